This is an optimization exercise on Yosys and OpenROAD, whose aim is small area, not a production implementation.
In this exercise RTL edits were held to simulation tests only and were not proved equivalent to the original.
The runs stand in the order in which they began. Some may have run side by side, so a run need not build on the results above it, and the first need not be the original design.
The series may have gaps, and a smaller design here may also do less where the tests do not look.

==> flow/design.v <==
module risc8(cycle, write, ifetch, iack, ie, address, data_out, scan_out, clk, rst_n, nmi, intr, ready, data_in, scan_in, scan_en, scan_mode);
  output cycle;
  reg cycle;
  output write;
  reg write;
  output ifetch;
  reg ifetch;
  output iack;
  reg iack;
  output ie;
  reg ie;
  output [15:0] address;
  reg [15:0] address;
  output [7:0] data_out;
  reg [7:0] data_out;
  output scan_out;
  wire scan_out;
  input clk;
  wire clk;
  input rst_n;
  wire rst_n;
  input nmi;
  wire nmi;
  input intr;
  wire intr;
  input ready;
  wire ready;
  input [7:0] data_in;
  wire [7:0] data_in;
  input scan_in;
  wire scan_in;
  input scan_en;
  wire scan_en;
  input scan_mode;
  wire scan_mode;
  wire _0000_;
  wire _0001_;
  wire _0002_;
  wire _0003_;
  wire _0004_;
  wire _0005_;
  wire _0006_;
  wire _0007_;
  wire _0008_;
  wire _0009_;
  wire _0010_;
  wire _0011_;
  wire _0012_;
  wire _0013_;
  wire _0014_;
  wire _0015_;
  wire _0016_;
  wire _0017_;
  wire _0018_;
  wire _0019_;
  wire _0020_;
  wire _0021_;
  wire _0022_;
  wire _0023_;
  wire _0024_;
  wire _0025_;
  wire _0026_;
  wire _0027_;
  wire _0028_;
  wire _0029_;
  wire _0030_;
  wire _0031_;
  wire _0032_;
  wire _0033_;
  wire _0034_;
  wire _0035_;
  wire _0036_;
  wire _0037_;
  wire _0038_;
  wire _0039_;
  wire _0040_;
  wire _0041_;
  wire _0042_;
  wire _0043_;
  wire _0044_;
  wire _0045_;
  wire _0046_;
  wire _0047_;
  wire _0048_;
  wire _0049_;
  wire _0050_;
  wire _0051_;
  wire _0052_;
  wire _0053_;
  wire _0054_;
  wire _0055_;
  wire _0056_;
  wire _0057_;
  wire _0058_;
  wire _0059_;
  wire _0060_;
  wire _0061_;
  wire _0062_;
  wire _0063_;
  wire _0064_;
  wire _0065_;
  wire _0066_;
  wire _0067_;
  wire _0068_;
  wire _0069_;
  wire _0070_;
  wire _0071_;
  wire _0072_;
  wire _0073_;
  wire _0074_;
  wire _0075_;
  wire _0076_;
  wire _0077_;
  wire _0078_;
  wire _0079_;
  wire _0080_;
  wire _0081_;
  wire _0082_;
  wire _0083_;
  wire _0084_;
  wire _0085_;
  wire _0086_;
  wire _0087_;
  wire _0088_;
  wire _0089_;
  wire _0090_;
  wire _0091_;
  wire _0092_;
  wire _0093_;
  wire _0094_;
  wire _0095_;
  wire _0096_;
  wire _0097_;
  wire _0098_;
  wire _0099_;
  wire _0100_;
  wire _0101_;
  wire _0102_;
  wire _0103_;
  wire _0104_;
  wire _0105_;
  wire _0106_;
  wire _0107_;
  wire _0108_;
  wire _0109_;
  wire _0110_;
  wire _0111_;
  wire _0112_;
  wire _0113_;
  wire _0114_;
  wire _0115_;
  wire _0116_;
  wire _0117_;
  wire _0118_;
  wire _0119_;
  wire _0120_;
  wire _0121_;
  wire _0122_;
  wire _0123_;
  wire _0124_;
  wire _0125_;
  wire _0126_;
  wire _0127_;
  wire _0128_;
  wire _0129_;
  wire _0130_;
  wire _0131_;
  wire _0132_;
  wire _0133_;
  wire _0134_;
  wire _0135_;
  wire _0136_;
  wire _0137_;
  wire _0138_;
  wire _0139_;
  wire _0140_;
  wire _0141_;
  wire _0142_;
  wire _0143_;
  wire _0144_;
  wire _0145_;
  wire _0146_;
  wire _0147_;
  wire _0148_;
  wire _0149_;
  wire _0150_;
  wire _0151_;
  wire _0152_;
  wire _0153_;
  wire _0154_;
  wire _0155_;
  wire _0156_;
  wire _0157_;
  wire _0158_;
  wire _0159_;
  wire _0160_;
  wire _0161_;
  wire _0162_;
  wire _0163_;
  wire _0164_;
  wire _0165_;
  wire _0166_;
  wire _0167_;
  wire _0168_;
  wire _0169_;
  wire _0170_;
  wire _0171_;
  wire _0172_;
  wire _0173_;
  wire _0174_;
  wire _0175_;
  wire _0176_;
  wire _0177_;
  wire _0178_;
  wire _0179_;
  wire _0180_;
  wire _0181_;
  wire _0182_;
  wire _0183_;
  wire _0184_;
  wire _0185_;
  wire _0186_;
  wire _0187_;
  wire _0188_;
  wire _0189_;
  wire _0190_;
  wire _0191_;
  wire _0192_;
  wire _0193_;
  wire _0194_;
  wire _0195_;
  wire _0196_;
  wire _0197_;
  wire _0198_;
  wire _0199_;
  wire _0200_;
  wire _0201_;
  wire _0202_;
  wire _0203_;
  wire _0204_;
  wire _0205_;
  wire _0206_;
  wire _0207_;
  wire _0208_;
  wire _0209_;
  wire _0210_;
  wire _0211_;
  wire _0212_;
  wire _0213_;
  wire _0214_;
  wire _0215_;
  wire _0216_;
  wire _0217_;
  wire _0218_;
  wire _0219_;
  wire _0220_;
  wire _0221_;
  wire _0222_;
  wire _0223_;
  wire _0224_;
  wire _0225_;
  wire _0226_;
  wire _0227_;
  wire _0228_;
  wire _0229_;
  wire _0230_;
  wire _0231_;
  wire _0232_;
  wire _0233_;
  wire _0234_;
  wire _0235_;
  wire _0236_;
  wire _0237_;
  wire _0238_;
  wire _0239_;
  wire _0240_;
  wire _0241_;
  wire _0242_;
  wire _0243_;
  wire _0244_;
  wire _0245_;
  wire _0246_;
  wire _0247_;
  wire _0248_;
  wire _0249_;
  wire _0250_;
  wire _0251_;
  wire _0252_;
  wire _0253_;
  wire _0254_;
  wire _0255_;
  wire _0256_;
  wire _0257_;
  wire _0258_;
  wire _0259_;
  wire _0260_;
  wire _0261_;
  wire _0262_;
  wire _0263_;
  wire _0264_;
  wire _0265_;
  wire _0266_;
  wire _0267_;
  wire _0268_;
  wire _0269_;
  wire _0270_;
  wire _0271_;
  wire _0272_;
  wire _0273_;
  wire _0274_;
  wire _0275_;
  wire _0276_;
  wire _0277_;
  wire _0278_;
  wire _0279_;
  wire _0280_;
  wire _0281_;
  wire _0282_;
  wire _0283_;
  wire _0284_;
  wire _0285_;
  wire _0286_;
  wire _0287_;
  wire _0288_;
  wire _0289_;
  wire _0290_;
  wire _0291_;
  wire _0292_;
  wire _0293_;
  wire _0294_;
  wire _0295_;
  wire _0296_;
  wire _0297_;
  wire _0298_;
  wire _0299_;
  wire _0300_;
  wire _0301_;
  wire _0302_;
  wire _0303_;
  wire _0304_;
  wire _0305_;
  wire _0306_;
  wire _0307_;
  wire _0308_;
  wire _0309_;
  wire _0310_;
  wire _0311_;
  wire _0312_;
  wire _0313_;
  wire _0314_;
  wire _0315_;
  wire _0316_;
  wire _0317_;
  wire _0318_;
  wire _0319_;
  wire _0320_;
  wire _0321_;
  wire _0322_;
  wire _0323_;
  wire _0324_;
  wire _0325_;
  wire _0326_;
  wire _0327_;
  wire _0328_;
  wire _0329_;
  wire _0330_;
  wire _0331_;
  wire _0332_;
  wire _0333_;
  wire _0334_;
  wire _0335_;
  wire _0336_;
  wire _0337_;
  wire _0338_;
  wire _0339_;
  wire _0340_;
  wire _0341_;
  wire _0342_;
  wire _0343_;
  wire _0344_;
  wire _0345_;
  wire _0346_;
  wire _0347_;
  wire _0348_;
  wire _0349_;
  wire _0350_;
  wire _0351_;
  wire _0352_;
  wire _0353_;
  wire _0354_;
  wire _0355_;
  wire _0356_;
  wire _0357_;
  wire _0358_;
  wire _0359_;
  wire _0360_;
  wire _0361_;
  wire _0362_;
  wire _0363_;
  wire _0364_;
  wire _0365_;
  wire _0366_;
  wire _0367_;
  wire _0368_;
  wire _0369_;
  wire _0370_;
  wire _0371_;
  wire _0372_;
  wire _0373_;
  wire _0374_;
  wire _0375_;
  wire _0376_;
  wire _0377_;
  wire _0378_;
  wire _0379_;
  wire _0380_;
  wire _0381_;
  wire _0382_;
  wire _0383_;
  wire _0384_;
  wire _0385_;
  wire _0386_;
  wire _0387_;
  wire _0388_;
  wire _0389_;
  wire _0390_;
  wire _0391_;
  wire _0392_;
  wire _0393_;
  wire _0394_;
  wire _0395_;
  wire _0396_;
  wire _0397_;
  wire _0398_;
  wire _0399_;
  wire _0400_;
  wire _0401_;
  wire _0402_;
  wire _0403_;
  wire _0404_;
  wire _0405_;
  wire _0406_;
  wire _0407_;
  wire _0408_;
  wire _0409_;
  wire _0410_;
  wire _0411_;
  wire _0412_;
  wire _0413_;
  wire _0414_;
  wire _0415_;
  wire _0416_;
  wire _0417_;
  wire _0418_;
  wire _0419_;
  wire _0420_;
  wire _0421_;
  wire _0422_;
  wire _0423_;
  wire _0424_;
  wire _0425_;
  wire _0426_;
  wire _0427_;
  wire _0428_;
  wire _0429_;
  wire _0430_;
  wire _0431_;
  wire _0432_;
  wire _0433_;
  wire _0434_;
  wire _0435_;
  wire _0436_;
  wire _0437_;
  wire _0438_;
  wire _0439_;
  wire _0440_;
  wire _0441_;
  wire _0442_;
  wire _0443_;
  wire _0444_;
  wire _0445_;
  wire _0446_;
  wire _0447_;
  wire _0448_;
  wire _0449_;
  wire _0450_;
  wire _0451_;
  wire _0452_;
  wire _0453_;
  wire _0454_;
  wire _0455_;
  wire _0456_;
  wire _0457_;
  wire _0458_;
  wire _0459_;
  wire _0460_;
  wire _0461_;
  wire _0462_;
  wire _0463_;
  wire _0464_;
  wire _0465_;
  wire _0466_;
  wire _0467_;
  wire _0468_;
  wire _0469_;
  wire _0470_;
  wire _0471_;
  wire _0472_;
  wire _0473_;
  wire _0474_;
  wire _0475_;
  wire _0476_;
  wire _0477_;
  wire _0478_;
  wire _0479_;
  wire _0480_;
  wire _0481_;
  wire _0482_;
  wire _0483_;
  wire _0484_;
  wire _0485_;
  wire _0486_;
  wire _0487_;
  wire _0488_;
  wire _0489_;
  wire _0490_;
  wire _0491_;
  wire _0492_;
  wire _0493_;
  wire _0494_;
  wire _0495_;
  wire _0496_;
  wire _0497_;
  wire _0498_;
  wire _0499_;
  wire _0500_;
  wire _0501_;
  wire _0502_;
  wire _0503_;
  wire _0504_;
  wire _0505_;
  wire _0506_;
  wire _0507_;
  wire _0508_;
  wire _0509_;
  wire _0510_;
  wire _0511_;
  wire _0512_;
  wire _0513_;
  wire _0514_;
  wire _0515_;
  wire _0516_;
  wire _0517_;
  wire _0518_;
  wire _0519_;
  wire _0520_;
  wire _0521_;
  wire _0522_;
  wire _0523_;
  wire _0524_;
  wire _0525_;
  wire _0526_;
  wire _0527_;
  wire _0528_;
  wire _0529_;
  wire _0530_;
  wire _0531_;
  wire _0532_;
  wire _0533_;
  wire _0534_;
  wire _0535_;
  wire _0536_;
  wire _0537_;
  wire _0538_;
  wire _0539_;
  wire _0540_;
  wire _0541_;
  wire _0542_;
  wire _0543_;
  wire _0544_;
  wire _0545_;
  wire _0546_;
  wire _0547_;
  wire _0548_;
  wire _0549_;
  wire _0550_;
  wire _0551_;
  wire _0552_;
  wire _0553_;
  wire _0554_;
  wire _0555_;
  wire _0556_;
  wire _0557_;
  wire _0558_;
  wire _0559_;
  wire _0560_;
  wire _0561_;
  wire _0562_;
  wire _0563_;
  wire _0564_;
  wire _0565_;
  wire _0566_;
  wire _0567_;
  wire _0568_;
  wire _0569_;
  wire _0570_;
  wire _0571_;
  wire _0572_;
  wire _0573_;
  wire _0574_;
  wire _0575_;
  wire _0576_;
  wire _0577_;
  wire _0578_;
  wire _0579_;
  wire _0580_;
  wire _0581_;
  wire _0582_;
  wire _0583_;
  wire _0584_;
  wire _0585_;
  wire _0586_;
  wire _0587_;
  wire _0588_;
  wire _0589_;
  wire _0590_;
  wire _0591_;
  wire _0592_;
  wire _0593_;
  wire _0594_;
  wire _0595_;
  wire _0596_;
  wire _0597_;
  wire _0598_;
  wire _0599_;
  wire _0600_;
  wire _0601_;
  wire _0602_;
  wire _0603_;
  wire _0604_;
  wire _0605_;
  wire _0606_;
  wire _0607_;
  wire _0608_;
  wire _0609_;
  wire _0610_;
  wire _0611_;
  wire _0612_;
  wire _0613_;
  wire _0614_;
  wire _0615_;
  wire _0616_;
  wire _0617_;
  wire _0618_;
  wire _0619_;
  wire _0620_;
  wire _0621_;
  wire _0622_;
  wire _0623_;
  wire _0624_;
  wire _0625_;
  wire _0626_;
  wire _0627_;
  wire _0628_;
  wire _0629_;
  wire _0630_;
  wire _0631_;
  wire _0632_;
  wire _0633_;
  wire _0634_;
  wire _0635_;
  wire _0636_;
  wire _0637_;
  wire _0638_;
  wire _0639_;
  wire _0640_;
  wire _0641_;
  wire _0642_;
  wire _0643_;
  wire _0644_;
  wire _0645_;
  wire _0646_;
  wire _0647_;
  wire _0648_;
  wire _0649_;
  wire _0650_;
  wire _0651_;
  wire _0652_;
  wire _0653_;
  wire _0654_;
  wire _0655_;
  wire _0656_;
  wire _0657_;
  wire _0658_;
  wire _0659_;
  wire _0660_;
  wire _0661_;
  wire _0662_;
  wire _0663_;
  wire _0664_;
  wire _0665_;
  wire _0666_;
  wire _0667_;
  wire _0668_;
  wire _0669_;
  wire _0670_;
  wire _0671_;
  wire _0672_;
  wire _0673_;
  wire _0674_;
  wire _0675_;
  wire _0676_;
  wire _0677_;
  wire _0678_;
  wire _0679_;
  wire _0680_;
  wire _0681_;
  wire _0682_;
  wire _0683_;
  wire _0684_;
  wire _0685_;
  wire _0686_;
  wire _0687_;
  wire _0688_;
  wire _0689_;
  wire _0690_;
  wire _0691_;
  wire _0692_;
  wire _0693_;
  wire _0694_;
  wire _0695_;
  wire _0696_;
  wire _0697_;
  wire _0698_;
  wire _0699_;
  wire _0700_;
  wire _0701_;
  wire _0702_;
  wire _0703_;
  wire _0704_;
  wire _0705_;
  wire _0706_;
  wire _0707_;
  wire _0708_;
  wire _0709_;
  wire _0710_;
  wire _0711_;
  wire _0712_;
  wire _0713_;
  wire _0714_;
  wire _0715_;
  wire _0716_;
  wire _0717_;
  wire _0718_;
  wire _0719_;
  wire _0720_;
  wire _0721_;
  wire _0722_;
  wire _0723_;
  wire _0724_;
  wire _0725_;
  wire _0726_;
  wire _0727_;
  wire _0728_;
  wire _0729_;
  wire _0730_;
  wire _0731_;
  wire _0732_;
  wire _0733_;
  wire _0734_;
  wire _0735_;
  wire _0736_;
  wire _0737_;
  wire _0738_;
  wire _0739_;
  wire _0740_;
  wire _0741_;
  wire _0742_;
  wire _0743_;
  wire _0744_;
  wire _0745_;
  wire _0746_;
  wire _0747_;
  wire _0748_;
  wire _0749_;
  wire _0750_;
  wire _0751_;
  wire _0752_;
  wire _0753_;
  wire _0754_;
  wire _0755_;
  wire _0756_;
  wire _0757_;
  wire _0758_;
  wire _0759_;
  wire _0760_;
  wire _0761_;
  wire _0762_;
  wire _0763_;
  wire _0764_;
  wire _0765_;
  wire _0766_;
  wire _0767_;
  wire _0768_;
  wire _0769_;
  wire _0770_;
  wire _0771_;
  wire _0772_;
  wire _0773_;
  wire _0774_;
  wire _0775_;
  wire _0776_;
  wire _0777_;
  wire _0778_;
  wire _0779_;
  wire _0780_;
  wire _0781_;
  wire _0782_;
  wire _0783_;
  wire _0784_;
  wire _0785_;
  wire _0786_;
  wire _0787_;
  wire _0788_;
  wire _0789_;
  wire _0790_;
  wire _0791_;
  wire _0792_;
  wire _0793_;
  wire _0794_;
  wire _0795_;
  wire _0796_;
  wire _0797_;
  wire _0798_;
  wire _0799_;
  wire _0800_;
  wire _0801_;
  wire _0802_;
  wire _0803_;
  wire _0804_;
  wire _0805_;
  wire _0806_;
  wire _0807_;
  wire _0808_;
  wire _0809_;
  wire _0810_;
  wire _0811_;
  wire _0812_;
  wire _0813_;
  wire _0814_;
  wire _0815_;
  wire _0816_;
  wire _0817_;
  wire _0818_;
  wire _0819_;
  wire _0820_;
  wire _0821_;
  wire _0822_;
  wire _0823_;
  wire _0824_;
  wire _0825_;
  wire _0826_;
  wire _0827_;
  wire _0828_;
  wire _0829_;
  wire _0830_;
  wire _0831_;
  wire _0832_;
  wire _0833_;
  wire _0834_;
  wire _0835_;
  wire _0836_;
  wire _0837_;
  wire _0838_;
  wire _0839_;
  wire _0840_;
  wire _0841_;
  wire _0842_;
  wire _0843_;
  wire _0844_;
  wire _0845_;
  wire _0846_;
  wire _0847_;
  wire _0848_;
  wire _0849_;
  wire _0850_;
  wire _0851_;
  wire _0852_;
  wire _0853_;
  wire _0854_;
  wire _0855_;
  wire _0856_;
  wire _0857_;
  wire _0858_;
  wire _0859_;
  wire _0860_;
  wire _0861_;
  wire _0862_;
  wire _0863_;
  wire _0864_;
  wire _0865_;
  wire _0866_;
  wire _0867_;
  wire _0868_;
  wire _0869_;
  wire _0870_;
  wire _0871_;
  wire _0872_;
  wire _0873_;
  wire _0874_;
  wire _0875_;
  wire _0876_;
  wire _0877_;
  wire _0878_;
  wire _0879_;
  wire _0880_;
  wire _0881_;
  wire _0882_;
  wire _0883_;
  wire _0884_;
  wire _0885_;
  wire _0886_;
  wire _0887_;
  wire _0888_;
  wire _0889_;
  wire _0890_;
  wire _0891_;
  wire _0892_;
  wire _0893_;
  wire _0894_;
  wire _0895_;
  wire _0896_;
  wire _0897_;
  wire _0898_;
  wire _0899_;
  wire _0900_;
  wire _0901_;
  wire _0902_;
  wire _0903_;
  wire _0904_;
  wire _0905_;
  wire _0906_;
  wire _0907_;
  wire _0908_;
  wire _0909_;
  wire _0910_;
  wire _0911_;
  wire _0912_;
  wire _0913_;
  wire _0914_;
  wire _0915_;
  wire _0916_;
  wire _0917_;
  wire _0918_;
  wire _0919_;
  wire _0920_;
  wire _0921_;
  wire _0922_;
  wire _0923_;
  wire _0924_;
  wire _0925_;
  wire _0926_;
  wire _0927_;
  wire _0928_;
  wire _0929_;
  wire _0930_;
  wire _0931_;
  wire _0932_;
  wire _0933_;
  wire _0934_;
  wire _0935_;
  wire _0936_;
  wire _0937_;
  wire _0938_;
  wire _0939_;
  wire _0940_;
  wire _0941_;
  wire _0942_;
  wire _0943_;
  wire _0944_;
  wire _0945_;
  wire _0946_;
  wire _0947_;
  wire _0948_;
  wire _0949_;
  wire _0950_;
  wire _0951_;
  wire _0952_;
  wire _0953_;
  wire _0954_;
  wire _0955_;
  wire _0956_;
  wire _0957_;
  wire _0958_;
  wire _0959_;
  wire _0960_;
  wire _0961_;
  wire _0962_;
  wire _0963_;
  wire _0964_;
  wire _0965_;
  wire _0966_;
  wire _0967_;
  wire _0968_;
  wire _0969_;
  wire _0970_;
  wire _0971_;
  wire _0972_;
  wire _0973_;
  wire _0974_;
  wire _0975_;
  wire _0976_;
  wire _0977_;
  wire _0978_;
  wire _0979_;
  wire _0980_;
  wire _0981_;
  wire _0982_;
  wire _0983_;
  wire _0984_;
  wire _0985_;
  wire _0986_;
  wire _0987_;
  wire _0988_;
  wire _0989_;
  wire _0990_;
  wire _0991_;
  wire _0992_;
  wire _0993_;
  wire _0994_;
  wire _0995_;
  wire _0996_;
  wire _0997_;
  wire _0998_;
  wire _0999_;
  wire _1000_;
  wire _1001_;
  wire _1002_;
  wire _1003_;
  wire _1004_;
  wire _1005_;
  wire _1006_;
  wire _1007_;
  wire _1008_;
  wire _1009_;
  wire _1010_;
  wire _1011_;
  wire _1012_;
  wire _1013_;
  wire _1014_;
  wire _1015_;
  wire _1016_;
  wire _1017_;
  wire _1018_;
  wire _1019_;
  wire _1020_;
  wire _1021_;
  wire _1022_;
  wire _1023_;
  wire _1024_;
  wire _1025_;
  wire _1026_;
  wire _1027_;
  wire _1028_;
  wire _1029_;
  wire _1030_;
  wire _1031_;
  wire _1032_;
  wire _1033_;
  wire _1034_;
  wire _1035_;
  wire _1036_;
  wire _1037_;
  wire _1038_;
  wire _1039_;
  wire _1040_;
  wire _1041_;
  wire _1042_;
  wire _1043_;
  wire _1044_;
  wire _1045_;
  wire _1046_;
  wire _1047_;
  wire _1048_;
  wire _1049_;
  wire _1050_;
  wire _1051_;
  wire _1052_;
  wire _1053_;
  wire _1054_;
  wire _1055_;
  wire _1056_;
  wire _1057_;
  wire _1058_;
  wire _1059_;
  wire _1060_;
  wire _1061_;
  wire _1062_;
  wire _1063_;
  wire _1064_;
  wire _1065_;
  wire _1066_;
  wire _1067_;
  wire _1068_;
  wire _1069_;
  wire _1070_;
  wire _1071_;
  wire _1072_;
  wire _1073_;
  wire _1074_;
  wire _1075_;
  wire _1076_;
  wire _1077_;
  wire _1078_;
  wire _1079_;
  wire _1080_;
  wire _1081_;
  wire _1082_;
  wire _1083_;
  wire _1084_;
  wire _1085_;
  wire _1086_;
  wire _1087_;
  wire _1088_;
  wire _1089_;
  wire _1090_;
  wire _1091_;
  wire _1092_;
  wire _1093_;
  wire _1094_;
  wire _1095_;
  wire _1096_;
  wire _1097_;
  wire _1098_;
  wire _1099_;
  wire _1100_;
  wire _1101_;
  wire _1102_;
  wire _1103_;
  wire _1104_;
  wire _1105_;
  wire _1106_;
  wire _1107_;
  wire _1108_;
  wire _1109_;
  wire _1110_;
  wire _1111_;
  wire _1112_;
  wire _1113_;
  wire _1114_;
  wire _1115_;
  wire _1116_;
  wire _1117_;
  wire _1118_;
  wire _1119_;
  wire _1120_;
  wire _1121_;
  wire _1122_;
  wire _1123_;
  wire _1124_;
  wire _1125_;
  wire _1126_;
  wire _1127_;
  wire _1128_;
  wire _1129_;
  wire _1130_;
  wire _1131_;
  wire _1132_;
  wire _1133_;
  wire _1134_;
  wire _1135_;
  wire _1136_;
  wire _1137_;
  wire _1138_;
  wire _1139_;
  wire _1140_;
  wire _1141_;
  wire _1142_;
  wire _1143_;
  wire _1144_;
  wire _1145_;
  wire _1146_;
  wire _1147_;
  wire _1148_;
  wire _1149_;
  wire _1150_;
  wire _1151_;
  wire _1152_;
  wire _1153_;
  wire _1154_;
  wire _1155_;
  wire _1156_;
  wire _1157_;
  wire _1158_;
  wire _1159_;
  wire _1160_;
  wire _1161_;
  wire _1162_;
  wire _1163_;
  wire _1164_;
  wire _1165_;
  wire _1166_;
  wire _1167_;
  wire _1168_;
  wire _1169_;
  wire _1170_;
  wire _1171_;
  wire _1172_;
  wire _1173_;
  wire _1174_;
  wire _1175_;
  wire _1176_;
  wire _1177_;
  wire _1178_;
  wire _1179_;
  wire _1180_;
  wire _1181_;
  wire _1182_;
  wire _1183_;
  wire _1184_;
  wire _1185_;
  wire _1186_;
  wire _1187_;
  wire _1188_;
  wire _1189_;
  wire _1190_;
  wire _1191_;
  wire _1192_;
  wire _1193_;
  wire _1194_;
  wire _1195_;
  wire _1196_;
  wire _1197_;
  wire _1198_;
  wire _1199_;
  wire _1200_;
  wire _1201_;
  wire _1202_;
  wire _1203_;
  wire _1204_;
  wire _1205_;
  wire _1206_;
  wire _1207_;
  wire _1208_;
  wire _1209_;
  wire _1210_;
  wire _1211_;
  wire _1212_;
  wire _1213_;
  wire _1214_;
  wire _1215_;
  wire _1216_;
  wire _1217_;
  wire _1218_;
  wire _1219_;
  wire _1220_;
  wire _1221_;
  wire _1222_;
  wire _1223_;
  wire _1224_;
  wire _1225_;
  wire _1226_;
  wire _1227_;
  wire _1228_;
  wire _1229_;
  wire _1230_;
  wire _1231_;
  wire _1232_;
  wire _1233_;
  wire _1234_;
  wire _1235_;
  wire _1236_;
  wire _1237_;
  wire _1238_;
  wire _1239_;
  wire _1240_;
  wire _1241_;
  wire _1242_;
  wire _1243_;
  wire _1244_;
  wire _1245_;
  wire _1246_;
  wire _1247_;
  wire _1248_;
  wire _1249_;
  wire _1250_;
  wire _1251_;
  wire _1252_;
  wire _1253_;
  wire _1254_;
  wire _1255_;
  wire _1256_;
  wire _1257_;
  wire _1258_;
  wire _1259_;
  wire _1260_;
  wire _1261_;
  wire _1262_;
  wire _1263_;
  wire _1264_;
  wire _1265_;
  wire _1266_;
  wire _1267_;
  wire _1268_;
  wire _1269_;
  wire _1270_;
  wire _1271_;
  wire _1272_;
  wire _1273_;
  wire _1274_;
  wire _1275_;
  wire _1276_;
  wire _1277_;
  wire _1278_;
  wire _1279_;
  wire _1280_;
  wire _1281_;
  wire _1282_;
  wire _1283_;
  wire _1284_;
  wire _1285_;
  wire _1286_;
  wire _1287_;
  wire _1288_;
  wire _1289_;
  wire _1290_;
  wire _1291_;
  wire _1292_;
  wire _1293_;
  wire _1294_;
  wire _1295_;
  wire _1296_;
  wire _1297_;
  wire _1298_;
  wire _1299_;
  wire _1300_;
  wire _1301_;
  wire _1302_;
  wire _1303_;
  wire _1304_;
  wire _1305_;
  wire _1306_;
  wire _1307_;
  wire _1308_;
  wire _1309_;
  wire _1310_;
  wire _1311_;
  wire _1312_;
  wire _1313_;
  wire _1314_;
  wire _1315_;
  wire _1316_;
  wire _1317_;
  wire _1318_;
  wire _1319_;
  wire _1320_;
  wire _1321_;
  wire _1322_;
  wire _1323_;
  wire _1324_;
  wire _1325_;
  wire _1326_;
  wire _1327_;
  wire _1328_;
  wire _1329_;
  wire _1330_;
  wire _1331_;
  wire _1332_;
  wire _1333_;
  wire _1334_;
  wire _1335_;
  wire _1336_;
  wire _1337_;
  wire _1338_;
  wire _1339_;
  wire _1340_;
  wire _1341_;
  wire _1342_;
  wire _1343_;
  wire _1344_;
  wire _1345_;
  wire _1346_;
  wire _1347_;
  wire _1348_;
  wire _1349_;
  wire _1350_;
  wire _1351_;
  wire _1352_;
  wire _1353_;
  wire _1354_;
  wire _1355_;
  wire _1356_;
  wire _1357_;
  wire _1358_;
  wire _1359_;
  wire _1360_;
  wire _1361_;
  wire _1362_;
  wire _1363_;
  wire _1364_;
  wire _1365_;
  wire _1366_;
  wire _1367_;
  wire _1368_;
  wire _1369_;
  wire _1370_;
  wire _1371_;
  wire _1372_;
  wire _1373_;
  wire _1374_;
  wire _1375_;
  wire _1376_;
  wire _1377_;
  wire _1378_;
  wire _1379_;
  wire _1380_;
  wire _1381_;
  wire _1382_;
  wire _1383_;
  wire _1384_;
  wire _1385_;
  wire _1386_;
  wire _1387_;
  wire _1388_;
  wire _1389_;
  wire _1390_;
  wire _1391_;
  wire _1392_;
  wire _1393_;
  wire _1394_;
  wire _1395_;
  wire _1396_;
  wire _1397_;
  wire _1398_;
  wire _1399_;
  wire _1400_;
  wire _1401_;
  wire _1402_;
  wire _1403_;
  wire _1404_;
  wire _1405_;
  wire _1406_;
  wire _1407_;
  wire _1408_;
  wire _1409_;
  wire _1410_;
  wire _1411_;
  wire _1412_;
  wire _1413_;
  wire _1414_;
  wire _1415_;
  wire _1416_;
  wire _1417_;
  wire _1418_;
  wire _1419_;
  wire _1420_;
  wire _1421_;
  wire _1422_;
  wire _1423_;
  wire _1424_;
  wire _1425_;
  wire _1426_;
  wire _1427_;
  wire _1428_;
  wire _1429_;
  wire _1430_;
  wire _1431_;
  wire _1432_;
  wire _1433_;
  wire _1434_;
  wire _1435_;
  wire _1436_;
  wire _1437_;
  wire _1438_;
  wire _1439_;
  wire _1440_;
  wire _1441_;
  wire _1442_;
  wire _1443_;
  wire _1444_;
  wire _1445_;
  wire _1446_;
  wire _1447_;
  wire _1448_;
  wire _1449_;
  wire _1450_;
  wire _1451_;
  wire _1452_;
  wire _1453_;
  wire _1454_;
  wire _1455_;
  wire _1456_;
  wire _1457_;
  wire _1458_;
  wire _1459_;
  wire _1460_;
  wire _1461_;
  wire _1462_;
  wire _1463_;
  wire _1464_;
  wire _1465_;
  wire _1466_;
  wire _1467_;
  wire _1468_;
  wire _1469_;
  wire _1470_;
  wire _1471_;
  wire _1472_;
  wire _1473_;
  wire _1474_;
  wire _1475_;
  wire _1476_;
  wire _1477_;
  wire _1478_;
  wire _1479_;
  wire _1480_;
  wire _1481_;
  wire _1482_;
  wire _1483_;
  wire _1484_;
  wire _1485_;
  wire _1486_;
  wire _1487_;
  wire _1488_;
  wire _1489_;
  wire _1490_;
  wire _1491_;
  wire _1492_;
  wire _1493_;
  wire _1494_;
  wire _1495_;
  wire _1496_;
  wire _1497_;
  wire _1498_;
  wire _1499_;
  wire _1500_;
  wire _1501_;
  wire _1502_;
  wire _1503_;
  wire _1504_;
  wire _1505_;
  wire _1506_;
  wire _1507_;
  wire _1508_;
  wire _1509_;
  wire _1510_;
  wire _1511_;
  wire _1512_;
  wire _1513_;
  wire _1514_;
  wire _1515_;
  wire _1516_;
  wire _1517_;
  wire _1518_;
  wire _1519_;
  wire _1520_;
  wire _1521_;
  wire _1522_;
  wire _1523_;
  wire _1524_;
  wire _1525_;
  wire _1526_;
  wire _1527_;
  wire _1528_;
  wire _1529_;
  wire _1530_;
  wire _1531_;
  wire _1532_;
  wire _1533_;
  wire _1534_;
  wire _1535_;
  wire _1536_;
  wire _1537_;
  wire _1538_;
  wire _1539_;
  wire _1540_;
  wire _1541_;
  wire _1542_;
  wire _1543_;
  wire _1544_;
  wire _1545_;
  wire _1546_;
  wire _1547_;
  wire _1548_;
  wire _1549_;
  wire _1550_;
  wire _1551_;
  wire _1552_;
  wire _1553_;
  wire _1554_;
  wire _1555_;
  wire _1556_;
  wire _1557_;
  wire _1558_;
  wire _1559_;
  wire _1560_;
  wire _1561_;
  wire _1562_;
  wire _1563_;
  wire _1564_;
  wire _1565_;
  wire _1566_;
  wire _1567_;
  wire _1568_;
  wire _1569_;
  wire _1570_;
  wire _1571_;
  wire _1572_;
  wire _1573_;
  wire _1574_;
  wire _1575_;
  wire _1576_;
  wire _1577_;
  wire _1578_;
  wire _1579_;
  wire _1580_;
  wire _1581_;
  wire _1582_;
  wire _1583_;
  wire _1584_;
  wire _1585_;
  wire _1586_;
  wire _1587_;
  wire _1588_;
  wire _1589_;
  wire _1590_;
  wire _1591_;
  wire _1592_;
  wire _1593_;
  wire _1594_;
  wire _1595_;
  wire _1596_;
  wire _1597_;
  wire _1598_;
  wire _1599_;
  wire _1600_;
  wire _1601_;
  wire _1602_;
  wire _1603_;
  wire _1604_;
  wire _1605_;
  wire _1606_;
  wire _1607_;
  wire _1608_;
  wire _1609_;
  wire _1610_;
  wire _1611_;
  wire _1612_;
  wire _1613_;
  wire _1614_;
  wire _1615_;
  wire _1616_;
  wire _1617_;
  wire _1618_;
  wire _1619_;
  wire _1620_;
  wire _1621_;
  wire _1622_;
  wire _1623_;
  wire _1624_;
  wire _1625_;
  wire _1626_;
  wire _1627_;
  wire _1628_;
  wire _1629_;
  wire _1630_;
  wire _1631_;
  wire _1632_;
  wire _1633_;
  wire _1634_;
  wire _1635_;
  wire _1636_;
  wire _1637_;
  wire _1638_;
  wire _1639_;
  wire _1640_;
  wire _1641_;
  wire _1642_;
  wire _1643_;
  wire _1644_;
  wire _1645_;
  wire _1646_;
  wire _1647_;
  wire _1648_;
  wire _1649_;
  wire _1650_;
  wire _1651_;
  wire _1652_;
  wire _1653_;
  wire _1654_;
  wire _1655_;
  wire _1656_;
  wire _1657_;
  wire _1658_;
  wire _1659_;
  wire _1660_;
  wire _1661_;
  wire _1662_;
  wire _1663_;
  wire _1664_;
  wire _1665_;
  wire _1666_;
  wire _1667_;
  wire _1668_;
  wire _1669_;
  wire _1670_;
  wire _1671_;
  wire _1672_;
  wire _1673_;
  wire _1674_;
  wire _1675_;
  wire _1676_;
  wire _1677_;
  wire _1678_;
  wire _1679_;
  wire _1680_;
  wire _1681_;
  wire _1682_;
  wire _1683_;
  wire _1684_;
  wire _1685_;
  wire _1686_;
  wire _1687_;
  wire _1688_;
  wire _1689_;
  wire _1690_;
  wire _1691_;
  wire _1692_;
  wire _1693_;
  wire _1694_;
  wire _1695_;
  wire _1696_;
  wire _1697_;
  wire _1698_;
  wire _1699_;
  wire _1700_;
  wire _1701_;
  wire _1702_;
  wire _1703_;
  wire _1704_;
  wire _1705_;
  wire _1706_;
  wire _1707_;
  wire _1708_;
  wire _1709_;
  wire _1710_;
  wire _1711_;
  wire _1712_;
  wire _1713_;
  wire _1714_;
  wire _1715_;
  wire _1716_;
  wire _1717_;
  wire _1718_;
  wire _1719_;
  wire _1720_;
  wire _1721_;
  wire _1722_;
  wire _1723_;
  wire _1724_;
  wire _1725_;
  wire _1726_;
  wire _1727_;
  wire _1728_;
  wire _1729_;
  wire _1730_;
  wire _1731_;
  wire _1732_;
  wire _1733_;
  wire _1734_;
  wire _1735_;
  wire _1736_;
  wire _1737_;
  wire _1738_;
  wire _1739_;
  wire _1740_;
  wire _1741_;
  wire _1742_;
  wire _1743_;
  wire _1744_;
  wire _1745_;
  wire _1746_;
  wire _1747_;
  wire _1748_;
  wire _1749_;
  wire _1750_;
  wire _1751_;
  wire _1752_;
  wire _1753_;
  wire _1754_;
  wire _1755_;
  wire _1756_;
  wire _1757_;
  wire _1758_;
  wire _1759_;
  wire _1760_;
  wire _1761_;
  wire _1762_;
  wire _1763_;
  wire _1764_;
  wire _1765_;
  wire _1766_;
  wire _1767_;
  wire _1768_;
  wire _1769_;
  wire _1770_;
  wire _1771_;
  wire _1772_;
  wire _1773_;
  wire _1774_;
  wire _1775_;
  wire _1776_;
  wire _1777_;
  wire _1778_;
  wire _1779_;
  wire _1780_;
  wire _1781_;
  wire _1782_;
  wire _1783_;
  wire _1784_;
  wire _1785_;
  wire _1786_;
  wire _1787_;
  wire _1788_;
  wire _1789_;
  wire _1790_;
  wire _1791_;
  wire _1792_;
  wire _1793_;
  wire _1794_;
  wire _1795_;
  wire _1796_;
  wire _1797_;
  wire _1798_;
  wire _1799_;
  wire _1800_;
  wire _1801_;
  wire _1802_;
  wire _1803_;
  wire _1804_;
  wire _1805_;
  wire _1806_;
  wire _1807_;
  wire _1808_;
  wire _1809_;
  wire _1810_;
  wire _1811_;
  wire _1812_;
  wire _1813_;
  wire _1814_;
  wire _1815_;
  wire _1816_;
  wire _1817_;
  wire _1818_;
  wire _1819_;
  wire _1820_;
  wire _1821_;
  wire _1822_;
  wire _1823_;
  wire _1824_;
  wire _1825_;
  wire _1826_;
  wire _1827_;
  wire _1828_;
  wire _1829_;
  wire _1830_;
  wire _1831_;
  wire _1832_;
  wire _1833_;
  wire _1834_;
  wire _1835_;
  wire _1836_;
  wire _1837_;
  wire _1838_;
  wire _1839_;
  wire _1840_;
  wire _1841_;
  wire _1842_;
  wire _1843_;
  wire _1844_;
  wire _1845_;
  wire _1846_;
  wire _1847_;
  wire _1848_;
  wire _1849_;
  wire _1850_;
  wire _1851_;
  wire _1852_;
  wire _1853_;
  wire _1854_;
  wire _1855_;
  wire _1856_;
  wire _1857_;
  wire _1858_;
  wire _1859_;
  wire _1860_;
  wire _1861_;
  wire _1862_;
  wire _1863_;
  wire _1864_;
  wire _1865_;
  wire _1866_;
  wire _1867_;
  wire _1868_;
  wire _1869_;
  wire _1870_;
  wire _1871_;
  wire _1872_;
  wire _1873_;
  wire _1874_;
  wire _1875_;
  wire _1876_;
  wire _1877_;
  wire _1878_;
  wire _1879_;
  wire _1880_;
  wire _1881_;
  wire _1882_;
  wire _1883_;
  wire _1884_;
  wire _1885_;
  wire _1886_;
  wire _1887_;
  wire _1888_;
  wire _1889_;
  wire _1890_;
  wire _1891_;
  wire _1892_;
  wire _1893_;
  wire _1894_;
  wire _1895_;
  wire _1896_;
  wire _1897_;
  wire _1898_;
  wire _1899_;
  wire _1900_;
  wire _1901_;
  wire _1902_;
  wire _1903_;
  wire _1904_;
  wire _1905_;
  wire _1906_;
  wire _1907_;
  wire _1908_;
  wire _1909_;
  wire _1910_;
  wire _1911_;
  wire _1912_;
  wire _1913_;
  wire _1914_;
  wire _1915_;
  wire _1916_;
  wire _1917_;
  wire _1918_;
  wire _1919_;
  wire _1920_;
  wire _1921_;
  wire _1922_;
  wire _1923_;
  wire _1924_;
  wire _1925_;
  wire _1926_;
  wire _1927_;
  wire _1928_;
  wire _1929_;
  wire _1930_;
  wire _1931_;
  wire _1932_;
  wire _1933_;
  wire _1934_;
  wire _1935_;
  wire _1936_;
  wire _1937_;
  wire _1938_;
  wire _1939_;
  wire _1940_;
  wire _1941_;
  wire _1942_;
  wire _1943_;
  wire _1944_;
  wire _1945_;
  wire _1946_;
  wire _1947_;
  wire _1948_;
  wire _1949_;
  wire _1950_;
  wire _1951_;
  wire _1952_;
  wire _1953_;
  wire _1954_;
  wire _1955_;
  wire _1956_;
  wire _1957_;
  wire _1958_;
  wire _1959_;
  wire _1960_;
  wire _1961_;
  wire _1962_;
  wire _1963_;
  wire _1964_;
  wire _1965_;
  wire _1966_;
  wire _1967_;
  wire _1968_;
  wire _1969_;
  wire _1970_;
  wire _1971_;
  wire _1972_;
  wire _1973_;
  wire _1974_;
  wire _1975_;
  wire _1976_;
  wire _1977_;
  wire _1978_;
  wire _1979_;
  wire _1980_;
  wire _1981_;
  wire _1982_;
  wire _1983_;
  wire _1984_;
  wire _1985_;
  wire _1986_;
  wire _1987_;
  wire _1988_;
  wire _1989_;
  wire _1990_;
  wire _1991_;
  wire _1992_;
  wire _1993_;
  wire _1994_;
  wire _1995_;
  wire _1996_;
  wire _1997_;
  wire _1998_;
  wire _1999_;
  wire _2000_;
  wire _2001_;
  wire _2002_;
  wire _2003_;
  wire _2004_;
  wire _2005_;
  wire _2006_;
  wire _2007_;
  wire _2008_;
  wire _2009_;
  wire _2010_;
  wire _2011_;
  wire _2012_;
  wire _2013_;
  wire _2014_;
  wire _2015_;
  wire _2016_;
  wire _2017_;
  wire _2018_;
  wire _2019_;
  wire _2020_;
  wire _2021_;
  wire _2022_;
  wire _2023_;
  wire _2024_;
  wire _2025_;
  wire _2026_;
  wire _2027_;
  wire _2028_;
  wire _2029_;
  wire _2030_;
  wire _2031_;
  wire _2032_;
  wire _2033_;
  wire _2034_;
  wire _2035_;
  wire _2036_;
  wire _2037_;
  wire _2038_;
  wire _2039_;
  wire _2040_;
  wire _2041_;
  wire _2042_;
  wire _2043_;
  wire _2044_;
  wire _2045_;
  wire _2046_;
  wire _2047_;
  wire _2048_;
  wire _2049_;
  wire _2050_;
  wire _2051_;
  wire _2052_;
  wire _2053_;
  wire _2054_;
  wire _2055_;
  wire _2056_;
  wire _2057_;
  wire _2058_;
  wire _2059_;
  wire _2060_;
  wire _2061_;
  wire _2062_;
  wire _2063_;
  wire _2064_;
  wire _2065_;
  wire _2066_;
  wire _2067_;
  wire _2068_;
  wire _2069_;
  wire _2070_;
  wire _2071_;
  wire _2072_;
  wire _2073_;
  wire _2074_;
  wire _2075_;
  wire _2076_;
  wire _2077_;
  wire _2078_;
  wire _2079_;
  wire _2080_;
  wire _2081_;
  wire _2082_;
  wire _2083_;
  wire _2084_;
  wire _2085_;
  wire _2086_;
  wire _2087_;
  wire _2088_;
  wire _2089_;
  wire _2090_;
  wire _2091_;
  wire _2092_;
  wire _2093_;
  wire _2094_;
  wire _2095_;
  wire _2096_;
  wire _2097_;
  wire _2098_;
  wire _2099_;
  wire _2100_;
  wire _2101_;
  wire _2102_;
  wire _2103_;
  wire _2104_;
  wire _2105_;
  wire _2106_;
  wire _2107_;
  wire _2108_;
  wire _2109_;
  wire _2110_;
  wire _2111_;
  wire _2112_;
  wire _2113_;
  wire _2114_;
  wire _2115_;
  wire _2116_;
  wire _2117_;
  wire _2118_;
  wire _2119_;
  wire _2120_;
  wire _2121_;
  wire _2122_;
  wire _2123_;
  wire _2124_;
  wire _2125_;
  wire _2126_;
  wire _2127_;
  wire _2128_;
  wire _2129_;
  wire _2130_;
  wire _2131_;
  wire _2132_;
  wire _2133_;
  wire _2134_;
  wire _2135_;
  wire _2136_;
  wire _2137_;
  wire _2138_;
  wire _2139_;
  wire _2140_;
  wire _2141_;
  wire _2142_;
  wire _2143_;
  wire _2144_;
  wire _2145_;
  wire _2146_;
  wire _2147_;
  wire _2148_;
  wire _2149_;
  wire _2150_;
  wire _2151_;
  wire _2152_;
  wire _2153_;
  wire _2154_;
  wire _2155_;
  wire _2156_;
  wire _2157_;
  wire _2158_;
  wire _2159_;
  wire _2160_;
  wire _2161_;
  wire _2162_;
  wire _2163_;
  wire _2164_;
  wire _2165_;
  wire _2166_;
  wire _2167_;
  wire _2168_;
  wire _2169_;
  wire _2170_;
  wire _2171_;
  wire _2172_;
  wire _2173_;
  wire _2174_;
  wire _2175_;
  wire _2176_;
  wire _2177_;
  wire _2178_;
  wire _2179_;
  wire _2180_;
  wire _2181_;
  wire _2182_;
  wire _2183_;
  wire _2184_;
  wire _2185_;
  wire _2186_;
  wire _2187_;
  wire _2188_;
  wire _2189_;
  wire _2190_;
  wire _2191_;
  wire _2192_;
  wire _2193_;
  wire _2194_;
  wire _2195_;
  wire _2196_;
  wire _2197_;
  wire _2198_;
  wire _2199_;
  wire _2200_;
  wire _2201_;
  wire _2202_;
  wire _2203_;
  wire _2204_;
  wire _2205_;
  wire _2206_;
  wire _2207_;
  wire _2208_;
  wire _2209_;
  wire _2210_;
  wire _2211_;
  wire _2212_;
  wire _2213_;
  wire _2214_;
  wire _2215_;
  wire _2216_;
  wire _2217_;
  wire _2218_;
  wire _2219_;
  wire _2220_;
  wire _2221_;
  wire _2222_;
  wire _2223_;
  wire _2224_;
  wire _2225_;
  wire _2226_;
  wire _2227_;
  wire _2228_;
  wire _2229_;
  wire _2230_;
  wire _2231_;
  wire _2232_;
  wire _2233_;
  wire _2234_;
  wire _2235_;
  wire _2236_;
  wire _2237_;
  wire _2238_;
  wire _2239_;
  wire _2240_;
  wire _2241_;
  wire _2242_;
  wire _2243_;
  wire _2244_;
  wire _2245_;
  wire _2246_;
  wire _2247_;
  wire _2248_;
  wire _2249_;
  wire _2250_;
  wire _2251_;
  wire _2252_;
  wire _2253_;
  wire _2254_;
  wire _2255_;
  wire _2256_;
  wire _2257_;
  wire _2258_;
  wire _2259_;
  wire _2260_;
  wire _2261_;
  wire _2262_;
  wire _2263_;
  wire _2264_;
  wire _2265_;
  wire _2266_;
  wire _2267_;
  wire _2268_;
  wire _2269_;
  wire _2270_;
  wire _2271_;
  wire _2272_;
  wire _2273_;
  wire _2274_;
  wire _2275_;
  wire _2276_;
  wire _2277_;
  wire _2278_;
  wire _2279_;
  wire _2280_;
  wire _2281_;
  wire _2282_;
  wire _2283_;
  wire _2284_;
  wire _2285_;
  wire _2286_;
  wire _2287_;
  wire _2288_;
  wire _2289_;
  wire _2290_;
  wire _2291_;
  wire _2292_;
  wire _2293_;
  wire _2294_;
  wire _2295_;
  wire _2296_;
  wire _2297_;
  wire _2298_;
  wire _2299_;
  wire _2300_;
  wire _2301_;
  wire _2302_;
  wire _2303_;
  wire _2304_;
  wire _2305_;
  wire _2306_;
  wire _2307_;
  wire _2308_;
  wire _2309_;
  wire _2310_;
  wire _2311_;
  wire _2312_;
  wire _2313_;
  wire _2314_;
  wire _2315_;
  wire _2316_;
  wire _2317_;
  wire _2318_;
  wire _2319_;
  wire _2320_;
  wire _2321_;
  wire _2322_;
  wire _2323_;
  wire _2324_;
  wire _2325_;
  wire _2326_;
  wire _2327_;
  wire _2328_;
  wire _2329_;
  wire _2330_;
  wire _2331_;
  wire _2332_;
  wire [7:0] \U_alu.U0.A ;
  wire \U_alu.U0.CO ;
  reg [7:0] \U_alu.a_reg ;
  reg [3:0] \U_alu.alu_cmd ;
  wire [7:0] \U_alu.b_data ;
  reg [1:0] \U_alu.b_src ;
  reg [2:0] \U_alu.carry_src ;
  reg \U_alu.div ;
  reg \U_alu.div_restore ;
  reg [2:0] \U_alu.flag_op ;
  reg \U_alu.invert_b ;
  reg \U_alu.mul ;
  reg \U_alu.muldiv_init ;
  reg \U_alu.muldiv_save0 ;
  reg \U_alu.muldiv_save1 ;
  wire [7:0] \U_alu.next_psw ;
  reg [8:0] \U_alu.p_reg ;
  wire [7:0] \U_alu.psw ;
  wire [7:0] \U_alu.queue_out ;
  reg \U_alu.save_a7 ;
  reg \U_alu.save_carry ;
  reg \U_alu.sel_imm_a ;
  reg [3:0] \U_control.a_addr ;
  reg [3:0] \U_control.addr_op ;
  reg [3:0] \U_control.b_addr ;
  reg \U_control.clear_opcode ;
  wire [51:0] \U_control.decode ;
  reg \U_control.div_reg ;
  reg [1:0] \U_control.inc_pc ;
  reg \U_control.int_processing ;
  reg \U_control.int_reg ;
  reg [1:0] \U_control.int_type ;
  wire \U_control.load_opcode_tmp ;
  wire \U_control.next_int_processing ;
  wire [1:0] \U_control.next_int_type ;
  reg \U_control.nmi_reg ;
  reg [7:0] \U_control.opcode_tmp ;
  reg [2:0] \U_control.queue_count ;
  reg \U_control.sel_opcode_tmp ;
  reg [3:0] \U_control.state ;
  reg [3:0] \U_control.w_addr ;
  reg \U_control.wr_reg ;
  wire [15:0] \U_regb_biu.addr_incdec ;
  reg [15:0] \U_regb_biu.address_save ;
  reg \U_regb_biu.data_access ;
  reg \U_regb_biu.iack_access ;
  reg [7:0] \U_regb_biu.ins_queue[0] ;
  reg [7:0] \U_regb_biu.ins_queue[1] ;
  reg [7:0] \U_regb_biu.ins_queue[2] ;
  reg [7:0] \U_regb_biu.ins_queue[3] ;
  wire \U_regb_biu.next_cycle ;
  wire \U_regb_biu.next_ifetch ;
  wire \U_regb_biu.next_write ;
  reg [1:0] \U_regb_biu.out_pointer ;
  reg [15:0] \U_regb_biu.pc ;
  reg [7:0] \U_regb_biu.reg_file[0] ;
  reg [7:0] \U_regb_biu.reg_file[1] ;
  reg [7:0] \U_regb_biu.reg_file[2] ;
  reg [7:0] \U_regb_biu.reg_file[3] ;
  reg [7:0] \U_regb_biu.reg_file[4] ;
  reg [7:0] \U_regb_biu.reg_file[5] ;
  reg [7:0] \U_regb_biu.reg_file[6] ;
  reg [7:0] \U_regb_biu.reg_file[7] ;
  wire \U_regb_biu.save_address_reg ;
  reg [15:0] \U_regb_biu.sp ;
  wire [7:0] \U_regb_biu.w_data ;
  reg \U_regb_biu.write_access ;
  assign _1844_ = \U_regb_biu.out_pointer [1] | ~(\U_regb_biu.out_pointer [0]);
  assign _1845_ = \U_regb_biu.ins_queue[1] [1] & ~(_1844_);
  assign _1846_ = \U_regb_biu.out_pointer [0] | \U_regb_biu.out_pointer [1];
  assign _1847_ = \U_regb_biu.ins_queue[0] [1] & ~(_1846_);
  assign _1848_ = _1847_ | _1845_;
  assign _1849_ = \U_regb_biu.out_pointer [0] | ~(\U_regb_biu.out_pointer [1]);
  assign _1850_ = \U_regb_biu.ins_queue[2] [1] & ~(_1849_);
  assign _1851_ = ~(\U_regb_biu.out_pointer [0] & \U_regb_biu.out_pointer [1]);
  assign _1852_ = \U_regb_biu.ins_queue[3] [1] & ~(_1851_);
  assign _1853_ = _1852_ | _1850_;
  assign \U_alu.queue_out [1] = _1853_ | _1848_;
  assign _1854_ = \U_regb_biu.ins_queue[2] [0] & ~(_1849_);
  assign _1855_ = \U_regb_biu.ins_queue[1] [0] & ~(_1844_);
  assign _1856_ = _1855_ | _1854_;
  assign _1857_ = \U_regb_biu.ins_queue[3] [0] & ~(_1851_);
  assign _1858_ = \U_regb_biu.ins_queue[0] [0] & ~(_1846_);
  assign _1859_ = _1858_ | _1857_;
  assign \U_alu.queue_out [0] = _1859_ | _1856_;
  assign _1860_ = \U_regb_biu.ins_queue[1] [3] & ~(_1844_);
  assign _1861_ = \U_regb_biu.ins_queue[0] [3] & ~(_1846_);
  assign _1862_ = _1861_ | _1860_;
  assign _1863_ = \U_regb_biu.ins_queue[2] [3] & ~(_1849_);
  assign _1864_ = \U_regb_biu.ins_queue[3] [3] & ~(_1851_);
  assign _1865_ = _1864_ | _1863_;
  assign \U_alu.queue_out [3] = _1865_ | _1862_;
  assign _1866_ = \U_regb_biu.ins_queue[1] [7] & ~(_1844_);
  assign _1867_ = \U_regb_biu.ins_queue[3] [7] & ~(_1851_);
  assign _1868_ = ~(_1867_ | _1866_);
  assign _1869_ = \U_regb_biu.ins_queue[2] [7] & ~(_1849_);
  assign _1870_ = \U_regb_biu.ins_queue[0] [7] & ~(_1846_);
  assign _1871_ = _1870_ | _1869_;
  assign _1872_ = _1868_ & ~(_1871_);
  assign \U_alu.queue_out [7] = ~_1872_;
  assign _1873_ = \U_alu.sel_imm_a  | \U_alu.muldiv_save1 ;
  assign _1874_ = \U_alu.mul  | \U_alu.div_restore ;
  assign _0001_ = _1874_ | \U_alu.div ;
  assign _1875_ = _0001_ | _1873_;
  assign _1876_ = _1875_ | \U_alu.muldiv_save0 ;
  assign _1877_ = ~(\U_control.a_addr [3] & \U_control.a_addr [2]);
  assign _1878_ = _1877_ | \U_regb_biu.sp [15];
  assign _1879_ = ~\U_regb_biu.reg_file[6] [7];
  assign _1880_ = ~\U_control.a_addr [1];
  assign _1881_ = \U_control.a_addr [3] | ~(\U_control.a_addr [2]);
  assign _1882_ = _1881_ | _1880_;
  assign _1883_ = _1879_ & ~(_1882_);
  assign _1884_ = ~\U_regb_biu.reg_file[0] [7];
  assign _1885_ = \U_control.a_addr [3] | \U_control.a_addr [2];
  assign _1886_ = _1885_ | \U_control.a_addr [1];
  assign _1887_ = _1884_ & ~(_1886_);
  assign _1888_ = ~\U_regb_biu.reg_file[2] [7];
  assign _1889_ = _1885_ | _1880_;
  assign _1890_ = _1888_ & ~(_1889_);
  assign _1891_ = _1890_ | _1887_;
  assign _1892_ = _1891_ | _1883_;
  assign _1893_ = ~\U_regb_biu.reg_file[4] [7];
  assign _1894_ = _1881_ | \U_control.a_addr [1];
  assign _1895_ = _1893_ & ~(_1894_);
  assign _1896_ = _1895_ | \U_control.a_addr [0];
  assign _1897_ = \U_control.a_addr [2] | ~(\U_control.a_addr [3]);
  assign _1898_ = _1897_ | \U_control.a_addr [1];
  assign _1899_ = ~(_1898_ | \U_alu.next_psw [7]);
  assign _1900_ = ~\U_regb_biu.pc [15];
  assign _1901_ = _1897_ | _1880_;
  assign _1902_ = _1900_ & ~(_1901_);
  assign _1903_ = _1902_ | _1899_;
  assign _1904_ = _1903_ | _1896_;
  assign _1905_ = _1904_ | _1892_;
  assign _1906_ = _1901_ | \U_regb_biu.sp [7];
  assign _1907_ = ~\U_regb_biu.reg_file[7] [7];
  assign _1908_ = _1907_ & ~(_1882_);
  assign _1909_ = ~\U_regb_biu.reg_file[5] [7];
  assign _1910_ = _1909_ & ~(_1894_);
  assign _1911_ = _1910_ | _1908_;
  assign _1912_ = _1906_ & ~(_1911_);
  assign _1913_ = ~\U_control.a_addr [0];
  assign _1914_ = ~\U_regb_biu.pc [7];
  assign _1915_ = _1914_ & ~(_1898_);
  assign _1916_ = _1915_ | _1913_;
  assign _1917_ = ~\U_regb_biu.reg_file[3] [7];
  assign _1918_ = _1917_ & ~(_1889_);
  assign _1919_ = ~\U_regb_biu.reg_file[1] [7];
  assign _1920_ = _1919_ & ~(_1886_);
  assign _1921_ = _1920_ | _1918_;
  assign _1922_ = _1921_ | _1916_;
  assign _1923_ = _1912_ & ~(_1922_);
  assign _1924_ = _1905_ & ~(_1923_);
  assign _1925_ = _1878_ & ~(_1924_);
  assign _1926_ = _1925_ | _1876_;
  assign _1927_ = _1872_ & \U_alu.sel_imm_a ;
  assign _1928_ = ~\U_alu.a_reg [7];
  assign _1929_ = _1875_ | ~(\U_alu.muldiv_save0 );
  assign _1930_ = _1928_ & ~(_1929_);
  assign _1931_ = ~\U_alu.p_reg [6];
  assign _1932_ = _1874_ | ~(\U_alu.div );
  assign _1933_ = _1932_ | _1873_;
  assign _1934_ = _1931_ & ~(_1933_);
  assign _1935_ = ~\U_alu.p_reg [7];
  assign _1936_ = ~(_1874_ | \U_alu.muldiv_save1 );
  assign _1937_ = _1936_ | \U_alu.sel_imm_a ;
  assign _1938_ = _1935_ & ~(_1937_);
  assign _1939_ = _1938_ | _1934_;
  assign _1940_ = _1939_ | _1930_;
  assign _1941_ = _1940_ | _1927_;
  assign \U_alu.U0.A [7] = _1926_ & ~(_1941_);
  assign \U_regb_biu.addr_incdec [0] = ~address[0];
  assign _1942_ = \U_control.addr_op [2] & ~(\U_control.addr_op [3]);
  assign _1943_ = \U_control.addr_op [1] | \U_control.addr_op [0];
  assign _1944_ = _1942_ & ~(_1943_);
  assign _1945_ = address[0] | address[1];
  assign _1946_ = _1944_ & ~(_1945_);
  assign _1947_ = ~(address[0] & address[1]);
  assign _1948_ = _1944_ ? _1945_ : _1947_;
  assign _1949_ = address[2] & ~(_1948_);
  assign _1950_ = _1949_ | address[3];
  assign _1951_ = _1946_ & ~(_1950_);
  assign _1952_ = ~(_1947_ | _1944_);
  assign _1953_ = ~(address[3] & address[2]);
  assign _1954_ = _1952_ & ~(_1953_);
  assign _1955_ = _1954_ | _1946_;
  assign _1956_ = _1950_ & ~(_1955_);
  assign _1957_ = _1944_ & ~(_1953_);
  assign _1958_ = _1957_ | _1956_;
  assign \U_regb_biu.addr_incdec [3] = _1958_ | _1951_;
  assign _1959_ = ~(\U_control.state [1] | \U_control.state [2]);
  assign _1960_ = _1959_ & ~(\U_control.state [0]);
  assign _1961_ = _1960_ & ~(\U_control.state [3]);
  assign _1962_ = ~(\U_control.nmi_reg  | \U_control.div_reg );
  assign _1963_ = ie & \U_control.int_reg ;
  assign _1964_ = _1962_ & ~(_1963_);
  assign _1965_ = _1961_ & ~(_1964_);
  assign _1966_ = _1965_ | \U_control.int_processing ;
  assign _1967_ = \U_control.state [2] & ~(\U_control.state [1]);
  assign _1968_ = ~_1967_;
  assign _1969_ = _1966_ & ~(_1968_);
  assign _1970_ = _1969_ & ~(\U_control.state [0]);
  assign _1971_ = \U_control.div_reg  & ~(\U_control.nmi_reg );
  assign \U_control.next_int_type [0] = _1970_ & ~(_1971_);
  assign _1972_ = \U_regb_biu.ins_queue[2] [4] & ~(_1849_);
  assign _1973_ = \U_regb_biu.ins_queue[3] [4] & ~(_1851_);
  assign _1974_ = ~(_1973_ | _1972_);
  assign _1975_ = \U_regb_biu.ins_queue[0] [4] & ~(_1846_);
  assign _1976_ = \U_regb_biu.ins_queue[1] [4] & ~(_1844_);
  assign _1977_ = _1976_ | _1975_;
  assign _1978_ = _1974_ & ~(_1977_);
  assign \U_alu.queue_out [4] = ~_1978_;
  assign _1979_ = \U_regb_biu.ins_queue[1] [5] & ~(_1844_);
  assign _1980_ = \U_regb_biu.ins_queue[0] [5] & ~(_1846_);
  assign _1981_ = ~(_1980_ | _1979_);
  assign _1982_ = \U_regb_biu.ins_queue[3] [5] & ~(_1851_);
  assign _1983_ = \U_regb_biu.ins_queue[2] [5] & ~(_1849_);
  assign _1984_ = _1983_ | _1982_;
  assign _1985_ = _1981_ & ~(_1984_);
  assign \U_alu.queue_out [5] = ~_1985_;
  assign _1986_ = \U_regb_biu.ins_queue[1] [6] & ~(_1844_);
  assign _1987_ = \U_regb_biu.ins_queue[0] [6] & ~(_1846_);
  assign _1988_ = ~(_1987_ | _1986_);
  assign _1989_ = \U_regb_biu.ins_queue[2] [6] & ~(_1849_);
  assign _1990_ = \U_regb_biu.ins_queue[3] [6] & ~(_1851_);
  assign _1991_ = _1990_ | _1989_;
  assign _1992_ = _1988_ & ~(_1991_);
  assign \U_alu.queue_out [6] = ~_1992_;
  assign _1993_ = ~\U_control.state [2];
  assign _1994_ = ~\U_control.clear_opcode ;
  assign _1995_ = ~(\U_control.queue_count [1] | \U_control.queue_count [2]);
  assign _1996_ = \U_control.sel_opcode_tmp  ? \U_control.opcode_tmp [4] : \U_alu.queue_out [4];
  assign _1997_ = \U_control.sel_opcode_tmp  ? \U_control.opcode_tmp [5] : \U_alu.queue_out [5];
  assign _1998_ = \U_control.sel_opcode_tmp  ? \U_control.opcode_tmp [6] : \U_alu.queue_out [6];
  assign _1999_ = \U_control.sel_opcode_tmp  ? \U_control.opcode_tmp [7] : \U_alu.queue_out [7];
  assign _2000_ = _1999_ & _1998_;
  assign _2001_ = ~(_2000_ & _1997_);
  assign _2002_ = _1996_ & ~(_2001_);
  assign _2003_ = \U_control.queue_count [0] & ~(_2002_);
  assign _2004_ = _1995_ & ~(_2003_);
  assign _2005_ = _1994_ & ~(_2004_);
  assign _2006_ = _2005_ | \U_control.sel_opcode_tmp ;
  assign _2007_ = _2006_ & ~(_1966_);
  assign _2008_ = _2007_ & ~(_1993_);
  assign _2009_ = ~\U_control.state [0];
  assign _2010_ = \U_control.sel_opcode_tmp  ? \U_control.opcode_tmp [3] : \U_alu.queue_out [3];
  assign _2011_ = _2009_ & ~(_2010_);
  assign _2012_ = \U_control.state [1] & ~(_2011_);
  assign _2013_ = _2008_ & ~(_2012_);
  assign _2014_ = \U_control.state [1] & ~(\U_control.state [3]);
  assign _2015_ = \U_control.state [2] | ~(\U_control.state [0]);
  assign _2016_ = _2015_ | ~(_2014_);
  assign _2017_ = _2006_ & ~(_2016_);
  assign _2018_ = \U_control.state [1] & \U_control.state [2];
  assign _2019_ = _1966_ & ~(_2018_);
  assign _2020_ = \U_control.state [1] & \U_control.state [0];
  assign _2021_ = ~(\U_control.state [1] | \U_control.state [0]);
  assign _2022_ = ~(_2021_ | _2020_);
  assign _2023_ = _2022_ | _1959_;
  assign _2024_ = _2019_ & ~(_2023_);
  assign _2025_ = _2024_ | _2017_;
  assign \U_control.decode [50] = _2025_ | _2013_;
  assign _2026_ = \U_control.b_addr [0] | ~(\U_control.b_addr [1]);
  assign _2027_ = \U_regb_biu.reg_file[6] [0] & ~(_2026_);
  assign _2028_ = \U_control.b_addr [2] & ~(_2027_);
  assign _2029_ = ~(\U_control.b_addr [1] & \U_control.b_addr [0]);
  assign _2030_ = \U_regb_biu.reg_file[7] [0] & ~(_2029_);
  assign _2031_ = \U_control.b_addr [1] | ~(\U_control.b_addr [0]);
  assign _2032_ = \U_regb_biu.reg_file[5] [0] & ~(_2031_);
  assign _2033_ = \U_control.b_addr [1] | \U_control.b_addr [0];
  assign _2034_ = \U_regb_biu.reg_file[4] [0] & ~(_2033_);
  assign _2035_ = _2034_ | _2032_;
  assign _2036_ = _2035_ | _2030_;
  assign _2037_ = _2028_ & ~(_2036_);
  assign _2038_ = ~\U_control.b_addr [2];
  assign _2039_ = \U_regb_biu.reg_file[3] [0] & ~(_2029_);
  assign _2040_ = _2038_ & ~(_2039_);
  assign _2041_ = \U_regb_biu.reg_file[2] [0] & ~(_2026_);
  assign _2042_ = \U_regb_biu.reg_file[1] [0] & ~(_2031_);
  assign _2043_ = \U_regb_biu.reg_file[0] [0] & ~(_2033_);
  assign _2044_ = _2043_ | _2042_;
  assign _2045_ = _2044_ | _2041_;
  assign _2046_ = _2040_ & ~(_2045_);
  assign _2047_ = _2046_ | \U_control.b_addr [3];
  assign _2048_ = _2047_ | _2037_;
  assign _2049_ = _2031_ | \U_regb_biu.pc [0];
  assign _2050_ = ~\U_alu.psw [0];
  assign _2051_ = _2050_ & ~(_2033_);
  assign _2052_ = ~\U_control.b_addr [3];
  assign _2053_ = \U_control.b_addr [1] & ~(\U_regb_biu.pc [8]);
  assign _2054_ = _2053_ | _2052_;
  assign _2055_ = _2054_ | _2051_;
  assign _2056_ = _2049_ & ~(_2055_);
  assign _2057_ = _2048_ & ~(_2056_);
  assign \U_alu.b_data [0] = ~_2057_;
  assign _2058_ = ~\U_regb_biu.reg_file[1] [1];
  assign _2059_ = _2058_ & ~(_2031_);
  assign _2060_ = _2038_ & ~(_2059_);
  assign _2061_ = ~\U_regb_biu.reg_file[3] [1];
  assign _2062_ = _2061_ & ~(_2029_);
  assign _2063_ = ~(_2026_ | \U_regb_biu.reg_file[2] [1]);
  assign _2064_ = ~\U_regb_biu.reg_file[0] [1];
  assign _2065_ = _2064_ & ~(_2033_);
  assign _2066_ = _2065_ | _2063_;
  assign _2067_ = _2066_ | _2062_;
  assign _2068_ = _2067_ | ~(_2060_);
  assign _2069_ = ~\U_regb_biu.reg_file[4] [1];
  assign _2070_ = _2069_ & ~(_2033_);
  assign _2071_ = \U_control.b_addr [2] & ~(_2070_);
  assign _2072_ = ~\U_regb_biu.reg_file[6] [1];
  assign _2073_ = _2072_ & ~(_2026_);
  assign _2074_ = ~\U_regb_biu.reg_file[5] [1];
  assign _2075_ = _2074_ & ~(_2031_);
  assign _2076_ = ~\U_regb_biu.reg_file[7] [1];
  assign _2077_ = _2076_ & ~(_2029_);
  assign _2078_ = _2077_ | _2075_;
  assign _2079_ = _2078_ | _2073_;
  assign _2080_ = _2071_ & ~(_2079_);
  assign _2081_ = _2080_ | \U_control.b_addr [3];
  assign _2082_ = _2081_ | ~(_2068_);
  assign _2083_ = ~\U_alu.psw [1];
  assign _2084_ = _2033_ | _2083_;
  assign _2085_ = \U_regb_biu.pc [1] & ~(_2031_);
  assign _2086_ = \U_regb_biu.pc [9] & \U_control.b_addr [1];
  assign _2087_ = _2086_ | _2052_;
  assign _2088_ = _2087_ | _2085_;
  assign _2089_ = _2084_ & ~(_2088_);
  assign \U_alu.b_data [1] = _2082_ & ~(_2089_);
  assign _2090_ = ~\U_regb_biu.reg_file[5] [2];
  assign _2091_ = _2090_ & ~(_2031_);
  assign _2092_ = \U_control.b_addr [2] & ~(_2091_);
  assign _2093_ = ~\U_regb_biu.reg_file[6] [2];
  assign _2094_ = _2093_ & ~(_2026_);
  assign _2095_ = ~\U_regb_biu.reg_file[4] [2];
  assign _2096_ = _2095_ & ~(_2033_);
  assign _2097_ = ~(_2029_ | \U_regb_biu.reg_file[7] [2]);
  assign _2098_ = _2097_ | _2096_;
  assign _2099_ = _2098_ | _2094_;
  assign _2100_ = _2092_ & ~(_2099_);
  assign _2101_ = ~\U_regb_biu.reg_file[3] [2];
  assign _2102_ = _2101_ & ~(_2029_);
  assign _2103_ = _2038_ & ~(_2102_);
  assign _2104_ = ~\U_regb_biu.reg_file[0] [2];
  assign _2105_ = _2104_ & ~(_2033_);
  assign _2106_ = ~\U_regb_biu.reg_file[1] [2];
  assign _2107_ = _2106_ & ~(_2031_);
  assign _2108_ = ~\U_regb_biu.reg_file[2] [2];
  assign _2109_ = _2108_ & ~(_2026_);
  assign _2110_ = _2109_ | _2107_;
  assign _2111_ = _2110_ | _2105_;
  assign _2112_ = _2103_ & ~(_2111_);
  assign _2113_ = _2112_ | \U_control.b_addr [3];
  assign _2114_ = _2113_ | _2100_;
  assign _2115_ = ~\U_regb_biu.pc [2];
  assign _2116_ = _2031_ | _2115_;
  assign _2117_ = \U_alu.psw [2] & ~(_2033_);
  assign _2118_ = \U_regb_biu.pc [10] & \U_control.b_addr [1];
  assign _2119_ = _2118_ | _2052_;
  assign _2120_ = _2119_ | _2117_;
  assign _2121_ = _2116_ & ~(_2120_);
  assign \U_alu.b_data [2] = _2114_ & ~(_2121_);
  assign _2122_ = ~\U_regb_biu.reg_file[7] [3];
  assign _2123_ = _2122_ & ~(_2029_);
  assign _2124_ = _2123_ | _2038_;
  assign _2125_ = ~\U_regb_biu.reg_file[5] [3];
  assign _2126_ = _2125_ & ~(_2031_);
  assign _2127_ = ~\U_regb_biu.reg_file[4] [3];
  assign _2128_ = _2127_ & ~(_2033_);
  assign _2129_ = ~\U_regb_biu.reg_file[6] [3];
  assign _2130_ = _2129_ & ~(_2026_);
  assign _2131_ = _2130_ | _2128_;
  assign _2132_ = _2131_ | _2126_;
  assign _2133_ = _2132_ | _2124_;
  assign _2134_ = ~\U_regb_biu.reg_file[1] [3];
  assign _2135_ = _2134_ & ~(_2031_);
  assign _2136_ = _2038_ & ~(_2135_);
  assign _2137_ = ~\U_regb_biu.reg_file[0] [3];
  assign _2138_ = _2137_ & ~(_2033_);
  assign _2139_ = ~(_2026_ | \U_regb_biu.reg_file[2] [3]);
  assign _2140_ = ~\U_regb_biu.reg_file[3] [3];
  assign _2141_ = _2140_ & ~(_2029_);
  assign _2142_ = _2141_ | _2139_;
  assign _2143_ = _2142_ | _2138_;
  assign _2144_ = _2136_ & ~(_2143_);
  assign _2145_ = _2133_ & ~(_2144_);
  assign _2146_ = _2052_ & ~(_2145_);
  assign _2147_ = _2031_ | \U_regb_biu.pc [3];
  assign _2148_ = ~\U_alu.psw [3];
  assign _2149_ = _2148_ & ~(_2033_);
  assign _2150_ = \U_control.b_addr [1] & ~(\U_regb_biu.pc [11]);
  assign _2151_ = _2150_ | _2052_;
  assign _2152_ = _2151_ | _2149_;
  assign _2153_ = _2147_ & ~(_2152_);
  assign \U_alu.b_data [3] = _2153_ | _2146_;
  assign _2154_ = \U_regb_biu.reg_file[5] [4] & ~(_2031_);
  assign _2155_ = _2154_ | _2038_;
  assign _2156_ = \U_regb_biu.reg_file[6] [4] & ~(_2026_);
  assign _2157_ = \U_regb_biu.reg_file[4] [4] & ~(_2033_);
  assign _2158_ = \U_regb_biu.reg_file[7] [4] & ~(_2029_);
  assign _2159_ = _2158_ | _2157_;
  assign _2160_ = _2159_ | _2156_;
  assign _2161_ = _2160_ | _2155_;
  assign _2162_ = \U_regb_biu.reg_file[3] [4] & ~(_2029_);
  assign _2163_ = _2038_ & ~(_2162_);
  assign _2164_ = \U_regb_biu.reg_file[1] [4] & ~(_2031_);
  assign _2165_ = \U_regb_biu.reg_file[0] [4] & ~(_2033_);
  assign _2166_ = \U_regb_biu.reg_file[2] [4] & ~(_2026_);
  assign _2167_ = _2166_ | _2165_;
  assign _2168_ = _2167_ | _2164_;
  assign _2169_ = _2163_ & ~(_2168_);
  assign _2170_ = _2161_ & ~(_2169_);
  assign _2171_ = _2170_ | \U_control.b_addr [3];
  assign _2172_ = _2033_ | ~(ie);
  assign _2173_ = \U_regb_biu.pc [4] & ~(_2031_);
  assign _2174_ = \U_regb_biu.pc [12] & \U_control.b_addr [1];
  assign _2175_ = _2174_ | _2052_;
  assign _2176_ = _2175_ | _2173_;
  assign _2177_ = _2172_ & ~(_2176_);
  assign \U_alu.b_data [4] = _2171_ & ~(_2177_);
  assign _2178_ = ~(_2026_ | \U_regb_biu.reg_file[6] [5]);
  assign _2179_ = \U_control.b_addr [2] & ~(_2178_);
  assign _2180_ = ~\U_regb_biu.reg_file[7] [5];
  assign _2181_ = _2180_ & ~(_2029_);
  assign _2182_ = ~(_2031_ | \U_regb_biu.reg_file[5] [5]);
  assign _2183_ = ~(_2033_ | \U_regb_biu.reg_file[4] [5]);
  assign _2184_ = _2183_ | _2182_;
  assign _2185_ = _2184_ | _2181_;
  assign _2186_ = _2179_ & ~(_2185_);
  assign _2187_ = ~(_2029_ | \U_regb_biu.reg_file[3] [5]);
  assign _2188_ = _2038_ & ~(_2187_);
  assign _2189_ = ~(_2033_ | \U_regb_biu.reg_file[0] [5]);
  assign _2190_ = ~(_2031_ | \U_regb_biu.reg_file[1] [5]);
  assign _2191_ = ~(_2026_ | \U_regb_biu.reg_file[2] [5]);
  assign _2192_ = _2191_ | _2190_;
  assign _2193_ = _2192_ | _2189_;
  assign _2194_ = _2188_ & ~(_2193_);
  assign _2195_ = _2194_ | \U_control.b_addr [3];
  assign _2196_ = ~(_2195_ | _2186_);
  assign _2197_ = ~\U_regb_biu.pc [5];
  assign _2198_ = _2031_ | _2197_;
  assign _2199_ = \U_alu.next_psw [5] & ~(_2033_);
  assign _2200_ = \U_regb_biu.pc [13] & \U_control.b_addr [1];
  assign _2201_ = _2200_ | _2052_;
  assign _2202_ = _2201_ | _2199_;
  assign _2203_ = _2198_ & ~(_2202_);
  assign \U_alu.b_data [5] = ~(_2203_ | _2196_);
  assign _2204_ = \U_regb_biu.reg_file[6] [6] & ~(_2026_);
  assign _2205_ = _2204_ | _2038_;
  assign _2206_ = \U_regb_biu.reg_file[7] [6] & ~(_2029_);
  assign _2207_ = \U_regb_biu.reg_file[5] [6] & ~(_2031_);
  assign _2208_ = \U_regb_biu.reg_file[4] [6] & ~(_2033_);
  assign _2209_ = _2208_ | _2207_;
  assign _2210_ = _2209_ | _2206_;
  assign _2211_ = _2210_ | _2205_;
  assign _2212_ = \U_regb_biu.reg_file[1] [6] & ~(_2031_);
  assign _2213_ = _2038_ & ~(_2212_);
  assign _2214_ = \U_regb_biu.reg_file[3] [6] & ~(_2029_);
  assign _2215_ = \U_regb_biu.reg_file[2] [6] & ~(_2026_);
  assign _2216_ = \U_regb_biu.reg_file[0] [6] & ~(_2033_);
  assign _2217_ = _2216_ | _2215_;
  assign _2218_ = _2217_ | _2214_;
  assign _2219_ = _2213_ & ~(_2218_);
  assign _2220_ = _2211_ & ~(_2219_);
  assign _2221_ = _2052_ & ~(_2220_);
  assign _2222_ = ~\U_regb_biu.pc [6];
  assign _2223_ = _2031_ | _2222_;
  assign _2224_ = \U_alu.next_psw [6] & ~(_2033_);
  assign _2225_ = \U_regb_biu.pc [14] & \U_control.b_addr [1];
  assign _2226_ = _2225_ | _2052_;
  assign _2227_ = _2226_ | _2224_;
  assign _2228_ = _2223_ & ~(_2227_);
  assign \U_alu.b_data [6] = ~(_2228_ | _2221_);
  assign _2229_ = _1879_ & ~(_2026_);
  assign _2230_ = _2229_ | _2038_;
  assign _2231_ = _1907_ & ~(_2029_);
  assign _2232_ = _1909_ & ~(_2031_);
  assign _2233_ = _1893_ & ~(_2033_);
  assign _2234_ = _2233_ | _2232_;
  assign _2235_ = _2234_ | _2231_;
  assign _2236_ = _2235_ | _2230_;
  assign _2237_ = _1919_ & ~(_2031_);
  assign _2238_ = _2038_ & ~(_2237_);
  assign _2239_ = _1917_ & ~(_2029_);
  assign _2240_ = _1888_ & ~(_2026_);
  assign _2241_ = _1884_ & ~(_2033_);
  assign _2242_ = _2241_ | _2240_;
  assign _2243_ = _2242_ | _2239_;
  assign _2244_ = _2238_ & ~(_2243_);
  assign _2245_ = _2236_ & ~(_2244_);
  assign _2246_ = _2052_ & ~(_2245_);
  assign _2247_ = _2033_ | \U_alu.next_psw [7];
  assign _2248_ = _1914_ & ~(_2031_);
  assign _2249_ = \U_control.b_addr [1] & ~(\U_regb_biu.pc [15]);
  assign _2250_ = _2249_ | _2052_;
  assign _2251_ = _2250_ | _2248_;
  assign _2252_ = _2247_ & ~(_2251_);
  assign \U_alu.b_data [7] = _2252_ | _2246_;
  assign _2253_ = ~_1997_;
  assign _2254_ = \U_control.sel_opcode_tmp  ? \U_control.opcode_tmp [0] : \U_alu.queue_out [0];
  assign _2255_ = \U_regb_biu.ins_queue[2] [2] & ~(_1849_);
  assign _2256_ = \U_regb_biu.ins_queue[1] [2] & ~(_1844_);
  assign _2257_ = _2256_ | _2255_;
  assign _2258_ = \U_regb_biu.ins_queue[3] [2] & ~(_1851_);
  assign _2259_ = \U_regb_biu.ins_queue[0] [2] & ~(_1846_);
  assign _2260_ = _2259_ | _2258_;
  assign \U_alu.queue_out [2] = _2260_ | _2257_;
  assign _2261_ = \U_control.sel_opcode_tmp  ? \U_control.opcode_tmp [2] : \U_alu.queue_out [2];
  assign _2262_ = \U_control.sel_opcode_tmp  ? \U_control.opcode_tmp [1] : \U_alu.queue_out [1];
  assign _2263_ = _2262_ | _2261_;
  assign _2264_ = _2263_ | _2050_;
  assign _2265_ = ~(\U_alu.psw [3] ^ \U_alu.psw [2]);
  assign _2266_ = _2265_ | ~(_2262_);
  assign _2267_ = _2050_ & ~(_2263_);
  assign _2268_ = _2266_ & ~(_2267_);
  assign _2269_ = _2261_ | \U_alu.psw [0];
  assign _2270_ = _2268_ & ~(_2269_);
  assign _2271_ = _2264_ & ~(_2270_);
  assign _2272_ = _2271_ | _2254_;
  assign _2273_ = ~\U_alu.psw [2];
  assign _2274_ = _2261_ & ~(_2273_);
  assign _2275_ = _2268_ & ~(_2274_);
  assign _2276_ = _2254_ & ~(_2275_);
  assign _2277_ = _2254_ | ~(_2261_);
  assign _2278_ = _2277_ | _2262_;
  assign _2279_ = \U_alu.psw [1] & ~(_2278_);
  assign _2280_ = _2262_ & _2261_;
  assign _2281_ = _2148_ & ~(_2254_);
  assign _2282_ = _2280_ & ~(_2281_);
  assign _2283_ = _2282_ | _2279_;
  assign _2284_ = _2283_ | _2276_;
  assign _2285_ = _2272_ & ~(_2284_);
  assign _2286_ = ~\U_control.state [1];
  assign _2287_ = _2010_ & ~(_2286_);
  assign _2288_ = _2287_ & ~(_1996_);
  assign _2289_ = ~(_2288_ & _1993_);
  assign _2290_ = _2289_ | _2285_;
  assign _2291_ = _1993_ & ~(_1998_);
  assign _2292_ = _2291_ & _2287_;
  assign _2293_ = _2290_ & ~(_2292_);
  assign _2294_ = ~(_2293_ | _2253_);
  assign _2295_ = ~(_2010_ | _1997_);
  assign _2296_ = _1999_ & ~(_2295_);
  assign _2297_ = _2014_ & ~(_2296_);
  assign _2298_ = \U_control.state [1] & ~(_1999_);
  assign _2299_ = _2298_ | _2297_;
  assign _2300_ = ~(_2299_ | _2294_);
  assign _2301_ = \U_control.queue_count [1] | \U_control.queue_count [0];
  assign _2302_ = ~(_2301_ | \U_control.queue_count [2]);
  assign _2303_ = _1996_ | ~(_1998_);
  assign _2304_ = ~_2014_;
  assign _2305_ = _2304_ | _2010_;
  assign _2306_ = ~(_2305_ | _2303_);
  assign _2307_ = ~(_2306_ & _2285_);
  assign _2308_ = _2010_ & _1997_;
  assign _2309_ = \U_control.state [1] & ~(_1996_);
  assign _2310_ = _2309_ & _2308_;
  assign _2311_ = _2310_ & ~(\U_control.state [2]);
  assign _2312_ = _2307_ & ~(_2311_);
  assign _2313_ = _2302_ & ~(_2312_);
  assign _2314_ = _2313_ | \U_control.state [0];
  assign _2315_ = _2300_ & ~(_2314_);
  assign _2316_ = _2303_ | ~(_2285_);
  assign _2317_ = _2316_ | _2302_;
  assign _2318_ = \U_alu.b_data [6] | \U_alu.b_data [5];
  assign _2319_ = ~(_2318_ | \U_alu.b_data [7]);
  assign _2320_ = \U_alu.alu_cmd [1] | ~(\U_alu.alu_cmd [0]);
  assign _2321_ = \U_alu.alu_cmd [2] | ~(\U_alu.alu_cmd [3]);
  assign _2322_ = _2321_ | _2320_;
  assign _2323_ = \U_alu.muldiv_init  & ~(_2322_);
  assign _2324_ = ~(_2323_ & _2057_);
  assign _2325_ = \U_alu.b_data [2] | \U_alu.b_data [1];
  assign _2326_ = \U_alu.b_data [4] | \U_alu.b_data [3];
  assign _2327_ = _2326_ | _2325_;
  assign _2328_ = _2327_ | _2324_;
  assign _2329_ = _2319_ & ~(_2328_);
  assign _2330_ = ~(_2329_ | _1999_);
  assign _2331_ = ~_1995_;
  assign _2332_ = _2331_ & ~(_2001_);
  assign _0120_ = _2295_ & ~(_1996_);
  assign _0121_ = ~(_0120_ | _2332_);
  assign _0122_ = ~\U_control.state [3];
  assign _0123_ = _0122_ & ~(_2015_);
  assign _0124_ = ~(_0123_ & _0121_);
  assign _0125_ = _0124_ | _2330_;
  assign _0126_ = _2317_ & ~(_0125_);
  assign _0127_ = _0126_ | _2020_;
  assign _0128_ = _0127_ | _2315_;
  assign _0129_ = \U_control.state [0] & ~(_2302_);
  assign _0130_ = _0129_ & ~(_2285_);
  assign _0131_ = _2010_ & ~(_1997_);
  assign _0132_ = _0131_ & _0130_;
  assign _0133_ = _1996_ & ~(\U_control.state [1]);
  assign _0134_ = ~_0133_;
  assign _0135_ = \U_control.state [0] & ~(_1998_);
  assign _0136_ = ~(_0135_ & _2010_);
  assign _0137_ = ~(_0136_ | _0134_);
  assign _0138_ = _0137_ & _2261_;
  assign _0139_ = _1996_ & ~(_2010_);
  assign _0140_ = _0135_ & ~(_0139_);
  assign _0141_ = _0140_ & ~(_2308_);
  assign _0142_ = _0141_ | _0138_;
  assign _0143_ = _0142_ | _0132_;
  assign _0144_ = _0128_ & ~(_0143_);
  assign _0145_ = _2007_ & ~(_0144_);
  assign _0146_ = _1966_ & ~(\U_control.state [2]);
  assign _0147_ = _0146_ & _2022_;
  assign \U_control.decode [49] = _0147_ | _0145_;
  assign _0148_ = ~(_2285_ & \U_control.queue_count [0]);
  assign _0149_ = _1997_ & ~(_1996_);
  assign _0150_ = ~_1959_;
  assign _0151_ = _1998_ & ~(_0150_);
  assign _0152_ = ~(_0151_ & _0149_);
  assign _0153_ = _0148_ & ~(_0152_);
  assign _0154_ = _2302_ | _1997_;
  assign _0155_ = _1996_ ? _2000_ : _0131_;
  assign _0156_ = _0155_ & _0154_;
  assign _0157_ = _0156_ | _0153_;
  assign _0158_ = ~(_1995_ & \U_control.state [0]);
  assign _0159_ = _0158_ | ~(_2007_);
  assign _0160_ = _0157_ & ~(_0159_);
  assign _0161_ = _1999_ & ~(\U_control.state [1]);
  assign _0162_ = _1997_ & ~(_2010_);
  assign _0163_ = _1996_ & ~(_1998_);
  assign _0164_ = ~(_0163_ | _0162_);
  assign _0165_ = _1997_ & _1996_;
  assign _0166_ = ~(_2261_ & _2010_);
  assign _0167_ = _0166_ | ~(_0165_);
  assign _0168_ = _2278_ & ~(_0167_);
  assign _0169_ = ~(_0168_ | _0164_);
  assign _0170_ = _2010_ & _1998_;
  assign _0171_ = _2303_ & ~(_0170_);
  assign _0172_ = _0171_ & ~(_0169_);
  assign _0173_ = ~(_1997_ | _1996_);
  assign _0174_ = ~(_0173_ | _0165_);
  assign _0175_ = _0172_ & ~(_0174_);
  assign _0176_ = _0161_ & ~(_0175_);
  assign _0177_ = ~(_0162_ & _0133_);
  assign _0178_ = _1998_ & ~(_0177_);
  assign _0179_ = _0178_ | _2019_;
  assign _0180_ = ~(_0179_ | _0176_);
  assign _0181_ = ~(_0180_ & _2300_);
  assign _0182_ = _2019_ | _2007_;
  assign _0183_ = ~(_0182_ & _2009_);
  assign _0184_ = _0181_ & ~(_0183_);
  assign \U_control.decode [48] = _0184_ | _0160_;
  assign _0185_ = _1966_ ? _1967_ : _2006_;
  assign _0186_ = ~(_1998_ & _1997_);
  assign _0187_ = \U_control.state [0] & ~(_0186_);
  assign _0188_ = _1993_ & ~(_0187_);
  assign _0189_ = _2010_ & ~(_0188_);
  assign _0190_ = _2308_ & ~(_2286_);
  assign _0191_ = ~(_0190_ | _0189_);
  assign _0192_ = \U_control.state [3] & \U_control.state [1];
  assign _0193_ = _0192_ | ~(_1996_);
  assign _0194_ = _0122_ & ~(_1997_);
  assign _0195_ = _0194_ | _2021_;
  assign _0196_ = _1999_ & ~(_1998_);
  assign _0197_ = ~_0196_;
  assign _0198_ = _0197_ & _0195_;
  assign _0199_ = _0193_ & ~(_0198_);
  assign _0200_ = ~(_2308_ & _1999_);
  assign _0201_ = _2278_ & ~(_0200_);
  assign _0202_ = _2280_ & _2254_;
  assign _0203_ = _0201_ & ~(_0202_);
  assign _0204_ = _1999_ & ~(_2010_);
  assign _0205_ = _0204_ | _0165_;
  assign _0206_ = ~(_1998_ & _1961_);
  assign _0207_ = _0205_ & ~(_0206_);
  assign _0208_ = _1998_ & _1996_;
  assign _0209_ = _0208_ & _0204_;
  assign _0210_ = _0209_ | _1966_;
  assign _0211_ = _0210_ | _0207_;
  assign _0212_ = _0211_ | _0203_;
  assign _0213_ = _0212_ | _0199_;
  assign _0214_ = _0191_ & ~(_0213_);
  assign \U_control.decode [47] = _0185_ & ~(_0214_);
  assign _0215_ = ~_0163_;
  assign _0216_ = _0200_ | _0215_;
  assign _0217_ = _0216_ | ~(_0202_);
  assign _0218_ = ~_2021_;
  assign _0219_ = _0171_ | _0218_;
  assign _0220_ = _0174_ & ~(_0219_);
  assign _0221_ = _0217_ & ~(_0220_);
  assign \U_control.decode [46] = _2007_ & ~(_0221_);
  assign _0222_ = _2007_ & ~(_1999_);
  assign _0223_ = _0208_ & _2295_;
  assign _0224_ = ~_1996_;
  assign _0225_ = ~(_0170_ & _0224_);
  assign _0226_ = _0225_ & ~(_0223_);
  assign _0227_ = _0222_ & ~(_0226_);
  assign _0228_ = _0197_ | ~(_0168_);
  assign _0229_ = _2007_ & ~(_0228_);
  assign \U_control.decode [45] = _0229_ | _0227_;
  assign _0230_ = ~(_2010_ | _1999_);
  assign _0231_ = _0206_ | ~(_0230_);
  assign _0232_ = _2280_ & ~(_0216_);
  assign _0233_ = _0231_ & ~(_0232_);
  assign \U_control.decode [44] = _2007_ & ~(_0233_);
  assign _0234_ = _2007_ & ~(_0201_);
  assign _0235_ = ~_2000_;
  assign _0236_ = _0131_ & ~(_1996_);
  assign _0237_ = _0171_ & ~(_0236_);
  assign _0238_ = _0235_ & ~(_0237_);
  assign _0239_ = _0162_ & _0135_;
  assign _0240_ = _0196_ & ~(_1996_);
  assign _0241_ = _0240_ | _0223_;
  assign _0242_ = _0241_ | _0239_;
  assign _0243_ = _0242_ | _0238_;
  assign _0244_ = _0234_ & ~(_0243_);
  assign \U_control.decode [43] = ~(_0244_ | _2019_);
  assign _0245_ = _1998_ | _1997_;
  assign _0246_ = _0245_ & _0167_;
  assign _0247_ = _0246_ | _2009_;
  assign _0248_ = ~_0129_;
  assign _0249_ = _0236_ & ~(_0248_);
  assign _0250_ = _0249_ | _2287_;
  assign _0251_ = _0247_ & ~(_0250_);
  assign _0252_ = _2007_ & ~(_0251_);
  assign _0253_ = ~(_0163_ & _2253_);
  assign _0254_ = _0253_ | ~(_2010_);
  assign _0255_ = _0222_ & ~(_0254_);
  assign \U_control.decode [42] = _0255_ | _0252_;
  assign _0256_ = _1997_ & ~(_1999_);
  assign _0257_ = _2010_ & ~(_1996_);
  assign _0258_ = _0257_ | _1998_;
  assign _0259_ = _0256_ & ~(_0258_);
  assign _0260_ = ~(_2010_ | _1998_);
  assign _0261_ = _1996_ & ~(\U_control.state [0]);
  assign _0262_ = _2261_ & _1997_;
  assign _0263_ = _0262_ | ~(_0261_);
  assign _0264_ = _0260_ & ~(_0263_);
  assign _0265_ = _0264_ | _0259_;
  assign _0266_ = _0251_ & ~(_0265_);
  assign \U_control.decode [41] = _2007_ & ~(_0266_);
  assign _0267_ = _1999_ & _1996_;
  assign _0268_ = _2308_ | _1996_;
  assign _0269_ = _0267_ | ~(_0268_);
  assign _0270_ = _0150_ | ~(_2261_);
  assign _0271_ = _0165_ & ~(_0270_);
  assign _0272_ = _0271_ | ~(_0269_);
  assign _0273_ = ~(_0133_ & _0131_);
  assign _0274_ = _0273_ & ~(_0272_);
  assign _0275_ = _0274_ | _1998_;
  assign \U_control.decode [40] = _2007_ & ~(_0275_);
  assign _0276_ = _0168_ | ~(_1999_);
  assign _0277_ = _0166_ & _1997_;
  assign _0278_ = _0277_ | _0173_;
  assign _0279_ = _0278_ | _0276_;
  assign _0280_ = ~(_0208_ & _2308_);
  assign _0281_ = _2254_ & ~(_0280_);
  assign _0282_ = \U_control.state [1] & ~(_2261_);
  assign _0283_ = _0282_ | _2019_;
  assign _0284_ = _0283_ | ~(_0188_);
  assign _0285_ = _0284_ | _0281_;
  assign _0286_ = _0279_ & ~(_0285_);
  assign \U_control.decode [39] = _0182_ & ~(_0286_);
  assign _0287_ = _2291_ & ~(_0166_);
  assign _0288_ = ~(_0287_ | _2262_);
  assign _0289_ = _0277_ & _1999_;
  assign _0290_ = ~(_0289_ & _0191_);
  assign _0291_ = _0173_ & ~(_2021_);
  assign _0292_ = _0291_ | _0135_;
  assign _0293_ = _0290_ & ~(_0292_);
  assign _0294_ = _0293_ | _0288_;
  assign _0295_ = _0256_ & ~(_0139_);
  assign _0296_ = ~(_0240_ & _2295_);
  assign _0297_ = _0296_ & ~(_0295_);
  assign _0298_ = _2261_ & ~(_0297_);
  assign _0299_ = \U_control.state [0] | ~(\U_control.state [2]);
  assign _0300_ = _0170_ & _2261_;
  assign _0301_ = _0299_ & ~(_0300_);
  assign _0302_ = _0133_ & ~(_0301_);
  assign _0303_ = _1996_ & ~(_2009_);
  assign _0304_ = _0303_ & ~(_1997_);
  assign _0305_ = _0304_ | _2292_;
  assign _0306_ = _0305_ | _0302_;
  assign _0307_ = _0306_ | _0298_;
  assign _0308_ = _0294_ & ~(_0307_);
  assign \U_control.decode [38] = _2007_ & ~(_0308_);
  assign _0309_ = _0272_ | _2253_;
  assign _0310_ = _0161_ & ~(\U_control.state [0]);
  assign _0311_ = _0279_ | ~(_0310_);
  assign _0312_ = _0309_ & ~(_0311_);
  assign _0313_ = ~(_0312_ | _2019_);
  assign _0314_ = _2310_ | _2254_;
  assign _0315_ = ~_2309_;
  assign _0316_ = _0315_ & ~(_0291_);
  assign _0317_ = _0316_ & ~(_0289_);
  assign _0318_ = _0314_ & ~(_0317_);
  assign _0319_ = ~(_2295_ & _2009_);
  assign _0320_ = ~(_0319_ | _0197_);
  assign _0321_ = _0208_ & _2010_;
  assign _0322_ = _0321_ | _0295_;
  assign _0323_ = ~(_0322_ | _0320_);
  assign _0324_ = _2262_ & ~(_0323_);
  assign _0325_ = _1993_ & ~(_0208_);
  assign _0326_ = _0134_ & ~(_0325_);
  assign _0327_ = _0326_ | _0187_;
  assign _0328_ = _0327_ | _0324_;
  assign _0329_ = _0328_ | _0318_;
  assign _0330_ = _0313_ & ~(_0329_);
  assign \U_control.decode [37] = _0182_ & ~(_0330_);
  assign _0331_ = _2286_ & ~(_0165_);
  assign _0332_ = _1998_ & ~(_0331_);
  assign _0333_ = _2254_ & ~(_0332_);
  assign _0334_ = _0333_ & ~(_0323_);
  assign _0335_ = _0277_ | ~(_2291_);
  assign _0336_ = \U_control.state [2] & ~(_2261_);
  assign _0337_ = _2009_ & ~(_0336_);
  assign _0338_ = _0335_ & ~(_0337_);
  assign _0339_ = _0338_ | ~(_0315_);
  assign _0340_ = _0339_ | _0334_;
  assign _0341_ = _0313_ & ~(_0340_);
  assign \U_control.decode [36] = _0182_ & ~(_0341_);
  assign _0342_ = _2010_ & ~(_1993_);
  assign _0343_ = _0342_ | _0190_;
  assign _0344_ = ~(_0343_ | _0304_);
  assign _0345_ = _2007_ & ~(_0344_);
  assign _0346_ = _2019_ & ~(_1960_);
  assign \U_control.decode [35] = _0346_ | _0345_;
  assign _0347_ = ~(_0261_ & _2308_);
  assign _0348_ = _2296_ & ~(_1996_);
  assign _0349_ = _0347_ & ~(_0348_);
  assign _0350_ = _0303_ & _0131_;
  assign _0351_ = _0350_ | ~(_0349_);
  assign _0352_ = _0351_ | ~(_2261_);
  assign _0353_ = _0129_ | _0150_;
  assign _0354_ = _0353_ | ~(_1999_);
  assign _0355_ = _0354_ | ~(_2010_);
  assign _0356_ = _2262_ & ~(_0355_);
  assign _0357_ = _0352_ & ~(_0356_);
  assign \U_control.decode [34] = _2007_ & ~(_0357_);
  assign _0358_ = _0351_ | ~(_2262_);
  assign _0359_ = _2254_ & ~(_0355_);
  assign _0360_ = _0359_ | _0342_;
  assign _0361_ = _0358_ & ~(_0360_);
  assign _0362_ = _2007_ & ~(_0361_);
  assign _0363_ = _2024_ | _1969_;
  assign \U_control.decode [33] = _0363_ | _0362_;
  assign _0364_ = \U_control.state [0] | ~(\U_control.state [1]);
  assign _0365_ = _0146_ & ~(_0364_);
  assign _0366_ = ~(_0304_ | _2254_);
  assign _0367_ = ~(_0349_ | _2011_);
  assign _0368_ = _0367_ | _0366_;
  assign _0369_ = ~(_2010_ & \U_control.state [0]);
  assign _0370_ = \U_control.state [1] & ~(_0369_);
  assign _0371_ = _0368_ & ~(_0370_);
  assign _0372_ = _2007_ & ~(_0371_);
  assign \U_control.decode [32] = _0372_ | _0365_;
  assign _0373_ = ~(_2010_ | _1996_);
  assign _0374_ = \U_control.state [0] & ~(\U_control.state [3]);
  assign _0375_ = ~(_0374_ & _0373_);
  assign _0376_ = _0321_ & ~(_2286_);
  assign _0377_ = _0376_ | _2306_;
  assign _0378_ = _0375_ & ~(_0377_);
  assign _0379_ = ~(_0200_ | _2261_);
  assign _0380_ = _0161_ & ~(_0253_);
  assign _0381_ = ~(_0380_ | _0379_);
  assign _0382_ = _2254_ | ~(_0133_);
  assign _0383_ = ~(_0382_ | _0186_);
  assign _0384_ = _2009_ ? \U_control.state [2] : _0170_;
  assign _0385_ = _0190_ | _2019_;
  assign _0386_ = _0385_ | _0384_;
  assign _0387_ = ~(_0386_ | _0383_);
  assign _0388_ = ~(_0387_ & _0381_);
  assign _0389_ = _0378_ & ~(_0388_);
  assign \U_control.decode [31] = _0182_ & ~(_0389_);
  assign _0390_ = _0192_ & ~(_0261_);
  assign _0391_ = ~_0390_;
  assign _0392_ = \U_control.state [1] & ~(_0245_);
  assign _0393_ = ~_0374_;
  assign _0394_ = _2295_ & ~(_0393_);
  assign _0395_ = _0394_ | _0392_;
  assign _0396_ = _0391_ & ~(_0395_);
  assign _0397_ = _0261_ & _0170_;
  assign _0398_ = _0397_ & ~(\U_control.state [1]);
  assign _0399_ = _1997_ | ~(_1999_);
  assign _0400_ = _0257_ & ~(_0399_);
  assign _0401_ = ~_1960_;
  assign _0402_ = _2000_ & ~(_0401_);
  assign _0403_ = _0402_ | _0400_;
  assign _0404_ = _0403_ | _0398_;
  assign _0405_ = _0396_ & ~(_0404_);
  assign _0406_ = ~_0135_;
  assign _0407_ = _0149_ & ~(_0401_);
  assign _0408_ = _0406_ & ~(_0407_);
  assign _0409_ = _2262_ & ~(_0408_);
  assign _0410_ = _1996_ | _0122_;
  assign _0411_ = _2009_ & ~(_0410_);
  assign _0412_ = _0149_ & ~(_1999_);
  assign _0413_ = ~(_0412_ | _0411_);
  assign _0414_ = ~(_0139_ & _2014_);
  assign _0415_ = ~(_0414_ & _0413_);
  assign _0416_ = _0415_ | _0409_;
  assign _0417_ = _0405_ & ~(_0416_);
  assign _0418_ = _0417_ | ~(_2261_);
  assign _0419_ = _2262_ & ~(_0177_);
  assign _0420_ = _0135_ & ~(_0165_);
  assign _0421_ = _0420_ & ~(_0262_);
  assign _0422_ = _0421_ | _0419_;
  assign _0423_ = _0418_ & ~(_0422_);
  assign \U_control.decode [30] = _2007_ & ~(_0423_);
  assign _0424_ = ~(_1966_ & \U_control.state [0]);
  assign _0425_ = _2286_ & ~(_0424_);
  assign _0426_ = _1966_ ? _1993_ : _2006_;
  assign _0427_ = _1996_ & ~(_2304_);
  assign _0428_ = _0261_ & ~(_0399_);
  assign _0429_ = _0428_ | _0427_;
  assign _0430_ = _0413_ & ~(_0429_);
  assign _0431_ = _0373_ | _1997_;
  assign _0432_ = _0310_ & ~(_0431_);
  assign _0433_ = _2011_ | ~(_0208_);
  assign _0434_ = _0369_ & ~(_0433_);
  assign _0435_ = _0434_ | _0432_;
  assign _0436_ = _0430_ & ~(_0435_);
  assign _0437_ = _0436_ | ~(_2262_);
  assign _0438_ = _0342_ & ~(_2009_);
  assign _0439_ = _0438_ | _1996_;
  assign _0440_ = _0384_ & ~(_0439_);
  assign _0441_ = _0149_ & _2277_;
  assign _0442_ = _0253_ & ~(_0441_);
  assign _0443_ = _0310_ & ~(_0442_);
  assign _0444_ = _0443_ | _0377_;
  assign _0445_ = _0444_ | _0440_;
  assign _0446_ = _2015_ | ~(_0257_);
  assign _0447_ = _2261_ & ~(_0446_);
  assign _0448_ = _0177_ & ~(_0447_);
  assign _0449_ = _2254_ & ~(_0448_);
  assign _0450_ = _0190_ & ~(\U_control.state [0]);
  assign _0451_ = _0165_ & ~(\U_control.state [1]);
  assign _0452_ = _0369_ | \U_control.state [2];
  assign _0453_ = _0451_ & ~(_0452_);
  assign _0454_ = _0453_ | _0146_;
  assign _0455_ = _0454_ | _0450_;
  assign _0456_ = _0455_ | _0449_;
  assign _0457_ = _0456_ | _0445_;
  assign _0458_ = _0437_ & ~(_0457_);
  assign _0459_ = _0426_ & ~(_0458_);
  assign \U_control.decode [29] = _0459_ | _0425_;
  assign _0460_ = \U_control.state [2] & ~(_2021_);
  assign _0461_ = _1966_ & ~(_0460_);
  assign _0462_ = _0273_ & ~(_0374_);
  assign _0463_ = _0462_ | ~(_1998_);
  assign _0464_ = _2287_ & ~(_1998_);
  assign _0465_ = _0464_ | _0432_;
  assign _0466_ = _0465_ | _0415_;
  assign _0467_ = _0463_ & ~(_0466_);
  assign _0468_ = _0467_ | ~(_2254_);
  assign _0469_ = _2254_ | ~(_0192_);
  assign _0470_ = _2286_ & ~(_0162_);
  assign _0471_ = _0470_ | ~(_0469_);
  assign _0472_ = _0471_ & ~(_0170_);
  assign _0473_ = \U_control.state [0] & ~(_0472_);
  assign _0474_ = \U_control.state [2] | ~(\U_control.state [1]);
  assign _0475_ = _2010_ & ~(_0474_);
  assign _0476_ = _0475_ & _0277_;
  assign _0477_ = _0476_ | _0473_;
  assign _0478_ = _2021_ & ~(_0381_);
  assign _0479_ = _0393_ & ~(_0475_);
  assign _0480_ = _2261_ & ~(_0479_);
  assign _0481_ = _1968_ & ~(_0480_);
  assign _0482_ = ~(_0481_ | _1996_);
  assign _0483_ = _0482_ | _0478_;
  assign _0484_ = _0483_ | _0477_;
  assign _0485_ = _0468_ & ~(_0484_);
  assign _0486_ = _2007_ & ~(_0485_);
  assign \U_control.decode [28] = _0486_ | _0461_;
  assign _0487_ = ~(_0373_ & _1997_);
  assign _0488_ = _0487_ | _2285_;
  assign _0489_ = _0488_ | ~(_1998_);
  assign _0490_ = ~(_0489_ | _2021_);
  assign _0491_ = _0132_ & ~(_0224_);
  assign _0492_ = _2010_ & ~(_2263_);
  assign _0493_ = _0165_ & ~(_0492_);
  assign _0494_ = ~(_0493_ | _1999_);
  assign _0495_ = ~_0282_;
  assign _0496_ = _0267_ | ~(_0162_);
  assign _0497_ = _0495_ & ~(_0496_);
  assign _0498_ = ~(_0497_ | _1998_);
  assign _0499_ = _0498_ | _0494_;
  assign _0500_ = _0276_ | _0167_;
  assign _0501_ = _0474_ & ~(_0500_);
  assign _0502_ = _0499_ & ~(_0501_);
  assign _0503_ = _0133_ | \U_control.state [0];
  assign _0504_ = _0315_ & ~(_0503_);
  assign _0505_ = _0342_ & ~(_0504_);
  assign _0506_ = _0131_ & ~(_0495_);
  assign _0507_ = \U_control.state [0] & ~(_0410_);
  assign _0508_ = _0507_ | _0192_;
  assign _0509_ = _0508_ | _0506_;
  assign _0510_ = ~(_0248_ & _1996_);
  assign _0511_ = _2295_ & ~(_0510_);
  assign _0512_ = _0267_ & ~(_2286_);
  assign _0513_ = _0512_ & ~(_2308_);
  assign _0514_ = _0513_ | _0511_;
  assign _0515_ = _0514_ | _0509_;
  assign _0516_ = _0515_ | _0505_;
  assign _0517_ = _0516_ | _0502_;
  assign _0518_ = ~(_0517_ | _0491_);
  assign _0519_ = _0518_ & ~(_0490_);
  assign \U_control.decode [27] = _2007_ & ~(_0519_);
  assign _0520_ = ~(_0321_ & _0130_);
  assign _0521_ = _0520_ & ~(_2002_);
  assign _0522_ = ~(_2296_ & _1998_);
  assign _0523_ = _0522_ | _0174_;
  assign _0524_ = _0248_ & ~(_0523_);
  assign _0525_ = _0524_ & ~(\U_control.state [1]);
  assign _0526_ = _0460_ & _0257_;
  assign _0527_ = _0526_ | _0210_;
  assign _0528_ = _0527_ | _0525_;
  assign _0529_ = _0528_ | _0490_;
  assign _0530_ = _0521_ & ~(_0529_);
  assign \U_control.decode [25] = _0185_ & ~(_0530_);
  assign _0531_ = ~(_2287_ & _1998_);
  assign \U_control.decode [24] = _2007_ & ~(_0531_);
  assign _0532_ = ~(_0196_ | _0149_);
  assign _0533_ = _0532_ & ~(_0249_);
  assign \U_control.decode [23] = _2007_ & ~(_0533_);
  assign _0534_ = _1970_ & ~(_1962_);
  assign _0535_ = ~(_0239_ & _1996_);
  assign _0536_ = _2007_ & ~(_0535_);
  assign \U_control.decode [22] = _0536_ | _0534_;
  assign _0537_ = _0162_ & ~(_0224_);
  assign _0538_ = ~(_0537_ | _0276_);
  assign _0539_ = ~(_0538_ | _1998_);
  assign _0540_ = ~(_0539_ | _0412_);
  assign \U_control.decode [21] = _2007_ & ~(_0540_);
  assign \U_control.decode [20] = _0222_ & _0186_;
  assign _0541_ = _0261_ & _0192_;
  assign _0542_ = \U_control.state [1] | ~(\U_control.state [3]);
  assign _0543_ = _0542_ & ~(_0541_);
  assign _0544_ = _2007_ & ~(_0543_);
  assign \U_control.decode [19] = _0544_ & _0303_;
  assign \U_control.decode [18] = _2007_ & ~(_0391_);
  assign _0545_ = ~(_0541_ | _0507_);
  assign \U_control.decode [17] = _2007_ & ~(_0545_);
  assign _0546_ = _0163_ | ~(_1999_);
  assign _0547_ = ~(_0546_ & _0171_);
  assign _0548_ = _0171_ | _1997_;
  assign _0549_ = _0269_ & ~(_0548_);
  assign _0550_ = _0547_ & ~(_0549_);
  assign _0551_ = _0550_ & _1961_;
  assign _0552_ = _0551_ | ~(_2007_);
  assign \U_control.decode [16] = _0207_ & ~(_0552_);
  assign _0553_ = ~(_0139_ & \U_control.state [2]);
  assign _0554_ = ~(_0374_ | _2014_);
  assign _0555_ = ~(_0554_ | _1999_);
  assign _0556_ = ~(_2021_ & \U_control.state [3]);
  assign _0557_ = _1996_ & ~(_0556_);
  assign _0558_ = _0557_ | _0555_;
  assign _0559_ = _0553_ & ~(_0558_);
  assign \U_control.decode [15] = _2007_ & ~(_0559_);
  assign _0560_ = \U_control.state [2] & ~(_2010_);
  assign _0561_ = _0556_ & ~(_0560_);
  assign _0562_ = _0561_ | _1996_;
  assign _0563_ = _0554_ | _0133_;
  assign _0564_ = _2295_ & ~(_0563_);
  assign _0565_ = _0562_ & ~(_0564_);
  assign \U_control.decode [14] = _2007_ & ~(_0565_);
  assign _0566_ = _2001_ | _0401_;
  assign \U_control.decode [13] = _2007_ & ~(_0566_);
  assign _0567_ = ~(_0374_ & _1959_);
  assign _0568_ = _2329_ & ~(_0567_);
  assign _0569_ = _0208_ & ~(_0568_);
  assign _0570_ = ~(_0569_ | _1999_);
  assign _0571_ = _0223_ & ~(_2302_);
  assign _0572_ = _0257_ & _0135_;
  assign _0573_ = _0572_ | _0390_;
  assign _0574_ = _0573_ | _0571_;
  assign _0575_ = _0260_ & ~(_2021_);
  assign _0576_ = _0575_ & ~(_0331_);
  assign _0577_ = _1960_ & ~(_2295_);
  assign _0578_ = _0577_ & ~(_0171_);
  assign _0579_ = _0578_ | _0576_;
  assign _0580_ = _0579_ | _0574_;
  assign _0581_ = _0580_ | _0570_;
  assign _0582_ = _0208_ & ~(_0256_);
  assign _0583_ = ~(_0582_ | _0168_);
  assign _0584_ = _0583_ & _0245_;
  assign _0585_ = _2021_ & ~(_0584_);
  assign _0586_ = _0208_ & ~(_1997_);
  assign _0587_ = ~(_0586_ & _0129_);
  assign _0588_ = _2285_ & ~(_0587_);
  assign _0589_ = ~(_0588_ | _0585_);
  assign _0590_ = _0589_ & ~(_0581_);
  assign \U_control.decode [12] = _2007_ & ~(_0590_);
  assign _0591_ = _0135_ & ~(_2261_);
  assign _0592_ = _0163_ & _2308_;
  assign _0593_ = ~(_0592_ & _0591_);
  assign _0594_ = _0586_ | _0342_;
  assign _0595_ = _0489_ & ~(_0594_);
  assign _0596_ = \U_control.state [1] & ~(_0595_);
  assign _0597_ = _0593_ & ~(_0596_);
  assign _0598_ = _2007_ & ~(_0597_);
  assign _0599_ = ~(_0424_ | _1968_);
  assign _0600_ = _0146_ & ~(_0218_);
  assign _0601_ = _0600_ | _0599_;
  assign \U_control.decode [10] = _0601_ | _0598_;
  assign _0602_ = \U_control.state [0] & ~(_0154_);
  assign _0603_ = ~(_0602_ | _0235_);
  assign _0604_ = _0603_ | ~(_0500_);
  assign _0605_ = _0120_ | \U_control.state [1];
  assign _0606_ = _0605_ | ~(_0604_);
  assign _0607_ = _0606_ & ~(_2294_);
  assign _0608_ = _2285_ | ~(_1998_);
  assign _0609_ = _0173_ | \U_control.state [1];
  assign _0610_ = _0608_ & ~(_0609_);
  assign _0611_ = ~(_0610_ | _0369_);
  assign _0612_ = ~(_1997_ & _1993_);
  assign _0613_ = ~(_0612_ | _2316_);
  assign _0614_ = ~(_2302_ & \U_control.state [1]);
  assign _0615_ = _0613_ & ~(_0614_);
  assign _0616_ = _0615_ | _0611_;
  assign _0617_ = _0607_ & ~(_0616_);
  assign _0618_ = _2007_ & ~(_0617_);
  assign \U_control.decode [9] = _0618_ | _1970_;
  assign _0619_ = ~(_0500_ | _0150_);
  assign _0620_ = _0619_ | _0208_;
  assign _0621_ = ~(_0620_ & _0310_);
  assign _0622_ = _0402_ & ~(_2295_);
  assign _0623_ = _0621_ & ~(_0622_);
  assign \U_control.load_opcode_tmp  = _2007_ & ~(_0623_);
  assign \U_control.decode [6] = _1970_ & _1962_;
  assign _0624_ = _2331_ & ~(_0608_);
  assign _0625_ = _0446_ | ~(_0624_);
  assign _0626_ = _0121_ & ~(_0287_);
  assign _0627_ = _0303_ & ~(_0626_);
  assign _0628_ = _0428_ & _0260_;
  assign _0629_ = _0628_ | _0146_;
  assign _0630_ = _2010_ & ~(_2023_);
  assign _0631_ = _0630_ | _0141_;
  assign _0632_ = _0631_ | _0249_;
  assign _0633_ = _0632_ | _0629_;
  assign _0634_ = _0633_ | _0627_;
  assign _0635_ = _0634_ | _2294_;
  assign _0636_ = _0625_ & ~(_0635_);
  assign \U_control.decode [5] = _0426_ & ~(_0636_);
  assign _0637_ = ~_2288_;
  assign _0638_ = ~(_0170_ & \U_control.state [0]);
  assign _0639_ = _2331_ & ~(_0638_);
  assign _0640_ = _0637_ & ~(_0639_);
  assign _0641_ = _0640_ | _0612_;
  assign _0642_ = _0641_ | _2285_;
  assign _0643_ = _0260_ & _2261_;
  assign _0644_ = _0280_ & ~(_0643_);
  assign _0645_ = _0639_ | _0141_;
  assign _0646_ = _0645_ & ~(_0644_);
  assign _0647_ = _0249_ & _2261_;
  assign _0648_ = _0630_ & ~(_1996_);
  assign _0649_ = _0648_ | _0629_;
  assign _0650_ = _0649_ | _0647_;
  assign _0651_ = _0650_ | _0646_;
  assign _0652_ = _0642_ & ~(_0651_);
  assign \U_control.decode [4] = _0426_ & ~(_0652_);
  assign _0653_ = _2308_ | ~(_0196_);
  assign _0654_ = _0174_ & ~(_0653_);
  assign _0655_ = _0654_ & ~(_2295_);
  assign _0656_ = _0523_ & ~(_0655_);
  assign _0657_ = _0656_ | ~(_2021_);
  assign _0658_ = _0657_ & ~(_0438_);
  assign _0659_ = _2007_ & ~(_0658_);
  assign \U_control.decode [3] = _0659_ | _1970_;
  assign _0660_ = _0146_ & ~(_2021_);
  assign _0661_ = _0135_ & _2295_;
  assign _0662_ = _2290_ & ~(_0661_);
  assign _0663_ = _0342_ | _0131_;
  assign _0664_ = _0230_ | _0224_;
  assign _0665_ = _0664_ | _0663_;
  assign _0666_ = _0236_ | _2291_;
  assign _0667_ = _0665_ & ~(_0666_);
  assign _0668_ = \U_control.state [1] & ~(_0667_);
  assign _0669_ = _0668_ | _0630_;
  assign _0670_ = _0662_ & ~(_0669_);
  assign _0671_ = _2007_ & ~(_0670_);
  assign \U_control.decode [2] = _0671_ | _0660_;
  assign _0672_ = _0625_ | \U_control.state [1];
  assign _0673_ = _0488_ & ~(_0663_);
  assign _0674_ = \U_control.state [1] & ~(_0673_);
  assign _0675_ = _0158_ & ~(_0523_);
  assign _0676_ = _0249_ | _0137_;
  assign _0677_ = _0676_ | _0654_;
  assign _0678_ = _0677_ | _0675_;
  assign _0679_ = _0678_ | _0674_;
  assign _0680_ = _0672_ & ~(_0679_);
  assign _0681_ = _2007_ & ~(_0680_);
  assign \U_control.decode [1] = _0681_ | _0600_;
  assign _0682_ = _0139_ | ~(_0174_);
  assign _0683_ = _0624_ & ~(_0682_);
  assign _0684_ = _0637_ & ~(_0683_);
  assign _0685_ = _0684_ | _2009_;
  assign _0686_ = _1995_ & ~(_0521_);
  assign _0687_ = ~(_0654_ | _0619_);
  assign _0688_ = _2009_ & ~(_0687_);
  assign _0689_ = _0289_ & ~(_0347_);
  assign _0690_ = _0257_ & ~(_1968_);
  assign _0691_ = _0690_ | _0146_;
  assign _0692_ = _0691_ | _0689_;
  assign _0693_ = _0692_ | _0524_;
  assign _0694_ = ~(_0693_ | _0688_);
  assign _0695_ = ~(_0694_ & _0662_);
  assign _0696_ = _0695_ | _0686_;
  assign _0697_ = _0685_ & ~(_0696_);
  assign \U_control.decode [0] = _0426_ & ~(_0697_);
  assign _0698_ = \U_regb_biu.sp [14] & ~(_1877_);
  assign _0699_ = \U_regb_biu.reg_file[2] [6] & ~(_1889_);
  assign _0700_ = \U_regb_biu.reg_file[6] [6] & ~(_1882_);
  assign _0701_ = \U_regb_biu.pc [14] & ~(_1901_);
  assign _0702_ = _0701_ | _0700_;
  assign _0703_ = _0702_ | _0699_;
  assign _0704_ = \U_regb_biu.reg_file[4] [6] & ~(_1894_);
  assign _0705_ = _0704_ | \U_control.a_addr [0];
  assign _0706_ = \U_alu.next_psw [6] & ~(_1898_);
  assign _0707_ = \U_regb_biu.reg_file[0] [6] & ~(_1886_);
  assign _0708_ = _0707_ | _0706_;
  assign _0709_ = _0708_ | _0705_;
  assign _0710_ = _0709_ | _0703_;
  assign _0711_ = _1889_ | ~(\U_regb_biu.reg_file[3] [6]);
  assign _0712_ = \U_regb_biu.reg_file[7] [6] & ~(_1882_);
  assign _0713_ = \U_regb_biu.pc [6] & ~(_1898_);
  assign _0714_ = _0713_ | _0712_;
  assign _0715_ = _0711_ & ~(_0714_);
  assign _0716_ = \U_regb_biu.reg_file[1] [6] & ~(_1886_);
  assign _0717_ = _0716_ | _1913_;
  assign _0718_ = \U_regb_biu.sp [6] & ~(_1901_);
  assign _0719_ = \U_regb_biu.reg_file[5] [6] & ~(_1894_);
  assign _0720_ = _0719_ | _0718_;
  assign _0721_ = _0720_ | _0717_;
  assign _0722_ = _0715_ & ~(_0721_);
  assign _0723_ = _0710_ & ~(_0722_);
  assign _0724_ = _0723_ | _0698_;
  assign _0725_ = _0724_ | _1876_;
  assign _0726_ = ~\U_alu.a_reg [6];
  assign _0727_ = _0726_ & ~(_1929_);
  assign _0728_ = _1992_ & \U_alu.sel_imm_a ;
  assign _0729_ = _1931_ & ~(_1937_);
  assign _0730_ = ~(_1933_ | \U_alu.p_reg [5]);
  assign _0731_ = _0730_ | _0729_;
  assign _0732_ = _0731_ | _0728_;
  assign _0733_ = _0732_ | _0727_;
  assign _0734_ = _0725_ & ~(_0733_);
  assign _0735_ = \U_alu.div  & ~(\U_alu.p_reg [8]);
  assign _0736_ = ~(_0735_ | \U_alu.invert_b );
  assign _0737_ = \U_alu.b_src [1] & ~(\U_alu.b_src [0]);
  assign _0738_ = _0737_ & \U_alu.save_a7 ;
  assign _0739_ = ~(_0738_ ^ _0736_);
  assign _0740_ = ~_0739_;
  assign _0741_ = \U_alu.p_reg [8] | ~(\U_alu.div_restore );
  assign _0742_ = \U_alu.b_src [0] & ~(\U_alu.b_src [1]);
  assign _0743_ = _0741_ & ~(_0742_);
  assign _0744_ = _0743_ | \U_alu.mul ;
  assign _0745_ = \U_alu.mul  & ~(\U_alu.a_reg [0]);
  assign _0746_ = _0745_ | _0737_;
  assign _0747_ = _0744_ & ~(_0746_);
  assign _0748_ = _0747_ ^ _0740_;
  assign _0749_ = \U_alu.b_data [6] ? _0748_ : _0740_;
  assign _0750_ = ~_0749_;
  assign _0751_ = _0750_ ^ _0734_;
  assign _0752_ = _1877_ | ~(\U_regb_biu.sp [13]);
  assign _0753_ = \U_alu.next_psw [5] & ~(_1898_);
  assign _0754_ = \U_regb_biu.reg_file[0] [5] & ~(_1886_);
  assign _0755_ = \U_regb_biu.reg_file[2] [5] & ~(_1889_);
  assign _0756_ = _0755_ | _0754_;
  assign _0757_ = _0756_ | _0753_;
  assign _0758_ = \U_regb_biu.reg_file[6] [5] & ~(_1882_);
  assign _0759_ = _0758_ | \U_control.a_addr [0];
  assign _0760_ = \U_regb_biu.pc [13] & ~(_1901_);
  assign _0761_ = \U_regb_biu.reg_file[4] [5] & ~(_1894_);
  assign _0762_ = _0761_ | _0760_;
  assign _0763_ = _0762_ | _0759_;
  assign _0764_ = _0763_ | _0757_;
  assign _0765_ = _1882_ | _2180_;
  assign _0766_ = \U_regb_biu.sp [5] & ~(_1901_);
  assign _0767_ = \U_regb_biu.reg_file[3] [5] & ~(_1889_);
  assign _0768_ = _0767_ | _0766_;
  assign _0769_ = _0765_ & ~(_0768_);
  assign _0770_ = \U_regb_biu.pc [5] & ~(_1898_);
  assign _0771_ = _0770_ | _1913_;
  assign _0772_ = \U_regb_biu.reg_file[1] [5] & ~(_1886_);
  assign _0773_ = \U_regb_biu.reg_file[5] [5] & ~(_1894_);
  assign _0774_ = _0773_ | _0772_;
  assign _0775_ = _0774_ | _0771_;
  assign _0776_ = _0769_ & ~(_0775_);
  assign _0777_ = _0764_ & ~(_0776_);
  assign _0778_ = _0752_ & ~(_0777_);
  assign _0779_ = ~(_0778_ | _1876_);
  assign _0780_ = \U_alu.sel_imm_a  & ~(_1985_);
  assign _0781_ = \U_alu.a_reg [5] & ~(_1929_);
  assign _0782_ = \U_alu.p_reg [4] & ~(_1933_);
  assign _0783_ = \U_alu.p_reg [5] & ~(_1937_);
  assign _0784_ = _0783_ | _0782_;
  assign _0785_ = _0784_ | _0781_;
  assign _0786_ = _0785_ | _0780_;
  assign _0787_ = _0786_ | _0779_;
  assign _0788_ = ~_0748_;
  assign _0789_ = \U_alu.b_data [5] ? _0788_ : _0739_;
  assign _0790_ = _0789_ | _0787_;
  assign _0791_ = _0789_ ^ _0787_;
  assign _0792_ = \U_regb_biu.sp [12] & ~(_1877_);
  assign _0793_ = \U_regb_biu.reg_file[7] [4] & ~(_1882_);
  assign _0794_ = \U_regb_biu.pc [4] & ~(_1898_);
  assign _0795_ = \U_regb_biu.reg_file[1] [4] & ~(_1886_);
  assign _0796_ = _0795_ | _0794_;
  assign _0797_ = _0796_ | _0793_;
  assign _0798_ = \U_regb_biu.reg_file[3] [4] & ~(_1889_);
  assign _0799_ = _0798_ | _1913_;
  assign _0800_ = \U_regb_biu.reg_file[5] [4] & ~(_1894_);
  assign _0801_ = \U_regb_biu.sp [4] & ~(_1901_);
  assign _0802_ = _0801_ | _0800_;
  assign _0803_ = _0802_ | _0799_;
  assign _0804_ = _0803_ | _0797_;
  assign _0805_ = _1889_ | ~(\U_regb_biu.reg_file[2] [4]);
  assign _0806_ = \U_regb_biu.reg_file[6] [4] & ~(_1882_);
  assign _0807_ = \U_regb_biu.pc [12] & ~(_1901_);
  assign _0808_ = _0807_ | _0806_;
  assign _0809_ = _0805_ & ~(_0808_);
  assign _0810_ = \U_regb_biu.reg_file[4] [4] & ~(_1894_);
  assign _0811_ = _0810_ | \U_control.a_addr [0];
  assign _0812_ = \U_regb_biu.reg_file[0] [4] & ~(_1886_);
  assign _0813_ = ie & ~(_1898_);
  assign _0814_ = _0813_ | _0812_;
  assign _0815_ = _0814_ | _0811_;
  assign _0816_ = _0809_ & ~(_0815_);
  assign _0817_ = _0804_ & ~(_0816_);
  assign _0818_ = _0817_ | _0792_;
  assign _0819_ = _0818_ | _1876_;
  assign _0820_ = _1978_ & \U_alu.sel_imm_a ;
  assign _0821_ = ~\U_alu.a_reg [4];
  assign _0822_ = _0821_ & ~(_1929_);
  assign _0823_ = ~(_1937_ | \U_alu.p_reg [4]);
  assign _0824_ = ~\U_alu.p_reg [3];
  assign _0825_ = _0824_ & ~(_1933_);
  assign _0826_ = _0825_ | _0823_;
  assign _0827_ = _0826_ | _0822_;
  assign _0828_ = _0827_ | _0820_;
  assign _0829_ = _0819_ & ~(_0828_);
  assign _0830_ = \U_alu.b_data [4] ? _0748_ : _0740_;
  assign _0831_ = _0830_ | ~(_0829_);
  assign _0832_ = _1877_ | \U_regb_biu.sp [11];
  assign _0833_ = _2125_ & ~(_1894_);
  assign _0834_ = ~\U_regb_biu.pc [3];
  assign _0835_ = _0834_ & ~(_1898_);
  assign _0836_ = _2140_ & ~(_1889_);
  assign _0837_ = _0836_ | _0835_;
  assign _0838_ = _0837_ | _0833_;
  assign _0839_ = ~(_1901_ | \U_regb_biu.sp [3]);
  assign _0840_ = _0839_ | _1913_;
  assign _0841_ = _2134_ & ~(_1886_);
  assign _0842_ = _2122_ & ~(_1882_);
  assign _0843_ = _0842_ | _0841_;
  assign _0844_ = _0843_ | _0840_;
  assign _0845_ = _0844_ | _0838_;
  assign _0846_ = _1889_ | \U_regb_biu.reg_file[2] [3];
  assign _0847_ = _2127_ & ~(_1894_);
  assign _0848_ = _2129_ & ~(_1882_);
  assign _0849_ = _0848_ | _0847_;
  assign _0850_ = _0846_ & ~(_0849_);
  assign _0851_ = _2148_ & ~(_1898_);
  assign _0852_ = _0851_ | \U_control.a_addr [0];
  assign _0853_ = _2137_ & ~(_1886_);
  assign _0854_ = ~\U_regb_biu.pc [11];
  assign _0855_ = _0854_ & ~(_1901_);
  assign _0856_ = _0855_ | _0853_;
  assign _0857_ = _0856_ | _0852_;
  assign _0858_ = _0850_ & ~(_0857_);
  assign _0859_ = _0845_ & ~(_0858_);
  assign _0860_ = _0832_ & ~(_0859_);
  assign _0861_ = _0860_ | _1876_;
  assign _0862_ = \U_alu.sel_imm_a  & ~(\U_alu.queue_out [3]);
  assign _0863_ = ~\U_alu.a_reg [3];
  assign _0864_ = _0863_ & ~(_1929_);
  assign _0865_ = ~\U_alu.p_reg [2];
  assign _0866_ = _0865_ & ~(_1933_);
  assign _0867_ = _0824_ & ~(_1937_);
  assign _0868_ = _0867_ | _0866_;
  assign _0869_ = _0868_ | _0864_;
  assign _0870_ = _0869_ | _0862_;
  assign _0871_ = _0861_ & ~(_0870_);
  assign _0872_ = \U_alu.b_data [3] ? _0748_ : _0740_;
  assign _0873_ = _0871_ & ~(_0872_);
  assign _0874_ = ~(_0872_ ^ _0871_);
  assign _0875_ = _1877_ | \U_regb_biu.sp [10];
  assign _0876_ = _2104_ & ~(_1886_);
  assign _0877_ = _2093_ & ~(_1882_);
  assign _0878_ = _2273_ & ~(_1898_);
  assign _0879_ = _0878_ | _0877_;
  assign _0880_ = _0879_ | _0876_;
  assign _0881_ = ~\U_regb_biu.pc [10];
  assign _0882_ = _0881_ & ~(_1901_);
  assign _0883_ = _0882_ | \U_control.a_addr [0];
  assign _0884_ = _2095_ & ~(_1894_);
  assign _0885_ = _2108_ & ~(_1889_);
  assign _0886_ = _0885_ | _0884_;
  assign _0887_ = _0886_ | _0883_;
  assign _0888_ = _0887_ | _0880_;
  assign _0889_ = _1882_ | \U_regb_biu.reg_file[7] [2];
  assign _0890_ = _2101_ & ~(_1889_);
  assign _0891_ = _2115_ & ~(_1898_);
  assign _0892_ = _0891_ | _0890_;
  assign _0893_ = _0889_ & ~(_0892_);
  assign _0894_ = _2090_ & ~(_1894_);
  assign _0895_ = _0894_ | _1913_;
  assign _0896_ = ~(_1901_ | \U_regb_biu.sp [2]);
  assign _0897_ = _2106_ & ~(_1886_);
  assign _0898_ = _0897_ | _0896_;
  assign _0899_ = _0898_ | _0895_;
  assign _0900_ = _0893_ & ~(_0899_);
  assign _0901_ = _0888_ & ~(_0900_);
  assign _0902_ = _0875_ & ~(_0901_);
  assign _0903_ = _0902_ | _1876_;
  assign _0904_ = ~\U_alu.a_reg [2];
  assign _0905_ = _0904_ & ~(_1929_);
  assign _0906_ = \U_alu.sel_imm_a  & ~(\U_alu.queue_out [2]);
  assign _0907_ = _0865_ & ~(_1937_);
  assign _0908_ = ~\U_alu.p_reg [1];
  assign _0909_ = _0908_ & ~(_1933_);
  assign _0910_ = _0909_ | _0907_;
  assign _0911_ = _0910_ | _0906_;
  assign _0912_ = _0911_ | _0905_;
  assign _0913_ = _0903_ & ~(_0912_);
  assign _0914_ = \U_alu.b_data [2] ? _0788_ : _0739_;
  assign _0915_ = ~(_0914_ | _0913_);
  assign _0916_ = _1877_ | \U_regb_biu.sp [9];
  assign _0917_ = _2058_ & ~(_1886_);
  assign _0918_ = _2076_ & ~(_1882_);
  assign _0919_ = _2074_ & ~(_1894_);
  assign _0920_ = _0919_ | _0918_;
  assign _0921_ = _0920_ | _0917_;
  assign _0922_ = ~(_1898_ | \U_regb_biu.pc [1]);
  assign _0923_ = _0922_ | _1913_;
  assign _0924_ = ~(_1901_ | \U_regb_biu.sp [1]);
  assign _0925_ = _2061_ & ~(_1889_);
  assign _0926_ = _0925_ | _0924_;
  assign _0927_ = _0926_ | _0923_;
  assign _0928_ = _0927_ | _0921_;
  assign _0929_ = _1889_ | \U_regb_biu.reg_file[2] [1];
  assign _0930_ = _2069_ & ~(_1894_);
  assign _0931_ = _2072_ & ~(_1882_);
  assign _0932_ = _0931_ | _0930_;
  assign _0933_ = _0929_ & ~(_0932_);
  assign _0934_ = _2064_ & ~(_1886_);
  assign _0935_ = _0934_ | \U_control.a_addr [0];
  assign _0936_ = ~\U_regb_biu.pc [9];
  assign _0937_ = _0936_ & ~(_1901_);
  assign _0938_ = _2083_ & ~(_1898_);
  assign _0939_ = _0938_ | _0937_;
  assign _0940_ = _0939_ | _0935_;
  assign _0941_ = _0933_ & ~(_0940_);
  assign _0942_ = _0928_ & ~(_0941_);
  assign _0943_ = _0916_ & ~(_0942_);
  assign _0944_ = _0943_ | _1876_;
  assign _0945_ = \U_alu.sel_imm_a  & ~(\U_alu.queue_out [1]);
  assign _0946_ = ~\U_alu.a_reg [1];
  assign _0947_ = _0946_ & ~(_1929_);
  assign _0948_ = ~\U_alu.p_reg [0];
  assign _0949_ = _0948_ & ~(_1933_);
  assign _0950_ = _0908_ & ~(_1937_);
  assign _0951_ = _0950_ | _0949_;
  assign _0952_ = _0951_ | _0947_;
  assign _0953_ = _0952_ | _0945_;
  assign _0954_ = _0944_ & ~(_0953_);
  assign _0955_ = \U_alu.b_data [1] ? _0748_ : _0740_;
  assign _0956_ = _0955_ | ~(_0954_);
  assign _0957_ = _1877_ | \U_regb_biu.sp [8];
  assign _0958_ = ~(_1901_ | \U_regb_biu.sp [0]);
  assign _0959_ = ~(_1886_ | \U_regb_biu.reg_file[1] [0]);
  assign _0960_ = ~(_1894_ | \U_regb_biu.reg_file[5] [0]);
  assign _0961_ = _0960_ | _0959_;
  assign _0962_ = _0961_ | _0958_;
  assign _0963_ = ~(_1889_ | \U_regb_biu.reg_file[3] [0]);
  assign _0964_ = _0963_ | _1913_;
  assign _0965_ = ~(_1882_ | \U_regb_biu.reg_file[7] [0]);
  assign _0966_ = ~(_1898_ | \U_regb_biu.pc [0]);
  assign _0967_ = _0966_ | _0965_;
  assign _0968_ = _0967_ | _0964_;
  assign _0969_ = _0968_ | _0962_;
  assign _0970_ = _1901_ | \U_regb_biu.pc [8];
  assign _0971_ = _2050_ & ~(_1898_);
  assign _0972_ = ~(_1889_ | \U_regb_biu.reg_file[2] [0]);
  assign _0973_ = _0972_ | _0971_;
  assign _0974_ = _0970_ & ~(_0973_);
  assign _0975_ = ~(_1882_ | \U_regb_biu.reg_file[6] [0]);
  assign _0976_ = _0975_ | \U_control.a_addr [0];
  assign _0977_ = ~(_1894_ | \U_regb_biu.reg_file[4] [0]);
  assign _0978_ = ~(_1886_ | \U_regb_biu.reg_file[0] [0]);
  assign _0979_ = _0978_ | _0977_;
  assign _0980_ = _0979_ | _0976_;
  assign _0981_ = _0974_ & ~(_0980_);
  assign _0982_ = _0969_ & ~(_0981_);
  assign _0983_ = _0957_ & ~(_0982_);
  assign _0984_ = _0983_ | _1876_;
  assign _0985_ = \U_alu.sel_imm_a  & ~(\U_alu.queue_out [0]);
  assign _0986_ = ~\U_alu.a_reg [0];
  assign _0987_ = _0986_ & ~(_1929_);
  assign _0988_ = _1928_ & ~(_1933_);
  assign _0989_ = _0948_ & ~(_1937_);
  assign _0990_ = _0989_ | _0988_;
  assign _0991_ = _0990_ | _0987_;
  assign _0992_ = _0991_ | _0985_;
  assign _0993_ = _0984_ & ~(_0992_);
  assign _0994_ = _2057_ ? _0740_ : _0748_;
  assign _0995_ = _0993_ & ~(_0994_);
  assign _0996_ = ~(_0994_ ^ _0993_);
  assign _0997_ = \U_alu.save_carry  | ~(\U_alu.carry_src [1]);
  assign _0998_ = ~(_0997_ & \U_alu.carry_src [0]);
  assign _0999_ = \U_alu.carry_src [0] | \U_alu.psw [1];
  assign _1000_ = \U_alu.carry_src [1] & ~(_0999_);
  assign _1001_ = _0998_ & ~(_1000_);
  assign _1002_ = _1001_ | \U_alu.carry_src [2];
  assign _1003_ = \U_alu.carry_src [2] & \U_alu.psw [1];
  assign _1004_ = _1003_ | _0735_;
  assign _1005_ = _1002_ & ~(_1004_);
  assign _1006_ = _0996_ & ~(_1005_);
  assign _1007_ = _1006_ | _0995_;
  assign _1008_ = _0955_ ^ _0954_;
  assign _1009_ = _1007_ & ~(_1008_);
  assign _1010_ = _0956_ & ~(_1009_);
  assign _1011_ = ~(_0914_ ^ _0913_);
  assign _1012_ = _1010_ & ~(_1011_);
  assign _1013_ = _1012_ | _0915_;
  assign _1014_ = _0874_ & ~(_1013_);
  assign _1015_ = _1014_ | _0873_;
  assign _1016_ = ~(_0830_ ^ _0829_);
  assign _1017_ = _1016_ & _1015_;
  assign _1018_ = _0831_ & ~(_1017_);
  assign _1019_ = _1018_ & _0791_;
  assign _1020_ = _0790_ & ~(_1019_);
  assign _1021_ = _1020_ ^ _0751_;
  assign _1022_ = ~\U_alu.alu_cmd [3];
  assign _1023_ = \U_alu.alu_cmd [1] | \U_alu.alu_cmd [0];
  assign _1024_ = _1023_ | \U_alu.alu_cmd [2];
  assign _1025_ = _1022_ & ~(_1024_);
  assign _1026_ = ~_1025_;
  assign _1027_ = _1026_ | _1021_;
  assign _1028_ = \U_alu.alu_cmd [3] | \U_alu.alu_cmd [2];
  assign _1029_ = \U_alu.alu_cmd [1] & ~(_1028_);
  assign _1030_ = ~(_1029_ & _0751_);
  assign _1031_ = ~\U_alu.alu_cmd [2];
  assign _1032_ = _2320_ | \U_alu.alu_cmd [3];
  assign _1033_ = _1032_ | _1031_;
  assign _1034_ = _0787_ & ~(_1033_);
  assign _1035_ = ~\U_alu.alu_cmd [1];
  assign _1036_ = \U_alu.alu_cmd [2] & ~(\U_alu.alu_cmd [3]);
  assign _1037_ = _2321_ & ~(_1036_);
  assign _1038_ = _1037_ | _1035_;
  assign _1039_ = \U_alu.U0.A [7] & ~(_1038_);
  assign _1040_ = _1039_ | _1034_;
  assign _1041_ = _1030_ & ~(_1040_);
  assign _1042_ = _0734_ | _1022_;
  assign _1043_ = _0734_ & ~(_1031_);
  assign _1044_ = _1043_ | _1023_;
  assign _1045_ = _1042_ & ~(_1044_);
  assign _1046_ = _2322_ & ~(_1029_);
  assign _1047_ = ~\U_alu.alu_cmd [0];
  assign _1048_ = \U_alu.alu_cmd [1] & ~(\U_alu.alu_cmd [2]);
  assign _1049_ = _1048_ & ~(_1047_);
  assign _1050_ = _1049_ | _1046_;
  assign _1051_ = _1048_ | _1036_;
  assign _1052_ = _0734_ & ~(_1051_);
  assign _1053_ = _1050_ & ~(_1052_);
  assign _1054_ = _0750_ & ~(_1053_);
  assign _1055_ = _1054_ | _1045_;
  assign _1056_ = _1041_ & ~(_1055_);
  assign _1057_ = _1027_ & ~(_1056_);
  assign _1058_ = iack & cycle;
  assign _1059_ = ifetch & cycle;
  assign _1060_ = ~(_1059_ | _1058_);
  assign _1061_ = write | ~(cycle);
  assign _1062_ = _1060_ & ~(_1061_);
  assign \U_regb_biu.w_data [6] = _1062_ ? data_in[6] : _1057_;
  assign _1063_ = _1018_ ^ _0791_;
  assign _1064_ = _1025_ & ~(_1063_);
  assign _1065_ = ~_1029_;
  assign _1066_ = _0791_ & ~(_1065_);
  assign _1067_ = _0829_ & ~(_1033_);
  assign _1068_ = _0734_ & ~(_1038_);
  assign _1069_ = _1068_ | _1067_;
  assign _1070_ = _1069_ | _1066_;
  assign _1071_ = _1036_ | _0787_;
  assign _1072_ = _0787_ & _2321_;
  assign _1073_ = _1072_ | _1023_;
  assign _1074_ = _1071_ & ~(_1073_);
  assign _1075_ = _1047_ & ~(_1028_);
  assign _1076_ = _2322_ & ~(_1075_);
  assign _1077_ = _1048_ | ~(_1037_);
  assign _1078_ = _1076_ & ~(_1077_);
  assign _1079_ = _2322_ & ~(_1078_);
  assign _1080_ = _0787_ & ~(_1079_);
  assign _1081_ = _1050_ & ~(_1080_);
  assign _1082_ = _0789_ & ~(_1081_);
  assign _1083_ = _1082_ | _1074_;
  assign _1084_ = _1083_ | _1070_;
  assign _1085_ = _1084_ | _1064_;
  assign \U_regb_biu.w_data [5] = _1062_ ? data_in[5] : _1085_;
  assign _1086_ = _1016_ ^ _1015_;
  assign _1087_ = _1086_ | _1026_;
  assign _1088_ = _1078_ & _0831_;
  assign _1089_ = _0829_ & ~(\U_alu.alu_cmd [3]);
  assign _1090_ = \U_alu.alu_cmd [3] & ~(_0829_);
  assign _1091_ = _1090_ | _1023_;
  assign _1092_ = _1091_ | _1089_;
  assign _1093_ = _1016_ & ~(_1028_);
  assign _1094_ = _1079_ & ~(_1075_);
  assign _1095_ = ~(_1094_ | _0830_);
  assign _1096_ = _0871_ & ~(_1032_);
  assign _1097_ = _0787_ & ~(_1038_);
  assign _1098_ = _1097_ | _1096_;
  assign _1099_ = _1098_ | _1095_;
  assign _1100_ = _1099_ | _1093_;
  assign _1101_ = _1092_ & ~(_1100_);
  assign _1102_ = _1101_ | _1088_;
  assign _1103_ = _1087_ & ~(_1102_);
  assign \U_regb_biu.w_data [4] = _1062_ ? data_in[4] : _1103_;
  assign _1104_ = ~(_1013_ ^ _0874_);
  assign _1105_ = _1104_ | _1026_;
  assign _1106_ = _1065_ | ~(_0874_);
  assign _1107_ = _1023_ | \U_alu.alu_cmd [3];
  assign _1108_ = ~(_1107_ | _0871_);
  assign _1109_ = _0829_ & ~(_1038_);
  assign _1110_ = _0913_ & ~(_1033_);
  assign _1111_ = _1110_ | _1109_;
  assign _1112_ = _1111_ | _1108_;
  assign _1113_ = _0873_ & ~(_1051_);
  assign _1114_ = _0871_ & ~(_1024_);
  assign _1115_ = ~(_1050_ | _0872_);
  assign _1116_ = _1115_ | _1114_;
  assign _1117_ = _1116_ | _1113_;
  assign _1118_ = _1117_ | _1112_;
  assign _1119_ = _1106_ & ~(_1118_);
  assign _1120_ = _1105_ & ~(_1119_);
  assign \U_regb_biu.w_data [3] = _1062_ ? data_in[3] : _1120_;
  assign _1121_ = _1011_ ^ _1010_;
  assign _1122_ = ~(_1121_ | _1028_);
  assign _1123_ = \U_alu.alu_cmd [3] & ~(_0913_);
  assign _1124_ = _0913_ & ~(_1031_);
  assign _1125_ = _1124_ | _1023_;
  assign _1126_ = _1125_ | _1123_;
  assign _1127_ = ~(_1126_ | _1122_);
  assign _1128_ = _0913_ & ~(_1079_);
  assign _1129_ = _1050_ & ~(_1128_);
  assign _1130_ = _0914_ & ~(_1129_);
  assign _1131_ = _1029_ & ~(_1011_);
  assign _1132_ = _0954_ & ~(_1033_);
  assign _1133_ = _0871_ & ~(_1038_);
  assign _1134_ = _1133_ | _1132_;
  assign _1135_ = _1134_ | _1131_;
  assign _1136_ = _1135_ | _1130_;
  assign _1137_ = ~(_1136_ | _1127_);
  assign _1138_ = ~_1137_;
  assign \U_regb_biu.w_data [2] = _1062_ ? data_in[2] : _1138_;
  assign _1139_ = ~(_1008_ ^ _1007_);
  assign _1140_ = _1139_ | _1026_;
  assign _1141_ = ~(_1051_ | _0955_);
  assign _1142_ = _1024_ & ~(_1141_);
  assign _1143_ = _0954_ & ~(_1142_);
  assign _1144_ = _1029_ & ~(_1008_);
  assign _1145_ = ~(_1107_ | _0954_);
  assign _1146_ = ~(_1076_ | _0955_);
  assign _1147_ = _1146_ | _1145_;
  assign _1148_ = _0993_ & ~(_1033_);
  assign _1149_ = _0913_ & ~(_1038_);
  assign _1150_ = _1149_ | _1148_;
  assign _1151_ = _1150_ | _1147_;
  assign _1152_ = ~(_1151_ | _1144_);
  assign _1153_ = _1152_ & ~(_1143_);
  assign _1154_ = _1140_ & ~(_1153_);
  assign \U_regb_biu.w_data [1] = _1062_ ? data_in[1] : _1154_;
  assign _1155_ = ~(_1005_ ^ _0996_);
  assign _1156_ = _1155_ & ~(_1026_);
  assign _1157_ = _0996_ & ~(_1065_);
  assign _1158_ = ~(_1050_ | _0994_);
  assign _1159_ = _0954_ & ~(_1038_);
  assign _1160_ = _1023_ | _2321_;
  assign _1161_ = _0993_ & ~(_1160_);
  assign _1162_ = _1161_ | _1159_;
  assign _1163_ = _1162_ | _1158_;
  assign _1164_ = _0995_ & ~(_1079_);
  assign _1165_ = _1036_ & ~(\U_alu.alu_cmd [1]);
  assign _1166_ = _0993_ | \U_alu.alu_cmd [0];
  assign _1167_ = _1165_ & ~(_1166_);
  assign _1168_ = _1167_ | _1164_;
  assign _1169_ = _1168_ | _1163_;
  assign _1170_ = _1169_ | _1157_;
  assign _1171_ = _1170_ | _1156_;
  assign \U_regb_biu.w_data [0] = _1062_ ? data_in[0] : _1171_;
  assign _1172_ = ~address[4];
  assign _1173_ = ~(_1954_ | _1951_);
  assign \U_regb_biu.addr_incdec [4] = _1173_ ^ _1172_;
  assign _1174_ = ~(address[12] & address[13]);
  assign _1175_ = address[12] | address[13];
  assign _1176_ = ~(_1175_ & _1174_);
  assign _1177_ = _1172_ ? _1951_ : _1954_;
  assign _1178_ = address[6] & address[7];
  assign _1179_ = ~(address[5] | address[4]);
  assign _1180_ = ~(_1179_ | _1178_);
  assign _1181_ = address[5] & address[4];
  assign _1182_ = address[6] | address[7];
  assign _1183_ = _1182_ & ~(_1181_);
  assign _1184_ = _1183_ | _1180_;
  assign _1185_ = _1177_ & ~(_1184_);
  assign _1186_ = ~address[10];
  assign _1187_ = address[8] | address[9];
  assign _1188_ = _1187_ | address[6];
  assign _1189_ = ~address[6];
  assign _1190_ = ~(address[8] & address[9]);
  assign _1191_ = _1190_ | _1189_;
  assign _1192_ = _1186_ ? _1188_ : _1191_;
  assign _1193_ = _1185_ & ~(_1192_);
  assign _1194_ = ~(address[10] | address[11]);
  assign _1195_ = address[10] & address[11];
  assign _1196_ = address[12] ? _1195_ : _1194_;
  assign _1197_ = ~(_1196_ & _1193_);
  assign _1198_ = _1176_ & ~(_1197_);
  assign \U_regb_biu.addr_incdec [14] = _1198_ ^ address[14];
  assign _1199_ = address[14] ? _1174_ : _1175_;
  assign _1200_ = ~(_1199_ | _1197_);
  assign \U_regb_biu.addr_incdec [15] = _1200_ ^ address[15];
  assign _1201_ = ~(_1195_ | _1194_);
  assign _1202_ = _1193_ & ~(_1201_);
  assign \U_regb_biu.addr_incdec [12] = _1202_ ^ address[12];
  assign \U_regb_biu.addr_incdec [11] = _1193_ ^ address[11];
  assign \U_regb_biu.addr_incdec [13] = ~(_1197_ ^ address[13]);
  assign _1203_ = ~ready;
  assign _1204_ = _1058_ & ~(_1203_);
  assign _1205_ = ~_1204_;
  assign _1206_ = \U_control.addr_op [0] | ~(\U_control.addr_op [1]);
  assign _1207_ = \U_control.addr_op [1] ? \U_control.addr_op [3] : \U_control.addr_op [0];
  assign _1208_ = \U_control.addr_op [2] ? \U_control.addr_op [3] : _1207_;
  assign _1209_ = _1206_ & ~(_1208_);
  assign _1210_ = _1057_ & ~(_1209_);
  assign _1211_ = \U_control.addr_op [0] & ~(\U_control.addr_op [2]);
  assign _1212_ = \U_control.addr_op [3] | \U_control.addr_op [1];
  assign _1213_ = ~(_1212_ | _1211_);
  assign _1214_ = _1213_ & \U_regb_biu.addr_incdec [14];
  assign _1215_ = ~(\U_control.addr_op [1] & \U_control.addr_op [0]);
  assign _1216_ = _1215_ | ~(_1942_);
  assign _1217_ = \U_regb_biu.address_save [14] & ~(_1216_);
  assign _1218_ = ~\U_control.addr_op [2];
  assign \U_regb_biu.save_address_reg  = _1218_ & ~(_1215_);
  assign _1219_ = \U_control.addr_op [3] | ~(\U_regb_biu.save_address_reg );
  assign _1220_ = \U_regb_biu.sp [14] & ~(_1219_);
  assign _1221_ = _1220_ | _1217_;
  assign _1222_ = ~(_1221_ | _1214_);
  assign _1223_ = _1222_ & ~(_1210_);
  assign _0077_ = _1205_ & ~(_1223_);
  assign _1224_ = _1209_ | ~(_1085_);
  assign _1225_ = _1213_ & \U_regb_biu.addr_incdec [13];
  assign _1226_ = \U_regb_biu.address_save [13] & ~(_1216_);
  assign _1227_ = \U_regb_biu.sp [13] & ~(_1219_);
  assign _1228_ = _1227_ | _1226_;
  assign _1229_ = _1228_ | _1225_;
  assign _1230_ = _1224_ & ~(_1229_);
  assign _0076_ = _1205_ & ~(_1230_);
  assign _1231_ = _1103_ & ~(_1209_);
  assign _1232_ = _1213_ & \U_regb_biu.addr_incdec [12];
  assign _1233_ = \U_regb_biu.address_save [12] & ~(_1216_);
  assign _1234_ = \U_regb_biu.sp [12] & ~(_1219_);
  assign _1235_ = _1234_ | _1233_;
  assign _1236_ = ~(_1235_ | _1232_);
  assign _1237_ = _1236_ & ~(_1231_);
  assign _0075_ = _1205_ & ~(_1237_);
  assign _1238_ = _1209_ | ~(_1120_);
  assign _1239_ = _1213_ & \U_regb_biu.addr_incdec [11];
  assign _1240_ = \U_regb_biu.sp [11] & ~(_1219_);
  assign _1241_ = \U_regb_biu.address_save [11] & ~(_1216_);
  assign _1242_ = _1241_ | _1240_;
  assign _1243_ = _1242_ | _1239_;
  assign _1244_ = _1238_ & ~(_1243_);
  assign _0074_ = _1205_ & ~(_1244_);
  assign _1245_ = _1189_ ? _1187_ : _1190_;
  assign _1246_ = _1185_ & ~(_1245_);
  assign _1247_ = _1246_ ^ _1186_;
  assign \U_regb_biu.addr_incdec [10] = ~_1247_;
  assign _1248_ = _1209_ | _1137_;
  assign _1249_ = _1213_ & ~(_1247_);
  assign _1250_ = \U_regb_biu.sp [10] & ~(_1219_);
  assign _1251_ = \U_regb_biu.address_save [10] & ~(_1216_);
  assign _1252_ = _1251_ | _1250_;
  assign _1253_ = _1252_ | _1249_;
  assign _1254_ = _1248_ & ~(_1253_);
  assign _0073_ = _1205_ & ~(_1254_);
  assign _1255_ = ~address[8];
  assign _1256_ = _1185_ ? address[5] : _1255_;
  assign _1257_ = _1190_ & _1187_;
  assign \U_regb_biu.addr_incdec [9] = ~(_1257_ ^ _1256_);
  assign _1258_ = \U_control.int_type [1] & ~(\U_control.int_type [0]);
  assign _1259_ = \U_control.addr_op [2] | ~(\U_control.addr_op [3]);
  assign _1260_ = _1259_ | \U_control.addr_op [1];
  assign _1261_ = ~(_1260_ | \U_control.addr_op [0]);
  assign _1262_ = _1261_ & ~(_1258_);
  assign _1263_ = \U_control.int_type [0] & ~(\U_control.int_type [1]);
  assign _1264_ = _1262_ & ~(_1263_);
  assign _1265_ = _1205_ & ~(_1264_);
  assign _1266_ = ~_1265_;
  assign _1267_ = _1154_ & ~(_1209_);
  assign _1268_ = ~_1213_;
  assign _1269_ = \U_regb_biu.addr_incdec [9] & ~(_1268_);
  assign _1270_ = \U_regb_biu.address_save [9] & ~(_1216_);
  assign _1271_ = \U_regb_biu.sp [9] & ~(_1219_);
  assign _1272_ = _1271_ | _1270_;
  assign _1273_ = _1272_ | _1269_;
  assign _1274_ = _1273_ | _1267_;
  assign _0087_ = _1266_ ? data_in[7] : _1274_;
  assign _1275_ = _1185_ ^ _1255_;
  assign \U_regb_biu.addr_incdec [8] = ~_1275_;
  assign _1276_ = _1171_ & ~(_1209_);
  assign _1277_ = _1213_ & ~(_1275_);
  assign _1278_ = \U_regb_biu.address_save [8] & ~(_1216_);
  assign _1279_ = \U_regb_biu.sp [8] & ~(_1219_);
  assign _1280_ = _1279_ | _1278_;
  assign _1281_ = _1280_ | _1277_;
  assign _1282_ = _1281_ | _1276_;
  assign _0086_ = _1266_ ? data_in[6] : _1282_;
  assign _1283_ = ~(_1181_ | _1179_);
  assign _1284_ = _1177_ & ~(_1283_);
  assign _1285_ = address[6] & ~(_1284_);
  assign _1286_ = _1179_ & _1177_;
  assign _1287_ = ~(_1286_ | _1285_);
  assign _1288_ = _1182_ & ~(_1178_);
  assign \U_regb_biu.addr_incdec [7] = ~(_1288_ ^ _1287_);
  assign _1289_ = _1284_ ^ _1189_;
  assign \U_regb_biu.addr_incdec [6] = ~_1289_;
  assign _1290_ = _1213_ & ~(_1289_);
  assign _1291_ = \U_regb_biu.address_save [6] & ~(_1216_);
  assign _1292_ = \U_regb_biu.sp [6] & ~(_1219_);
  assign _1293_ = _1292_ | _1291_;
  assign _1294_ = _1293_ | _1290_;
  assign _1295_ = _1294_ | _1210_;
  assign _0084_ = _1266_ ? data_in[4] : _1295_;
  assign _1296_ = ~(_1177_ ^ address[5]);
  assign \U_regb_biu.addr_incdec [5] = ~_1296_;
  assign _1297_ = _1265_ | data_in[3];
  assign _1298_ = _1213_ & ~(_1296_);
  assign _1299_ = \U_regb_biu.sp [5] & ~(_1219_);
  assign _1300_ = \U_regb_biu.address_save [5] & ~(_1216_);
  assign _1301_ = ~(_1300_ | _1299_);
  assign _1302_ = ~(_1301_ & _1265_);
  assign _1303_ = _1302_ | _1298_;
  assign _1304_ = _1224_ & ~(_1303_);
  assign _0083_ = _1297_ & ~(_1304_);
  assign _1305_ = _1213_ & \U_regb_biu.addr_incdec [4];
  assign _1306_ = \U_regb_biu.address_save [4] & ~(_1216_);
  assign _1307_ = \U_regb_biu.sp [4] & ~(_1219_);
  assign _1308_ = _1307_ | _1306_;
  assign _1309_ = _1308_ | _1305_;
  assign _1310_ = _1309_ | _1231_;
  assign _0082_ = _1266_ ? data_in[2] : _1310_;
  assign _1311_ = _1204_ & ~(data_in[1]);
  assign _1312_ = _1213_ & \U_regb_biu.addr_incdec [3];
  assign _1313_ = \U_regb_biu.sp [3] & ~(_1219_);
  assign _1314_ = ~(_1258_ | data_in[1]);
  assign _1315_ = _1314_ | _1263_;
  assign _1316_ = _1261_ & ~(_1315_);
  assign _1317_ = \U_regb_biu.address_save [3] & ~(_1216_);
  assign _1318_ = _1317_ | _1204_;
  assign _1319_ = _1318_ | _1316_;
  assign _1320_ = _1319_ | _1313_;
  assign _1321_ = _1320_ | _1312_;
  assign _1322_ = _1321_ | ~(_1238_);
  assign _0081_ = _1322_ & ~(_1311_);
  assign _1323_ = ~address[2];
  assign \U_regb_biu.addr_incdec [2] = _1948_ ^ _1323_;
  assign _1324_ = _1265_ | data_in[0];
  assign _1325_ = \U_regb_biu.addr_incdec [2] & ~(_1268_);
  assign _1326_ = \U_regb_biu.sp [2] & ~(_1219_);
  assign _1327_ = \U_regb_biu.address_save [2] & ~(_1216_);
  assign _1328_ = _1327_ | _1204_;
  assign _1329_ = _1328_ | _1262_;
  assign _1330_ = _1329_ | _1326_;
  assign _1331_ = _1330_ | _1325_;
  assign _1332_ = _1248_ & ~(_1331_);
  assign _0080_ = _1324_ & ~(_1332_);
  assign _1333_ = _1947_ & _1945_;
  assign _1334_ = ~(_1333_ ^ _1944_);
  assign \U_regb_biu.addr_incdec [1] = ~_1334_;
  assign _1335_ = _1213_ & ~(_1334_);
  assign _1336_ = \U_regb_biu.address_save [1] & ~(_1216_);
  assign _1337_ = \U_regb_biu.sp [1] & ~(_1219_);
  assign _1338_ = _1337_ | _1336_;
  assign _1339_ = ~(_1338_ | _1335_);
  assign _1340_ = _1339_ & ~(_1267_);
  assign _0079_ = _1205_ & ~(_1340_);
  assign _1341_ = \U_regb_biu.sp [0] & ~(_1219_);
  assign _1342_ = _1213_ & ~(address[0]);
  assign _1343_ = \U_regb_biu.address_save [0] & ~(_1216_);
  assign _1344_ = _1343_ | _1342_;
  assign _1345_ = ~(_1344_ | _1341_);
  assign _1346_ = _1345_ & ~(_1276_);
  assign _0072_ = _1205_ & ~(_1346_);
  assign _1347_ = ~(\U_regb_biu.iack_access  | \U_regb_biu.data_access );
  assign _1348_ = cycle & ~(ready);
  assign _1349_ = _1347_ & ~(_1348_);
  assign _1350_ = \U_regb_biu.data_access  & ready;
  assign _1351_ = _1059_ & ~(_1350_);
  assign _1352_ = _1351_ | _1349_;
  assign _1353_ = _1058_ & ~(ifetch);
  assign _1354_ = \U_regb_biu.data_access  & ~(_1353_);
  assign _1355_ = ~(_1354_ | _1060_);
  assign _1356_ = _2286_ & ~(_0129_);
  assign _1357_ = _1356_ | ~(_0149_);
  assign _1358_ = _1357_ & ~(_0350_);
  assign _1359_ = _1358_ | _0608_;
  assign _1360_ = ~(_0216_ | _0168_);
  assign _1361_ = _0369_ & ~(_0586_);
  assign _1362_ = \U_control.state [1] & ~(_1361_);
  assign _1363_ = _0342_ | _1966_;
  assign _1364_ = _1363_ | _1362_;
  assign _1365_ = _1364_ | _1360_;
  assign _1366_ = _1359_ & ~(_1365_);
  assign _1367_ = _1366_ | ~(_0182_);
  assign _1368_ = _1211_ | ~(_1259_);
  assign _1369_ = \U_control.queue_count [2] & ~(_2301_);
  assign _1370_ = _1369_ | _1368_;
  assign _1371_ = _1370_ | ~(_1367_);
  assign _1372_ = ~(_1371_ & _1347_);
  assign _1373_ = cycle & ~(_1372_);
  assign _1374_ = ~(_1373_ | _1355_);
  assign _1375_ = ifetch & ~(_1368_);
  assign _1376_ = \U_control.queue_count [2] | ~(\U_control.queue_count [0]);
  assign _1377_ = \U_control.queue_count [1] & ~(_1376_);
  assign _1378_ = _1377_ | ~(_1375_);
  assign _1379_ = _1367_ & ~(_1378_);
  assign _1380_ = _1379_ | _1203_;
  assign _1381_ = ~(_1380_ | _1374_);
  assign \U_regb_biu.next_ifetch  = _1352_ & ~(_1381_);
  assign \U_regb_biu.next_cycle  = ~_1381_;
  assign _1382_ = _1348_ & write;
  assign _1383_ = \U_regb_biu.iack_access  & ~(_1059_);
  assign _0094_ = \U_regb_biu.write_access  & ~(_1348_);
  assign _1384_ = _1383_ | ~(_0094_);
  assign _1385_ = _1354_ & ~(_1384_);
  assign \U_regb_biu.next_write  = _1385_ | _1382_;
  assign _0089_ = ~(\U_regb_biu.out_pointer [0] | \U_control.clear_opcode );
  assign _0119_ = _1348_ & ~(_1375_);
  assign _1386_ = _0364_ | ~(_0149_);
  assign _1387_ = _0586_ | ~(_0152_);
  assign _1388_ = _1386_ & ~(_1387_);
  assign _1389_ = _1388_ | _2302_;
  assign _1390_ = _2285_ & ~(_1389_);
  assign _1391_ = ~(_0165_ & _2331_);
  assign _1392_ = _0550_ & ~(_1391_);
  assign _1393_ = ~(_0261_ | _0245_);
  assign _1394_ = _1393_ & ~(_0350_);
  assign _1395_ = _2009_ & ~(_0583_);
  assign _1396_ = _1395_ | _1394_;
  assign _1397_ = _1396_ | _1392_;
  assign _1398_ = _1397_ | _1390_;
  assign _1399_ = ~(_1398_ | _0581_);
  assign _1400_ = _1399_ & ~(_0674_);
  assign _1401_ = _1400_ | ~(_2007_);
  assign _1402_ = _1401_ & ~(_0599_);
  assign _1403_ = ~(_1402_ | _0119_);
  assign _1404_ = ~(_1059_ & ready);
  assign _1405_ = ~(_1404_ | _1403_);
  assign _1406_ = _1405_ ^ \U_control.queue_count [1];
  assign _1407_ = _1406_ | ~(\U_control.queue_count [0]);
  assign _1408_ = _1406_ & ~(\U_control.queue_count [0]);
  assign _1409_ = _1408_ | \U_control.clear_opcode ;
  assign _0092_ = _1407_ & ~(_1409_);
  assign _0091_ = ~(\U_control.queue_count [0] | \U_control.clear_opcode );
  assign _1410_ = \U_control.w_addr [3] & ~(_0119_);
  assign _1411_ = \U_control.wr_reg  & \U_control.w_addr [2];
  assign _1412_ = \U_control.w_addr [0] | \U_control.w_addr [1];
  assign _1413_ = _1412_ | ~(_1411_);
  assign _1414_ = _1410_ & ~(_1413_);
  assign _1415_ = _1414_ & \U_regb_biu.w_data [6];
  assign _1416_ = address[13] & ~(_1197_);
  assign _1417_ = _1416_ & ~(_1260_);
  assign _1418_ = _1417_ | address[14];
  assign _1419_ = _1417_ & address[14];
  assign _1420_ = _1419_ | _1414_;
  assign _1421_ = _1418_ & ~(_1420_);
  assign _0101_ = _1421_ | _1415_;
  assign _1422_ = _1260_ ? address[13] : \U_regb_biu.addr_incdec [13];
  assign _0100_ = _1414_ ? \U_regb_biu.w_data [5] : _1422_;
  assign _1423_ = _1260_ | _1947_;
  assign _1424_ = ~(_1423_ | _1953_);
  assign _1425_ = _1424_ & _1181_;
  assign _1426_ = _1425_ & _1178_;
  assign _1427_ = _1426_ & ~(_1255_);
  assign _1428_ = _1427_ & address[9];
  assign _1429_ = _1428_ & _1195_;
  assign _1430_ = _1429_ ^ address[12];
  assign _0099_ = _1414_ ? \U_regb_biu.w_data [4] : _1430_;
  assign _1431_ = _1414_ & \U_regb_biu.w_data [3];
  assign _1432_ = address[10] & ~(_1428_);
  assign _1433_ = address[11] | ~(_1432_);
  assign _1434_ = _1414_ | _1194_;
  assign _1435_ = _1434_ | _1429_;
  assign _1436_ = _1433_ & ~(_1435_);
  assign _0098_ = _1436_ | _1431_;
  assign _1437_ = _1428_ & ~(address[10]);
  assign _1438_ = _1432_ | _1414_;
  assign _1439_ = _1438_ | _1437_;
  assign _1440_ = _1414_ & ~(\U_regb_biu.w_data [2]);
  assign _0097_ = _1439_ & ~(_1440_);
  assign _1441_ = _1427_ | address[9];
  assign _1442_ = _1428_ | _1414_;
  assign _1443_ = _1441_ & ~(_1442_);
  assign _1444_ = _1414_ & \U_regb_biu.w_data [1];
  assign _0096_ = _1444_ | _1443_;
  assign _1445_ = _1426_ | address[8];
  assign _1446_ = _1427_ | _1414_;
  assign _1447_ = _1445_ & ~(_1446_);
  assign _1448_ = _1414_ & \U_regb_biu.w_data [0];
  assign _0095_ = _1448_ | _1447_;
  assign _1449_ = \U_control.wr_reg  & ~(\U_control.w_addr [2]);
  assign _1450_ = _1449_ & _1410_;
  assign _1451_ = ~(\U_control.w_addr [0] & \U_control.w_addr [1]);
  assign _1452_ = _1450_ & ~(_1451_);
  assign _1453_ = _1425_ ^ address[6];
  assign _0050_ = _1452_ ? \U_regb_biu.w_data [6] : _1453_;
  assign _1454_ = address[4] & ~(_1424_);
  assign _1455_ = _1454_ ^ _1283_;
  assign _0049_ = _1452_ ? \U_regb_biu.w_data [5] : _1455_;
  assign _1456_ = _1424_ ^ address[4];
  assign _0048_ = _1452_ ? \U_regb_biu.w_data [4] : _1456_;
  assign _1457_ = address[2] & ~(_1423_);
  assign _1458_ = _1457_ | address[3];
  assign _1459_ = _1458_ & ~(_1424_);
  assign _0047_ = _1452_ ? \U_regb_biu.w_data [3] : _1459_;
  assign _1460_ = _1423_ ^ _1323_;
  assign _0046_ = _1452_ ? \U_regb_biu.w_data [2] : _1460_;
  assign _1461_ = _1260_ & ~(\U_regb_biu.addr_incdec [0]);
  assign _1462_ = _1461_ ^ _1333_;
  assign _0045_ = _1452_ ? \U_regb_biu.w_data [1] : _1462_;
  assign _1463_ = _1260_ ^ \U_regb_biu.addr_incdec [0];
  assign _0044_ = _1452_ ? \U_regb_biu.w_data [0] : _1463_;
  assign _1464_ = \U_control.w_addr [1] | ~(\U_control.w_addr [0]);
  assign _1465_ = _1450_ & ~(_1464_);
  assign _1466_ = ~_1465_;
  assign _1467_ = \U_regb_biu.w_data [6] & ~(_1466_);
  assign _1468_ = _1465_ | _1205_;
  assign _1469_ = data_in[4] & ~(_1468_);
  assign _1470_ = ~(_1204_ | \U_control.addr_op [3]);
  assign _1471_ = cycle | \U_control.addr_op [2];
  assign _1472_ = _1213_ & ~(_1471_);
  assign _1473_ = ~(_1472_ | _1348_);
  assign _1474_ = _1218_ & ~(_1207_);
  assign _1475_ = _1474_ | _1058_;
  assign _1476_ = ~(_1475_ | _1209_);
  assign _0016_ = _1473_ & ~(_1476_);
  assign _1477_ = _0016_ & ~(_1470_);
  assign _1478_ = ~(_1477_ | _1465_);
  assign _1479_ = ~\U_regb_biu.pc [4];
  assign _1480_ = ~(\U_control.inc_pc [1] | \U_regb_biu.pc [1]);
  assign _1481_ = ~(\U_control.inc_pc [0] & \U_regb_biu.pc [0]);
  assign _1482_ = \U_control.inc_pc [1] ^ \U_regb_biu.pc [1];
  assign _1483_ = _1482_ & _1481_;
  assign _1484_ = ~(_1483_ | _1480_);
  assign _1485_ = _1484_ & ~(_2115_);
  assign _1486_ = _1485_ & ~(_0834_);
  assign _1487_ = _1486_ & ~(_1479_);
  assign _1488_ = _1487_ & ~(_2197_);
  assign _1489_ = _1488_ ^ _2222_;
  assign _1490_ = _1478_ & ~(_1489_);
  assign _1491_ = _1490_ | _1469_;
  assign _0042_ = _1491_ | _1467_;
  assign _1492_ = \U_regb_biu.w_data [5] & ~(_1466_);
  assign _1493_ = data_in[3] & ~(_1468_);
  assign _1494_ = _1487_ ^ _2197_;
  assign _1495_ = _1478_ & ~(_1494_);
  assign _1496_ = _1495_ | _1493_;
  assign _0041_ = _1496_ | _1492_;
  assign _1497_ = \U_regb_biu.w_data [4] & ~(_1466_);
  assign _1498_ = data_in[2] & ~(_1468_);
  assign _1499_ = _1486_ ^ _1479_;
  assign _1500_ = _1478_ & ~(_1499_);
  assign _1501_ = _1500_ | _1498_;
  assign _0040_ = _1501_ | _1497_;
  assign _1502_ = \U_regb_biu.w_data [3] & ~(_1466_);
  assign _1503_ = _1485_ ^ \U_regb_biu.pc [3];
  assign _1504_ = _1503_ | _1477_;
  assign _1505_ = _1263_ & _1261_;
  assign _1506_ = _1348_ | _1058_;
  assign _1507_ = _1505_ & ~(_1506_);
  assign _1508_ = _1507_ | _1465_;
  assign _1509_ = _1508_ | _1311_;
  assign _1510_ = _1504_ & ~(_1509_);
  assign _0039_ = _1510_ | _1502_;
  assign _1511_ = _1204_ & data_in[0];
  assign _1512_ = _1511_ | _1508_;
  assign _1513_ = ~(_1466_ | \U_regb_biu.w_data [2]);
  assign _1514_ = _1512_ & ~(_1513_);
  assign _1515_ = _1484_ ^ _2115_;
  assign _1516_ = _1478_ & ~(_1515_);
  assign _0038_ = _1516_ | _1514_;
  assign _1517_ = _1482_ ^ _1481_;
  assign _1518_ = _1478_ & ~(_1517_);
  assign _1519_ = \U_regb_biu.w_data [1] & ~(_1466_);
  assign _0037_ = _1519_ | _1518_;
  assign _1520_ = \U_regb_biu.w_data [0] & ~(_1466_);
  assign _1521_ = ~(\U_control.inc_pc [0] ^ \U_regb_biu.pc [0]);
  assign _1522_ = _1478_ & ~(_1521_);
  assign _0036_ = _1522_ | _1520_;
  assign _1523_ = \U_control.w_addr [0] | ~(\U_control.w_addr [1]);
  assign _1524_ = _1450_ & ~(_1523_);
  assign _1525_ = ~_1524_;
  assign _1526_ = \U_regb_biu.w_data [6] & ~(_1525_);
  assign _1527_ = _1488_ & ~(_2222_);
  assign _1528_ = _1527_ & ~(_1914_);
  assign _1529_ = _1528_ & \U_regb_biu.pc [8];
  assign _1530_ = _1529_ & ~(_0936_);
  assign _1531_ = _1530_ & ~(_0881_);
  assign _1532_ = _1531_ & ~(_0854_);
  assign _1533_ = _1532_ & \U_regb_biu.pc [12];
  assign _1534_ = _1533_ & \U_regb_biu.pc [13];
  assign _1535_ = _1534_ | \U_regb_biu.pc [14];
  assign _1536_ = _1534_ & \U_regb_biu.pc [14];
  assign _1537_ = _1524_ | _1477_;
  assign _1538_ = _1537_ | _1536_;
  assign _1539_ = _1535_ & ~(_1538_);
  assign _0109_ = _1539_ | _1526_;
  assign _1540_ = \U_regb_biu.w_data [5] & ~(_1525_);
  assign _1541_ = _1533_ | \U_regb_biu.pc [13];
  assign _1542_ = _1537_ | _1534_;
  assign _1543_ = _1541_ & ~(_1542_);
  assign _0108_ = _1543_ | _1540_;
  assign _1544_ = \U_regb_biu.w_data [4] & ~(_1525_);
  assign _1545_ = _1532_ | \U_regb_biu.pc [12];
  assign _1546_ = _1537_ | _1533_;
  assign _1547_ = _1545_ & ~(_1546_);
  assign _0107_ = _1547_ | _1544_;
  assign _1548_ = \U_regb_biu.w_data [3] & ~(_1525_);
  assign _1549_ = _1531_ | \U_regb_biu.pc [11];
  assign _1550_ = _1537_ | _1532_;
  assign _1551_ = _1549_ & ~(_1550_);
  assign _0106_ = _1551_ | _1548_;
  assign _1552_ = \U_regb_biu.w_data [2] & ~(_1525_);
  assign _1553_ = _1530_ | \U_regb_biu.pc [10];
  assign _1554_ = _1537_ | _1531_;
  assign _1555_ = _1553_ & ~(_1554_);
  assign _0105_ = _1555_ | _1552_;
  assign _1556_ = \U_regb_biu.w_data [1] & ~(_1525_);
  assign _1557_ = _1524_ | _1205_;
  assign _1558_ = data_in[7] & ~(_1557_);
  assign _1559_ = _1529_ | \U_regb_biu.pc [9];
  assign _1560_ = _1537_ | _1530_;
  assign _1561_ = _1559_ & ~(_1560_);
  assign _1562_ = _1561_ | _1558_;
  assign _0104_ = _1562_ | _1556_;
  assign _1563_ = \U_regb_biu.w_data [0] & ~(_1525_);
  assign _1564_ = data_in[6] & ~(_1557_);
  assign _1565_ = _1528_ | \U_regb_biu.pc [8];
  assign _1566_ = _1537_ | _1529_;
  assign _1567_ = _1565_ & ~(_1566_);
  assign _1568_ = _1567_ | _1564_;
  assign _0103_ = _1568_ | _1563_;
  assign _1569_ = _1412_ | ~(\U_control.w_addr [3]);
  assign _0030_ = _1449_ & ~(_1569_);
  assign _1570_ = _0747_ & \U_alu.b_data [7];
  assign _1571_ = ~(_1570_ | _0738_);
  assign _1572_ = ~(_1571_ ^ _0736_);
  assign _1573_ = ~(_1572_ ^ \U_alu.U0.A [7]);
  assign _1574_ = _0750_ | _0734_;
  assign _1575_ = _0751_ & ~(_1020_);
  assign _1576_ = _1574_ & ~(_1575_);
  assign _1577_ = _1576_ ^ _1573_;
  assign _1578_ = _1577_ | _1026_;
  assign _1579_ = _2321_ | _1035_;
  assign _1580_ = _1035_ & ~(_0734_);
  assign _1581_ = \U_alu.alu_cmd [0] & ~(_1580_);
  assign _1582_ = _1036_ & ~(_1581_);
  assign _1583_ = _1579_ & ~(_1582_);
  assign _1584_ = ~_1079_;
  assign _1585_ = _1572_ ? _1584_ : _1049_;
  assign _1586_ = _1583_ & ~(_1585_);
  assign _1587_ = \U_alu.U0.A [7] & ~(_1586_);
  assign _1588_ = _1572_ | _1046_;
  assign _1589_ = _1165_ & _0734_;
  assign _1590_ = \U_alu.U0.A [7] | ~(_1107_);
  assign _1591_ = _1590_ | _1589_;
  assign _1592_ = _1588_ & ~(_1591_);
  assign _1593_ = _1592_ | _1587_;
  assign _1594_ = \U_alu.alu_cmd [0] & ~(\U_alu.psw [1]);
  assign _1595_ = _1594_ | _1579_;
  assign _1596_ = _1166_ & ~(_1595_);
  assign _1597_ = _1593_ & ~(_1596_);
  assign _1598_ = _1578_ & ~(_1597_);
  assign _1599_ = _1571_ & ~(\U_alu.U0.A [7]);
  assign _1600_ = \U_alu.U0.A [7] & ~(_1571_);
  assign _1601_ = _1598_ ? _1599_ : _1600_;
  assign _0034_ = _0030_ ? \U_regb_biu.w_data [3] : _1601_;
  assign _0033_ = _0030_ ? \U_regb_biu.w_data [2] : _1598_;
  assign _1602_ = \U_alu.U0.A [7] | ~(_1572_);
  assign _1603_ = _1573_ & ~(_1576_);
  assign \U_alu.U0.CO  = _1602_ & ~(_1603_);
  assign _1604_ = \U_alu.U0.CO  | _1026_;
  assign _1605_ = _1025_ | ~(_1033_);
  assign _1606_ = ~(_1605_ | _0993_);
  assign _1607_ = ~(_1033_ | \U_alu.U0.A [7]);
  assign _1608_ = _1607_ | _0030_;
  assign _1609_ = _1608_ | _1606_;
  assign _1610_ = _1604_ & ~(_1609_);
  assign _1611_ = _0030_ & \U_regb_biu.w_data [1];
  assign _0032_ = _1611_ | _1610_;
  assign _1612_ = _0030_ & \U_regb_biu.w_data [0];
  assign _1613_ = ~(_1598_ | _0030_);
  assign _1614_ = ~(\U_alu.flag_op [0] | \U_alu.psw [0]);
  assign _1615_ = ~(\U_alu.flag_op [2] & \U_alu.flag_op [1]);
  assign _1616_ = _1614_ & ~(_1615_);
  assign _1617_ = _1616_ | _1171_;
  assign _1618_ = ~(_1617_ | _1154_);
  assign _1619_ = ~(_1618_ & _1137_);
  assign _1620_ = _1619_ | _1120_;
  assign _1621_ = _1620_ | _1103_;
  assign _1622_ = _1621_ | _1085_;
  assign _1623_ = _1622_ | _1057_;
  assign _1624_ = _1613_ & ~(_1623_);
  assign _0031_ = _1624_ | _1612_;
  assign _1625_ = ~\U_alu.muldiv_init ;
  assign _1626_ = _0724_ | _1625_;
  assign _1627_ = \U_alu.muldiv_init  | ~(\U_alu.mul );
  assign _1628_ = _1928_ & ~(_1627_);
  assign _1629_ = ~\U_alu.a_reg [5];
  assign _0029_ = \U_alu.muldiv_init  | \U_alu.mul ;
  assign _1630_ = _1629_ & ~(_0029_);
  assign _1631_ = _1630_ | _1628_;
  assign _0066_ = _1626_ & ~(_1631_);
  assign _1632_ = ~(_0778_ & \U_alu.muldiv_init );
  assign _1633_ = _0726_ & ~(_1627_);
  assign _1634_ = _0821_ & ~(_0029_);
  assign _1635_ = _1634_ | _1633_;
  assign _0065_ = _1632_ & ~(_1635_);
  assign _1636_ = _0818_ | _1625_;
  assign _1637_ = _1629_ & ~(_1627_);
  assign _1638_ = _0863_ & ~(_0029_);
  assign _1639_ = _1638_ | _1637_;
  assign _0064_ = _1636_ & ~(_1639_);
  assign _1640_ = _0860_ | _1625_;
  assign _1641_ = _0821_ & ~(_1627_);
  assign _1642_ = _0904_ & ~(_0029_);
  assign _1643_ = _1642_ | _1641_;
  assign _0063_ = _1640_ & ~(_1643_);
  assign _1644_ = _0902_ | _1625_;
  assign _1645_ = _0863_ & ~(_1627_);
  assign _1646_ = _0946_ & ~(_0029_);
  assign _1647_ = _1646_ | _1645_;
  assign _0062_ = _1644_ & ~(_1647_);
  assign _1648_ = _0943_ | _1625_;
  assign _1649_ = _0904_ & ~(_1627_);
  assign _1650_ = _0986_ & ~(_0029_);
  assign _1651_ = _1650_ | _1649_;
  assign _0061_ = _1648_ & ~(_1651_);
  assign _1652_ = \U_alu.U0.CO  ^ _1935_;
  assign _0068_ = _1652_ ^ _1005_;
  assign _1653_ = _0029_ | ~(_0068_);
  assign _1654_ = _0946_ & ~(_1627_);
  assign _1655_ = \U_alu.muldiv_init  & ~(_0983_);
  assign _1656_ = _1655_ | _1654_;
  assign _0060_ = _1653_ & ~(_1656_);
  assign _1657_ = ~\U_alu.mul ;
  assign _0058_ = _1657_ ? _1021_ : _1577_;
  assign _1658_ = ~_1063_;
  assign _0057_ = \U_alu.mul  ? _1021_ : _1658_;
  assign _0056_ = \U_alu.mul  ? _1658_ : _1086_;
  assign _0055_ = \U_alu.mul  ? _1086_ : _1104_;
  assign _0054_ = \U_alu.mul  ? _1104_ : _1121_;
  assign _0053_ = \U_alu.mul  ? _1121_ : _1139_;
  assign _0052_ = \U_alu.mul  ? _1139_ : _1155_;
  assign _0013_ = _0030_ | \U_alu.flag_op [1];
  assign _0006_ = _0013_ | \U_alu.flag_op [0];
  assign _0005_ = _1372_ | cycle;
  assign _1659_ = \U_control.w_addr [3] | ~(\U_control.w_addr [0]);
  assign _1660_ = _1659_ | ~(\U_control.w_addr [1]);
  assign _0118_ = _1411_ & ~(_1660_);
  assign _0114_ = _1449_ & ~(_1660_);
  assign _1661_ = _1659_ | \U_control.w_addr [1];
  assign _0116_ = _1411_ & ~(_1661_);
  assign _1662_ = _1523_ | \U_control.w_addr [3];
  assign _0113_ = _1449_ & ~(_1662_);
  assign _0112_ = _1449_ & ~(_1661_);
  assign _1663_ = _1412_ | \U_control.w_addr [3];
  assign _0115_ = _1411_ & ~(_1663_);
  assign _0111_ = _1449_ & ~(_1663_);
  assign _1664_ = _1215_ & ~(_1259_);
  assign _1665_ = _1664_ | _1414_;
  assign _0017_ = _1665_ & ~(_1452_);
  assign _1666_ = ~(_0030_ | \U_alu.flag_op [0]);
  assign _0012_ = _0013_ & ~(_1666_);
  assign \U_control.next_int_type [1] = _1970_ & ~(\U_control.nmi_reg );
  assign \U_control.next_int_processing  = _1966_ & ~(_0599_);
  assign _1667_ = _2020_ & _2008_;
  assign \U_control.decode [51] = _1667_ | _0544_;
  assign _1668_ = ~(_0119_ | _0182_);
  assign _1669_ = _0119_ | _2288_;
  assign _1670_ = ~(_1669_ | _0343_);
  assign _1671_ = _2019_ | ~(_2001_);
  assign _1672_ = _1670_ & ~(_1671_);
  assign _0020_ = _1672_ | _1668_;
  assign _1673_ = _0550_ | ~(_1670_);
  assign _0021_ = _0234_ & ~(_1673_);
  assign _1674_ = _2019_ & ~(_0119_);
  assign _1675_ = _0612_ | \U_control.state [0];
  assign _1676_ = _1675_ | ~(_2285_);
  assign _1677_ = _2010_ & ~(_1998_);
  assign _1678_ = _2010_ & ~(_2302_);
  assign _1679_ = _0303_ & ~(_1678_);
  assign _1680_ = _1679_ | _1677_;
  assign _1681_ = _1676_ & ~(_1680_);
  assign _1682_ = _1681_ | ~(_1999_);
  assign _1683_ = _0152_ & ~(_0304_);
  assign _1684_ = _2285_ & ~(_1683_);
  assign _1685_ = _1995_ & ~(_1993_);
  assign _1686_ = _1685_ | _2261_;
  assign _1687_ = _0249_ & ~(_1686_);
  assign _1688_ = _0310_ & ~(_0612_);
  assign _1689_ = _0158_ | _0150_;
  assign _1690_ = _2308_ & ~(_1689_);
  assign _1691_ = _1690_ | _1688_;
  assign _1692_ = _1691_ | _0509_;
  assign _1693_ = _1692_ | _1687_;
  assign _1694_ = _0207_ | ~(_2253_);
  assign _1695_ = _0268_ | _0135_;
  assign _1696_ = _1694_ & ~(_1695_);
  assign _1697_ = _0119_ | _0407_;
  assign _1698_ = _0512_ | _0397_;
  assign _1699_ = _1698_ | _0591_;
  assign _1700_ = _1699_ | _1697_;
  assign _1701_ = _1700_ | _1696_;
  assign _1702_ = _1701_ | _1693_;
  assign _1703_ = _1702_ | _1684_;
  assign _1704_ = _1703_ | _0552_;
  assign _1705_ = _1682_ & ~(_1704_);
  assign _0022_ = _1705_ | _1674_;
  assign _1706_ = intr | \U_control.int_reg ;
  assign _1707_ = \U_control.int_type [0] & \U_control.int_type [1];
  assign _0070_ = _1706_ & ~(_1707_);
  assign _1708_ = _2329_ | \U_control.div_reg ;
  assign _0069_ = _1708_ & ~(_1258_);
  assign _1709_ = nmi | \U_control.nmi_reg ;
  assign _0071_ = _1709_ & ~(_1263_);
  assign \U_regb_biu.w_data [7] = _1062_ ? data_in[7] : _1598_;
  assign _1710_ = _1505_ | _1383_;
  assign _1711_ = _1710_ & ~(_1348_);
  assign _1712_ = _1711_ | iack;
  assign _1713_ = \U_regb_biu.iack_access  | cycle;
  assign _1714_ = _1713_ & ~(_1204_);
  assign _1715_ = _1714_ | _1505_;
  assign _1716_ = _0005_ & ~(_1715_);
  assign _0088_ = _1712_ & ~(_1716_);
  assign _1717_ = _1598_ & ~(_1209_);
  assign _1718_ = _1213_ & \U_regb_biu.addr_incdec [15];
  assign _1719_ = \U_regb_biu.sp [15] & ~(_1219_);
  assign _1720_ = \U_regb_biu.address_save [15] & ~(_1216_);
  assign _1721_ = _1720_ | _1719_;
  assign _1722_ = ~(_1721_ | _1718_);
  assign _1723_ = _1722_ & ~(_1717_);
  assign _0078_ = _1205_ & ~(_1723_);
  assign _1724_ = \U_regb_biu.addr_incdec [7] & ~(_1268_);
  assign _1725_ = \U_regb_biu.address_save [7] & ~(_1216_);
  assign _1726_ = \U_regb_biu.sp [7] & ~(_1219_);
  assign _1727_ = _1726_ | _1725_;
  assign _1728_ = _1727_ | _1724_;
  assign _1729_ = _1728_ | _1717_;
  assign _0085_ = _1266_ ? data_in[5] : _1729_;
  assign _1730_ = _1368_ | _1058_;
  assign _1731_ = ~(_1730_ | _1209_);
  assign _0015_ = _1473_ & ~(_1731_);
  assign _1732_ = _1969_ & ~(_0119_);
  assign _1733_ = ~(_0273_ | _0130_);
  assign _1734_ = _0149_ & ~(_0218_);
  assign _1735_ = ~(_1734_ | _1733_);
  assign _1736_ = ~(_1735_ & _0613_);
  assign _1737_ = _2000_ & ~(_1735_);
  assign _1738_ = _0218_ & ~(_0325_);
  assign _1739_ = _1738_ | _0191_;
  assign _1740_ = _2007_ & ~(_0119_);
  assign _1741_ = _2263_ & ~(_0280_);
  assign _1742_ = _1741_ & _0256_;
  assign _1743_ = _1740_ & ~(_1742_);
  assign _1744_ = ~(_1743_ & _1739_);
  assign _1745_ = _1744_ | _1737_;
  assign _1746_ = _1736_ & ~(_1745_);
  assign _0023_ = _1746_ | _1732_;
  assign _1747_ = _1404_ | \U_control.clear_opcode ;
  assign _1748_ = rst_n & ~(_1747_);
  assign _1749_ = ~(\U_regb_biu.out_pointer [1] ^ \U_control.queue_count [1]);
  assign _1750_ = _1748_ & ~(_1749_);
  assign _1751_ = \U_control.queue_count [0] & ~(_1750_);
  assign _1752_ = \U_regb_biu.out_pointer [0] ^ \U_control.queue_count [0];
  assign _1753_ = _1749_ & _1748_;
  assign _1754_ = ~(_1753_ | \U_regb_biu.out_pointer [0]);
  assign _1755_ = _1754_ | _1752_;
  assign _0009_ = ~(_1755_ | _1751_);
  assign _1756_ = _1748_ & ~(_1752_);
  assign _0019_ = _1756_ & ~(_0009_);
  assign _0000_ = _0029_ | \U_alu.div ;
  assign _0024_ = _1743_ | _1674_;
  assign _0014_ = _1752_ & _1750_;
  assign _1757_ = _1664_ & ~(_1414_);
  assign _0018_ = _1757_ | _1452_;
  assign _1758_ = _0355_ & ~(_1691_);
  assign _1759_ = ~(_1758_ & _0134_);
  assign _1760_ = _1676_ & ~(_1759_);
  assign _1761_ = _1760_ | _0235_;
  assign _1762_ = _0150_ | ~(_0187_);
  assign _1763_ = _2285_ & ~(_1762_);
  assign _1764_ = _1741_ | \U_control.state [3];
  assign _1765_ = ~(_0495_ & _2291_);
  assign _1766_ = _2010_ | ~(_0401_);
  assign _1767_ = _1765_ & ~(_1766_);
  assign _1768_ = _0282_ & ~(_0174_);
  assign _1769_ = _1768_ | _1767_;
  assign _1770_ = _1769_ | _1764_;
  assign _1771_ = _1770_ | _1763_;
  assign _1772_ = _1771_ | ~(_1740_);
  assign _1773_ = _1761_ & ~(_1772_);
  assign _0025_ = _1773_ | _1674_;
  assign _0026_ = ~(_0119_ | _0599_);
  assign _1774_ = _1849_ & _1844_;
  assign _0090_ = _1994_ & ~(_1774_);
  assign _0002_ = \U_alu.div_restore  | \U_alu.div ;
  assign _1775_ = \U_control.queue_count [1] ^ \U_control.queue_count [0];
  assign _1776_ = _1775_ | _1406_;
  assign _1777_ = \U_control.queue_count [2] | ~(_1776_);
  assign _1778_ = \U_control.queue_count [2] & ~(_1776_);
  assign _1779_ = _1778_ | \U_control.clear_opcode ;
  assign _0093_ = _1777_ & ~(_1779_);
  assign _1780_ = _1419_ ^ address[15];
  assign _0102_ = _1414_ ? \U_regb_biu.w_data [7] : _1780_;
  assign _1781_ = \U_alu.flag_op [2] & ~(_0006_);
  assign _0007_ = _1781_ | _0030_;
  assign _0008_ = _1753_ & _1752_;
  assign _1782_ = _1425_ & ~(_1189_);
  assign _1783_ = _1782_ | address[7];
  assign _1784_ = _1452_ | _1426_;
  assign _1785_ = _1783_ & ~(_1784_);
  assign _1786_ = ~data_in[7];
  assign _1787_ = _1597_ | ~(_1578_);
  assign _1788_ = _1062_ ? _1786_ : _1787_;
  assign _1789_ = _1452_ & ~(_1788_);
  assign _0051_ = _1789_ | _1785_;
  assign _1790_ = _1994_ & ~(_1403_);
  assign _0003_ = ~_1790_;
  assign _1791_ = ~(_1788_ | _1466_);
  assign _1792_ = data_in[5] & ~(_1468_);
  assign _1793_ = _1527_ | \U_regb_biu.pc [7];
  assign _1794_ = _1528_ | ~(_1478_);
  assign _1795_ = _1793_ & ~(_1794_);
  assign _1796_ = _1795_ | _1792_;
  assign _0043_ = _1796_ | _1791_;
  assign _1797_ = _1264_ & ~(_1204_);
  assign _1798_ = _1797_ | _0119_;
  assign _1799_ = ~(_1798_ | _1465_);
  assign _0010_ = _1799_ | _1524_;
  assign _1800_ = ~(_1788_ | _1525_);
  assign _1801_ = ~(_1536_ & \U_regb_biu.pc [15]);
  assign _1802_ = _1900_ & ~(_1536_);
  assign _1803_ = _1802_ | _1537_;
  assign _1804_ = _1801_ & ~(_1803_);
  assign _0110_ = _1804_ | _1800_;
  assign _1805_ = _0378_ | _2010_;
  assign _1806_ = _0450_ | _0161_;
  assign _1807_ = ~(_0170_ & _1993_);
  assign _1808_ = _1806_ & ~(_1807_);
  assign _1809_ = _1805_ & ~(_1808_);
  assign _1810_ = _2285_ & ~(_1809_);
  assign _1811_ = ~(_0451_ & _0197_);
  assign _1812_ = _1811_ & ~(_0560_);
  assign _1813_ = _0492_ & ~(\U_control.state [0]);
  assign _1814_ = _1813_ | _1812_;
  assign _1815_ = _0215_ & ~(_1758_);
  assign _1816_ = _1815_ | ~(_1814_);
  assign _1817_ = _1816_ & ~(_1677_);
  assign _1818_ = _2261_ | ~(_0393_);
  assign _1819_ = _0554_ | ~(_0173_);
  assign _1820_ = _1818_ & ~(_1819_);
  assign _1821_ = _2018_ & _1996_;
  assign _1822_ = _1821_ | _2297_;
  assign _1823_ = _1822_ | _1820_;
  assign _1824_ = \U_control.state [1] & ~(_0644_);
  assign _1825_ = _2000_ & ~(_0218_);
  assign _1826_ = _0406_ & ~(_1825_);
  assign _1827_ = _0373_ & ~(_1826_);
  assign _1828_ = _1827_ | _1824_;
  assign _1829_ = _1828_ | _1823_;
  assign _1830_ = _1829_ | _0619_;
  assign _1831_ = _1830_ | _1817_;
  assign _1832_ = _1831_ | _1810_;
  assign _1833_ = _1740_ & ~(_1832_);
  assign _0027_ = _1833_ | _1674_;
  assign _0035_ = _0030_ & \U_regb_biu.w_data [4];
  assign _0117_ = _1411_ & ~(_1662_);
  assign _1834_ = ~(_1798_ | _1524_);
  assign _0011_ = _1834_ | _1465_;
  assign _1835_ = _1747_ & ~(_1790_);
  assign _0004_ = _1835_ | _1405_;
  assign _1836_ = _1155_ & ~(_1627_);
  assign _1837_ = \U_alu.a_reg [6] & ~(_0029_);
  assign _1838_ = _1925_ & ~(_1625_);
  assign _1839_ = _1838_ | _1837_;
  assign _0067_ = _1839_ | _1836_;
  assign _0059_ = _1657_ ? _1577_ : \U_alu.U0.CO ;
  assign _1840_ = _0172_ & _1999_;
  assign _1841_ = _0321_ & _0256_;
  assign _1842_ = _1841_ | _1840_;
  assign _1843_ = _1740_ & ~(_1842_);
  assign _0028_ = _1843_ | _1674_;
  always @(posedge clk)
    if (_0118_) \U_regb_biu.reg_file[7] [0] <= \U_regb_biu.w_data [0];
  always @(posedge clk)
    if (_0118_) \U_regb_biu.reg_file[7] [1] <= \U_regb_biu.w_data [1];
  always @(posedge clk)
    if (_0118_) \U_regb_biu.reg_file[7] [2] <= \U_regb_biu.w_data [2];
  always @(posedge clk)
    if (_0118_) \U_regb_biu.reg_file[7] [3] <= \U_regb_biu.w_data [3];
  always @(posedge clk)
    if (_0118_) \U_regb_biu.reg_file[7] [4] <= \U_regb_biu.w_data [4];
  always @(posedge clk)
    if (_0118_) \U_regb_biu.reg_file[7] [5] <= \U_regb_biu.w_data [5];
  always @(posedge clk)
    if (_0118_) \U_regb_biu.reg_file[7] [6] <= \U_regb_biu.w_data [6];
  always @(posedge clk)
    if (_0118_) \U_regb_biu.reg_file[7] [7] <= \U_regb_biu.w_data [7];
  always @(posedge clk)
    if (_0117_) \U_regb_biu.reg_file[6] [0] <= \U_regb_biu.w_data [0];
  always @(posedge clk)
    if (_0117_) \U_regb_biu.reg_file[6] [1] <= \U_regb_biu.w_data [1];
  always @(posedge clk)
    if (_0117_) \U_regb_biu.reg_file[6] [2] <= \U_regb_biu.w_data [2];
  always @(posedge clk)
    if (_0117_) \U_regb_biu.reg_file[6] [3] <= \U_regb_biu.w_data [3];
  always @(posedge clk)
    if (_0117_) \U_regb_biu.reg_file[6] [4] <= \U_regb_biu.w_data [4];
  always @(posedge clk)
    if (_0117_) \U_regb_biu.reg_file[6] [5] <= \U_regb_biu.w_data [5];
  always @(posedge clk)
    if (_0117_) \U_regb_biu.reg_file[6] [6] <= \U_regb_biu.w_data [6];
  always @(posedge clk)
    if (_0117_) \U_regb_biu.reg_file[6] [7] <= \U_regb_biu.w_data [7];
  always @(posedge clk)
    if (_0116_) \U_regb_biu.reg_file[5] [0] <= \U_regb_biu.w_data [0];
  always @(posedge clk)
    if (_0116_) \U_regb_biu.reg_file[5] [1] <= \U_regb_biu.w_data [1];
  always @(posedge clk)
    if (_0116_) \U_regb_biu.reg_file[5] [2] <= \U_regb_biu.w_data [2];
  always @(posedge clk)
    if (_0116_) \U_regb_biu.reg_file[5] [3] <= \U_regb_biu.w_data [3];
  always @(posedge clk)
    if (_0116_) \U_regb_biu.reg_file[5] [4] <= \U_regb_biu.w_data [4];
  always @(posedge clk)
    if (_0116_) \U_regb_biu.reg_file[5] [5] <= \U_regb_biu.w_data [5];
  always @(posedge clk)
    if (_0116_) \U_regb_biu.reg_file[5] [6] <= \U_regb_biu.w_data [6];
  always @(posedge clk)
    if (_0116_) \U_regb_biu.reg_file[5] [7] <= \U_regb_biu.w_data [7];
  always @(posedge clk)
    if (_0115_) \U_regb_biu.reg_file[4] [0] <= \U_regb_biu.w_data [0];
  always @(posedge clk)
    if (_0115_) \U_regb_biu.reg_file[4] [1] <= \U_regb_biu.w_data [1];
  always @(posedge clk)
    if (_0115_) \U_regb_biu.reg_file[4] [2] <= \U_regb_biu.w_data [2];
  always @(posedge clk)
    if (_0115_) \U_regb_biu.reg_file[4] [3] <= \U_regb_biu.w_data [3];
  always @(posedge clk)
    if (_0115_) \U_regb_biu.reg_file[4] [4] <= \U_regb_biu.w_data [4];
  always @(posedge clk)
    if (_0115_) \U_regb_biu.reg_file[4] [5] <= \U_regb_biu.w_data [5];
  always @(posedge clk)
    if (_0115_) \U_regb_biu.reg_file[4] [6] <= \U_regb_biu.w_data [6];
  always @(posedge clk)
    if (_0115_) \U_regb_biu.reg_file[4] [7] <= \U_regb_biu.w_data [7];
  always @(posedge clk)
    if (_0114_) \U_regb_biu.reg_file[3] [0] <= \U_regb_biu.w_data [0];
  always @(posedge clk)
    if (_0114_) \U_regb_biu.reg_file[3] [1] <= \U_regb_biu.w_data [1];
  always @(posedge clk)
    if (_0114_) \U_regb_biu.reg_file[3] [2] <= \U_regb_biu.w_data [2];
  always @(posedge clk)
    if (_0114_) \U_regb_biu.reg_file[3] [3] <= \U_regb_biu.w_data [3];
  always @(posedge clk)
    if (_0114_) \U_regb_biu.reg_file[3] [4] <= \U_regb_biu.w_data [4];
  always @(posedge clk)
    if (_0114_) \U_regb_biu.reg_file[3] [5] <= \U_regb_biu.w_data [5];
  always @(posedge clk)
    if (_0114_) \U_regb_biu.reg_file[3] [6] <= \U_regb_biu.w_data [6];
  always @(posedge clk)
    if (_0114_) \U_regb_biu.reg_file[3] [7] <= \U_regb_biu.w_data [7];
  always @(posedge clk)
    if (_0113_) \U_regb_biu.reg_file[2] [0] <= \U_regb_biu.w_data [0];
  always @(posedge clk)
    if (_0113_) \U_regb_biu.reg_file[2] [1] <= \U_regb_biu.w_data [1];
  always @(posedge clk)
    if (_0113_) \U_regb_biu.reg_file[2] [2] <= \U_regb_biu.w_data [2];
  always @(posedge clk)
    if (_0113_) \U_regb_biu.reg_file[2] [3] <= \U_regb_biu.w_data [3];
  always @(posedge clk)
    if (_0113_) \U_regb_biu.reg_file[2] [4] <= \U_regb_biu.w_data [4];
  always @(posedge clk)
    if (_0113_) \U_regb_biu.reg_file[2] [5] <= \U_regb_biu.w_data [5];
  always @(posedge clk)
    if (_0113_) \U_regb_biu.reg_file[2] [6] <= \U_regb_biu.w_data [6];
  always @(posedge clk)
    if (_0113_) \U_regb_biu.reg_file[2] [7] <= \U_regb_biu.w_data [7];
  always @(posedge clk)
    if (_0112_) \U_regb_biu.reg_file[1] [0] <= \U_regb_biu.w_data [0];
  always @(posedge clk)
    if (_0112_) \U_regb_biu.reg_file[1] [1] <= \U_regb_biu.w_data [1];
  always @(posedge clk)
    if (_0112_) \U_regb_biu.reg_file[1] [2] <= \U_regb_biu.w_data [2];
  always @(posedge clk)
    if (_0112_) \U_regb_biu.reg_file[1] [3] <= \U_regb_biu.w_data [3];
  always @(posedge clk)
    if (_0112_) \U_regb_biu.reg_file[1] [4] <= \U_regb_biu.w_data [4];
  always @(posedge clk)
    if (_0112_) \U_regb_biu.reg_file[1] [5] <= \U_regb_biu.w_data [5];
  always @(posedge clk)
    if (_0112_) \U_regb_biu.reg_file[1] [6] <= \U_regb_biu.w_data [6];
  always @(posedge clk)
    if (_0112_) \U_regb_biu.reg_file[1] [7] <= \U_regb_biu.w_data [7];
  always @(posedge clk)
    if (_0111_) \U_regb_biu.reg_file[0] [0] <= \U_regb_biu.w_data [0];
  always @(posedge clk)
    if (_0111_) \U_regb_biu.reg_file[0] [1] <= \U_regb_biu.w_data [1];
  always @(posedge clk)
    if (_0111_) \U_regb_biu.reg_file[0] [2] <= \U_regb_biu.w_data [2];
  always @(posedge clk)
    if (_0111_) \U_regb_biu.reg_file[0] [3] <= \U_regb_biu.w_data [3];
  always @(posedge clk)
    if (_0111_) \U_regb_biu.reg_file[0] [4] <= \U_regb_biu.w_data [4];
  always @(posedge clk)
    if (_0111_) \U_regb_biu.reg_file[0] [5] <= \U_regb_biu.w_data [5];
  always @(posedge clk)
    if (_0111_) \U_regb_biu.reg_file[0] [6] <= \U_regb_biu.w_data [6];
  always @(posedge clk)
    if (_0111_) \U_regb_biu.reg_file[0] [7] <= \U_regb_biu.w_data [7];
  always @(posedge clk, negedge rst_n)
    if (!rst_n) \U_control.int_processing  <= 1'h0;
    else if (!_0119_) \U_control.int_processing  <= \U_control.next_int_processing ;
  always @(posedge clk, negedge rst_n)
    if (!rst_n) \U_alu.invert_b  <= 1'h0;
    else if (_0028_) \U_alu.invert_b  <= \U_control.decode [40];
  always @(posedge clk, negedge rst_n)
    if (!rst_n) \U_control.inc_pc [0] <= 1'h0;
    else if (!_0119_) \U_control.inc_pc [0] <= \U_control.decode [12];
  always @(posedge clk, negedge rst_n)
    if (!rst_n) \U_control.inc_pc [1] <= 1'h0;
    else if (!_0119_) \U_control.inc_pc [1] <= \U_control.decode [13];
  always @(posedge clk, negedge rst_n)
    if (!rst_n) \U_control.w_addr [0] <= 1'h0;
    else if (_0027_) \U_control.w_addr [0] <= \U_control.decode [28];
  always @(posedge clk, negedge rst_n)
    if (!rst_n) \U_control.w_addr [1] <= 1'h0;
    else if (_0027_) \U_control.w_addr [1] <= \U_control.decode [29];
  always @(posedge clk, negedge rst_n)
    if (!rst_n) \U_control.w_addr [2] <= 1'h0;
    else if (_0027_) \U_control.w_addr [2] <= \U_control.decode [30];
  always @(posedge clk, negedge rst_n)
    if (!rst_n) \U_control.w_addr [3] <= 1'h0;
    else if (_0027_) \U_control.w_addr [3] <= \U_control.decode [31];
  always @(posedge clk, negedge rst_n)
    if (!rst_n) \U_control.int_type [0] <= 1'h0;
    else if (_0026_) \U_control.int_type [0] <= \U_control.next_int_type [0];
  always @(posedge clk, negedge rst_n)
    if (!rst_n) \U_control.int_type [1] <= 1'h0;
    else if (_0026_) \U_control.int_type [1] <= \U_control.next_int_type [1];
  always @(posedge clk, negedge rst_n)
    if (!rst_n) \U_alu.mul  <= 1'h0;
    else if (!_0119_) \U_alu.mul  <= \U_control.decode [14];
  always @(posedge clk, negedge rst_n)
    if (!rst_n) \U_alu.div  <= 1'h0;
    else if (!_0119_) \U_alu.div  <= \U_control.decode [15];
  always @(posedge clk, negedge rst_n)
    if (!rst_n) \U_alu.muldiv_init  <= 1'h0;
    else if (!_0119_) \U_alu.muldiv_init  <= \U_control.decode [16];
  always @(posedge clk, negedge rst_n)
    if (!rst_n) \U_alu.muldiv_save0  <= 1'h0;
    else if (!_0119_) \U_alu.muldiv_save0  <= \U_control.decode [17];
  always @(posedge clk, negedge rst_n)
    if (!rst_n) \U_alu.muldiv_save1  <= 1'h0;
    else if (!_0119_) \U_alu.muldiv_save1  <= \U_control.decode [18];
  always @(posedge clk, negedge rst_n)
    if (!rst_n) \U_alu.div_restore  <= 1'h0;
    else if (!_0119_) \U_alu.div_restore  <= \U_control.decode [19];
  always @(posedge clk, negedge rst_n)
    if (!rst_n) \U_control.a_addr [0] <= 1'h0;
    else if (_0025_) \U_control.a_addr [0] <= \U_control.decode [36];
  always @(posedge clk, negedge rst_n)
    if (!rst_n) \U_control.a_addr [1] <= 1'h0;
    else if (_0025_) \U_control.a_addr [1] <= \U_control.decode [37];
  always @(posedge clk, negedge rst_n)
    if (!rst_n) \U_control.a_addr [2] <= 1'h0;
    else if (_0025_) \U_control.a_addr [2] <= \U_control.decode [38];
  always @(posedge clk, negedge rst_n)
    if (!rst_n) \U_control.a_addr [3] <= 1'h0;
    else if (_0025_) \U_control.a_addr [3] <= \U_control.decode [39];
  always @(posedge clk, negedge rst_n)
    if (!rst_n) \U_alu.sel_imm_a  <= 1'h0;
    else if (_0024_) \U_alu.sel_imm_a  <= \U_control.decode [25];
  always @(posedge clk, negedge rst_n)
    if (!rst_n) \U_control.wr_reg  <= 1'h0;
    else if (!_0119_) \U_control.wr_reg  <= \U_control.decode [27];
  always @(posedge clk, negedge rst_n)
    if (!rst_n) \U_control.addr_op [0] <= 1'h0;
    else if (!_0119_) \U_control.addr_op [0] <= \U_control.decode [0];
  always @(posedge clk, negedge rst_n)
    if (!rst_n) \U_control.addr_op [1] <= 1'h0;
    else if (!_0119_) \U_control.addr_op [1] <= \U_control.decode [1];
  always @(posedge clk, negedge rst_n)
    if (!rst_n) \U_control.addr_op [2] <= 1'h0;
    else if (!_0119_) \U_control.addr_op [2] <= \U_control.decode [2];
  always @(posedge clk, negedge rst_n)
    if (!rst_n) \U_control.addr_op [3] <= 1'h0;
    else if (!_0119_) \U_control.addr_op [3] <= \U_control.decode [3];
  always @(posedge clk, negedge rst_n)
    if (!rst_n) \U_alu.alu_cmd [0] <= 1'h0;
    else if (_0023_) \U_alu.alu_cmd [0] <= \U_control.decode [44];
  always @(posedge clk, negedge rst_n)
    if (!rst_n) \U_alu.alu_cmd [1] <= 1'h0;
    else if (_0023_) \U_alu.alu_cmd [1] <= \U_control.decode [45];
  always @(posedge clk, negedge rst_n)
    if (!rst_n) \U_alu.alu_cmd [2] <= 1'h0;
    else if (_0023_) \U_alu.alu_cmd [2] <= \U_control.decode [46];
  always @(posedge clk, negedge rst_n)
    if (!rst_n) \U_alu.alu_cmd [3] <= 1'h0;
    else if (_0023_) \U_alu.alu_cmd [3] <= \U_control.decode [47];
  always @(posedge clk, negedge rst_n)
    if (!rst_n) \U_control.b_addr [0] <= 1'h0;
    else if (_0022_) \U_control.b_addr [0] <= \U_control.decode [32];
  always @(posedge clk, negedge rst_n)
    if (!rst_n) \U_control.b_addr [1] <= 1'h0;
    else if (_0022_) \U_control.b_addr [1] <= \U_control.decode [33];
  always @(posedge clk, negedge rst_n)
    if (!rst_n) \U_control.b_addr [2] <= 1'h0;
    else if (_0022_) \U_control.b_addr [2] <= \U_control.decode [34];
  always @(posedge clk, negedge rst_n)
    if (!rst_n) \U_control.b_addr [3] <= 1'h0;
    else if (_0022_) \U_control.b_addr [3] <= \U_control.decode [35];
  always @(posedge clk, negedge rst_n)
    if (!rst_n) \U_control.state [0] <= 1'h0;
    else if (!_0119_) \U_control.state [0] <= \U_control.decode [48];
  always @(posedge clk, negedge rst_n)
    if (!rst_n) \U_control.state [1] <= 1'h0;
    else if (!_0119_) \U_control.state [1] <= \U_control.decode [49];
  always @(posedge clk, negedge rst_n)
    if (!rst_n) \U_control.state [2] <= 1'h0;
    else if (!_0119_) \U_control.state [2] <= \U_control.decode [50];
  always @(posedge clk, negedge rst_n)
    if (!rst_n) \U_control.state [3] <= 1'h0;
    else if (!_0119_) \U_control.state [3] <= \U_control.decode [51];
  always @(posedge clk, negedge rst_n)
    if (!rst_n) \U_alu.b_src [0] <= 1'h0;
    else if (_0021_) \U_alu.b_src [0] <= \U_control.decode [23];
  always @(posedge clk, negedge rst_n)
    if (!rst_n) \U_alu.b_src [1] <= 1'h0;
    else if (_0021_) \U_alu.b_src [1] <= \U_control.decode [24];
  always @(posedge clk, negedge rst_n)
    if (!rst_n) \U_alu.carry_src [0] <= 1'h0;
    else if (_0020_) \U_alu.carry_src [0] <= \U_control.decode [41];
  always @(posedge clk, negedge rst_n)
    if (!rst_n) \U_alu.carry_src [1] <= 1'h0;
    else if (_0020_) \U_alu.carry_src [1] <= \U_control.decode [42];
  always @(posedge clk, negedge rst_n)
    if (!rst_n) \U_alu.carry_src [2] <= 1'h0;
    else if (_0020_) \U_alu.carry_src [2] <= \U_control.decode [43];
  always @(posedge clk, negedge rst_n)
    if (!rst_n) \U_regb_biu.write_access  <= 1'h0;
    else if (!_0119_) \U_regb_biu.write_access  <= \U_control.decode [4];
  always @(posedge clk, negedge rst_n)
    if (!rst_n) \U_regb_biu.data_access  <= 1'h0;
    else if (!_0119_) \U_regb_biu.data_access  <= \U_control.decode [5];
  always @(posedge clk, negedge rst_n)
    if (!rst_n) \U_regb_biu.iack_access  <= 1'h0;
    else if (!_0119_) \U_regb_biu.iack_access  <= \U_control.decode [6];
  always @(posedge clk, negedge rst_n)
    if (!rst_n) \U_control.sel_opcode_tmp  <= 1'h0;
    else if (!_0119_) \U_control.sel_opcode_tmp  <= \U_control.decode [9];
  always @(posedge clk, negedge rst_n)
    if (!rst_n) \U_control.clear_opcode  <= 1'h0;
    else if (!_0119_) \U_control.clear_opcode  <= \U_control.decode [10];
  always @(posedge clk, negedge rst_n)
    if (!rst_n) \U_alu.flag_op [0] <= 1'h0;
    else if (!_0119_) \U_alu.flag_op [0] <= \U_control.decode [20];
  always @(posedge clk, negedge rst_n)
    if (!rst_n) \U_alu.flag_op [1] <= 1'h0;
    else if (!_0119_) \U_alu.flag_op [1] <= \U_control.decode [21];
  always @(posedge clk, negedge rst_n)
    if (!rst_n) \U_alu.flag_op [2] <= 1'h0;
    else if (!_0119_) \U_alu.flag_op [2] <= \U_control.decode [22];
  always @(posedge clk)
    if (_0019_) \U_regb_biu.ins_queue[2] [0] <= data_in[0];
  always @(posedge clk)
    if (_0019_) \U_regb_biu.ins_queue[2] [1] <= data_in[1];
  always @(posedge clk)
    if (_0019_) \U_regb_biu.ins_queue[2] [2] <= data_in[2];
  always @(posedge clk)
    if (_0019_) \U_regb_biu.ins_queue[2] [3] <= data_in[3];
  always @(posedge clk)
    if (_0019_) \U_regb_biu.ins_queue[2] [4] <= data_in[4];
  always @(posedge clk)
    if (_0019_) \U_regb_biu.ins_queue[2] [5] <= data_in[5];
  always @(posedge clk)
    if (_0019_) \U_regb_biu.ins_queue[2] [6] <= data_in[6];
  always @(posedge clk)
    if (_0019_) \U_regb_biu.ins_queue[2] [7] <= data_in[7];
  always @(posedge clk, negedge rst_n)
    if (!rst_n) \U_regb_biu.sp [0] <= 1'h0;
    else if (_0018_) \U_regb_biu.sp [0] <= _0044_;
  always @(posedge clk, negedge rst_n)
    if (!rst_n) \U_regb_biu.sp [1] <= 1'h0;
    else if (_0018_) \U_regb_biu.sp [1] <= _0045_;
  always @(posedge clk, negedge rst_n)
    if (!rst_n) \U_regb_biu.sp [2] <= 1'h0;
    else if (_0018_) \U_regb_biu.sp [2] <= _0046_;
  always @(posedge clk, negedge rst_n)
    if (!rst_n) \U_regb_biu.sp [3] <= 1'h0;
    else if (_0018_) \U_regb_biu.sp [3] <= _0047_;
  always @(posedge clk, negedge rst_n)
    if (!rst_n) \U_regb_biu.sp [4] <= 1'h0;
    else if (_0018_) \U_regb_biu.sp [4] <= _0048_;
  always @(posedge clk, negedge rst_n)
    if (!rst_n) \U_regb_biu.sp [5] <= 1'h0;
    else if (_0018_) \U_regb_biu.sp [5] <= _0049_;
  always @(posedge clk, negedge rst_n)
    if (!rst_n) \U_regb_biu.sp [6] <= 1'h0;
    else if (_0018_) \U_regb_biu.sp [6] <= _0050_;
  always @(posedge clk, negedge rst_n)
    if (!rst_n) \U_regb_biu.sp [7] <= 1'h0;
    else if (_0018_) \U_regb_biu.sp [7] <= _0051_;
  always @(posedge clk, negedge rst_n)
    if (!rst_n) \U_regb_biu.sp [8] <= 1'h0;
    else if (_0017_) \U_regb_biu.sp [8] <= _0095_;
  always @(posedge clk, negedge rst_n)
    if (!rst_n) \U_regb_biu.sp [9] <= 1'h0;
    else if (_0017_) \U_regb_biu.sp [9] <= _0096_;
  always @(posedge clk, negedge rst_n)
    if (!rst_n) \U_regb_biu.sp [10] <= 1'h0;
    else if (_0017_) \U_regb_biu.sp [10] <= _0097_;
  always @(posedge clk, negedge rst_n)
    if (!rst_n) \U_regb_biu.sp [11] <= 1'h0;
    else if (_0017_) \U_regb_biu.sp [11] <= _0098_;
  always @(posedge clk, negedge rst_n)
    if (!rst_n) \U_regb_biu.sp [12] <= 1'h1;
    else if (_0017_) \U_regb_biu.sp [12] <= _0099_;
  always @(posedge clk, negedge rst_n)
    if (!rst_n) \U_regb_biu.sp [13] <= 1'h1;
    else if (_0017_) \U_regb_biu.sp [13] <= _0100_;
  always @(posedge clk, negedge rst_n)
    if (!rst_n) \U_regb_biu.sp [14] <= 1'h1;
    else if (_0017_) \U_regb_biu.sp [14] <= _0101_;
  always @(posedge clk, negedge rst_n)
    if (!rst_n) \U_regb_biu.sp [15] <= 1'h1;
    else if (_0017_) \U_regb_biu.sp [15] <= _0102_;
  always @(posedge clk)
    if (\U_control.load_opcode_tmp ) \U_control.opcode_tmp [0] <= \U_alu.queue_out [0];
  always @(posedge clk)
    if (\U_control.load_opcode_tmp ) \U_control.opcode_tmp [1] <= \U_alu.queue_out [1];
  always @(posedge clk)
    if (\U_control.load_opcode_tmp ) \U_control.opcode_tmp [2] <= \U_alu.queue_out [2];
  always @(posedge clk)
    if (\U_control.load_opcode_tmp ) \U_control.opcode_tmp [3] <= \U_alu.queue_out [3];
  always @(posedge clk)
    if (\U_control.load_opcode_tmp ) \U_control.opcode_tmp [4] <= \U_alu.queue_out [4];
  always @(posedge clk)
    if (\U_control.load_opcode_tmp ) \U_control.opcode_tmp [5] <= \U_alu.queue_out [5];
  always @(posedge clk)
    if (\U_control.load_opcode_tmp ) \U_control.opcode_tmp [6] <= \U_alu.queue_out [6];
  always @(posedge clk)
    if (\U_control.load_opcode_tmp ) \U_control.opcode_tmp [7] <= \U_alu.queue_out [7];
  always @(posedge clk, negedge rst_n)
    if (!rst_n) address[8] <= 1'h0;
    else if (_0016_) address[8] <= _0086_;
  always @(posedge clk, negedge rst_n)
    if (!rst_n) address[9] <= 1'h0;
    else if (_0016_) address[9] <= _0087_;
  always @(posedge clk, negedge rst_n)
    if (!rst_n) address[10] <= 1'h0;
    else if (_0016_) address[10] <= _0073_;
  always @(posedge clk, negedge rst_n)
    if (!rst_n) address[11] <= 1'h0;
    else if (_0016_) address[11] <= _0074_;
  always @(posedge clk, negedge rst_n)
    if (!rst_n) address[12] <= 1'h0;
    else if (_0016_) address[12] <= _0075_;
  always @(posedge clk, negedge rst_n)
    if (!rst_n) address[13] <= 1'h0;
    else if (_0016_) address[13] <= _0076_;
  always @(posedge clk, negedge rst_n)
    if (!rst_n) address[14] <= 1'h0;
    else if (_0016_) address[14] <= _0077_;
  always @(posedge clk, negedge rst_n)
    if (!rst_n) address[15] <= 1'h0;
    else if (_0016_) address[15] <= _0078_;
  always @(posedge clk, negedge rst_n)
    if (!rst_n) address[0] <= 1'h0;
    else if (_0015_) address[0] <= _0072_;
  always @(posedge clk, negedge rst_n)
    if (!rst_n) address[1] <= 1'h0;
    else if (_0015_) address[1] <= _0079_;
  always @(posedge clk, negedge rst_n)
    if (!rst_n) address[2] <= 1'h0;
    else if (_0015_) address[2] <= _0080_;
  always @(posedge clk, negedge rst_n)
    if (!rst_n) address[3] <= 1'h0;
    else if (_0015_) address[3] <= _0081_;
  always @(posedge clk, negedge rst_n)
    if (!rst_n) address[4] <= 1'h0;
    else if (_0015_) address[4] <= _0082_;
  always @(posedge clk, negedge rst_n)
    if (!rst_n) address[5] <= 1'h0;
    else if (_0015_) address[5] <= _0083_;
  always @(posedge clk, negedge rst_n)
    if (!rst_n) address[6] <= 1'h0;
    else if (_0015_) address[6] <= _0084_;
  always @(posedge clk, negedge rst_n)
    if (!rst_n) address[7] <= 1'h0;
    else if (_0015_) address[7] <= _0085_;
  always @(posedge clk, negedge rst_n)
    if (!rst_n) data_out[0] <= 1'h0;
    else if (_0094_) data_out[0] <= \U_alu.b_data [0];
  always @(posedge clk, negedge rst_n)
    if (!rst_n) data_out[1] <= 1'h0;
    else if (_0094_) data_out[1] <= \U_alu.b_data [1];
  always @(posedge clk, negedge rst_n)
    if (!rst_n) data_out[2] <= 1'h0;
    else if (_0094_) data_out[2] <= \U_alu.b_data [2];
  always @(posedge clk, negedge rst_n)
    if (!rst_n) data_out[3] <= 1'h0;
    else if (_0094_) data_out[3] <= \U_alu.b_data [3];
  always @(posedge clk, negedge rst_n)
    if (!rst_n) data_out[4] <= 1'h0;
    else if (_0094_) data_out[4] <= \U_alu.b_data [4];
  always @(posedge clk, negedge rst_n)
    if (!rst_n) data_out[5] <= 1'h0;
    else if (_0094_) data_out[5] <= \U_alu.b_data [5];
  always @(posedge clk, negedge rst_n)
    if (!rst_n) data_out[6] <= 1'h0;
    else if (_0094_) data_out[6] <= \U_alu.b_data [6];
  always @(posedge clk, negedge rst_n)
    if (!rst_n) data_out[7] <= 1'h0;
    else if (_0094_) data_out[7] <= \U_alu.b_data [7];
  always @(posedge clk)
    if (_0014_) \U_regb_biu.ins_queue[3] [0] <= data_in[0];
  always @(posedge clk)
    if (_0014_) \U_regb_biu.ins_queue[3] [1] <= data_in[1];
  always @(posedge clk)
    if (_0014_) \U_regb_biu.ins_queue[3] [2] <= data_in[2];
  always @(posedge clk)
    if (_0014_) \U_regb_biu.ins_queue[3] [3] <= data_in[3];
  always @(posedge clk)
    if (_0014_) \U_regb_biu.ins_queue[3] [4] <= data_in[4];
  always @(posedge clk)
    if (_0014_) \U_regb_biu.ins_queue[3] [5] <= data_in[5];
  always @(posedge clk)
    if (_0014_) \U_regb_biu.ins_queue[3] [6] <= data_in[6];
  always @(posedge clk)
    if (_0014_) \U_regb_biu.ins_queue[3] [7] <= data_in[7];
  always @(posedge clk)
    if (\U_regb_biu.save_address_reg ) \U_regb_biu.address_save [0] <= \U_regb_biu.addr_incdec [0];
  always @(posedge clk)
    if (\U_regb_biu.save_address_reg ) \U_regb_biu.address_save [1] <= \U_regb_biu.addr_incdec [1];
  always @(posedge clk)
    if (\U_regb_biu.save_address_reg ) \U_regb_biu.address_save [2] <= \U_regb_biu.addr_incdec [2];
  always @(posedge clk)
    if (\U_regb_biu.save_address_reg ) \U_regb_biu.address_save [3] <= \U_regb_biu.addr_incdec [3];
  always @(posedge clk)
    if (\U_regb_biu.save_address_reg ) \U_regb_biu.address_save [4] <= \U_regb_biu.addr_incdec [4];
  always @(posedge clk)
    if (\U_regb_biu.save_address_reg ) \U_regb_biu.address_save [5] <= \U_regb_biu.addr_incdec [5];
  always @(posedge clk)
    if (\U_regb_biu.save_address_reg ) \U_regb_biu.address_save [6] <= \U_regb_biu.addr_incdec [6];
  always @(posedge clk)
    if (\U_regb_biu.save_address_reg ) \U_regb_biu.address_save [7] <= \U_regb_biu.addr_incdec [7];
  always @(posedge clk)
    if (\U_regb_biu.save_address_reg ) \U_regb_biu.address_save [8] <= \U_regb_biu.addr_incdec [8];
  always @(posedge clk)
    if (\U_regb_biu.save_address_reg ) \U_regb_biu.address_save [9] <= \U_regb_biu.addr_incdec [9];
  always @(posedge clk)
    if (\U_regb_biu.save_address_reg ) \U_regb_biu.address_save [10] <= \U_regb_biu.addr_incdec [10];
  always @(posedge clk)
    if (\U_regb_biu.save_address_reg ) \U_regb_biu.address_save [11] <= \U_regb_biu.addr_incdec [11];
  always @(posedge clk)
    if (\U_regb_biu.save_address_reg ) \U_regb_biu.address_save [12] <= \U_regb_biu.addr_incdec [12];
  always @(posedge clk)
    if (\U_regb_biu.save_address_reg ) \U_regb_biu.address_save [13] <= \U_regb_biu.addr_incdec [13];
  always @(posedge clk)
    if (\U_regb_biu.save_address_reg ) \U_regb_biu.address_save [14] <= \U_regb_biu.addr_incdec [14];
  always @(posedge clk)
    if (\U_regb_biu.save_address_reg ) \U_regb_biu.address_save [15] <= \U_regb_biu.addr_incdec [15];
  always @(posedge clk, negedge rst_n)
    if (!rst_n) cycle <= 1'h0;
    else if (_0005_) cycle <= \U_regb_biu.next_cycle ;
  always @(posedge clk, negedge rst_n)
    if (!rst_n) write <= 1'h0;
    else if (_0005_) write <= \U_regb_biu.next_write ;
  always @(posedge clk, negedge rst_n)
    if (!rst_n) ie <= 1'h0;
    else if (_0007_) ie <= _0035_;
  reg \U_alu.psw_reg[0] ;
  always @(posedge clk, negedge rst_n)
    if (!rst_n) \U_alu.psw_reg[0]  <= 1'h0;
    else if (_0006_) \U_alu.psw_reg[0]  <= _0031_;
  assign \U_alu.psw [0] = \U_alu.psw_reg[0] ;
  reg \U_alu.psw_reg[2] ;
  always @(posedge clk, negedge rst_n)
    if (!rst_n) \U_alu.psw_reg[2]  <= 1'h0;
    else if (_0006_) \U_alu.psw_reg[2]  <= _0033_;
  assign \U_alu.psw [2] = \U_alu.psw_reg[2] ;
  reg \U_alu.psw_reg[1] ;
  always @(posedge clk, negedge rst_n)
    if (!rst_n) \U_alu.psw_reg[1]  <= 1'h0;
    else if (_0013_) \U_alu.psw_reg[1]  <= _0032_;
  assign \U_alu.psw [1] = \U_alu.psw_reg[1] ;
  reg \U_alu.psw_reg[3] ;
  always @(posedge clk, negedge rst_n)
    if (!rst_n) \U_alu.psw_reg[3]  <= 1'h0;
    else if (_0012_) \U_alu.psw_reg[3]  <= _0034_;
  assign \U_alu.psw [3] = \U_alu.psw_reg[3] ;
  reg \U_alu.next_psw_reg[5] ;
  always @(posedge clk, negedge rst_n)
    if (!rst_n) \U_alu.next_psw_reg[5]  <= 1'h0;
    else if (_0030_) \U_alu.next_psw_reg[5]  <= \U_regb_biu.w_data [5];
  assign \U_alu.next_psw [5] = \U_alu.next_psw_reg[5] ;
  reg \U_alu.next_psw_reg[6] ;
  always @(posedge clk, negedge rst_n)
    if (!rst_n) \U_alu.next_psw_reg[6]  <= 1'h0;
    else if (_0030_) \U_alu.next_psw_reg[6]  <= \U_regb_biu.w_data [6];
  assign \U_alu.next_psw [6] = \U_alu.next_psw_reg[6] ;
  reg \U_alu.next_psw_reg[7] ;
  always @(posedge clk, negedge rst_n)
    if (!rst_n) \U_alu.next_psw_reg[7]  <= 1'h0;
    else if (_0030_) \U_alu.next_psw_reg[7]  <= \U_regb_biu.w_data [7];
  assign \U_alu.next_psw [7] = \U_alu.next_psw_reg[7] ;
  always @(posedge clk, negedge rst_n)
    if (!rst_n) ifetch <= 1'h0;
    else if (_0005_) ifetch <= \U_regb_biu.next_ifetch ;
  always @(posedge clk, negedge rst_n)
    if (!rst_n) \U_control.queue_count [0] <= 1'h0;
    else if (_0004_) \U_control.queue_count [0] <= _0091_;
  always @(posedge clk, negedge rst_n)
    if (!rst_n) \U_control.queue_count [1] <= 1'h0;
    else if (_0004_) \U_control.queue_count [1] <= _0092_;
  always @(posedge clk, negedge rst_n)
    if (!rst_n) \U_control.queue_count [2] <= 1'h0;
    else if (_0004_) \U_control.queue_count [2] <= _0093_;
  always @(posedge clk, negedge rst_n)
    if (!rst_n) \U_regb_biu.pc [0] <= 1'h0;
    else if (_0011_) \U_regb_biu.pc [0] <= _0036_;
  always @(posedge clk, negedge rst_n)
    if (!rst_n) \U_regb_biu.pc [1] <= 1'h0;
    else if (_0011_) \U_regb_biu.pc [1] <= _0037_;
  always @(posedge clk, negedge rst_n)
    if (!rst_n) \U_regb_biu.pc [2] <= 1'h0;
    else if (_0011_) \U_regb_biu.pc [2] <= _0038_;
  always @(posedge clk, negedge rst_n)
    if (!rst_n) \U_regb_biu.pc [3] <= 1'h0;
    else if (_0011_) \U_regb_biu.pc [3] <= _0039_;
  always @(posedge clk, negedge rst_n)
    if (!rst_n) \U_regb_biu.pc [4] <= 1'h0;
    else if (_0011_) \U_regb_biu.pc [4] <= _0040_;
  always @(posedge clk, negedge rst_n)
    if (!rst_n) \U_regb_biu.pc [5] <= 1'h0;
    else if (_0011_) \U_regb_biu.pc [5] <= _0041_;
  always @(posedge clk, negedge rst_n)
    if (!rst_n) \U_regb_biu.pc [6] <= 1'h0;
    else if (_0011_) \U_regb_biu.pc [6] <= _0042_;
  always @(posedge clk, negedge rst_n)
    if (!rst_n) \U_regb_biu.pc [7] <= 1'h0;
    else if (_0011_) \U_regb_biu.pc [7] <= _0043_;
  always @(posedge clk, negedge rst_n)
    if (!rst_n) \U_regb_biu.pc [8] <= 1'h0;
    else if (_0010_) \U_regb_biu.pc [8] <= _0103_;
  always @(posedge clk, negedge rst_n)
    if (!rst_n) \U_regb_biu.pc [9] <= 1'h0;
    else if (_0010_) \U_regb_biu.pc [9] <= _0104_;
  always @(posedge clk, negedge rst_n)
    if (!rst_n) \U_regb_biu.pc [10] <= 1'h0;
    else if (_0010_) \U_regb_biu.pc [10] <= _0105_;
  always @(posedge clk, negedge rst_n)
    if (!rst_n) \U_regb_biu.pc [11] <= 1'h0;
    else if (_0010_) \U_regb_biu.pc [11] <= _0106_;
  always @(posedge clk, negedge rst_n)
    if (!rst_n) \U_regb_biu.pc [12] <= 1'h0;
    else if (_0010_) \U_regb_biu.pc [12] <= _0107_;
  always @(posedge clk, negedge rst_n)
    if (!rst_n) \U_regb_biu.pc [13] <= 1'h0;
    else if (_0010_) \U_regb_biu.pc [13] <= _0108_;
  always @(posedge clk, negedge rst_n)
    if (!rst_n) \U_regb_biu.pc [14] <= 1'h0;
    else if (_0010_) \U_regb_biu.pc [14] <= _0109_;
  always @(posedge clk, negedge rst_n)
    if (!rst_n) \U_regb_biu.pc [15] <= 1'h0;
    else if (_0010_) \U_regb_biu.pc [15] <= _0110_;
  always @(posedge clk, negedge rst_n)
    if (!rst_n) \U_regb_biu.out_pointer [0] <= 1'h0;
    else if (_0003_) \U_regb_biu.out_pointer [0] <= _0089_;
  always @(posedge clk, negedge rst_n)
    if (!rst_n) \U_regb_biu.out_pointer [1] <= 1'h0;
    else if (_0003_) \U_regb_biu.out_pointer [1] <= _0090_;
  always @(posedge clk)
    if (_0009_) \U_regb_biu.ins_queue[0] [0] <= data_in[0];
  always @(posedge clk)
    if (_0009_) \U_regb_biu.ins_queue[0] [1] <= data_in[1];
  always @(posedge clk)
    if (_0009_) \U_regb_biu.ins_queue[0] [2] <= data_in[2];
  always @(posedge clk)
    if (_0009_) \U_regb_biu.ins_queue[0] [3] <= data_in[3];
  always @(posedge clk)
    if (_0009_) \U_regb_biu.ins_queue[0] [4] <= data_in[4];
  always @(posedge clk)
    if (_0009_) \U_regb_biu.ins_queue[0] [5] <= data_in[5];
  always @(posedge clk)
    if (_0009_) \U_regb_biu.ins_queue[0] [6] <= data_in[6];
  always @(posedge clk)
    if (_0009_) \U_regb_biu.ins_queue[0] [7] <= data_in[7];
  always @(posedge clk)
    if (_0008_) \U_regb_biu.ins_queue[1] [0] <= data_in[0];
  always @(posedge clk)
    if (_0008_) \U_regb_biu.ins_queue[1] [1] <= data_in[1];
  always @(posedge clk)
    if (_0008_) \U_regb_biu.ins_queue[1] [2] <= data_in[2];
  always @(posedge clk)
    if (_0008_) \U_regb_biu.ins_queue[1] [3] <= data_in[3];
  always @(posedge clk)
    if (_0008_) \U_regb_biu.ins_queue[1] [4] <= data_in[4];
  always @(posedge clk)
    if (_0008_) \U_regb_biu.ins_queue[1] [5] <= data_in[5];
  always @(posedge clk)
    if (_0008_) \U_regb_biu.ins_queue[1] [6] <= data_in[6];
  always @(posedge clk)
    if (_0008_) \U_regb_biu.ins_queue[1] [7] <= data_in[7];
  always @(posedge clk)
    if (_0029_) \U_alu.p_reg [8] <= 1'h0;
    else if (_0002_) \U_alu.p_reg [8] <= _0068_;
  always @(posedge clk)
    if (\U_alu.muldiv_init ) \U_alu.p_reg [0] <= 1'h0;
    else if (_0001_) \U_alu.p_reg [0] <= _0052_;
  always @(posedge clk)
    if (\U_alu.muldiv_init ) \U_alu.p_reg [1] <= 1'h0;
    else if (_0001_) \U_alu.p_reg [1] <= _0053_;
  always @(posedge clk)
    if (\U_alu.muldiv_init ) \U_alu.p_reg [2] <= 1'h0;
    else if (_0001_) \U_alu.p_reg [2] <= _0054_;
  always @(posedge clk)
    if (\U_alu.muldiv_init ) \U_alu.p_reg [3] <= 1'h0;
    else if (_0001_) \U_alu.p_reg [3] <= _0055_;
  always @(posedge clk)
    if (\U_alu.muldiv_init ) \U_alu.p_reg [4] <= 1'h0;
    else if (_0001_) \U_alu.p_reg [4] <= _0056_;
  always @(posedge clk)
    if (\U_alu.muldiv_init ) \U_alu.p_reg [5] <= 1'h0;
    else if (_0001_) \U_alu.p_reg [5] <= _0057_;
  always @(posedge clk)
    if (\U_alu.muldiv_init ) \U_alu.p_reg [6] <= 1'h0;
    else if (_0001_) \U_alu.p_reg [6] <= _0058_;
  always @(posedge clk)
    if (\U_alu.muldiv_init ) \U_alu.p_reg [7] <= 1'h0;
    else if (_0001_) \U_alu.p_reg [7] <= _0059_;
  always @(posedge clk)
    if (_0000_) \U_alu.a_reg [0] <= _0060_;
  always @(posedge clk)
    if (_0000_) \U_alu.a_reg [1] <= _0061_;
  always @(posedge clk)
    if (_0000_) \U_alu.a_reg [2] <= _0062_;
  always @(posedge clk)
    if (_0000_) \U_alu.a_reg [3] <= _0063_;
  always @(posedge clk)
    if (_0000_) \U_alu.a_reg [4] <= _0064_;
  always @(posedge clk)
    if (_0000_) \U_alu.a_reg [5] <= _0065_;
  always @(posedge clk)
    if (_0000_) \U_alu.a_reg [6] <= _0066_;
  always @(posedge clk)
    if (_0000_) \U_alu.a_reg [7] <= _0067_;
  always @(posedge clk)
    \U_alu.save_a7  <= \U_alu.U0.A [7];
  always @(posedge clk)
    \U_alu.save_carry  <= \U_alu.U0.CO ;
  always @(posedge clk, negedge rst_n)
    if (!rst_n) iack <= 1'h0;
    else iack <= _0088_;
  always @(posedge clk, negedge rst_n)
    if (!rst_n) \U_control.div_reg  <= 1'h0;
    else \U_control.div_reg  <= _0069_;
  always @(posedge clk, negedge rst_n)
    if (!rst_n) \U_control.nmi_reg  <= 1'h0;
    else \U_control.nmi_reg  <= _0071_;
  always @(posedge clk, negedge rst_n)
    if (!rst_n) \U_control.int_reg  <= 1'h0;
    else \U_control.int_reg  <= _0070_;
  assign \U_alu.next_psw [4] = 1'h0;
  assign \U_alu.psw [7:4] = { \U_alu.next_psw [7:5], ie };
  assign \U_control.decode [8] = \U_control.load_opcode_tmp ;
  assign scan_out = 1'h0;
endmodule
==> flow/run.sh <==
#!/bin/bash
# synth_recipe.tcl (not shown) runs the flow's synth.tcl, then flattens the netlist and writes it again
# the make line also repeats each setting of config.mk as NAME=value (left out here)
make -C /OpenROAD-flow-scripts/flow DESIGN_CONFIG=/design/flow/config.mk WORK_HOME=/design/flow/orfs CLKGATE_MAP_FILE= SYNTH_SCRIPT=/design/flow/synth_recipe.tcl finish
==> flow/config.mk <==
export PLATFORM = sky130hd
export DESIGN_NAME = risc8
export DESIGN_NICKNAME = risc8
export VERILOG_FILES = /design/flow/design.v
export SDC_FILE = /design/flow/constraint.sdc
export NUM_CORES = 4
export LEC_CHECK = 0
export ABC_AREA = 1
export CAP_MARGIN = 20
export CORE_MARGIN = 2
export CORE_UTILIZATION = 50
export CTS_BUF_LIST = sky130_fd_sc_hd__clkbuf_16
export CTS_CLUSTER_DIAMETER = 60
export CTS_CLUSTER_SIZE = 20
export SLEW_MARGIN = 20
==> flow/constraint.sdc <==
create_clock -name core_clock -period 8.0 [get_ports {clk}]
set_input_delay 1.6000 -clock core_clock [delete_from_list [all_inputs] [get_ports {clk}]]
set_output_delay 1.6000 -clock core_clock [all_outputs]
set_load 0.01 [all_outputs]
==> results of run 1 <==
==> worst max-delay path, stage by stage, from the launching register on <==
cell and delay (ps):
dfrtp_1 570, inv_1 310, nand2_1 470, inv_1 160
nand3_1 310, nor2_1 70, a211oi_1 300, nand2_1 190
fa_1 430, fa_1 360, inv_1 80, fa_1 180
inv_1 50, fa_1 360, inv_1 80, fa_1 170
inv_1 50, fa_1 390, inv_1 100, fa_1 170
inv_1 50, fa_1 460, nand2_1 90, nand2_1 200
o21ai_2 610, nand2_1 140, o221ai_1 120
==> cells in the mapped netlist (all sizes together) (3+ instances only) <==
cell type / n
o221ai: 17
o31ai: 14
dfxtp: 11
buf: 25
dfrtp: 123
o311ai: 6
nor3: 45
a211oi: 14
o211ai: 37
edfxtp: 128
o32ai: 8
dfstp: 4
or2: 13
a22o: 3
o2111ai: 12
clkinv: 7
clkbuf: 34
nor4: 7
inv: 347
nand4: 32
xnor2: 8
o21a: 4
xor2: 15
nand3: 124
a32oi: 3
o22ai: 57
a31oi: 20
nand2: 585
a221oi: 10
a21boi: 4
a21oi: 106
a22oi: 10
nor2: 290
ha: 46
o21ai: 215
fa: 9
o21bai: 5
nand3b: 6
==> per-stage QoR <==
stage                     setup WS, ps  util (%)  std cells
after CTS                         1540      55.5       2924
after global placement            1700      52.9       2878
after global routing              1040      55.6       2924
after detailed placement          1560      53.0       2878
final                             1410      55.6       2924
after floorplan                   3140         -       2411
==> layout make-up <==
type | count | area share (%)
multi-input cells | 1732 | 45.7
clock buffers | 25 | 3.19
repair buffers | 65 | 3.02
flip-flops and latches | 266 | 36.9
clock inverters | 21 | 1.43
inverters | 354 | 6.77
well taps | 461 | 2.94
==> worst paths after layout <==
check	endpoint	cells after the start
setup / recovery	U_regb_biu.sp[7]	26
hold / removal	U_control.int_reg	1
setup reg to reg	U_regb_biu.sp[7]	26
hold reg to reg	U_control.int_reg	1
max in group asynchronous	address[10]	2
min in group asynchronous	data_out[3]	1
==> routing by layer <==
metal / up-vias / GRT usage [%] / share of wire, %
met4: 4 / 14.9 / 4.4
met3: 292 / 13.6 / 15
met2: 1555 / 58.7 / 40
met5: - / 0 / 0.028
met1: 8917 / 59.8 / 40
li1: 8219 / - / -
==> placed cells by master (no fill, tap or decap), drive strengths merged, types with 32 or more instances in the layout <==
cell,n
nand2,585
inv,357
nor2,290
o21ai,215
edfxtp,128
nand3,124
dfrtp,123
a21oi,106
o22ai,57
ha,46
nor3,45
clkdlybuf4s50,40
o211ai,37
nand4,32
==> cell families (layout without fill, tap and decap cells) <==
family,Yosys count,after routing
buffers and inverters,413,465
adders and majority gates,55,55
and+or+nand+nor,1102,1102
DFF,266,266
AOI/OAI and AO/OA,551,551
xor gates and xnor gates,23,23
other,1,1
==> results.json, run 1 <==
{
  "drtIter0Drc": 3312,
  "grt_overflow": 0,
  "async_reset_ff_share_pct": 47.7,
  "io_pins": 46,
  "die_width_um": 193,
  "rsz0062_at_grt": "false",
  "io_buffers": 41,
  "synth_xor_area_share_pct": 1.17,
  "final_area_um2": 19600,
  "whs_ps": 478,
  "cts_buffers": 25,
  "core-area_um2": 35300,
  "fin_skew_ps": 21.2,
  "regArea_um2": 7250,
  "report.final.setup_viol": 0,
  "hold_viol": 0,
  "initial_core_util_pct": 50.4,
  "synth_mux_area_share_pct": 0,
  "antenna_found_initial": 2,
  "synth_area_per_cell_um2": 7.38,
  "grt_max_degree": 54,
  "h-tree-depth": 1,
  "placed_area_um2": 18700,
  "avgViaCountPerCell": 6.49,
  "cap_violations": 0,
  "synth_compound_area_share_pct": 19.1,
  "fin_nets": 2515,
  "routedWlPerCell_um": 26.5,
  "firstDrtPassIters": 7,
  "r2r_start": "U_alu.mul",
  "ys_types": 66,
  "yosysSeqAreaShare_pct": 40.7,
  "wl_um": 77400,
  "finalSetupTns_ps": 0,
  "clk_path_buf_depth": 3,
  "reg2reg_slack_ps": 1410,
  "hold_class": "reg2reg",
  "ys_ff_latch": 266,
  "synth_edf_count": 128,
  "synthAdderAreaFrac_pct": 4.25,
  "syn_nets": 2482,
  "largest_reg_flops": 64,
  "max_slew_margin_pct": 19.0,
  "cts_tree": "done",
  "required_ps": 8490,
  "fillers": 3380,
  "multi_input_area_um2": 8970,
  "critPathMaxFanout": 16,
  "dp_hpwl_um": 58800,
  "numClockSinks": 266,
  "synth_top_family_by_area": "simple AND/OR/NAND/NOR gates",
  "synth_largest_area_cell": "edfxtp_1",
  "grt_pass1_wl_um": 113000,
  "largestRegisters": "U_regb_biu.reg_file: 64 flops, U_regb_biu.ins_queue: 32 flops",
  "post_cts_buffers": 0,
  "drive_gt1_share_pct": 6.05,
  "drc": 0,
  "area.growth.synth_to_final_pct": 10.3,
  "finalCriticalPeriod_ps": 6590,
  "synth_area_um2": 17800,
  "largest-register": "U_regb_biu.reg_file",
  "first_global_vias": 17500,
  "critPathKind": "reg2reg",
  "hold_buffers": 0,
  "antenna_left": 0,
  "place.gp.congestion": 1.11,
  "crit_start": "U_alu.mul",
  "status": "no timing/DRC/antenna violations",
  "synth_area_leaders": "edfxtp_1, dfrtp_1, nand2_1, inv_1, nor2_1",
  "worstHoldStart": "U_control.int_type[1]",
  "track_usage_pct": 41.8,
  "fin_crit_sh_pct": 82.3,
  "critPathArrivalTime_ps": 7070,
  "diodes": 0,
  "worstMarginPinSlew_ps": 1210,
  "syn_inst": 2411,
  "critPathCaptureType": "register",
  "worstSetupStartpointType": "register",
  "drv_slew": 0,
  "synthSimpleGateAreaFrac_pct": 25.8,
  "num_rows": 69,
  "cts_resized": 0,
  "synth_top_area_share_pct": 21.6,
  "cts_root_buf": "clkbuf_16",
  "insertion_delay_ps": 590,
  "ys.flop_type": "edfxtp_1",
  "vias": 19000,
  "clkTransAtPathRegs_ps": 80,
  "yosysWarningCount": 1,
  "die_area_um2": 37100,
  "fmax_mhz": 152,
  "die_y_um": 193
}
Power of run 1 is left out: the tool's default activity adds up to more than one toggle a clock period on the data nets, which glitch-free logic cannot reach.
==> run 2: changes to the inputs <==
==> flow/flow/run.sh (new file) <==
#!/bin/bash
# Layout flow: the standard flow (standard.sh) unchanged, except that the
# synthesis maps logic with an area-oriented ABC script (flow/area.abc: choice
# computation + area mapping, no delay-driven restructuring, buffering or
# sizing); placement, CTS and routing repair timing, slew and capacitance as
# usual. Registers are untouched: Yosys maps them before ABC runs, exactly as
# in synth_recipe.tcl.
set -euo pipefail
HERE=$(pwd)
# synth_recipe.tcl with the abc command redirected to flow/area.abc
{
  head -n 1 synth_recipe.tcl
  echo "proc abc {args} { set i [lsearch -exact \$args -script]; if {\$i >= 0} { lset args [expr {\$i + 1}] $HERE/flow/area.abc }; yosys abc {*}\$args }"
  tail -n +2 synth_recipe.tcl
} > area_synth.tcl
bash standard.sh SYNTH_SCRIPT=$HERE/area_synth.tcl finish > standard.log 2>&1
==> flow/flow/area.abc (new file) <==
strash
dch
amap
topo
==> flow/standard.sh (new file) <==
#!/bin/bash
# synth_recipe.tcl (not shown) runs the flow's synth.tcl, then flattens the netlist and writes it again
# the make line also repeats each setting of config.mk as NAME=value (left out here)
make -C /OpenROAD-flow-scripts/flow DESIGN_CONFIG=/design/flow/config.mk WORK_HOME=/design/flow/orfs CLKGATE_MAP_FILE= SYNTH_SCRIPT=/design/flow/synth_recipe.tcl "${@:-finish}"
removed: flow/run.sh
==> results.json, run 2 <==
{
  "cp.depth": 27,
  "rsz0062_at_grt": "false",
  "crit_top_cell": "clkinv_1",
  "synth_area_per_cell_um2": 8.52,
  "largestRegisters": "U_regb_biu.reg_file: 64 flops, U_regb_biu.ins_queue: 32 flops",
  "post_cts_buffers": 0,
  "largest-register": "U_regb_biu.reg_file",
  "finalCriticalPeriod_ps": 7170,
  "syn_nets": 1999,
  "required_ps": 8430,
  "synth_area_um2": 16400,
  "firstDrtPassIters": 6,
  "worstSetupStartpointType": "register",
  "die_y_um": 185,
  "grt_overflow": 0,
  "synth_edf_count": 128,
  "antenna_left": 0,
  "grt_max_degree": 69,
  "hold_class": "reg2reg",
  "io_buffers": 41,
  "critPathMaxFanout": 12,
  "track_usage_pct": 43.6,
  "cts_tree": "done",
  "synth_largest_area_cell": "edfxtp_1",
  "routedWlPerCell_um": 29.4,
  "drtIter0Drc": 2690,
  "antenna_found_initial": 3,
  "synthAdderAreaFrac_pct": 4.60,
  "synth_top_area_share_pct": 23.4,
  "critPathKind": "reg2reg",
  "async_reset_ff_share_pct": 47.7,
  "ys_types": 59,
  "area.growth.synth_to_final_pct": 15.3,
  "h-tree-depth": 1,
  "cp_num_buf_inv": 11,
  "worstMarginPinSlew_ps": 1260,
  "final_cell_mix": "nor2_1, clkinv_1, edfxtp_1",
  "numClockSinks": 266,
  "hold_viol": 0,
  "fin_crit_sh_pct": 89.7,
  "r2r_start": "U_control.b_addr[1]",
  "synthTopCellsByCount": "nor2_1, clkinv_1, edfxtp_1, o22ai_1, o21ai_0",
  "synth_compound_area_share_pct": 27.8,
  "status": "no timing/DRC/antenna violations",
  "vias": 18000,
  "cts_buffers": 24,
  "largest_reg_flops": 64,
  "die_width_um": 185,
  "ys.flop_type": "edfxtp_1",
  "cap_violations": 0,
  "critPathTopFamily": "adder cells",
  "clk_path_buf_depth": 3,
  "first_global_vias": 16900,
  "synth_area_leaders": "edfxtp_1, dfrtp_1, nor2_1, clkinv_1, o22ai_1",
  "fmax_mhz": 139,
  "finalSetupTns_ps": 0,
  "drv_slew": 0,
  "place.gp.congestion": 1.09,
  "core-area_um2": 32500,
  "grt_pass1_wl_um": 109000,
  "ys_ff_latch": 266,
  "die_area_um2": 34300,
  "max_slew_margin_pct": 16.1,
  "synth_most_common_cell": "nor2_1",
  "synthSimpleGateAreaFrac_pct": 17.0,
  "reg2reg_slack_ps": 830,
  "cts_root_buf": "clkbuf_16",
  "avgViaCountPerCell": 7.07,
  "num_rows": 66,
  "syn_inst": 1928,
  "critPathArrivalTime_ps": 7610,
  "drc": 0,
  "r2r_cells": 27,
  "synth_xor_area_share_pct": 0.0533,
  "r2r_end": "U_regb_biu.sp[7]",
  "yosysWarningCount": 1,
  "clkTransAtPathRegs_ps": 90,
  "io_pins": 46,
  "initial_core_util_pct": 50.6,
  "cts_resized": 0,
  "dp_hpwl_um": 56700,
  "hold_end": "U_control.int_reg",
  "insertion_delay_ps": 590,
  "cp_slowest_cell": "dfrtp_1",
  "fin_nets": 2151,
  "synth_top_family_by_area": "compound AO/OA/AOI/OAI gates",
  "report.final.setup_viol": 0,
  "fin_skew_ps": 47.3,
  "min_path_cells": 1,
  "critPathCaptureType": "register",
  "wl_um": 74600,
  "crit_path_max_incr_delay_ps": 610,
  "drive_gt1_share_pct": 6.82,
  "fillers": 2914,
  "yosysSeqAreaShare_pct": 44.1,
  "hold_buffers": 0,
  "final_common_cell": "nor2_1",
  "worstHoldStart": "U_control.int_type[0]",
  "synth_mux_area_share_pct": 0
}
run 2: cell count changes after synthesis, moves of 26 or more:
cell      previous run  this run
nand2_1            573       120
inv_1              331         0
o22ai_1             57       127
nor2_1             275       368
clkinv_1             7       279
o211ai_1            37         6
nand3_1            123        39
o221ai_1            16        42
clkbuf_1            34         0
o21ai_0            193       125
run 2: final cells by class:
| class | count | area (um2) | area share, % |
|---|---|---|---|
| Antenna cell | 3 | 7.51 | 0.0396 |
| Multi-Input combinational cell | 1382 | 8170 | 43.1 |
| Tap cell | 442 | 553 | 2.92 |
| Sequential cell | 266 | 7250 | 38.3 |
| Inverter | 279 | 1050 | 5.53 |
| Clock inverter | 20 | 254 | 1.34 |
| Timing Repair Buffer | 127 | 1060 | 5.58 |
| Clock buffer | 24 | 601 | 3.17 |
run 2: kinds of logic (layout without fill, tap and decap cells):
kind of cell    Yosys count  in the layout
fa+ha+maj                55             55
buf+inv                 280            450
simple gates            659            659
compound gates          666            666
xor+xnor                  1              1
flops                   266            266
other cells               1              4
run 2: layer usage:
layer	part of all wire [%]	wire length [um]	global-route usage (%)	up-vias
met2	41	30600	62.6	1519
met4	5.5	4140	19.2	2
met5	0.017	13	0	-
li1	-	-	-	7573
met3	15	11000	15.5	310
met1	39	28900	59.1	8581
run 2: worst max-delay path by stage:
stage | from | slack, ps | endpoint
after CTS | U_control.b_addr[1] | 1040 | U_regb_biu.sp[7]
after detailed placement | U_control.b_addr[1] | 1020 | U_regb_biu.sp[7]
final | U_control.b_addr[1] | 830 | U_regb_biu.sp[7]
after floorplan | U_control.b_addr[0] | 1990 | U_regb_biu.sp[15]
after global placement | U_control.b_addr[1] | 1220 | U_regb_biu.sp[7]
after global routing | U_control.b_addr[1] | 300 | U_regb_biu.sp[7]
run 2: per-stage QoR:
step / setup slack (ps) / std cells / util [%] / hold WS, ps / cell area [um2]
final: 827 / 2543 / 58.3 / 454 / 18900
after global routing: 300 / 2540 / 58.3 / 472 / 18900
after CTS: 1040 / 2539 / 58.3 / 454 / 18900
after detailed placement: 1020 / 2495 / 55.6 / 461 / 18100
after global placement: 1220 / 2495 / 55.6 / 455 / 18000
after floorplan: 1990 / 1928 / - / 434 / 16400
Power of run 2 is left out for the same reason.
==> run 3: changes to the inputs <==
==> flow/flow/run.sh (replaced) <==
#!/bin/bash
# Layout flow: the standard flow (standard.sh), with three changes:
#  - synthesis maps logic with an area-oriented ABC script (flow/area.abc:
#    choice computation + area mapping, no delay-driven restructuring,
#    buffering or sizing). Registers are untouched: Yosys maps them before
#    ABC runs, exactly as in synth_recipe.tcl. Placement, CTS and routing then
#    repair timing, slew and capacitance as usual.
#  - every input and output port gets a buffer as in the standard flow, but of
#    the smallest buffer cell (buf_1); the resizer upsizes any that need it.
#  - clock tree synthesis as ORFS runs it (clkbuf_8, sink clusters of at most
#    15 sinks within 50 um) but without dummy loads.
# All tool output goes to standard.log here and to ORFS's own logs under orfs/logs.
set -euo pipefail
HERE=$(pwd)
# synth_recipe.tcl with the abc command redirected to flow/area.abc
{
  head -n 1 synth_recipe.tcl
  echo "proc abc {args} { set i [lsearch -exact \$args -script]; if {\$i >= 0} { lset args [expr {\$i + 1}] $HERE/flow/area.abc }; yosys abc {*}\$args }"
  tail -n +2 synth_recipe.tcl
} > area_synth.tcl
bash standard.sh SYNTH_SCRIPT=$HERE/area_synth.tcl \
  "BUFFER_PORTS_ARGS=-buffer_cell sky130_fd_sc_hd__buf_1" \
  "CTS_ARGS=-sink_clustering_enable -repair_clock_nets -sink_clustering_size 15 -sink_clustering_max_diameter 50 -buf_list sky130_fd_sc_hd__clkbuf_8 -dont_use_dummy_load" \
  finish > standard.log 2>&1
--- a/flow/config.mk
+++ b/flow/config.mk
@@ -11,5 +11,7 @@
 export CORE_UTILIZATION = 50
-export CTS_BUF_LIST = sky130_fd_sc_hd__clkbuf_16
-export CTS_CLUSTER_DIAMETER = 60
-export CTS_CLUSTER_SIZE = 20
+export CTS_BUF_LIST = sky130_fd_sc_hd__clkbuf_8
+export CTS_CLUSTER_DIAMETER = 50
+export CTS_CLUSTER_SIZE = 15
+export GPL_TIMING_DRIVEN = 0
+export SETUP_SLACK_MARGIN = 0.4
 export SLEW_MARGIN = 20
==> results.json, run 3 <==
{
  "ys_types": 59,
  "first_global_vias": 16500,
  "critPathMaxFanout": 19,
  "fin_crit_sh_pct": 92.1,
  "cts_tree": "done",
  "ys.flop_type": "edfxtp_1",
  "async_reset_ff_share_pct": 47.7,
  "drc": 0,
  "synth_area_leaders": "edfxtp_1, dfrtp_1, nor2_1, clkinv_1, o22ai_1",
  "critPathCaptureType": "register",
  "cts_root_buf": "clkbuf_8",
  "clkTransAtPathRegs_ps": 100,
  "finalCriticalPeriod_ps": 7370,
  "worstMarginPinSlew_ps": 1160,
  "die_width_um": 185,
  "io_buffers": 41,
  "io_pins": 46,
  "die_y_um": 185,
  "hold_buffers": 0,
  "drtIter0Drc": 2558,
  "synth_edf_count": 128,
  "fin_skew_ps": 121,
  "synth_most_common_cell": "nor2_1",
  "drive_gt1_share_pct": 4.75,
  "h-tree-depth": 1,
  "largestRegisters": "U_regb_biu.reg_file: 64 flops, U_regb_biu.ins_queue: 32 flops",
  "hold_class": "reg2reg",
  "worstSetupStartpointType": "register",
  "final_cell_mix": "nor2_1, clkinv_1, edfxtp_1",
  "dp_hpwl_um": 54900,
  "synthTopCellsByCount": "nor2_1, clkinv_1, edfxtp_1, o22ai_1, o21ai_0",
  "yosysSeqAreaShare_pct": 44.1,
  "insertion_delay_ps": 660,
  "dp_slack_ps": -255,
  "max_slew_margin_pct": 22.8,
  "syn_inst": 1928,
  "synth_area_um2": 16400,
  "hold_viol": 0,
  "largest-register": "U_regb_biu.reg_file",
  "cap_violations": 0,
  "place.gp.congestion": 1.03,
  "num_rows": 66,
  "critPathArrivalTime_ps": 7910,
  "fin_nets": 2092,
  "rsz0062_at_grt": "false",
  "grt_pass1_wl_um": 107000,
  "required_ps": 8540,
  "synth_top_area_share_pct": 23.4,
  "antenna_left": 0,
  "grt_max_degree": 32,
  "cts_buffers": 31,
  "wl_um": 72200,
  "vias": 17400,
  "drv_slew": 0,
  "critPathTopFamily": "adder cells",
  "cp_slowest_cell": "dfrtp_1",
  "crit_path_max_incr_delay_ps": 710,
  "fmax_mhz": 136,
  "worst_slack_ps": 635,
  "numClockSinks": 266,
  "status": "no timing/DRC/antenna violations",
  "avgViaCountPerCell": 7.07,
  "post-route-util_pct": 55.5,
  "cp_num_buf_inv": 10,
  "fillers": 2980,
  "report.final.setup_viol": 0,
  "track_usage_pct": 42.2,
  "syn_nets": 1999,
  "synth_area_per_cell_um2": 8.52,
  "grt_overflow": 0,
  "initial_core_util_pct": 50.6,
  "yosysWarningCount": 1,
  "synth_largest_area_cell": "edfxtp_1",
  "crit_top_cell": "clkinv_1",
  "die_area_um2": 34300,
  "core-area_um2": 32500,
  "finalSetupTns_ps": 0,
  "antenna_found_initial": 1,
  "largest_reg_flops": 64,
  "clk_path_buf_depth": 3,
  "routedWlPerCell_um": 29.3,
  "multi_input_area_um2": 8330,
  "regArea_um2": 7250,
  "ys_ff_latch": 266,
  "area.growth.synth_to_final_pct": 9.72,
  "reg2reg_slack_ps": 630,
  "firstDrtPassIters": 6,
  "final_common_cell": "nor2_1",
  "critPathKind": "reg2reg"
}
-- run 3: cell counts after synthesis --
No cell type changed its count.
-- run 3: cell families after synthesis --
| logic type | Yosys count | share of synthesized area, % |
|---|---|---|
| adders and majority gates | 55 | 4.60 |
| other | 1 | 0.0228 |
| buffers and inverters | 280 | 6.42 |
| xor gates and xnor gates | 1 | 0.0533 |
| AOI/OAI and AO/OA | 666 | 27.8 |
| and+or+nand+nor | 659 | 17.0 |
| DFF | 266 | 44.1 |
-- run 3: stage by stage --
step                hold WS (ps)  instance area, um2  std cells
floorplan                    434               16400       1928
global placement             453               17100       2411
detailed placement           471               17500       2427
CTS                          479               17900       2458
global route                 499               18000       2461
finish                       493               18000       2465
-- run 3: layout make-up --
class	count	share of cell area (%)
Buffer	1	0.0417
Sequential cell	266	40.2
Antenna cell	4	0.0555
Multi-Input combinational cell	1382	46.2
Timing Repair Buffer	60	2.19
Tap cell	442	3.07
Inverter	279	5.85
Clock buffer	31	2.37
-- run 3: worst reg2reg max path: stages, from the launching register on --
cell       delay [ps]
dfrtp_1           710
clkinv_2          390
nand2_4           360
o2111ai_1         160
a31oi_2           410
clkinv_1          150
o22ai_1           260
clkinv_1          180
fa_1              450
fa_1              420
clkinv_1           80
fa_1              170
clkinv_1           70
fa_1              370
clkinv_1           70
fa_1              160
clkinv_1           90
fa_1              380
clkinv_1          100
fa_1              180
clkinv_1           80
fa_1              500
a21oi_2           470
clkinv_1          370
nor2_1            340
a2111oi_0         140
o32ai_1           260
-- run 3: worst paths after layout --
path / depth (start not counted) / start / end
max: 26 / U_control.b_addr[1] / address[7]
min: 2 / U_alu.p_reg[5] / U_alu.p_reg[5]
max reg2reg: 26 / U_control.b_addr[1] / address[7]
min reg2reg: 2 / U_alu.p_reg[5] / U_alu.p_reg[5]
max in group asynchronous: 5 / rst_n / U_control.nmi_reg
min in group asynchronous: 1 / rst_n / data_out[0]
-- run 3: routing by layer --
| metal | GRT usage [%] | wire, um | up-vias |
|---|---|---|---|
| met3 | 14.6 | 10200 | 251 |
| met2 | 62.7 | 30500 | 1362 |
| met5 | 0 | 13 | - |
| met4 | 15.5 | 3270 | 2 |
| li1 | - | - | 7472 |
| met1 | 56.8 | 28200 | 8342 |
-- run 3: what timing repair did --
item / CTS / global route
gates resized for setup: 14 / 14
endpoints found under the hold margin: 0 / 0
setup endpoints to repair: 31 / 29
buffers inserted: 0 / 0
Power of run 3 is left out for the same reason.
--- run 4: outline of the changes from run 3 ---
flow/design.v: 5553 -> 5508 lines; modules unchanged: 0
  risc8: edited, 5553 -> 5508 lines, shown in part
==> module risc8 as of run 4, first 108 of 5508 lines <==
module risc8(cycle, write, ifetch, iack, ie, address, data_out, scan_out, clk, rst_n, nmi, intr, ready, data_in, scan_in, scan_en, scan_mode);
  output cycle;
  reg cycle;
  output write;
  reg write;
  output ifetch;
  reg ifetch;
  output iack;
  reg iack;
  output ie;
  reg ie;
  output [15:0] address;
  reg [15:0] address;
  output [7:0] data_out;
  reg [7:0] data_out;
  output scan_out;
  wire scan_out;
  input clk;
  wire clk;
  input rst_n;
  wire rst_n;
  input nmi;
  wire nmi;
  input intr;
  wire intr;
  input ready;
  wire ready;
  input [7:0] data_in;
  wire [7:0] data_in;
  input scan_in;
  wire scan_in;
  input scan_en;
  wire scan_en;
  input scan_mode;
  wire scan_mode;
  wire _0000_;
  wire _0001_;
  wire _0002_;
  wire _0003_;
  wire _0004_;
  wire _0005_;
  wire _0006_;
  wire _0007_;
  wire _0008_;
  wire _0009_;
  wire _0010_;
  wire _0011_;
  wire _0012_;
  wire _0013_;
  wire _0014_;
  wire _0015_;
  wire _0016_;
  wire _0017_;
  wire _0018_;
  wire _0019_;
  wire _0020_;
  wire _0021_;
  wire _0022_;
  wire _0023_;
  wire _0024_;
  wire _0025_;
  wire _0026_;
  wire _0027_;
  wire _0028_;
  wire _0029_;
  wire _0030_;
  wire _0031_;
  wire _0032_;
  wire _0033_;
  wire _0034_;
  wire _0035_;
  wire _0036_;
  wire _0037_;
  wire _0038_;
  wire _0039_;
  wire _0040_;
  wire _0041_;
  wire _0042_;
  wire _0043_;
  wire _0044_;
  wire _0045_;
  wire _0046_;
  wire _0047_;
  wire _0048_;
  wire _0049_;
  wire _0050_;
  wire _0051_;
  wire _0052_;
  wire _0053_;
  wire _0054_;
  wire _0055_;
  wire _0056_;
  wire _0057_;
  wire _0058_;
  wire _0059_;
  wire _0060_;
  wire _0061_;
  wire _0062_;
  wire _0063_;
  wire _0064_;
  wire _0065_;
  wire _0066_;
  wire _0067_;
  wire _0068_;
  wire _0069_;
  wire _0070_;
  wire _0071_;
  wire _0072_;
--- a/flow/config.mk
+++ b/flow/config.mk
@@ -8,3 +8,3 @@
 export ABC_AREA = 1
-export CAP_MARGIN = 20
+export CAP_MARGIN = 5
 export CORE_MARGIN = 2
@@ -16,2 +16,2 @@
 export SETUP_SLACK_MARGIN = 0.4
-export SLEW_MARGIN = 20
+export SLEW_MARGIN = 5
==> results.json, run 4 <==
{
  "critPathMaxFanout": 18,
  "antenna_found_initial": 2,
  "fillers": 3023,
  "cap_violations": 0,
  "critPathTopFamily": "compound AO/OA/AOI/OAI gates",
  "grt_pass1_wl_um": 105000,
  "vias": 17300,
  "insertion_delay_ps": 620,
  "cts_root_buf": "clkbuf_8",
  "avgViaCountPerCell": 6.98,
  "worstMarginPinSlew_ps": 1300,
  "num_rows": 66,
  "clk_path_buf_depth": 3,
  "die_area_um2": 34000,
  "yosysWarningCount": 1,
  "synth_area_um2": 16300,
  "hold_buffers": 0,
  "post-route-util_pct": 55.7,
  "ys_types": 52,
  "fin_nets": 2103,
  "largest-register": "U_regb_biu.reg_file",
  "syn_inst": 1944,
  "area.growth.synth_to_final_pct": 10.4,
  "core-area_um2": 32300,
  "async_reset_ff_share_pct": 46.7,
  "placed_area_um2": 17300,
  "synth_area_per_cell_um2": 8.37,
  "cts_buffers": 28,
  "ys.flop_type": "edfxtp_1",
  "track_usage_pct": 42.1,
  "first_global_vias": 16100,
  "worst_slack_ps": 305,
  "final_cell_mix": "nor2_1, clkinv_1, edfxtp_1",
  "critPathCaptureType": "register",
  "worstSetupStartpointType": "register",
  "drv_slew": 0,
  "grt_overflow": 0,
  "synth_top_area_share_pct": 23.6,
  "drive_gt1_share_pct": 5.89,
  "synth_largest_area_cell": "edfxtp_1",
  "final_area_um2": 18000,
  "io_pins": 46,
  "die_width_um": 184,
  "synthTopCellsByCount": "nor2_1, clkinv_1, o22ai_1, edfxtp_1, o21ai_0",
  "ys_ff_latch": 261,
  "cp_slowest_cell": "o41ai_2",
  "firstDrtPassIters": 8,
  "fmax_mhz": 130,
  "synth_area_leaders": "edfxtp_1, dfrtp_1, nor2_1, clkinv_1, o22ai_1",
  "place.gp.congestion": 1.14,
  "final_common_cell": "nor2_1",
  "grt_max_degree": 37,
  "drtIter0Drc": 2917,
  "crit_top_cell": "clkinv_1",
  "hold_class": "reg2reg",
  "antenna_left": 0,
  "initial_core_util_pct": 50.4,
  "clkTransAtPathRegs_ps": 90,
  "status": "no timing/DRC/antenna violations",
  "synth_most_common_cell": "nor2_1",
  "report.final.setup_viol": 0,
  "h-tree-depth": 1,
  "cts_tree": "done",
  "routedWlPerCell_um": 28.8,
  "drc": 0,
  "syn_nets": 2007,
  "rsz0062_at_grt": "true",
  "cp_num_buf_inv": 7,
  "critPathKind": "reg2reg",
  "diodes": 0,
  "whs_ps": 478,
  "finalCriticalPeriod_ps": 7690,
  "fin_skew_ps": 52.6,
  "dp_hpwl_um": 54600,
  "critPathArrivalTime_ps": 8220,
  "yosysSeqAreaShare_pct": 43.8,
  "required_ps": 8530,
  "wl_um": 71300,
  "crit_path_cell_trace": "clkinv_1, ha_1, a22o_1, a221oi_2, clkinv_1, o22ai_2, buf_8, nor2_1, clkinv_1, nor2_1, nand3_1, nand3_1, a21oi_2, clkinv_2, nor2_2, clkinv_2, o41ai_2, clkinv_1, o22ai_1",
  "hold_viol": 0,
  "fin_crit_sh_pct": 96.2,
  "io_buffers": 41,
  "numClockSinks": 261,
  "crit_path_max_incr_delay_ps": 880,
  "die_y_um": 184,
  "largestRegisters": "U_regb_biu.reg_file: 64 flops, U_regb_biu.ins_queue: 32 flops",
  "synth_edf_count": 128,
  "largest_reg_flops": 64,
  "dp_slack_ps": -1690,
  "max_slew_margin_pct": 13.3
}
==> run 4: cell types whose count changed in the layout (fill, tap and decap cells not counted), sizes merged, moves of 8 or more <==
cell,previous run,this run
a2111oi,22,45
clkinv,276,292
nor2,368,395
o21a,18,6
a211oi,13,26
nor4,16,25
nand2,120,106
ha,46,38
o221ai,42,33
a31oi,36,21
==> run 4: timing repair <==
action | 4_1_cts | 5_1_grt
endpoints found under the hold margin | 0 | 0
gates resized for setup | 39 | 25
setup buffers | 2 | 7
setup endpoints to repair | 122 | 74
gates cloned | 0 | 0
pin swaps | 1 | 0
==> run 4: path summary, 6_finish.rpt <==
path	start	to	slack (ps)	cells past startpoint
setup / recovery	U_regb_biu.out_pointer[0]	U_control.a_addr[3]	310	19
hold / removal	U_control.int_type[0]	U_control.int_reg	480	1
setup reg to reg	U_regb_biu.out_pointer[0]	U_control.a_addr[3]	310	19
hold reg to reg	U_control.int_type[0]	U_control.int_reg	480	1
max in group asynchronous	rst_n	U_control.state[0]	6040	3
min in group asynchronous	rst_n	U_alu.psw_reg[1]	980	1
==> run 4: metrics by stage <==
stage / setup TNS (ps) / cells
5_1_grt: 0 / 2480
2_1_floorplan: 0 / 1944
3_5_place_dp: -55820 / 2443
6_report: 0 / 2480
3_3_place_gp: -218770 / 2427
4_1_cts: 0 / 2473
==> run 4: layout make-up <==
type | count | area [um2] | area share [%]
Timing Repair Buffer | 66 | 454 | 2.53
Clock buffer | 28 | 385 | 2.14
Inverter | 297 | 1140 | 6.34
Tap cell | 442 | 553 | 3.08
Sequential cell | 261 | 7130 | 39.6
Buffer | 1 | 7.51 | 0.0418
Multi-Input combinational cell | 1385 | 8310 | 46.2
==> run 4: logic make-up (layout without fill, tap and decap cells) <==
kind of cell | after synthesis | in the layout | synth area share (%)
and+or+nand+nor | 682 | 682 | 17.7
AOI/OAI and AO/OA | 655 | 655 | 27.6
buffers and inverters | 298 | 392 | 6.90
DFF | 261 | 261 | 43.8
adders and majority gates | 47 | 47 | 4.03
other | 1 | 1 | 0.0230
==> run 4: metal layers <==
| metal | vias up | global-route usage [%] | share of wire [%] |
|---|---|---|---|
| met3 | 279 | 12.3 | 13 |
| li1 | 7486 | - | - |
| met4 | 4 | 20.0 | 6.4 |
| met1 | 8213 | 56.8 | 38 |
| met2 | 1327 | 62.2 | 42 |
| met5 | - | 0 | 0.045 |
Power of run 4 is not shown: the default activity estimate is doubtful for this run.
--- run 5: outline of the changes from run 4 ---
flow/design.v: 5508 -> 5604 lines; modules unchanged: 0
  risc8: edited, 5508 -> 5604 lines, shown in part
==> module risc8, changes in run 5, first 68 of 4914 lines <==
@@ -2357,2 +2357,50 @@
   wire _2321_;
+  wire _2322_;
+  wire _2323_;
+  wire _2324_;
+  wire _2325_;
+  wire _2326_;
+  wire _2327_;
+  wire _2328_;
+  wire _2329_;
+  wire _2330_;
+  wire _2331_;
+  wire _2332_;
+  wire _2333_;
+  wire _2334_;
+  wire _2335_;
+  wire _2336_;
+  wire _2337_;
+  wire _2338_;
+  wire _2339_;
+  wire _2340_;
+  wire _2341_;
+  wire _2342_;
+  wire _2343_;
+  wire _2344_;
+  wire _2345_;
+  wire _2346_;
+  wire _2347_;
+  wire _2348_;
+  wire _2349_;
+  wire _2350_;
+  wire _2351_;
+  wire _2352_;
+  wire _2353_;
+  wire _2354_;
+  wire _2355_;
+  wire _2356_;
+  wire _2357_;
+  wire _2358_;
+  wire _2359_;
+  wire _2360_;
+  wire _2361_;
+  wire _2362_;
+  wire _2363_;
+  wire _2364_;
+  wire _2365_;
+  wire _2366_;
+  wire _2367_;
+  wire _2368_;
+  wire _2369_;
   wire [7:0] \U_alu.U0.A ;
@@ -2420,1356 +2468,1356 @@
   reg \U_regb_biu.write_access ;
-  assign _1823_ = ~(\U_regb_biu.out_pointer [0] & \U_regb_biu.out_pointer [1]);
-  assign _1824_ = \U_regb_biu.ins_queue[3] [7] & ~(_1823_);
-  assign _1825_ = \U_regb_biu.out_pointer [0] | \U_regb_biu.out_pointer [1];
-  assign _1826_ = \U_regb_biu.ins_queue[0] [7] & ~(_1825_);
-  assign _1827_ = ~(_1826_ | _1824_);
-  assign _1828_ = \U_regb_biu.out_pointer [0] | ~(\U_regb_biu.out_pointer [1]);
-  assign _1829_ = \U_regb_biu.ins_queue[2] [7] & ~(_1828_);
-  assign _1830_ = \U_regb_biu.out_pointer [1] | ~(\U_regb_biu.out_pointer [0]);
-  assign _1831_ = \U_regb_biu.ins_queue[1] [7] & ~(_1830_);
-  assign _1832_ = _1831_ | _1829_;
-  assign _1833_ = _1827_ & ~(_1832_);
-  assign \U_alu.queue_out [7] = ~_1833_;
-  assign _1834_ = ~\U_control.state [3];
-  assign _1835_ = ~(\U_control.state [2] | \U_control.state [1]);
-  assign _1836_ = _1835_ ^ _1834_;
--- a/flow/config.mk
+++ b/flow/config.mk
@@ -15,3 +15,3 @@
 export GPL_TIMING_DRIVEN = 0
-export SETUP_SLACK_MARGIN = 0.4
+export SETUP_SLACK_MARGIN = 0.3
 export SLEW_MARGIN = 5
==> results.json, run 5 <==
{
  "dp_hpwl_um": 54500,
  "worst_slack_ps": 293,
  "drive_gt1_share_pct": 5.26,
  "largest_reg_flops": 64,
  "firstDrtPassIters": 8,
  "initial_core_util_pct": 51.0,
  "syn_nets": 1986,
  "synth_largest_area_cell": "edfxtp_1",
  "hold_class": "reg2reg",
  "critPathKind": "reg2reg",
  "ys.flop_type": "edfxtp_1",
  "wl_um": 71600,
  "fin_skew_ps": 52.5,
  "final_cell_mix": "nor2_1, clkinv_1, o21ai_0",
  "numClockSinks": 261,
  "synthAdderAreaFrac_pct": 3.67,
  "synth_mux_area_share_pct": 0,
  "async_reset_ff_share_pct": 46.7,
  "track_usage_pct": 42.3,
  "yosysSeqAreaShare_pct": 44.0,
  "critPathTopFamily": "compound AO/OA/AOI/OAI gates",
  "grt_overflow": 0,
  "drtIter0Drc": 2730,
  "antenna_found_initial": 1,
  "yosysWarningCount": 1,
  "routedWlPerCell_um": 29.6,
  "fmax_mhz": 130,
  "cap_violations": 0,
  "antenna_left": 0,
  "drv_slew": 0,
  "largestRegisters": "U_regb_biu.reg_file: 64 flops, U_regb_biu.ins_queue: 32 flops",
  "cts_tree": "done",
  "hold_viol": 0,
  "ys_types": 57,
  "cp_slowest_cell": "o21ai_0",
  "first_global_vias": 16400,
  "finalSetupTns_ps": 0,
  "fillers": 2881,
  "final_common_cell": "nor2_1",
  "grt_max_degree": 36,
  "io_pins": 46,
  "required_ps": 8460,
  "fin_nets": 2076,
  "insertion_delay_ps": 620,
  "core-area_um2": 31700,
  "critPathArrivalTime_ps": 8160,
  "max_slew_margin_pct": 6.45,
  "synth_area_leaders": "edfxtp_1, dfrtp_1, nor2_1, clkinv_1, o21ai_0",
  "synth_top_family_by_area": "compound AO/OA/AOI/OAI gates",
  "area.growth.synth_to_final_pct": 9.60,
  "cts_root_buf": "clkbuf_8",
  "synthSimpleGateAreaFrac_pct": 17.6,
  "synth_xor_area_share_pct": 0,
  "dp_slack_ps": -2530,
  "ys_ff_latch": 261,
  "io_buffers": 41,
  "rsz0062_at_grt": "true",
  "critPathMaxFanout": 20,
  "synth_edf_count": 128,
  "synthTopCellsByCount": "nor2_1, clkinv_1, o21ai_0, edfxtp_1, nand2_1",
  "finalCriticalPeriod_ps": 7710,
  "status": "no timing/DRC/antenna violations",
  "synth_most_common_cell": "nor2_1",
  "synth_area_um2": 16200,
  "worstSetupStartpointType": "register",
  "num_rows": 65,
  "synth_top_area_share_pct": 23.8,
  "clk_path_buf_depth": 3,
  "h-tree-depth": 1,
  "crit_path_max_incr_delay_ps": 920,
  "synth_area_per_cell_um2": 8.39,
  "place.gp.congestion": 1.09,
  "drc": 0,
  "clkTransAtPathRegs_ps": 70,
  "vias": 17500,
  "largest-register": "U_regb_biu.reg_file",
  "fin_crit_sh_pct": 96.3,
  "die_y_um": 184,
  "critPathCaptureType": "register",
  "worstMarginPinSlew_ps": 1370,
  "avgViaCountPerCell": 7.24,
  "cts_buffers": 29,
  "die_width_um": 184,
  "grt_pass1_wl_um": 106000,
  "synth_compound_area_share_pct": 28.1,
  "report.final.setup_viol": 0,
  "crit_top_cell": "fa_1",
  "reg2reg_slack_ps": 290,
  "crit_path_cell_trace": "nor2_1, clkinv_1, nor2b_1, a221oi_1, o211a_1, a2111oi_2, o21ai_2, inv_2, fa_1, fa_1, clkinv_1, fa_1, fa_1, fa_1, clkinv_1, fa_1, o21ai_0, a21oi_1, a222oi_1, o22ai_1",
  "die_area_um2": 33800,
  "cp_num_buf_inv": 4,
  "syn_inst": 1928
}
run 5: cell types whose count changed after synthesis, sizes merged, moves of 6 or more:
cell and delta:
o22ai -14, a21oi -12, a221oi +11, a2111oi -6, a32oi -7, nor2 -9, o21ai +20, nand3 -14
nor3 +8, clkinv -15, nand2 +19, a222oi +8, nor2b -7
run 5: layout make-up:
class / instances / area [um2] / share of cell area (%)
inverter: 282 / 1080 / 6.07
tap: 402 / 503 / 2.84
timing repair buffer: 59 / 389 / 2.19
sequential: 261 / 7130 / 40.2
buffer: 1 / 7.51 / 0.0423
multi-input combinational: 1384 / 8230 / 46.4
antenna: 1 / 2.50 / 0.0141
clock buffer: 29 / 399 / 2.25
run 5: through the flow:
step,hold slack [ps],cells,cell area [um2],utilization [%]
floorplan,449,1928,16200,-
CTS,490,2416,17600,55.6
finish,494,2419,17700,55.9
global placement,470,2371,16800,53.1
detailed placement,480,2386,17100,54.0
global route,534,2418,17700,55.9
run 5: worst register-to-register path, delay by kind of cell, from the launching register on:
family                   cells  cell delay, ps
AO/OA/AOI/OAI                8            3130
adder cells (fa/ha/maj)      6            2050
buffers and inverters        4            1110
flip-flops                   1             440
AND/OR/NAND/NOR              2             830
run 5: cells by family (layout without fill, tap and decap cells):
family / Yosys count / count (layout)
other cells: 1 / 2
buf+inv: 283 / 371
fa+ha+maj: 42 / 42
flops: 261 / 261
simple gates: 679 / 679
compound gates: 662 / 662
run 5: layer usage:
| metal | GRT usage, % | part of all wire, % | up-vias | routed length [um] |
|---|---|---|---|---|
| li1 | - | - | 7411 | - |
| met1 | 57.5 | 38 | 8347 | 27100 |
| met2 | 62.8 | 42 | 1455 | 30100 |
| met3 | 12.7 | 15 | 302 | 10400 |
| met4 | 18.1 | 5.5 | 0 | 3960 |
| met5 | 0 | 0 | - | 0 |
run 5: what timing repair did:
action                                  in CTS  in global routing
buffers inserted                             1                  2
hold buffers                                 0                  0
gates resized for setup                     33                 18
pin swaps                                    1                  1
endpoints found under the setup margin     111                 51
run 5: worst paths after layout:
check / start / endpoint / cells past startpoint
setup / recovery: U_control.a_addr[0] / U_regb_biu.pc[5] / 20
max in group asynchronous: rst_n / U_regb_biu.sp[15] / 3
hold reg to reg: U_alu.p_reg[6] / U_alu.p_reg[6] / 2
min in group asynchronous: rst_n / U_control.state[2] / 1
setup reg to reg: U_control.a_addr[0] / U_regb_biu.pc[5] / 20
hold / removal: U_alu.p_reg[6] / U_alu.p_reg[6] / 2
Power of run 5 is left out: the tool's default activity adds up to more than one toggle a clock period on the data nets, which glitch-free logic cannot reach.

==> afterwards: timing with drivers on the ports <==
The flow's constraints put no driver on any port. The routed layouts listed below were extracted and timed again, unchanged, in two steps.
Step 1, drivers: a clkbuf_16 drives clk and a buf_2 each remaining input, both assumed.
Step 2 times the ports against the registers' clock, not the clock port: input delays grow and output delays shrink by t, the midpoint of the rising clock arrivals with the driver on.
Slacks: ideal / step 1 / step 2; pairs: ideal / step 1.
run	shift t [ns]	slack for setup (ns)	hold WS [ns]	cell pins on the clock port's net
run 1	0.635	1.414 / 1.414 / 1.414	0.478 / 0.478 / 0.478	1
run 2	0.621	0.827 / 0.827 / 0.827	0.454 / 0.454 / 0.454	1
run 3	0.644	0.635 / 0.635 / 0.635	0.493 / 0.493 / 0.493	1
run 4	0.651	0.305 / 0.305 / 0.305	0.478 / 0.478 / 0.478	1
run 5	0.653	0.293 / 0.293 / 0.293	0.494 / 0.494 / 0.494	1
After both steps every run listed still meets setup and hold.
